Source: an optimization exercise on an open RTL-to-GDS flow (aim: small area). Production flows keep margins and buffers that such runs may drop.
At most, simulation tests tie the RTL to the original design; equivalence was not proved.
Runs are listed by start time; runs that overlapped did not see each other's results, and the first one shown may already differ from the original design.
Some runs may be left out. An edit can pass the tests and still lose a function that they never use.
For runs 2 to 4, 23, 25 and 29, only the layout was checked, not whether the RTL still works.
The clock port is modelled as an ideal driver; clocking choices that lean on that would not hold on a real chip.
No activity file was given, so power comes from the tool's default toggle rates.

==> design/flow/design.v <==
module paritygen(ip,clk,rst_p,parity);
	input ip,rst_p,clk;  
	output reg parity;  
	reg [5:0]counter;
	always @(posedge clk)
	begin
		if (rst_p || counter == 33)  
		begin
			parity <= 1'b0;
			counter <= 0;
		end
		else begin  
		    parity <= ^{ip,parity};
			counter <= counter + 1;
		end
	end
endmodule
module UART_Tx(TransmittedSerialData,DoneTx,DataIn,CLK_Baudin,RstTx,NewData,Flag_in);  
	localparam IDLE = 2'b00, TRANSFER = 2'b01, PARITY = 2'b10; 
	localparam size = 32;  
	input [size-1:0]DataIn;  
	input CLK_Baudin,RstTx,NewData;  
  	input Flag_in; 
	output reg TransmittedSerialData;  
	output reg DoneTx;  
	reg [size-1:0]shift;  
  	reg [size-1:0]DataBuffer;  
	reg [$clog2(size)+1:0]counter;  
	reg [1:0]STATE;  
	reg Paritygen_rst;  
	reg ReTransmit;  
	wire Parity; 
	paritygen parity1(  .ip(shift[0]), 
						.clk(CLK_Baudin),
						.rst_p(Paritygen_rst), 
						.parity(Parity)); 
	always @(posedge CLK_Baudin or posedge RstTx)
	begin
		if (RstTx) 
		begin
			TransmittedSerialData <= 1'b1;
			counter <= 0;
          	DataBuffer <= {size{1'b0}};
			STATE <= IDLE ;
			DoneTx <= 1'b0;
			Paritygen_rst <= 1'b1;
          	ReTransmit <= 1'b0;
		end
		else  
		begin
			case(STATE)
			IDLE : begin  
              		if (ReTransmit) begin  
                			Paritygen_rst<=1'b1;
                			shift <= DataBuffer;
                			STATE <= TRANSFER;
					counter <= 0;  
         				DoneTx<=0;
              		end
              		else if (NewData)  
				begin
					Paritygen_rst<=1'b1;
                  			DataBuffer <= DataIn;
					shift <= DataIn;
					STATE <= TRANSFER;
                  			DoneTx<=0;
				end
				else begin  
					STATE <= IDLE;
					TransmittedSerialData <= 1'b1;
					counter <= 0;
					Paritygen_rst <= 1'b1;
					shift <= {size{1'b0}};
				end
			end
			TRANSFER : begin  
				if (counter == 0) begin
					TransmittedSerialData <= 1'b0;
					counter <= counter + 1;
					STATE <= TRANSFER;
					DoneTx <= 1'b0;
					Paritygen_rst <= 1'b0;
                  			ReTransmit <= 1'b0;
				end
				else if (counter != 0 & counter <= size) begin  
					TransmittedSerialData <= shift[0];
					shift <= shift >> 1;
					counter <= counter + 1;
					STATE <= TRANSFER;
				end
				else if (counter == size+1) begin  
					TransmittedSerialData <= Parity;
					STATE <= TRANSFER;
					counter <= counter + 1 ;
				end
              			else begin
                  			STATE <= PARITY;
                		end
			end
			PARITY : begin
				if (Flag_in == 1'b0) begin  
					TransmittedSerialData <= 1'b1;
					STATE <= IDLE ;
					DoneTx <= 1'b1;
					Paritygen_rst <= 1'b0;
					counter <= 0;
                  			ReTransmit <=1'b0;
                  			DataBuffer <= {size{1'b0}};
				end
				else begin  
					TransmittedSerialData <= 1'b1;  
					STATE <= IDLE ;
					DoneTx <= 1'b0;
					Paritygen_rst <= 1'b1;
					counter <= 0;
                  			ReTransmit <= 1'b1;
				end
			end
			default : begin  
				STATE <= IDLE;
				Paritygen_rst<=1'b1;
              			DoneTx <= 1'b0;
			end
			endcase
		end
	end
endmodule
module UART_Rx(DataOut, DoneRx, SerialInputData, CLK_Baudin, RstRx, Flag_Rx, DoneTx);  
	parameter IDLE = 2'b00, RECEIVE = 2'b01, STOP = 2'b10;  
	parameter size = 32;  
	input SerialInputData;  
	input CLK_Baudin, RstRx;  
	input DoneTx;  
	output reg [size-1:0] DataOut;  
	output reg DoneRx;  
	output reg Flag_Rx;  
	reg [1:0] STATE;  
	reg [$clog2(size)+1:0] counter;  
	reg Paritygen_rstR;  
	reg [size-1:0] shift_reg;  
	wire Parity_Rx;
  paritygen parity2 (.ip(SerialInputData),
						.clk(CLK_Baudin),
						.rst_p(Paritygen_rstR),
						.parity(Parity_Rx));  
	always @(posedge CLK_Baudin or posedge RstRx)
	begin
		if (RstRx)  
		begin
			DataOut <= {size{1'b0}};
			shift_reg <= {size{1'b0}};
			counter <= 0;
			STATE <= IDLE;
			DoneRx <= 1'b0;
			Flag_Rx <= 1'b0;
			Paritygen_rstR <= 1'b1;
		end
		else  
		begin
			case (STATE)
			IDLE : begin  
				shift_reg <= {size{1'b0}};
				DataOut <= shift_reg;  
				counter <= 1'b0;
				Flag_Rx <= 1'b0;
				Paritygen_rstR <= 1'b1;
                DoneRx <=1'b0;
				if(SerialInputData == 1'b0)  
                  begin
					STATE <= RECEIVE;
					Paritygen_rstR <= 1'b0;
					DoneRx <= 1'b0;  
					counter <= 1'b1;
                    Flag_Rx <= 1'b0;
				end
				else begin
					STATE <= IDLE;
					counter <= 1'b0;
				end
			end
			RECEIVE : begin  
              if(counter <= size) begin
                shift_reg <= {SerialInputData, shift_reg[size-1:1]};
				counter <= counter + 1;
				end
			  else if(counter == size+1) begin
                   if(Parity_Rx != SerialInputData) begin
						Flag_Rx <= 1'b1;  
						shift_reg <={size{1'b0}};  
                        DataOut <= shift_reg;
						STATE <= STOP;  
                        DoneRx <=0;
                        counter <= counter +1;
				    end
				   else begin
						Flag_Rx <= 1'b0;
						DataOut <= shift_reg;
						STATE <= STOP;
                        counter <= counter +1;
                    end
				end
			end
			STOP: begin
              if(counter == size +2) begin
                STATE <= IDLE;
				DoneRx <= !Flag_Rx;  
                Flag_Rx <= 1'b0;
			  end 
              else begin
                counter <= counter+1;
              end
			end
			default : begin
				STATE <= IDLE;
			end
			endcase
        end
    end
endmodule
module uart_txrx (
    input  wire        clk,        
    input  wire        rst,        
    input  wire [31:0] tx_data,    
    input  wire        tx_start,   
    input  wire        tx_retry,   
    output wire        txd,        
    output wire        tx_done,    
    input  wire        rxd,        
    output wire [31:0] rx_data,    
    output wire        rx_done,    
    output wire        rx_error    
);
    UART_Tx u_tx (
        .TransmittedSerialData(txd),
        .DoneTx(tx_done),
        .DataIn(tx_data),
        .CLK_Baudin(clk),
        .RstTx(rst),
        .NewData(tx_start),
        .Flag_in(tx_retry)
    );
    UART_Rx u_rx (
        .DataOut(rx_data),
        .DoneRx(rx_done),
        .SerialInputData(rxd),
        .CLK_Baudin(clk),
        .RstRx(rst),
        .Flag_Rx(rx_error),
        .DoneTx(tx_done)
    );
endmodule
==> design/flow/run.sh <==
#!/bin/bash
# synth_recipe.tcl (not shown) runs the flow's synth.tcl, then flattens the netlist and writes it again
# the make line also repeats each setting of config.mk as NAME=value (left out here)
make -C /OpenROAD-flow-scripts/flow DESIGN_CONFIG=/design/flow/config.mk WORK_HOME=/design/flow/orfs CLKGATE_MAP_FILE= SYNTH_SCRIPT=/design/flow/synth_recipe.tcl finish
==> design/flow/config.mk <==
export PLATFORM = sky130hd
export DESIGN_NAME = uart_txrx
export DESIGN_NICKNAME = uart_txrx
export VERILOG_FILES = /design/flow/design.v
export SDC_FILE = /design/flow/constraint.sdc
export NUM_CORES = 4
export LEC_CHECK = 0
export CAP_MARGIN = 20
export CORE_MARGIN = 2
export CORE_UTILIZATION = 40
export PLACE_DENSITY = 0.6
export SLEW_MARGIN = 20
==> design/flow/constraint.sdc <==
create_clock -name core_clock -period 5.0 [get_ports {clk}]
set_input_delay 1.0000 -clock core_clock [delete_from_list [all_inputs] [get_ports {clk}]]
set_output_delay 1.0000 -clock core_clock [all_outputs]
set_load 0.01 [all_outputs]
==> results of run 1 <==
## power by group through the flow
| stage | clock network [mW] | logic [mW] | registers, mW |
|---|---|---|---|
| CTS | 1.29 | 1.34 | 2.08 |
| finish | 1.25 | 1.36 | 2.08 |
| detailed placement | 0 | 1.32 | 2.09 |
| global placement | 0 | 1.27 | 2.08 |
| global route | 1.34 | 1.53 | 2.12 |
| floorplan | 0 | 1.07 | 2.01 |
## layout make-up
class                           instances  area [µm²]
Fill cell                            1591        9150
Sequential cell                       167        4270
Multi-Input combinational cell        431        2790
Timing Repair Buffer                   82         828
Clock buffer                           17         425
Tap cell                              229         287
Clock inverter                         15         145
Inverter                               14        56.3
## through the flow
step | instances | total power [mW] | cell area (µm²) | utilization, % | hold slack (ns)
detailed placement | 921 | 3.42 | 8190 | 45.6 | 0.467
floorplan | 655 | 3.08 | 7320 | - | 0.429
global route | 955 | 4.99 | 8810 | 49.0 | 0.503
CTS | 953 | 4.70 | 8760 | 48.8 | 0.482
global placement | 921 | 3.35 | 8190 | 45.6 | 0.445
finish | 955 | 4.69 | 8810 | 49.0 | 0.471
## per-layer routing
layer	up-vias	wire (µm)	track usage [%]
met4	0	158	5.05
met3	13	655	4.40
met1	2515	7060	21.9
met5	-	0	0
li1	2449	-	-
met2	107	7440	26.2
## critical path: stages
cell             delay [ns]
clkdlybuf4s50_1        0.46
buf_4                  0.34
and3_1                 0.56
buf_4                  0.41
nand2_1                0.09
a2bb2oi_1              0.16
## cell usage after synthesis, types with 2 or more instances
master,n,share of area [%]
a211oi_1,2,0.21
a21oi_1,37,2.5
a22o_1,64,7.7
a31o_2,3,0.36
a31oi_1,2,0.17
a32o_1,5,0.68
and3_1,3,0.26
buf_1,3,0.15
buf_2,7,0.48
buf_6,6,0.92
clkbuf_1,27,1.4
dfrtp_1,118,40
dfstp_2,3,1.1
dfxtp_1,14,3.8
edfxtp_1,32,13
ha_1,15,2.6
inv_1,13,0.67
mux2_2,33,5.1
mux2i_1,5,0.68
nand2_1,81,4.2
nand2b_1,2,0.17
nand3_1,18,1.2
nand3b_1,3,0.31
nand4_1,4,0.34
nor2_1,62,3.2
nor2b_1,2,0.17
nor3_1,9,0.62
nor4b_1,3,0.36
o211ai_1,3,0.31
o21ai_0,41,2.8
or4_1,2,0.21
xnor2_1,7,0.84
xor2_1,7,0.84
## how the worst min path moves through the flow
| stage | start | to | slack, ns | cells after the start |
|---|---|---|---|---|
| final | u_rx.parity2.counter[0]$_SDFF_PP0_ | u_rx.parity2.counter[0]$_SDFF_PP0_ | 0.47 | 1 |
| after global routing | u_rx.parity2.counter[0]$_SDFF_PP0_ | u_rx.parity2.counter[0]$_SDFF_PP0_ | 0.50 | 1 |
| after CTS | u_tx.parity1.counter[0]$_SDFF_PP0_ | u_tx.parity1.counter[0]$_SDFF_PP0_ | 0.48 | 1 |
| after detailed placement | u_tx.parity1.counter[0]$_SDFF_PP0_ | u_tx.parity1.counter[0]$_SDFF_PP0_ | 0.47 | 1 |
| after global placement | u_rx.parity2.counter[0]$_SDFF_PP0_ | u_rx.parity2.counter[0]$_SDFF_PP0_ | 0.44 | 1 |
| after floorplan | u_rx.parity2.counter[0]$_SDFF_PP0_ | u_rx.parity2.counter[0]$_SDFF_PP0_ | 0.43 | 1 |
## kinds of logic (layout without fill, tap and decap cells)
family,after synthesis,in the layout
xor gates and xnor gates,14,14
and+or+nand+nor,197,197
muxes,39,39
buffers and inverters,57,128
adders and majority gates,15,15
DFF,167,167
AOI/OAI and AO/OA,166,166
==> reports/qor.csv, run 1 <==
stage,metric,value,unit
status,status,finished clean,
clock_tree,clk_latency,0.43,ns
timing,hold_viol_final,0,
drt,drc,0,
power,switchingPower,1.57,mW
floorplan,dieHeight,139,µm
grt,overflow,0,
place,numPortBuffers,72,
synth,synth-xor-area-share,1.68,%
layout,drive_gt1_share,12.9,%
clock_tree,cts_hold_buf,0,
drt,num_vias,5084,
power,comb_power_share,28.9,%
drt,dr.pass1.iters,5,
clock_tree,cts_made_buffers,17,
setup_path,crit_required,5.35,ns
synth,synth_top_family_by_area,compound AO/OA/AOI/OAI gates,
synth,ys.flop_type,dfrtp_1,
power,netSwitchingFraction,33.5,%
setup_path,critPathArrivalTime,3.03,ns
synth,async_reset_ff_share,72.5,%
synth,synth-seq-cells,167,
clock_tree,htree_levels,4,
floorplan,core,18000,µm²
timing,tightest_slew,0.936,ns
setup_path,cp-start-kind,primary input,
layout,final_cell_mix,"dfrtp_1, nand2_1, clkdlybuf4s50_1, a22o_1, nor2_1",
synth,synth_cells,655,
grt,grt_max_degree,77,
layout,layout_commonest_cell,dfrtp_1,
synth,synthAdderAreaFrac,2.56,%
place,gp_congestion,0.784,
power,seqPwrFrac,44.3,%
power,peakVddDrop,0.296,mV
timing,setup_viol,0,
timing,fin_tns_setup,0,ns
floorplan,rows,49,
setup_path,reg2reg_from,u_tx.counter[0]$_DFFE_PP0P_,
timing,fin_crit,2.68,ns
timing,clock.fmax,0.373,GHz
setup_path,path_class,in -> reg,
clock_tree,cts_tree,done,
drt,routedWlPerCell,16.0,µm
floorplan,num_io_pins,73,
grt,antenna_found_initial,0,
place,dpl_worst_slack,1.88,ns
power,intPower,3.12,mW
synth,syn_area_per_cell,11.2,µm²
clock_tree,cts_setup_buffers,0,
timing,fin_skew,0.0132,ns
clock_tree,clockBufferDepth,2,
power,p_clk_share,26.8,%
min_path,hold_class,reg -> reg,
setup_path,rrSetupSlack,2.43,ns
drt,ant_nets,0,
synth,syn_nets,707,
timing,setup_slack,2.32,ns
layout,layout.nets,765,
setup_path,crit_start,tx_start,
grt,grt_pass1_wl,25.6,mm
synth,seq_area_frac_synth,58.4,%
flow_run,drv_cap,0,
synth,muxShareOfSynthArea,5.92,%
timing,period_share,53.7,%
synth,synth_compound_area_share,15.9,%
timing,final_max_slew_viol_count,0,
layout,synthToLayoutAreaGrowth,20.4,%
setup_path,cp_max_fo,34,
clock_tree,post_cts_resized,0,
setup_path,cp-endpoint,u_tx.counter[5]$_DFFE_PP0P_,
timing,max-slew-margin-rel,37.6,%
synth,synth_area,7320,µm²
power,power_density,532,nW/µm²
grt,grt_usage,16.4,%
power,p_leak,3.93,nW
clock_tree,cts.sinks,167,
grt,first_global_vias,5058,
synth,synth-simple-area-share,11.9,%
clock_tree,root_buffer,clkbuf_16,
synth,ys.warnings.count,3,
place,dpl.hpwl,9.68,mm
setup_path,worst_setup_path_end_kind,flop,
setup_path,rr_endpoint,u_tx.shift[8]$_DFFE_PP_,
drt,via_per_inst,5.32,
layout,diodes,0,
synth,synth_cell_types,52,
synth,synth-edff-count,32,
floorplan,dieArea,19400,µm²
floorplan,initial_core_util,40.7,%
timing,rsz0062_at_grt,no,
clock_tree,cts.clk_slew.worst_paths,0.07,ns
setup_path,rr_worst_depth,7,
drt,drt_wl_total,15.3,mm
floorplan,die_w,139,µm
drt,drtIter0Drc,397,
==> inputs of run 2 (changes only) <==
==> design/flow/design.v (replaced) <==
module paritygen(ip, clk, en, hold, parity);
	input ip, clk, en, hold;
	output reg parity;
	always @(posedge clk)
		parity <= en ? (parity ^ ip) : (hold & parity);
endmodule
module UART_Tx(TransmittedSerialData,DoneTx,DataIn,CLK_Baudin,RstTx,NewData,Flag_in);
	localparam size = 32;
	input [size-1:0] DataIn;
	input CLK_Baudin, RstTx, NewData;
	input Flag_in;
	output TransmittedSerialData;
	output DoneTx;
	localparam [5:0] ST_START = 6'd30, ST_PEND = 6'd2, ST_IDLE = 6'd3, ST_DONE = 6'd4;
	reg [5:0] counter;
	reg [36:0] ring;
	wire idle   = (counter == ST_IDLE) | (counter == ST_DONE);
	wire load   = idle & NewData;
	wire data_ph = counter[5];
	wire par_ph  = (counter[5:1] == 5'd0);
	wire Parity;
	paritygen parity1(.ip(ring[0]), .clk(CLK_Baudin), .en(data_ph), .hold(par_ph), .parity(Parity));
	always @(posedge CLK_Baudin or posedge RstTx) begin
		if (RstTx)
			counter <= ST_IDLE;
		else if (idle) begin
			if (NewData) counter <= ST_START;
		end
		else if (counter == 6'd1)
			counter <= Flag_in ? ST_PEND : ST_DONE;
		else if (counter == ST_PEND)
			counter <= ST_START;
		else
			counter <= counter + 6'd1;
	end
	integer i;
	always @(posedge CLK_Baudin) begin
		for (i = 0; i < 37; i = i + 1)
			ring[i] <= ring[(i + 1) % 37];
		if (load)
			ring[33:2] <= DataIn;
	end
	assign TransmittedSerialData = data_ph ? ring[0] :
	                               par_ph ? Parity :
	                               (counter != 6'd31);
	assign DoneTx = (counter == ST_DONE);
endmodule
module UART_Rx(DataOut, DoneRx, SerialInputData, CLK_Baudin, RstRx, Flag_Rx, DoneTx);
	parameter size = 32;
	input SerialInputData;
	input CLK_Baudin, RstRx;
	input DoneTx;  
	output [size-1:0] DataOut;
	output DoneRx;
	output Flag_Rx;
	localparam [5:0] ST_START = 6'd30, ST_CHECK = 6'd63, ST_END = 6'd0, ST_IDLE = 6'd1;
	reg [5:0] counter;
	reg [size+1:0] shift_reg;
	wire Parity_Rx;
	wire idle = (counter == ST_IDLE) | (counter == ST_END);
	wire check = (counter == ST_CHECK);
	paritygen parity2(.ip(SerialInputData), .clk(CLK_Baudin), .en(!idle & !check), .hold(check), .parity(Parity_Rx));
	always @(posedge CLK_Baudin or posedge RstRx) begin
		if (RstRx)
			counter <= ST_IDLE;
		else if (idle)
			counter <= SerialInputData ? ST_IDLE : ST_START;
		else
			counter <= counter + 6'd1;
	end
	always @(posedge CLK_Baudin)
		shift_reg <= {SerialInputData, shift_reg[size+1:1]};
	assign DataOut = shift_reg[size-1:0];
	assign Flag_Rx = check & Parity_Rx;
	assign DoneRx = (counter == ST_END) & !Parity_Rx;
endmodule
module uart_txrx (
    input  wire        clk,        
    input  wire        rst,        
    input  wire [31:0] tx_data,    
    input  wire        tx_start,   
    input  wire        tx_retry,   
    output wire        txd,        
    output wire        tx_done,    
    input  wire        rxd,        
    output wire [31:0] rx_data,    
    output wire        rx_done,    
    output wire        rx_error    
);
    UART_Tx u_tx (
        .TransmittedSerialData(txd),
        .DoneTx(tx_done),
        .DataIn(tx_data),
        .CLK_Baudin(clk),
        .RstTx(rst),
        .NewData(tx_start),
        .Flag_in(tx_retry)
    );
    UART_Rx u_rx (
        .DataOut(rx_data),
        .DoneRx(rx_done),
        .SerialInputData(rxd),
        .CLK_Baudin(clk),
        .RstRx(rst),
        .Flag_Rx(rx_error),
        .DoneTx(tx_done)
    );
endmodule
==> run 2 against run 1 <==
  * Critical endpoint is now txd
  * Clock power decreased by 62%
  * Sequential power decreased by about 50%
  * Cell count decreased by 60%
  * Non-clock buffer count decreased by 10
  * Clock-buffer cell count decreased by 6
  * Largest power group unchanged
  * Flip-flop and latch count decreased by 82
  * Worst setup slack got worse by 0.70 ns
  * Die area decreased by 57%
  * Maximum frequency decreased by 21%
  * Clock skew decreased by 0.0067 ns
  * Critical path depth decreased by 1
==> reports/qor.csv, run 2 <==
stage,metric,value,unit
status,status,finished clean,
timing,rsz0062_at_grt,no,
synth,netlist_top_cells_count,"dfxtp_1, buf_4, mux2_4",
floorplan,dieArea,8310,µm²
timing,hold_viol_final,0,
place,gp_congestion,0.797,
synth,muxShareOfSynthArea,16.1,%
drt,drtIter0Drc,12,
setup_path,rrSetupSlack,2.14,ns
floorplan,core,7290,µm²
timing,clock.fmax,0.296,GHz
setup_path,path_buf_inv,1,
timing,tightest_slew,1.05,ns
layout,final_cell_mix,"dfxtp_1, clkdlybuf4s50_1, mux2_4, nand2_1, clkbuf_8",
floorplan,rows,31,
synth,async_reset_ff_share,14.1,%
drt,routedWlPerCell,12.5,µm
timing,fin_skew,0.00657,ns
layout,diodes,0,
synth,synth_compound_area_share,4.86,%
synth,synth-simple-area-share,5.14,%
setup_path,crit_start,u_tx.counter[5]$_DFFE_PP0P_,
synth,syn_area_per_cell,13.0,µm²
grt,grt_usage,12.0,%
drt,num_vias,1671,
clock_tree,cts_setup_buffers,0,
setup_path,critPathSlowestCell,nor4_1,
min_path,hold_class,reg -> reg,
synth,yosys.area.top_type,dfxtp_1,
clock_tree,htree_levels,3,
timing,setup_viol,0,
setup_path,reg2reg_from,u_tx.counter[0]$_DFFE_PP1P_,
setup_path,crit_cells,5,
place,placedInstanceArea,3580,µm²
clock_tree,clockBufferDepth,2,
floorplan,num_io_pins,73,
place,dp_cells,366,
place,dpl_worst_slack,1.99,ns
grt,antenna_found_initial,0,
power,peakVddDrop,0.266,mV
timing,holdWs,0.330,ns
drt,dr.pass1.iters,4,
synth,synth_area,3040,µm²
synth,synth_most_common_cell,dfxtp_1,
grt,overflow,0,
setup_path,rr_endpoint,u_tx.ring[16]$_DFF_P_,
grt,grt_max_degree,34,
synth,synth-xor-area-share,2.02,%
layout,postLayoutCellArea,3780,µm²
synth,synth-edff-count,0,
place,numPortBuffers,72,
synth,synth_cell_types,33,
setup_path,cp-start-kind,flop,
timing,fin_tns_setup,0,ns
place,dpl.hpwl,3.28,mm
floorplan,initial_core_util,41.7,%
timing,max-slew-margin-rel,30.1,%
synth,seq_area_frac_synth,58.1,%
drt,drt_wl_total,4.76,mm
synth,netlist.area_leader.share,48.1,%
clock_tree,cts_hold_buf,0,
layout,layout.cells.non_filler,382,
synth,ys.warnings.count,3,
setup_path,crit_chain,nor4_1 > nand2_1 > o2bb2ai_1 > o21ai_0 > clkdlybuf4s50_1,
synth,synthAdderAreaFrac,2.88,%
layout,layout_commonest_cell,dfxtp_1,
timing,final_max_slew_viol_count,0,
synth,synth_top_family_by_area,multiplexers,
setup_path,slowest_delay,0.74,ns
clock_tree,cts_made_buffers,9,
setup_path,cp_max_fo,8,
setup_path,crit_required,4.00,ns
drt,drc,0,
clock_tree,cts.clk_slew.worst_paths,0.08,ns
setup_path,path_class,reg -> out,
timing,fin_crit,3.38,ns
clock_tree,clk_latency,0.34,ns
flow_run,drv_cap,0,
clock_tree,root_buffer,clkbuf_8,
grt,first_global_vias,1618,
setup_path,cp-endpoint,txd,
drt,ant_nets,0,
floorplan,die_w,91.2,µm
clock_tree,cts_tree,done,
layout,fill_cells,657,
synth,synth-seq-cells,85,
layout,drive_gt1_share,18.4,%
timing,setup_slack,1.62,ns
clock_tree,post_cts_resized,0,
power,p_leak,1.66,nW
synth,synth_cells,234,
power,power_density,531,nW/µm²
setup_path,worst_setup_path_end_kind,output port,
setup_path,critPathArrivalTime,2.38,ns
floorplan,dieHeight,91.2,µm
timing,period_share,67.6,%
synth,yosys-top-cells-area,"dfxtp_1, mux2_4, buf_4, dfrtp_1, ha_1",
layout,synthToLayoutAreaGrowth,24.3,%
setup_path,cp_top_family,simple AND/OR/NAND/NOR gates,
layout,layout.nets,322,
clock_tree,cts.sinks,85,
synth,ys.flop_type,dfxtp_1,
drt,via_per_inst,4.37,
synth,syn_nets,278,
grt,grt_pass1_wl,7.80,mm
setup_path,rr_worst_depth,5,
layout,largest_reg_flops,37,
[run 2: cell type report]
class | instances | area, µm² | area share [%]
inverters | 7 | 26.3 | 0.695
flip-flops and latches | 85 | 1770 | 46.7
clock buffers | 11 | 141 | 3.74
clock inverters | 5 | 60.1 | 1.59
well taps | 99 | 124 | 3.28
repair buffers | 72 | 721 | 19.1
multi-input cells | 103 | 942 | 24.9
[run 2: cells by family (layout without fill, tap and decap cells)]
logic type | after synthesis | in the layout
AO/OA/AOI/OAI | 23 | 23
XOR/XNOR | 7 | 7
adder cells (fa/ha/maj) | 7 | 7
buffers and inverters | 46 | 95
flip-flops | 85 | 85
multiplexers | 34 | 34
AND/OR/NAND/NOR | 32 | 32
[run 2: worst register-to-register path, stage by stage, from the launching register on]
cell and delay [ns]:
dfstp_2 0.61, ha_1 0.28, mux2i_1 0.10, or4_1 0.58
or2_2 0.72, mux2_4 0.46
[run 2: stage by stage]
stage	power, mW	utilization [%]
2_1_floorplan	1.43	-
3_3_place_gp	1.54	49.1
3_5_place_dp	1.55	49.1
4_1_cts	2.04	51.8
5_1_grt	2.15	51.8
6_report	2.01	51.8
[run 2: worst min-delay path by stage]
stage                                     startpoint                          to  slack, ns  cells past startpoint
final                          u_tx.ring[35]$_DFF_P_       u_tx.ring[34]$_DFF_P_       0.33                      0
after global routing            u_tx.ring[2]$_DFF_P_        u_tx.ring[1]$_DFF_P_       0.34                      0
after CTS                      u_tx.ring[35]$_DFF_P_       u_tx.ring[34]$_DFF_P_       0.33                      0
after detailed placement       u_tx.ring[35]$_DFF_P_       u_tx.ring[34]$_DFF_P_       0.31                      0
after global placement    u_rx.shift_reg[32]$_DFF_P_  u_rx.shift_reg[31]$_DFF_P_       0.31                      0
after floorplan           u_rx.shift_reg[32]$_DFF_P_  u_rx.shift_reg[31]$_DFF_P_       0.31                      0
[run 2: layer usage]
metal  wire length, µm  up-vias  global-route usage, %
met4                82        0                   6.44
met2              1950       51                   15.7
met5                 0        -                      0
met1              2460      770                   17.5
met3               264        8                   3.49
li1                  -      842                      -
[run 2: report_power, final]
part	switching, mW	total [mW]	internal, mW
Clock	0.227	0.473	0.246
Sequential	0.123	1.03	0.909
Combinational	0.173	0.503	0.330
==> inputs of run 3 (changes only) <==
==> design/flow/flow/run.sh (new file) <==
#!/bin/bash
# The standard ORFS layout (standard.sh, standard synthesis included),
# with smaller port buffers, a clock tree without dummy loads, and power
# (size) recovery after global routing. Each ORFS step logs to orfs/logs/;
# make's own output goes to flow_make.log.
set -euo pipefail
bash standard.sh \
  "BUFFER_PORTS_ARGS=-buffer_cell sky130_fd_sc_hd__buf_1" \
  "CTS_ARGS=-sink_clustering_enable -repair_clock_nets -dont_use_dummy_load -buf_list sky130_fd_sc_hd__clkbuf_16 -sink_clustering_size 100 -sink_clustering_max_diameter 500" \
  RECOVER_POWER=100 \
  finish > flow_make.log 2>&1
==> design/flow/standard.sh (new file) <==
#!/bin/bash
# synth_recipe.tcl (not shown) runs the flow's synth.tcl, then flattens the netlist and writes it again
# the make line also repeats each setting of config.mk as NAME=value (left out here)
make -C /OpenROAD-flow-scripts/flow DESIGN_CONFIG=/design/flow/config.mk WORK_HOME=/design/flow/orfs CLKGATE_MAP_FILE= SYNTH_SCRIPT=/design/flow/synth_recipe.tcl "${@:-finish}"
removed: design/flow/run.sh
==> run 3 against run 2 <==
  * Clock-buffer cell count fell by 2
  * Global-route usage fell by 0.64 points
  * Power fell by 4.3%
  * Largest power group unchanged
  * Synthesized area did not move
==> reports/qor.csv, run 3 <==
stage,metric,value,unit
clock_tree,cts_setup_buffers,0,
min_path,hold_class,reg -> reg,
synth,yosys.area.top_type,dfxtp_1,
layout,drive_gt1_share,5.43,%
drt,drc,0,
place,dpl.hpwl,3.16,mm
setup_path,slowest_delay,0.78,ns
layout,diodes,0,
drt,dr.pass1.iters,4,
layout,final_cell_mix,"dfxtp_1, buf_1, mux2_1, nand2_1",
drt,via_per_inst,4.36,
floorplan,die_w,91.2,µm
clock_tree,htree_levels,3,
synth,syn_area_per_cell,13.0,µm²
layout,layout_commonest_cell,dfxtp_1,
floorplan,num_io_pins,73,
clock_tree,clockBufferDepth,2,
power,p_leak,1.36,nW
synth,synth-xor-area-share,2.02,%
clock_tree,cts_tree,done,
timing,setup_viol,0,
timing,tightest_slew,1.38,ns
synth,yosys-top-cells-area,"dfxtp_1, mux2_4, buf_4, dfrtp_1, ha_1",
timing,setup_slack,1.97,ns
grt,overflow,0,
synth,synth-seq-cells,85,
status,status,finished clean,
synth,async_reset_ff_share,14.1,%
clock_tree,cts.sinks,85,
setup_path,worst_setup_path_end_kind,output port,
timing,hold_viol_final,0,
clock_tree,cts.clk_slew.worst_paths,0.05,ns
setup_path,cp_max_fo,8,
flow_run,drv_cap,0,
timing,rsz0062_at_grt,no,
place,gp_congestion,0.821,
synth,synth_area,3040,µm²
timing,final_max_slew_viol_count,0,
place,placedInstanceArea,3130,µm²
setup_path,crit_required,4.00,ns
timing,max-slew-margin-rel,8.14,%
place,dpl_worst_slack,2.19,ns
timing,fin_crit,3.03,ns
synth,synth_cell_types,33,
power,power_density,592,nW/µm²
floorplan,initial_core_util,41.7,%
layout,largest_reg_flops,37,
floorplan,core,7290,µm²
synth,ys.flop_type,dfxtp_1,
grt,grt_pass1_wl,7.31,mm
drt,ant_nets,0,
synth,ys.warnings.count,3,
drt,routedWlPerCell,11.9,µm
setup_path,crit_chain,nor4_1 > nand2_1 > o2bb2ai_1 > o21ai_0 > buf_1,
synth,netlist_top_cells_count,"dfxtp_1, buf_4, mux2_4",
grt,first_global_vias,1519,
drt,drt_wl_total,4.47,mm
timing,fin_skew,0.0194,ns
place,numPortBuffers,72,
timing,period_share,60.7,%
synth,muxShareOfSynthArea,16.1,%
setup_path,path_class,reg -> out,
clock_tree,root_buffer,clkbuf_16,
synth,netlist.area_leader.share,48.1,%
synth,synth_compound_area_share,4.86,%
clock_tree,cts_made_buffers,9,
grt,antenna_found_initial,0,
place,dp_cells,366,
timing,clock.fmax,0.330,GHz
synth,synth_most_common_cell,dfxtp_1,
layout,utilization,44.5,%
layout,synthToLayoutAreaGrowth,6.83,%
synth,synth_cells,234,
clock_tree,post_cts_resized,0,
setup_path,critPathSlowestCell,nor4_1,
synth,synth-edff-count,0,
power,peakVddDrop,0.256,mV
drt,drtIter0Drc,29,
layout,layout.nets,322,
clock_tree,clk_latency,0.33,ns
setup_path,cp-start-kind,flop,
clock_tree,cts_hold_buf,0,
layout,postLayoutCellArea,3250,µm²
timing,fin_tns_setup,0,ns
floorplan,dieHeight,91.2,µm
synth,synth-simple-area-share,5.14,%
grt,grt_usage,11.4,%
synth,synthAdderAreaFrac,2.88,%
setup_path,critPathArrivalTime,2.03,ns
layout,layout.cells.non_filler,375,
synth,seq_area_frac_synth,58.1,%
floorplan,rows,31,
drt,num_vias,1634,
synth,syn_nets,278,
synth,synth_top_family_by_area,multiplexers,
floorplan,dieArea,8310,µm²
grt,grt_max_degree,34,
[run 3: cell types whose count changed in the layout (fill, tap and decap cells not counted), sizes merged]
cell | before | now
buf | 0 | 71
bufinv | 1 | 0
clkbuf | 11 | 10
clkdlybuf4s50 | 72 | 0
clkinv | 3 | 0
clkinvlp | 1 | 0
[run 3: metal layers]
layer  global-route usage (%)  up-vias  share of wire, %
li1                         -      837                 -
met1                     15.8      733                49
met2                     15.1       59                41
met3                     5.23        5               7.6
met4                     4.55        0               1.4
met5                        0        -                 0
[run 3: logic make-up (layout without fill, tap and decap cells)]
kind of cell,Yosys count,count (layout)
buffers and inverters,46,88
muxes,34,34
AOI/OAI and AO/OA,23,23
DFF,85,85
xor gates and xnor gates,7,7
adders and majority gates,7,7
and+or+nand+nor,32,32
[run 3: cell type report]
| class | instances | area [µm²] |
|---|---|---|
| fill | 743 | 4040 |
| sequential | 85 | 1770 |
| multi-input combinational | 103 | 837 |
| timing repair buffer | 72 | 270 |
| clock buffer | 9 | 225 |
| tap | 99 | 124 |
| inverter | 7 | 26.3 |
[run 3: critical path, delay by kind of cell, from the launching register on]
| family | cells | cell delay (ns) |
|---|---|---|
| simple gates | 2 | 0.89 |
| flops | 1 | 0.45 |
| compound gates | 2 | 0.24 |
| buf+inv | 1 | 0.14 |
[run 3: stage by stage]
stage	power, mW	hold WS, ns
after floorplan	1.43	0.310
final	1.92	0.322
after global routing	2.06	0.333
after detailed placement	1.50	0.316
after CTS	2.05	0.320
after global placement	1.49	0.313
[run 3: worst paths after layout]
kind                                             startpoint                           to  slack (ns)  cells after the start
worst max-delay path            u_tx.counter[5]$_DFFE_PP0P_                          txd        1.97                      5
worst min-delay path                   u_tx.ring[1]$_DFF_P_         u_tx.ring[0]$_DFF_P_        0.32                      0
worst max register to register  u_tx.counter[1]$_DFFE_PP1P_         u_tx.ring[2]$_DFF_P_        1.97                      6
worst min register to register         u_tx.ring[1]$_DFF_P_         u_tx.ring[0]$_DFF_P_        0.32                      0
max in group asynchronous                               rst  u_tx.counter[0]$_DFFE_PP1P_        3.98                      2
min in group asynchronous                               rst    u_rx.counter[3]$_DFF_PP0_        0.66                      2
[run 3: report_power, final]
| group | switching, mW | total, mW | internal, mW |
|---|---|---|---|
| logic | 0.166 | 0.368 | 0.202 |
| clock network | 0.213 | 0.528 | 0.315 |
| registers | 0.118 | 1.03 | 0.908 |
==> inputs of run 4 (changes only) <==
--- a/design/flow/flow/run.sh
+++ b/design/flow/flow/run.sh
@@ -8,3 +8,3 @@
   "BUFFER_PORTS_ARGS=-buffer_cell sky130_fd_sc_hd__buf_1" \
-  "CTS_ARGS=-sink_clustering_enable -repair_clock_nets -dont_use_dummy_load -buf_list sky130_fd_sc_hd__clkbuf_16 -sink_clustering_size 100 -sink_clustering_max_diameter 500" \
+  "CTS_ARGS=-sink_clustering_enable -repair_clock_nets -dont_use_dummy_load -buf_list sky130_fd_sc_hd__clkbuf_8" \
   RECOVER_POWER=100 \
==> run 4 against run 3 <==
  * Still clean on timing, DRC and antenna
  * First-iteration DRC count fell by 21%
  * Routed wire length fell by 1.7%
  * Clock skew increased by 0.0061 ns
  * Critical path depth unchanged
  * Via count barely moved
  * Flip-flop and latch count stayed put
  * Global-route usage down 0.21 points
  * Design area fell by 3.0%
  * Critical path type unchanged
  * Critical endpoint unchanged
==> reports/qor.csv, run 4 <==
stage,metric,value,unit
drt,ant_nets,0,
layout,layout.cells.non_filler,375,
drt,drtIter0Drc,23,
timing,tightest_slew,1.40,ns
grt,top_usage_layer,met1,
drt,num_vias,1633,
synth,yosys-top-cells-area,"dfxtp_1, mux2_4, buf_4, dfrtp_1, ha_1",
floorplan,rows,31,
place,placedInstanceArea,3130,µm²
min_path,hold_class,reg -> reg,
clock_tree,cts.sinks,85,
floorplan,dieArea,8310,µm²
clock_tree,cts_made_buffers,9,
power,finalPower,1.75,mW
setup_path,path_class,reg -> out,
drt,drc,0,
layout,diodes,0,
synth,synth_cells,234,
layout,multi_input_area,841,µm²
layout,layout.nets,322,
layout,register_area,1770,µm²
timing,setup_viol,0,
synth,ys.flop_type,dfxtp_1,
setup_path,rrSetupSlack,1.96,ns
setup_path,rr_endpoint,u_tx.ring[2]$_DFF_P_,
clock_tree,root_buffer,clkbuf_8,
timing,fin_tns_setup,0,ns
floorplan,core,7290,µm²
drt,drt_wl_total,4.39,mm
synth,ys.warnings.count,3,
place,dpl_worst_slack,2.19,ns
synth,synth_most_common_cell,dfxtp_1,
clock_tree,post_cts_resized,0,
setup_path,cp_max_fo,8,
setup_path,crit_chain,nor4_1 > nand2_1 > o2bb2ai_1 > o21ai_0 > buf_1,
setup_path,cp-endpoint,txd,
clock_tree,cts.clk_slew.worst_paths,0.07,ns
synth,synth-seq-cells,85,
synth,syn_area_per_cell,13.0,µm²
grt,grt_max_degree,34,
setup_path,slowest_delay,0.77,ns
synth,synth_cell_types,33,
setup_path,cp-start-kind,flop,
grt,grt_util_met1,15.6,%
clock_tree,htree_levels,3,
synth,seq_area_frac_synth,58.1,%
min_path,worstHoldStart,u_tx.ring[36]$_DFF_P_,
clock_tree,clockBufferDepth,2,
drt,dr.pass1.iters,4,
setup_path,critPathSlowestCell,nor4_1,
setup_path,reg2reg_from,u_tx.counter[1]$_DFFE_PP1P_,
synth,synth_area,3040,µm²
setup_path,rr_worst_depth,6,
synth,async_reset_ff_share,14.1,%
power,power_density,555,nW/µm²
place,dpl.hpwl,3.16,mm
layout,layout_commonest_cell,dfxtp_1,
timing,rsz0062_at_grt,no,
layout,final_cell_mix,"dfxtp_1, buf_1, mux2_1, nand2_1",
place,gp_congestion,0.821,
layout,drive_gt1_share,5.80,%
layout,largest_reg_flops,37,
grt,grt_pass1_wl,7.23,mm
power,p_leak,1.32,nW
place,dp_cells,366,
timing,clock.fmax,0.329,GHz
flow_run,drv_cap,0,
synth,synth-edff-count,0,
timing,setup_slack,1.96,ns
timing,hold_viol_final,0,
timing,period_share,60.9,%
grt,grtUsageMet2,14.8,%
clock_tree,cts_tree,done,
synth,netlist.area_leader.share,48.1,%
floorplan,dieHeight,91.2,µm
floorplan,initial_core_util,41.7,%
grt,first_global_vias,1510,
layout,synthToLayoutAreaGrowth,3.62,%
grt,met3_usage,5.48,%
status,status,finished clean,
clock_tree,cts_hold_buf,0,
grt,antenna_found_initial,0,
clock_tree,clk_latency,0.34,ns
floorplan,num_io_pins,73,
layout,postLayoutCellArea,3150,µm²
setup_path,crit_start,u_tx.counter[5]$_DFFE_PP0P_,
grt,overflow,0,
place,numPortBuffers,72,
drt,routedWlPerCell,11.7,µm
setup_path,crit_required,4.00,ns
timing,fin_crit,3.04,ns
synth,syn_nets,278,
clock_tree,cts_setup_buffers,0,
timing,final_max_slew_viol_count,0,
power,peakVddDrop,0.215,mV
timing,fin_skew,0.0255,ns
grt,grt_usage,11.1,%
synth,yosys.area.top_type,dfxtp_1,
drt,via_per_inst,4.35,
setup_path,worst_setup_path_end_kind,output port,
synth,netlist_top_cells_count,"dfxtp_1, buf_4, mux2_4",
layout,fill_cells,759,
setup_path,critPathArrivalTime,2.04,ns
timing,max-slew-margin-rel,6.71,%
floorplan,die_w,91.2,µm
run 4: kinds of logic after synthesis:
group,Yosys count,share of synthesized area (%)
DFF,85,58.1
xor gates and xnor gates,7,2.02
adders and majority gates,7,2.88
and+or+nand+nor,32,5.14
buffers and inverters,46,10.9
muxes,34,16.1
AOI/OAI and AO/OA,23,4.86
run 4: per-stage QoR:
stage                     hold slack (ns)  utilization [%]
final                               0.316             43.2
after detailed placement            0.316             42.9
after global placement              0.313             42.9
after CTS                           0.315             44.6
after global routing                0.337             43.2
after floorplan                     0.310                -
run 4: worst max-delay path, delay by kind of cell (launching register included):
family,cells,cell delay [ns]
AND/OR/NAND/NOR,2,0.88
flip-flops,1,0.45
AO/OA/AOI/OAI,2,0.24
buffers and inverters,1,0.14
run 4: cell type report:
cell class / instances / share of cell area (%)
clock buffer: 9 / 3.93
sequential: 85 / 56.0
multi-input combinational: 103 / 26.7
timing repair buffer: 72 / 8.58
inverter: 7 / 0.834
tap: 99 / 3.93
run 4: where the power goes:
group,internal (mW),switching (mW)
logic,0.205,0.166
clock network,0.161,0.190
registers,0.906,0.118
total,1.27,0.475
run 4: worst min-delay path by stage:
stage	end	slack [ns]	depth (start not counted)
after floorplan	u_rx.shift_reg[31]$_DFF_P_	0.31	0
after global routing	u_tx.ring[34]$_DFF_P_	0.34	0
after global placement	u_rx.shift_reg[31]$_DFF_P_	0.31	0
final	u_tx.ring[35]$_DFF_P_	0.32	0
after detailed placement	u_tx.ring[35]$_DFF_P_	0.32	0
after CTS	u_tx.ring[35]$_DFF_P_	0.32	0
run 4: routing by layer:
| layer | vias up | routed length, µm |
|---|---|---|
| li1 | 839 | - |
| met1 | 732 | 2230 |
| met3 | 2 | 318 |
| met4 | 0 | 27 |
| met5 | - | 0 |
| met2 | 60 | 1820 |
==> inputs of run 5 (changes only) <==
==> design/flow/design.v (replaced) <==
module paritygen(ip, clk, clr, parity);
	input ip, clk, clr;
	output reg parity;
	always @(posedge clk)
		parity <= !clr & (parity ^ ip);
endmodule
module UART_Tx(TransmittedSerialData,DoneTx,DataIn,CLK_Baudin,RstTx,NewData,Flag_in);
	localparam size = 32;
	input [size-1:0] DataIn;
	input CLK_Baudin, RstTx, NewData;
	input Flag_in;
	output TransmittedSerialData;
	output reg DoneTx;
	localparam [5:0] ST_IDLE  = 6'd0;
	localparam [5:0] ST_FIRST = 6'd1;    
	localparam [5:0] ST_INJ   = 6'd18;   
	localparam [5:0] ST_LAST  = 6'd11;   
	localparam [5:0] ST_PEND  = 6'd22;   
	reg [5:0] counter;
	reg [36:0] ring;
	wire idle = (counter == ST_IDLE);
	wire pend = (counter == ST_PEND);
	wire last = (counter == ST_LAST);
	wire inj  = (counter == ST_INJ);
	wire load = idle & NewData;
	wire Parity;
	paritygen parity1(.ip(ring[1]), .clk(CLK_Baudin), .clr(idle | pend), .parity(Parity));
	always @(posedge CLK_Baudin or posedge RstTx) begin
		if (RstTx) begin
			counter <= ST_IDLE;
			DoneTx <= 1'b0;
		end else begin
			if (load | pend)
				counter <= ST_FIRST;
			else if (last & !Flag_in)
				counter <= ST_IDLE;
			else
				counter <= {counter[4:0], counter[5] ^ counter[4]};
			if (load)
				DoneTx <= 1'b0;
			else if (last)
				DoneTx <= !Flag_in;
		end
	end
	always @(posedge CLK_Baudin) begin
		ring[36]    <= load | ring[0];
		ring[35:34] <= ring[36:35];
		ring[33:2]  <= load ? DataIn : ring[34:3];
		ring[1]     <= load ? 1'b0 : inj ? Parity : ring[2];
		ring[0]     <= load ? 1'b1 : inj ? Parity : ring[1];
	end
	assign TransmittedSerialData = ring[0] | idle;
endmodule
module UART_Rx(DataOut, DoneRx, SerialInputData, CLK_Baudin, RstRx, Flag_Rx, DoneTx);
	parameter size = 32;
	input SerialInputData;
	input CLK_Baudin, RstRx;
	input DoneTx;  
	output [size-1:0] DataOut;
	output DoneRx;
	output Flag_Rx;
	localparam [5:0] ST_IDLE  = 6'd0;
	localparam [5:0] ST_FIRST = 6'd1;
	localparam [5:0] ST_CHECK = 6'd18;
	reg [5:0] counter;
	reg [size+1:0] shift_reg;
	reg good;
	wire idle  = (counter == ST_IDLE);
	wire check = (counter == ST_CHECK);
	always @(posedge CLK_Baudin or posedge RstRx) begin
		if (RstRx) begin
			counter <= ST_IDLE;
			good <= 1'b0;
		end else begin
			if (idle)
				counter <= SerialInputData ? ST_IDLE : ST_FIRST;
			else if (check)
				counter <= ST_IDLE;
			else
				counter <= {counter[4:0], counter[5] ^ counter[4]};
			if (idle)
				good <= !SerialInputData;
			else if (!check)
				good <= good ^ SerialInputData;
		end
	end
	always @(posedge CLK_Baudin)
		shift_reg <= {SerialInputData, shift_reg[size+1:1]};
	assign DataOut = shift_reg[size-1:0];
	assign Flag_Rx = check & !good;
	assign DoneRx = idle & good;
endmodule
module uart_txrx (
    input  wire        clk,        
    input  wire        rst,        
    input  wire [31:0] tx_data,    
    input  wire        tx_start,   
    input  wire        tx_retry,   
    output wire        txd,        
    output wire        tx_done,    
    input  wire        rxd,        
    output wire [31:0] rx_data,    
    output wire        rx_done,    
    output wire        rx_error    
);
    UART_Tx u_tx (
        .TransmittedSerialData(txd),
        .DoneTx(tx_done),
        .DataIn(tx_data),
        .CLK_Baudin(clk),
        .RstTx(rst),
        .NewData(tx_start),
        .Flag_in(tx_retry)
    );
    UART_Rx u_rx (
        .DataOut(rx_data),
        .DoneRx(rx_done),
        .SerialInputData(rxd),
        .CLK_Baudin(clk),
        .RstRx(rst),
        .Flag_Rx(rx_error),
        .DoneTx(tx_done)
    );
endmodule
==> run 5 against run 4 <==
  * The layout now fails its checks (max-capacitance violations, max-slew violations)
  * Combinational power shrank 42%
  * Clock-buffer cell count unchanged
  * Cell count shrank 6.7%
  * Worst setup slack better by 0.24 ns
  * Global-route usage decreased by 0.29 points
  * Maximum frequency increased by 8.4%
  * Sequential power shrank 13%
  * Synthesized cell count down 9.4%
  * Flip-flop and latch count is 1 higher
  * Sequential share of layout area rose by 3.4 points
  * Critical endpoint is now u_tx.counter[0]$_DFF_PP0_
  * Largest power group unchanged
==> reports/qor.csv, run 5 <==
stage,metric,value,unit
timing,period_share,56.1,%
drt,via_per_inst,4.28,
floorplan,die_w,88.0,µm
synth,synth-seq-cells,86,
drt,drc,0,
synth,synth_top_family_by_area,multiplexers,
synth,syn_nets,251,
setup_path,path_class,in -> reg,
power,p_leak,1.24,nW
clock_tree,cts_tree,done,
floorplan,dieArea,7750,µm²
drt,routedWlPerCell,11.3,µm
clock_tree,cts_hold_buf,0,
grt,grt_max_degree,37,
timing,fin_tns_setup,0,ns
timing,setup_slack,2.19,ns
timing,final_max_slew_viol_count,37,
floorplan,rows,30,
grt,grt_usage,10.8,%
synth,synth_area,2820,µm²
synth,synth-xor-area-share,0.310,%
grt,grt_pass1_wl,6.17,mm
synth,synth_compound_area_share,2.44,%
timing,setup_viol,0,
setup_path,cp-start-kind,primary input,
setup_path,crit_chain,buf_1 > nand4b_1 > clkbuf_1 > and2_0 > or2b_1,
clock_tree,root_buffer,clkbuf_8,
clock_tree,cts.clk_slew.worst_paths,0.07,ns
setup_path,crit_required,5.21,ns
synth,ys.warnings.count,3,
power,peakVddDrop,0.176,mV
layout,largest_reg_flops,37,
floorplan,dieHeight,88.0,µm
layout,fill_cells,685,
layout,utilization,44.2,%
clock_tree,cts_made_buffers,9,
setup_path,critPathArrivalTime,3.01,ns
layout,multi_input_area,696,µm²
timing,clock.fmax,0.356,GHz
place,numPortBuffers,72,
floorplan,core,6830,µm²
drt,drt_wl_total,3.97,mm
flow_run,drv_cap,1,
timing,rsz0062_at_grt,no,
grt,first_global_vias,1361,
floorplan,num_io_pins,73,
setup_path,cp_top_family,buffers and inverters,
timing,tightest_slew,1.80,ns
layout,synthToLayoutAreaGrowth,6.82,%
drt,drtIter0Drc,36,
clock_tree,cts_setup_buffers,0,
timing,max-slew-margin-rel,-20.0,%
min_path,hold_class,reg -> reg,
clock_tree,cts.sinks,86,
place,gp_congestion,0.772,
clock_tree,clk_latency,0.33,ns
synth,synth_most_common_cell,dfxtp_1,
place,dp_cells,341,
clock_tree,clockBufferDepth,2,
place,dpl_worst_slack,2.75,ns
layout,layout.nets,295,
drt,dr.pass1.iters,4,
status,so_faults,"max-capacitance violations, max-slew violations",
synth,netlist.area_leader.share,51.0,%
clock_tree,htree_levels,3,
setup_path,path_buf_inv,2,
power,power_density,486,nW/µm²
synth,ys.flop_type,dfxtp_1,
layout,register_area,1790,µm²
synth,synth_cell_types,36,
drt,num_vias,1497,
grt,overflow,0,
synth,synth-edff-count,0,
synth,syn_area_per_cell,13.3,µm²
grt,antenna_found_initial,0,
clock_tree,post_cts_resized,0,
layout,layout.cells.non_filler,350,
layout,final_cell_mix,"buf_1, dfxtp_1, mux2_2, dfrtp_1, clkbuf_8",
setup_path,worst_setup_path_end_kind,flop,
layout,drive_gt1_share,16.5,%
synth,netlist_top_cells_count,"dfxtp_1, buf_4, mux2_2",
synth,synth-simple-area-share,8.51,%
power,finalPower,1.46,mW
synth,yosys.area.top_type,dfxtp_1,
synth,muxShareOfSynthArea,13.4,%
synth,seq_area_frac_synth,63.4,%
drt,ant_nets,0,
setup_path,cp_max_fo,36,
synth,yosys-top-cells-area,"dfxtp_1, dfrtp_1, mux2_2, buf_4, buf_6",
timing,fin_crit,2.81,ns
setup_path,slowest_delay,1.30,ns
synth,synth_cells,212,
floorplan,initial_core_util,41.3,%
synth,async_reset_ff_share,16.3,%
layout,diodes,0,
status,status,"complete, but fails checks",
place,dpl.hpwl,2.72,mm
setup_path,critPathSlowestCell,clkbuf_1,
synth,synthAdderAreaFrac,0.886,%
timing,fin_skew,0.0171,ns
timing,hold_viol_final,0,
## run 5: cells by family (layout without fill, tap and decap cells)
group,Yosys count,count (layout)
AOI/OAI and AO/OA,11,11
adders and majority gates,2,2
DFF,86,86
buffers and inverters,43,85
xor gates and xnor gates,1,1
muxes,33,33
and+or+nand+nor,36,36
## run 5: final timing paths
check,startpoint,end,slack [ns],depth (start not counted)
max in group asynchronous,rst,u_tx.counter[5]$_DFF_PP0_,3.98,2
worst max-delay path,tx_start,u_tx.counter[0]$_DFF_PP0_,2.19,5
min in group asynchronous,rst,u_rx.good$_DFFE_PP0P_,0.66,2
worst min-delay path,u_rx.shift_reg[32]$_DFF_P_,u_rx.shift_reg[31]$_DFF_P_,0.33,0
worst min register to register,u_rx.shift_reg[32]$_DFF_P_,u_rx.shift_reg[31]$_DFF_P_,0.33,0
worst max register to register,u_tx.counter[4]$_DFF_PP0_,u_tx.counter[0]$_DFF_PP0_,2.27,6
## run 5: metal layers
| metal | vias up | wire length, µm | global-route usage [%] |
|---|---|---|---|
| met3 | 6 | 254 | 4.05 |
| met2 | 39 | 1790 | 15.4 |
| met4 | 0 | 83 | 8.26 |
| met1 | 703 | 1840 | 13.3 |
| met5 | - | 0 | 0 |
| li1 | 749 | - | - |
## run 5: through the flow
step | hold WS (ns) | cell area [µm²]
floorplan | 0.310 | 2820
global placement | 0.310 | 2920
global route | 0.343 | 3020
finish | 0.331 | 3020
CTS | 0.332 | 3050
detailed placement | 0.314 | 2920
## run 5: layout make-up
class	instances	area share [%]
Timing Repair Buffer	73	9.08
Multi-Input combinational cell	83	23.1
Sequential cell	86	59.4
Tap cell	96	3.98
Clock buffer	9	4.11
Inverter	3	0.373
## run 5: report_power, final
group | internal, mW | total [mW] | leakage, nW | switching, mW
logic | 0.127 | 0.217 | 0.414 | 0.0896
clock network | 0.161 | 0.357 | 0.0647 | 0.196
registers | 0.819 | 0.891 | 0.766 | 0.0715
total | 1.11 | 1.46 | 1.24 | 0.357
## run 5: worst reg2reg max path: cells and delay by family (launching register included)
family / cells / cell delay (ns)
adder cells (fa/ha/maj): 1 / 0.24
flip-flops: 1 / 0.36
buffers and inverters: 2 / 1.35
AND/OR/NAND/NOR: 3 / 0.68
==> inputs of run 6 (changes only) <==
--- a/design/flow/config.mk
+++ b/design/flow/config.mk
@@ -9,4 +9,4 @@
 export CORE_MARGIN = 2
-export CORE_UTILIZATION = 40
-export PLACE_DENSITY = 0.6
+export CORE_UTILIZATION = 75
+export PLACE_DENSITY = 0.85
 export SLEW_MARGIN = 20
==> run 6 against run 5 <==
  * Still fails the layout checks on max-capacitance violations, max-slew violations
  * Clock skew down 0.0015 ns
  * Utilization rose by 37 points
  * Register-to-register slack is essentially flat
  * Maximum frequency shrank 1.9%
  * Hold slack worse by 0.015 ns
  * Power up 0.54%
  * Synthesized area unchanged
  * Critical endpoint is now rx_done
  * Largest power group unchanged
==> reports/qor.csv, run 6 <==
stage,metric,value,unit
timing,max-slew-margin-rel,-23.6,%
synth,seq_area_frac_synth,63.4,%
drt,drt_wl_total,4.20,mm
synth,syn_area_per_cell,13.3,µm²
clock_tree,cts_hold_buf,0,
synth,syn_nets,251,
grt,grt_usage,22.2,%
clock_tree,clk_latency,0.34,ns
clock_tree,cts.clk_slew.worst_paths,0.07,ns
drt,ant_nets,0,
power,peakVddDrop,0.285,mV
synth,synth_area,2820,µm²
synth,ys.flop_type,dfxtp_1,
synth,yosys.area.top_type,dfxtp_1,
layout,synthToLayoutAreaGrowth,4.87,%
synth,synth_most_common_cell,dfxtp_1,
status,status,"complete, but fails checks",
clock_tree,cts_setup_buffers,0,
layout,fill_cells,225,
grt,antenna_found_initial,0,
floorplan,num_io_pins,73,
status,so_faults,"max-capacitance violations, max-slew violations",
drt,dr.pass1.iters,4,
timing,fin_crit,2.86,ns
timing,setup_viol,0,
setup_path,critPathArrivalTime,1.86,ns
place,numPortBuffers,72,
grt,first_global_vias,1508,
drt,num_vias,1491,
drt,routedWlPerCell,13.9,µm
min_path,worstHoldStart,u_tx.ring[35]$_DFF_P_,
power,p_leak,1.25,nW
clock_tree,cts_tree,done,
floorplan,dieArea,4270,µm²
min_path,hold_depth,0,
grt,overflow,0,
drt,via_per_inst,4.94,
place,dpl.hpwl,2.97,mm
setup_path,rr_worst_depth,6,
setup_path,worst_setup_path_end_kind,output port,
synth,synth_cells,212,
floorplan,die_w,65.4,µm
setup_path,rr_endpoint,u_tx.counter[0]$_DFF_PP0_,
timing,tightest_slew,1.85,ns
setup_path,rrSetupSlack,2.26,ns
min_path,min_to,u_tx.ring[34]$_DFF_P_,
flow_run,drv_cap,1,
timing,rsz0062_at_grt,no,
floorplan,dieHeight,65.4,µm
setup_path,path_class,reg -> out,
clock_tree,cts.sinks,86,
layout,layout.cells.non_filler,302,
setup_path,cp-start-kind,flop,
synth,yosys-top-cells-area,"dfxtp_1, dfrtp_1, mux2_2, buf_4, buf_6",
synth,synth_cell_types,36,
grt,grt_pass1_wl,6.80,mm
timing,fin_tns_setup,0,ns
timing,fin_skew,0.0156,ns
clock_tree,root_buffer,clkbuf_8,
timing,hold_viol_final,0,
timing,clock.fmax,0.350,GHz
min_path,hold_class,reg -> reg,
setup_path,cp_max_fo,6,
layout,drive_gt1_share,17.3,%
synth,netlist.area_leader.share,51.0,%
synth,synth-seq-cells,86,
synth,netlist_top_cells_count,"dfxtp_1, buf_4, mux2_2",
setup_path,crit_required,4.00,ns
layout,largest_reg_flops,37,
synth,async_reset_ff_share,16.3,%
timing,final_max_slew_viol_count,38,
power,power_density,497,nW/µm²
floorplan,rows,22,
clock_tree,htree_levels,3,
layout,final_cell_mix,"buf_1, dfxtp_1, mux2_2, dfrtp_1, clkbuf_8",
layout,layout.nets,295,
setup_path,reg2reg_from,u_tx.counter[4]$_DFF_PP0_,
clock_tree,post_cts_resized,0,
timing,period_share,57.2,%
place,dp_cells,293,
layout,diodes,0,
floorplan,initial_core_util,77.7,%
synth,synth-edff-count,0,
grt,grt_max_degree,38,
synth,ys.warnings.count,3,
drt,drtIter0Drc,62,
drt,drc,0,
clock_tree,clockBufferDepth,2,
clock_tree,cts_made_buffers,9,
floorplan,core,3630,µm²
place,gp_congestion,0.764,
-- run 6: cell counts after synthesis --
Identical to the previous run, type by type.
-- run 6: report_power, final --
| part | internal, mW | total, mW | switching, mW |
|---|---|---|---|
| Combinational | 0.128 | 0.223 | 0.0942 |
| Sequential | 0.819 | 0.896 | 0.0765 |
| Clock | 0.161 | 0.354 | 0.193 |
-- run 6: through the flow --
step | worst slack, ns | utilization (%) | hold slack, ns | area (µm²) | power, mW
CTS | 2.35 | 82.2 | 0.318 | 2990 | 1.49
detailed placement | 2.72 | 78.8 | 0.316 | 2860 | 1.14
finish | 2.14 | 81.5 | 0.316 | 2960 | 1.47
floorplan | 2.94 | - | 0.310 | 2820 | 1.09
global placement | 2.76 | 78.8 | 0.311 | 2860 | 1.13
global route | 1.99 | 81.5 | 0.320 | 2960 | 1.56
-- run 6: layout make-up --
| cell class | instances | area, µm² | area share [%] |
|---|---|---|---|
| Inverter | 3 | 11.3 | 0.380 |
| Sequential cell | 86 | 1790 | 60.5 |
| Timing Repair Buffer | 73 | 274 | 9.25 |
| Clock buffer | 9 | 124 | 4.18 |
| Tap cell | 48 | 60.1 | 2.03 |
| Multi-Input combinational cell | 83 | 701 | 23.7 |
-- run 6: metal layers --
layer | up-vias | share of wire [%] | track usage, %
met1 | 690 | 42 | 25.6
met5 | - | 0 | 0
met2 | 46 | 49 | 35.3
met4 | 0 | 1.8 | 10.2
met3 | 6 | 7.3 | 10.1
li1 | 749 | - | -
-- run 6: worst max path at each step --
stage                         startpoint      end  slack (ns)  cells past startpoint
6_report       u_rx.counter[5]$_DFF_PP0_  rx_done        2.14                      3
5_1_grt        u_rx.counter[5]$_DFF_PP0_  rx_done        1.99                      3
4_1_cts        u_rx.counter[5]$_DFF_PP0_  rx_done        2.35                      3
3_5_place_dp   u_rx.counter[0]$_DFF_PP0_  rx_done        2.72                      3
3_3_place_gp   u_rx.counter[0]$_DFF_PP0_  rx_done        2.76                      3
2_1_floorplan  u_rx.counter[0]$_DFF_PP0_  rx_done        2.94                      2
-- run 6: cells by family after synthesis --
family / synth area share (%)
flops: 63.4
buf+inv: 11.0
simple gates: 8.51
mux: 13.4
compound gates: 2.44
fa+ha+maj: 0.886
xor+xnor: 0.310
-- run 6: worst max-delay path, stage by stage (launching register included) --
cell and delay, ns:
dfrtp_1 0.41, nor4_1 0.70, and3_1 0.27, buf_1 0.15
==> inputs of run 7 (changes only) <==
==> design/flow/flow/run.sh (replaced) <==
#!/bin/bash
# The standard ORFS layout (standard.sh, standard synthesis included),
# with smaller port buffers, cells sized down after placement, and a clock
# tree without dummy loads. Each ORFS step logs to orfs/logs/; make's own
# output goes to flow_make.log.
set -euo pipefail
bash standard.sh \
  "BUFFER_PORTS_ARGS=-buffer_cell sky130_fd_sc_hd__buf_1" \
  "POST_RESIZE_TCL=$PWD/flow/post_resize.tcl" \
  "CTS_ARGS=-sink_clustering_enable -repair_clock_nets -dont_use_dummy_load -buf_list sky130_fd_sc_hd__clkbuf_8" \
  finish > flow_make.log 2>&1
==> design/flow/flow/post_resize.tcl (new file) <==
# After the standard placement resize: size cells down where timing allows
# (power recovery), then repair any slew or capacitance the downsizing broke.
log_cmd repair_timing -recover_power 100 -verbose
log_cmd repair_design -verbose
--- a/design/flow/config.mk
+++ b/design/flow/config.mk
@@ -9,4 +9,4 @@
 export CORE_MARGIN = 2
-export CORE_UTILIZATION = 75
-export PLACE_DENSITY = 0.85
+export CORE_UTILIZATION = 70
+export PLACE_DENSITY = 0.8
 export SLEW_MARGIN = 20
==> run 7 against run 6 <==
  * Now clean on timing, DRC and antenna
  * Worst setup slack worse by 0.035 ns
  * Clock power up 2%
  * Synthesized cell count unchanged
  * Sequential share of layout area down 0.077 points
  * Sequential power about the same
  * Register-to-register slack better by 0.42 ns
  * Highest routed layer unchanged
==> reports/qor.csv, run 7 <==
stage,metric,value,unit
place,numPortBuffers,72,
drt,ant_nets,0,
clock_tree,cts.clk_slew.worst_paths,0.07,ns
synth,netlist_top_cells_count,"dfxtp_1, buf_4, mux2_2",
synth,synth-edff-count,0,
synth,synth_area,2820,µm²
drt,routedWlPerCell,12.9,µm
layout,multi_input_area,701,µm²
drt,dr.pass1.iters,4,
synth,ys.warnings.count,3,
setup_path,cp_max_fo,6,
setup_path,critPathArrivalTime,1.90,ns
synth,synth-seq-cells,86,
layout,largest_reg_flops,37,
timing,fin_skew,0.0192,ns
floorplan,num_io_pins,73,
synth,ys.flop_type,dfxtp_1,
setup_path,cp-start-kind,flop,
grt,grt_usage,18.6,%
timing,fin_tns_setup,0,ns
synth,synth_cells,212,
floorplan,dieArea,4560,µm²
setup_path,worst_setup_path_end_kind,output port,
timing,hold_viol_final,0,
power,peakVddDrop,0.309,mV
clock_tree,cts.sinks,86,
setup_path,rrSetupSlack,2.68,ns
drt,drtIter0Drc,48,
synth,yosys.area.top_type,dfxtp_1,
synth,synth_most_common_cell,dfxtp_1,
status,status,finished clean,
clock_tree,cts_hold_buf,0,
grt,antenna_found_initial,0,
clock_tree,cts_made_buffers,9,
timing,setup_viol,0,
grt,grt_pass1_wl,6.00,mm
synth,syn_nets,251,
grt,first_global_vias,1354,
drt,via_per_inst,4.89,
setup_path,rr_endpoint,u_tx.counter[0]$_DFF_PP0_,
timing,fin_crit,2.90,ns
clock_tree,cts_tree,done,
setup_path,crit_required,4.00,ns
synth,syn_area_per_cell,13.3,µm²
drt,drc,0,
floorplan,rows,23,
layout,final_cell_mix,"buf_1, dfxtp_1, mux2_2, dfrtp_1, clkbuf_8",
place,dpl.hpwl,2.80,mm
floorplan,core,3940,µm²
timing,final_max_slew_viol_count,0,
timing,tightest_slew,0.823,ns
clock_tree,htree_levels,3,
layout,register_area,1790,µm²
layout,fill_cells,277,
setup_path,rr_worst_depth,6,
drt,num_vias,1486,
timing,period_share,57.9,%
floorplan,dieHeight,67.5,µm
place,gp_congestion,0.743,
floorplan,initial_core_util,71.6,%
layout,synthToLayoutAreaGrowth,5.01,%
timing,rsz0062_at_grt,no,
synth,seq_area_frac_synth,63.4,%
drt,drt_wl_total,3.92,mm
min_path,hold_class,reg -> reg,
clock_tree,clk_latency,0.34,ns
grt,grt_max_degree,27,
power,p_leak,1.25,nW
synth,synth_cell_types,36,
place,dpl_worst_slack,1.83,ns
synth,netlist.area_leader.share,51.0,%
layout,drive_gt1_share,18.5,%
setup_path,path_class,reg -> out,
flow_run,drv_cap,0,
clock_tree,root_buffer,clkbuf_8,
synth,yosys-top-cells-area,"dfxtp_1, dfrtp_1, mux2_2, buf_4, buf_6",
timing,setup_slack,2.10,ns
layout,diodes,0,
setup_path,crit_start,u_rx.counter[0]$_DFF_PP0_,
setup_path,reg2reg_from,u_tx.counter[4]$_DFF_PP0_,
grt,overflow,0,
floorplan,die_w,67.5,µm
timing,clock.fmax,0.345,GHz
layout,layout.nets,295,
synth,async_reset_ff_share,16.3,%
power,power_density,498,nW/µm²
clock_tree,post_cts_resized,0,
clock_tree,clockBufferDepth,2,
timing,max-slew-margin-rel,44.6,%
setup_path,cp-endpoint,rx_done,
clock_tree,cts_setup_buffers,0,
==> run 7: area by class of cell <==
type	instances	share of cell area [%]
sequential	86	60.4
multi-input combinational	83	23.6
timing repair buffer	73	9.28
clock buffer	9	4.18
tap	50	2.11
inverter	3	0.380
==> run 7: worst min path at each step <==
stage | from | to | slack, ns | depth (start not counted)
3_3_place_gp | u_tx.ring[35]$_DFF_P_ | u_tx.ring[34]$_DFF_P_ | 0.31 | 0
6_report | u_tx.ring[36]$_DFF_P_ | u_tx.ring[35]$_DFF_P_ | 0.33 | 0
3_5_place_dp | u_rx.shift_reg[33]$_DFF_P_ | u_rx.shift_reg[32]$_DFF_P_ | 0.31 | 0
5_1_grt | u_rx.shift_reg[11]$_DFF_P_ | u_rx.shift_reg[10]$_DFF_P_ | 0.34 | 0
2_1_floorplan | u_rx.shift_reg[32]$_DFF_P_ | u_rx.shift_reg[31]$_DFF_P_ | 0.31 | 0
4_1_cts | u_tx.ring[36]$_DFF_P_ | u_tx.ring[35]$_DFF_P_ | 0.32 | 0
==> run 7: layer usage <==
| layer | wire length [µm] | GRT usage [%] | vias to the layer above |
|---|---|---|---|
| met5 | 0 | 0 | - |
| met1 | 1850 | 23.7 | 677 |
| met3 | 298 | 8.33 | 9 |
| li1 | - | - | 753 |
| met4 | 75 | 9.95 | 0 |
| met2 | 1700 | 26.5 | 47 |
==> run 7: critical path, cell delays in order, from the launching register on <==
cell	delay, ns
dfrtp_1	0.40
nor4_1	0.73
and3_1	0.27
buf_1	0.15
==> run 7: kinds of logic (layout without fill, tap and decap cells) <==
| family | Yosys count | in the layout | synth area share, % |
|---|---|---|---|
| flops | 86 | 86 | 63.4 |
| mux | 33 | 33 | 13.4 |
| simple gates | 36 | 36 | 8.51 |
| fa+ha+maj | 2 | 2 | 0.886 |
| buf+inv | 43 | 85 | 11.0 |
| compound gates | 11 | 11 | 2.44 |
| xor+xnor | 1 | 1 | 0.310 |
==> run 7: power breakdown <==
part	internal (mW)	switching [mW]
Clock	0.161	0.199
Sequential	0.819	0.0755
Combinational	0.130	0.0925
Total	1.11	0.367
==> run 7: per-stage QoR <==
step / total power [mW] / hold slack [ns] / area, µm² / util [%] / cells
2_1_floorplan: 1.09 / 0.310 / 2820 / - / 212
3_3_place_gp: 1.13 / 0.310 / 2860 / 72.6 / 295
3_5_place_dp: 1.13 / 0.314 / 2840 / 72.0 / 295
4_1_cts: 1.49 / 0.323 / 2960 / 75.2 / 304
5_1_grt: 1.56 / 0.338 / 2970 / 75.2 / 304
6_report: 1.48 / 0.327 / 2970 / 75.2 / 304
==> inputs of run 8 (changes only) <==
--- a/design/flow/config.mk
+++ b/design/flow/config.mk
@@ -9,4 +9,4 @@
 export CORE_MARGIN = 2
-export CORE_UTILIZATION = 70
-export PLACE_DENSITY = 0.8
+export CORE_UTILIZATION = 40
+export PLACE_DENSITY = 0.6
 export SLEW_MARGIN = 20
==> run 8 against run 7 <==
  * Still clean on timing, DRC and antenna
  * Cell count grew 15%
  * Clock power is essentially flat
  * First-iteration DRC count shrank 2.1%
  * Critical endpoint unchanged
  * Largest cell class unchanged
  * Highest routed layer unchanged
==> reports/qor.csv, run 8 <==
stage,metric,value,unit
floorplan,num_io_pins,73,
clock_tree,cts.sinks,86,
min_path,hold_class,reg -> reg,
drt,num_vias,1490,
floorplan,rows,30,
flow_run,drv_cap,0,
synth,async_reset_ff_share,16.3,%
synth,netlist_top_cells_count,"dfxtp_1, buf_4, mux2_2",
synth,netlist.area_leader.share,51.0,%
timing,max-slew-margin-rel,44.4,%
setup_path,cp-start-kind,flop,
layout,largest_reg_flops,37,
synth,yosys.area.top_type,dfxtp_1,
power,power_density,486,nW/µm²
clock_tree,cts.clk_slew.worst_paths,0.07,ns
clock_tree,htree_levels,3,
place,dpl.hpwl,2.70,mm
timing,rsz0062_at_grt,no,
drt,via_per_inst,4.26,
synth,seq_area_frac_synth,63.4,%
setup_path,reg2reg_from,u_tx.counter[0]$_DFF_PP0_,
layout,final_cell_mix,"buf_1, dfxtp_1, mux2_2, dfrtp_1, clkbuf_8",
setup_path,cp_max_fo,6,
setup_path,crit_chain,nor4_1 > and3_1 > buf_1,
clock_tree,root_buffer,clkbuf_8,
clock_tree,cts_setup_buffers,0,
power,p_leak,1.25,nW
synth,synth_most_common_cell,dfxtp_1,
synth,synth-seq-cells,86,
timing,clock.fmax,0.355,GHz
layout,diodes,0,
synth,syn_area_per_cell,13.3,µm²
timing,fin_tns_setup,0,ns
status,status,finished clean,
setup_path,path_class,reg -> out,
drt,routedWlPerCell,11.3,µm
clock_tree,post_cts_resized,0,
floorplan,initial_core_util,41.3,%
floorplan,dieArea,7750,µm²
layout,layout.nets,295,
floorplan,die_w,88.0,µm
timing,fin_skew,0.0173,ns
grt,first_global_vias,1350,
synth,ys.flop_type,dfxtp_1,
place,numPortBuffers,72,
clock_tree,cts_made_buffers,9,
drt,ant_nets,0,
grt,grt_usage,10.8,%
drt,dr.pass1.iters,4,
clock_tree,clockBufferDepth,2,
clock_tree,cts_hold_buf,0,
drt,drt_wl_total,3.96,mm
place,gp_congestion,0.772,
synth,synth-edff-count,0,
synth,syn_nets,251,
setup_path,rr_worst_depth,5,
synth,synth_cells,212,
synth,ys.warnings.count,3,
synth,yosys-top-cells-area,"dfxtp_1, dfrtp_1, mux2_2, buf_4, buf_6",
clock_tree,clk_latency,0.33,ns
setup_path,critPathArrivalTime,1.82,ns
setup_path,crit_start,u_rx.counter[5]$_DFF_PP0_,
grt,grt_max_degree,37,
setup_path,critPathSlowestCell,nor4_1,
setup_path,slowest_delay,0.68,ns
power,peakVddDrop,0.177,mV
floorplan,core,6830,µm²
timing,setup_viol,0,
grt,overflow,0,
synth,synth_area,2820,µm²
setup_path,rr_endpoint,u_tx.counter[5]$_DFF_PP0_,
timing,hold_viol_final,0,
grt,antenna_found_initial,0,
timing,fin_crit,2.82,ns
layout,drive_gt1_share,17.7,%
setup_path,worst_setup_path_end_kind,output port,
timing,period_share,56.3,%
timing,tightest_slew,0.834,ns
setup_path,cp-endpoint,rx_done,
layout,synthToLayoutAreaGrowth,6.87,%
layout,layout.cells.non_filler,350,
clock_tree,cts_tree,done,
drt,drc,0,
timing,final_max_slew_viol_count,0,
drt,drtIter0Drc,47,
setup_path,rrSetupSlack,2.94,ns
place,dp_cells,341,
setup_path,crit_required,4.00,ns
grt,grt_pass1_wl,6.11,mm
synth,synth_cell_types,36,
floorplan,dieHeight,88.0,µm
-- run 8: cell count changes in the layout (fill, tap and decap cells not counted) --
cell    delta
nor3_1     +1
mux2_1     +1
mux2_2     -1
nor3_2     -1
-- run 8: layer usage --
layer | track usage [%] | vias to the layer above | share of wire (%)
li1 | - | 752 | -
met1 | 13.1 | 696 | 46
met2 | 15.5 | 38 | 46
met3 | 4.34 | 4 | 6.8
met4 | 7.85 | 0 | 1.3
met5 | 0 | - | 0
-- run 8: worst max-delay path, delay by kind of cell (launching register included) --
family / cells / cell delay [ns]
flip-flops: 1 / 0.41
AND/OR/NAND/NOR: 2 / 0.94
buffers and inverters: 1 / 0.15
-- run 8: through the flow --
| stage | hold WS (ns) | cell area, µm² | worst slack (ns) | util [%] | power, mW |
|---|---|---|---|---|---|
| 2_1_floorplan | 0.310 | 2820 | 2.94 | - | 1.09 |
| 3_3_place_gp | 0.310 | 2920 | 2.75 | 42.8 | 1.13 |
| 3_5_place_dp | 0.314 | 2890 | 2.52 | 42.4 | 1.12 |
| 4_1_cts | 0.315 | 3020 | 2.15 | 44.2 | 1.49 |
| 5_1_grt | 0.328 | 3020 | 2.00 | 44.2 | 1.56 |
| 6_report | 0.317 | 3020 | 2.18 | 44.2 | 1.47 |
-- run 8: how the worst min path moves through the flow --
| stage | start | to | cells after the start |
|---|---|---|---|
| global placement | u_tx.ring[35]$_DFF_P_ | u_tx.ring[34]$_DFF_P_ | 0 |
| global route | u_tx.ring[36]$_DFF_P_ | u_tx.ring[35]$_DFF_P_ | 0 |
| floorplan | u_rx.shift_reg[32]$_DFF_P_ | u_rx.shift_reg[31]$_DFF_P_ | 0 |
| detailed placement | u_rx.shift_reg[32]$_DFF_P_ | u_rx.shift_reg[31]$_DFF_P_ | 0 |
| finish | u_tx.ring[36]$_DFF_P_ | u_tx.ring[35]$_DFF_P_ | 0 |
| CTS | u_tx.ring[36]$_DFF_P_ | u_tx.ring[35]$_DFF_P_ | 0 |
-- run 8: logic make-up (layout without fill, tap and decap cells) --
kind of cell | after synthesis | count (layout) | share of synthesized area (%)
buffers and inverters | 43 | 85 | 11.0
XOR/XNOR | 1 | 1 | 0.310
flip-flops | 86 | 86 | 63.4
adder cells (fa/ha/maj) | 2 | 2 | 0.886
AO/OA/AOI/OAI | 11 | 11 | 2.44
multiplexers | 33 | 33 | 13.4
AND/OR/NAND/NOR | 36 | 36 | 8.51
-- run 8: area by class of cell --
type / count / area [µm²]
repair buffers: 73 / 275
multi-input cells: 83 / 696
inverters: 3 / 11.3
flip-flops and latches: 86 / 1790
clock buffers: 9 / 124
well taps: 96 / 120
fillers: 685 / 3810
-- run 8: report_power, final --
part / internal [mW] / total, mW / switching [mW]
Clock: 0.161 / 0.358 / 0.197
Sequential: 0.819 / 0.890 / 0.0707
Combinational: 0.128 / 0.218 / 0.0896
Total: 1.11 / 1.47 / 0.358
==> inputs of run 9 (changes only) <==
--- a/design/flow/design.v
+++ b/design/flow/design.v
@@ -15,11 +15,8 @@
 	localparam [5:0] ST_FIRST = 6'd1;    
-	localparam [5:0] ST_INJ   = 6'd18;   
-	localparam [5:0] ST_LAST  = 6'd11;   
-	localparam [5:0] ST_PEND  = 6'd22;   
 	reg [5:0] counter;
 	reg [36:0] ring;
-	wire idle = (counter == ST_IDLE);
-	wire pend = (counter == ST_PEND);
-	wire last = (counter == ST_LAST);
-	wire inj  = (counter == ST_INJ);
+	wire idle = (counter[3:0] == 4'b0000);
+	wire pend = (counter[3:0] == 4'b1000);
+	wire last = ({counter[5], counter[2:0]} == 4'b0100);
+	wire inj  = ({counter[5:3], counter[0]} == 4'b1001);
 	wire load = idle & NewData;
@@ -37,3 +34,3 @@
 			else
-				counter <= {counter[4:0], counter[5] ^ counter[4]};
+				counter <= {counter[4:0], counter[5] ^ counter[0]};
 			if (load)
@@ -63,3 +60,2 @@
 	localparam [5:0] ST_FIRST = 6'd1;
-	localparam [5:0] ST_CHECK = 6'd18;
 	reg [5:0] counter;
@@ -67,4 +63,4 @@
 	reg good;
-	wire idle  = (counter == ST_IDLE);
-	wire check = (counter == ST_CHECK);
+	wire idle  = (counter[2:0] == 3'b000);
+	wire check = ({counter[5:3], counter[0]} == 4'b1001);
 	always @(posedge CLK_Baudin or posedge RstRx) begin
@@ -79,3 +75,3 @@
 			else
-				counter <= {counter[4:0], counter[5] ^ counter[4]};
+				counter <= {counter[4:0], counter[5] ^ counter[0]};
 			if (idle)
--- a/design/flow/config.mk
+++ b/design/flow/config.mk
@@ -7,2 +7,3 @@
 export LEC_CHECK = 0
+export ABC_AREA = 1
 export CAP_MARGIN = 20
==> run 9 against run 8 <==
  * Clock-buffer cell count is the same
  * First-iteration DRC count shrank 2.1%
  * Highest routed layer unchanged
  * Largest cell class unchanged
  * Still clean on timing, DRC and antenna
  * Synthesized cell count grew 37%
  * Via count grew 14%
  * Hold slack gained 0.011 ns
==> reports/qor.csv, run 9 <==
stage,metric,value,unit
status,status,finished clean,
synth,synth_cells,290,
grt,antenna_found_initial,0,
synth,yosys.area.top_type,dfxtp_1,
place,placedInstanceArea,2810,µm²
place,dpl.hpwl,2.91,mm
clock_tree,cts_made_buffers,9,
drt,dr.pass1.iters,4,
timing,setup_viol,0,
power,p_clk_share,21.5,%
power,power_density,567,nW/µm²
synth,ys.flop_type,dfxtp_1,
layout,largest_reg_flops,37,
floorplan,num_io_pins,73,
power,seqPwrFrac,59.7,%
flow_run,drv_cap,0,
timing,period_share,51.5,%
power,comb_power_share,18.8,%
floorplan,core,6720,µm²
synth,seq_area_frac_synth,65.0,%
timing,tightest_slew,0.722,ns
power,peakVddDrop,0.226,mV
clock_tree,clk_latency,0.34,ns
layout,postLayoutCellArea,2940,µm²
setup_path,cp-start-kind,flop,
synth,synth-seq-cells,86,
drt,drc,0,
min_path,hold_class,reg -> reg,
clock_tree,cts_hold_buf,0,
floorplan,dieArea,7570,µm²
power,netSwitchingFraction,27.9,%
drt,num_vias,1701,
floorplan,initial_core_util,41.0,%
timing,rsz0062_at_grt,no,
clock_tree,post_cts_resized,0,
place,numPortBuffers,72,
clock_tree,clockBufferDepth,2,
grt,overflow,0,
drt,routedWlPerCell,10.4,µm
timing,clock.fmax,0.388,GHz
grt,grt_util_met1,13.3,%
timing,fin_crit,2.58,ns
synth,synth_most_common_cell,nand2_1,
floorplan,rows,30,
layout,final_cell_mix,"nand2_1, buf_1, dfxtp_1, nor2_1, inv_1",
grt,grt_usage,11.6,%
synth,syn_nets,327,
drt,via_per_inst,4.14,
grt,grt_pass1_wl,6.64,mm
clock_tree,htree_levels,3,
synth,synth-edff-count,0,
synth,netlist_top_cells_count,"nand2_1, dfxtp_1, buf_4",
grt,first_global_vias,1533,
layout,diodes,0,
synth,yosys-top-cells-area,"dfxtp_1, nand2_1, dfrtp_1, buf_4, nor2_1",
power,intPower,1.20,mW
clock_tree,cts.sinks,86,
grt,met3_usage,6.92,%
grt,top_usage_layer,met2,
layout,drive_gt1_share,3.63,%
synth,synth_cell_types,19,
synth,ys.warnings.count,3,
setup_path,worst_setup_path_end_kind,output port,
drt,ant_nets,0,
timing,max-slew-margin-rel,51.8,%
synth,netlist.area_leader.share,52.3,%
grt,grtUsageMet2,18.1,%
setup_path,crit_required,4.00,ns
timing,hold_viol_final,0,
clock_tree,cts_setup_buffers,0,
clock_tree,cts_tree,done,
setup_path,path_class,reg -> out,
timing,fin_tns_setup,0,ns
power,switchingPower,0.464,mW
timing,final_max_slew_viol_count,0,
clock_tree,root_buffer,clkbuf_8,
clock_tree,cts.clk_slew.worst_paths,0.06,ns
synth,synth_area,2760,µm²
timing,fin_skew,0.0255,ns
floorplan,die_w,87.0,µm
drt,drt_wl_total,4.29,mm
setup_path,cp_max_fo,5,
synth,syn_area_per_cell,9.51,µm²
grt,grt_max_degree,37,
floorplan,dieHeight,87.0,µm
power,p_leak,1.39,nW
place,gp_congestion,0.771,
drt,drtIter0Drc,46,
setup_path,critPathArrivalTime,1.58,ns
layout,layout.nets,370,
layout,layout_commonest_cell,nand2_1,
layout,synthToLayoutAreaGrowth,6.62,%
synth,async_reset_ff_share,16.3,%
-- run 9: changes by cell type after synthesis, moves of 4 or more --
cell and delta:
nand2_1 +113, mux2_2 -30, nor2_1 +13, inv_1 +12
and2_1 -4, nand2b_1 -4
-- run 9: worst max-delay path: stages, from the launching register on --
cell and delay (ns):
dfrtp_1 0.41, nor2_1 0.30, nand2_1 0.17, o21ai_0 0.18, buf_1 0.19
-- run 9: power by group through the flow --
stage,clock network [mW],registers [mW],logic (mW)
after floorplan,0,0.993,0.279
after CTS,0.382,0.996,0.320
after detailed placement,0,1.01,0.318
after global routing,0.407,1.02,0.373
after global placement,0,1.01,0.315
final,0.357,0.995,0.313
-- run 9: layout make-up --
type / instances / area [µm²]
multi-input cells: 148 / 592
repair buffers: 72 / 270
fillers: 658 / 3780
flip-flops and latches: 86 / 1790
inverters: 16 / 62.6
well taps: 80 / 100
clock buffers: 9 / 124
-- run 9: worst paths after layout --
| kind | slack, ns | start | endpoint | depth (start not counted) |
|---|---|---|---|---|
| worst min register to register | 0.33 | u_tx.ring[35]$_DFF_P_ | u_tx.ring[34]$_DFF_P_ | 0 |
| worst max-delay path | 2.42 | u_tx.counter[0]$_DFF_PP0_ | txd | 4 |
| worst min-delay path | 0.33 | u_tx.ring[35]$_DFF_P_ | u_tx.ring[34]$_DFF_P_ | 0 |
| worst max register to register | 2.87 | u_tx.counter[0]$_DFF_PP0_ | u_tx.ring[4]$_DFF_P_ | 5 |
| min in group asynchronous | 0.66 | rst | u_rx.good$_DFFE_PP0P_ | 2 |
| max in group asynchronous | 3.94 | rst | u_rx.counter[0]$_DFF_PP0_ | 2 |
-- run 9: layer usage --
metal,up-vias,wire length [µm]
li1,914,-
met1,733,1980
met2,49,1910
met3,5,357
met4,0,46
met5,-,0
-- run 9: kinds of logic (layout without fill, tap and decap cells) --
family / count (synthesis) / count (layout) / synth area share (%)
compound gates: 7 / 7 / 1.32
xor+xnor: 2 / 2 / 0.635
buf+inv: 56 / 97 / 13.0
flops: 86 / 86 / 65.0
simple gates: 139 / 139 / 20.1
-- run 9: stage by stage --
step	cells	utilization (%)	hold slack (ns)	power [mW]	setup slack [ns]
global route	411	43.8	0.336	1.80	2.26
detailed placement	402	41.8	0.317	1.32	1.93
global placement	402	42.1	0.311	1.33	2.85
floorplan	290	-	0.310	1.27	3.05
CTS	411	43.7	0.333	1.70	2.26
finish	411	43.8	0.328	1.67	2.42
==> inputs of run 10 (changes only) <==
--- a/design/flow/config.mk
+++ b/design/flow/config.mk
@@ -7,3 +7,2 @@
 export LEC_CHECK = 0
-export ABC_AREA = 1
 export CAP_MARGIN = 20
==> run 10 against run 9 <==
  * Hold slack got worse by 0.00098 ns
  * Synthesized area grew 3.0%
  * Clock-buffer cell count unchanged
  * Maximum frequency shrank 2.0%
  * Global-route usage is 0.69 points lower
  * Clock skew decreased by 0.014 ns
  * Sequential power is 4% higher
  * Via count down 16%
  * Design area is essentially flat
  * Largest power group unchanged
==> reports/qor.csv, run 10 <==
stage,metric,value,unit
clock_tree,htree_levels,3,
timing,clock.fmax,0.381,GHz
drt,ant_nets,0,
place,gp_congestion,0.746,
floorplan,rows,30,
timing,max-slew-margin-rel,47.6,%
setup_path,rrSetupSlack,2.85,ns
timing,fin_tns_setup,0,ns
synth,netlist_top_cells_count,"dfxtp_1, buf_4, mux2_4",
drt,drc,0,
synth,synth_area,2840,µm²
synth,seq_area_frac_synth,63.1,%
place,dpl_worst_slack,2.18,ns
setup_path,cp-start-kind,flop,
min_path,hold_depth,0,
min_path,hold_class,reg -> reg,
synth,synth-edff-count,0,
layout,largest_reg_flops,37,
floorplan,num_io_pins,73,
timing,tightest_slew,0.784,ns
synth,netlist.area_leader.share,50.7,%
synth,synth_most_common_cell,dfxtp_1,
timing,period_share,52.6,%
timing,setup_slack,2.37,ns
clock_tree,cts_made_buffers,9,
layout,drive_gt1_share,6.56,%
layout,diodes,0,
grt,first_global_vias,1310,
timing,setup_viol,0,
synth,synth-seq-cells,86,
synth,muxShareOfSynthArea,16.6,%
synth,synthAdderAreaFrac,0,%
floorplan,initial_core_util,41.6,%
synth,ys.warnings.count,3,
synth,yosys.area.top_type,dfxtp_1,
synth,synth_top_family_by_area,multiplexers,
grt,grt_pass1_wl,6.15,mm
setup_path,cp_max_fo,8,
drt,drtIter0Drc,29,
clock_tree,cts_tree,done,
layout,utilization,43.1,%
status,status,finished clean,
clock_tree,cts_hold_buf,0,
floorplan,core,6830,µm²
timing,fin_skew,0.0118,ns
setup_path,path_class,reg -> out,
drt,num_vias,1434,
layout,layout.nets,283,
drt,dr.pass1.iters,4,
synth,synth_cell_types,30,
synth,syn_area_per_cell,14.1,µm²
clock_tree,cts.clk_slew.worst_paths,0.07,ns
drt,via_per_inst,4.22,
synth,ys.flop_type,dfxtp_1,
power,peakVddDrop,0.262,mV
clock_tree,root_buffer,clkbuf_8,
place,dpl.hpwl,2.77,mm
flow_run,drv_cap,0,
clock_tree,clk_latency,0.34,ns
clock_tree,post_cts_resized,0,
synth,synth_cells,201,
synth,synth-xor-area-share,0.616,%
synth,async_reset_ff_share,16.3,%
clock_tree,clockBufferDepth,2,
grt,grt_usage,10.9,%
drt,drt_wl_total,4.03,mm
power,finalPower,1.66,mW
synth,synth_compound_area_share,3.21,%
clock_tree,cts.sinks,86,
synth,yosys-top-cells-area,"dfxtp_1, mux2_4, dfrtp_1, buf_4, mux2_2",
synth,synth-simple-area-share,5.94,%
power,power_density,566,nW/µm²
timing,rsz0062_at_grt,no,
layout,final_cell_mix,"buf_1, dfxtp_1, mux2_1, dfrtp_1, clkbuf_8",
setup_path,crit_start,u_tx.counter[0]$_DFF_PP0_,
floorplan,dieHeight,88.3,µm
power,p_leak,1.16,nW
grt,overflow,0,
grt,grt_max_degree,36,
floorplan,dieArea,7790,µm²
layout,synthToLayoutAreaGrowth,3.52,%
timing,fin_crit,2.63,ns
synth,syn_nets,238,
clock_tree,cts_setup_buffers,0,
setup_path,cp-endpoint,txd,
timing,hold_viol_final,0,
timing,final_max_slew_viol_count,0,
setup_path,critPathArrivalTime,1.63,ns
floorplan,die_w,88.3,µm
setup_path,worst_setup_path_end_kind,output port,
drt,routedWlPerCell,11.8,µm
place,numPortBuffers,72,
setup_path,rr_endpoint,u_tx.ring[32]$_DFF_P_,
setup_path,crit_required,4.00,ns
setup_path,rr_worst_depth,3,
grt,antenna_found_initial,0,
setup_path,reg2reg_from,u_tx.counter[0]$_DFF_PP0_,
## run 10: critical path, stage by stage, from the launching register on
cell and delay (ns):
dfrtp_1 0.45, nor4_1 0.49, or2_2 0.20, buf_1 0.15
## run 10: logic make-up after synthesis
family,count (synthesis)
buffers and inverters,40
multiplexers,33
AND/OR/NAND/NOR,27
flip-flops,86
AO/OA/AOI/OAI,13
XOR/XNOR,2
## run 10: where the power goes
group	leakage (nW)	switching (mW)	internal, mW
Combinational	0.329	0.117	0.158
Sequential	0.770	0.113	0.917
Clock	0.0647	0.199	0.161
## run 10: routing by layer
layer | global-route usage (%) | part of all wire, % | vias to the layer above
li1 | - | - | 719
met1 | 12.8 | 44 | 671
met2 | 15.5 | 47 | 39
met3 | 7.09 | 7.9 | 5
met4 | 4.96 | 1.3 | 0
met5 | 0 | 0 | -
## run 10: final cells by class
type / count / area [µm²]
flip-flops and latches: 86 / 1790
repair buffers: 72 / 270
inverters: 2 / 7.51
clock buffers: 9 / 124
multi-input cells: 75 / 628
well taps: 96 / 120
fillers: 668 / 3890
## run 10: worst min path at each step
stage          slack [ns]                         end                  startpoint
2_1_floorplan        0.31  u_rx.shift_reg[31]$_DFF_P_  u_rx.shift_reg[32]$_DFF_P_
3_3_place_gp         0.31       u_tx.ring[35]$_DFF_P_       u_tx.ring[36]$_DFF_P_
3_5_place_dp         0.31       u_tx.ring[35]$_DFF_P_       u_tx.ring[36]$_DFF_P_
4_1_cts              0.33  u_rx.shift_reg[32]$_DFF_P_  u_rx.shift_reg[33]$_DFF_P_
5_1_grt              0.34  u_rx.shift_reg[32]$_DFF_P_  u_rx.shift_reg[33]$_DFF_P_
6_report             0.33  u_rx.shift_reg[32]$_DFF_P_  u_rx.shift_reg[33]$_DFF_P_
## run 10: through the flow
stage	area, µm²	std cells	hold WS [ns]
after floorplan	2840	201	0.310
after global placement	2940	331	0.312
after detailed placement	2820	331	0.314
after CTS	2940	340	0.331
after global routing	2940	340	0.337
final	2940	340	0.327
==> inputs of run 11 (changes only) <==
--- a/design/flow/design.v
+++ b/design/flow/design.v
@@ -1,6 +1,13 @@
-module paritygen(ip, clk, clr, parity);
-	input ip, clk, clr;
+module paritygen(ip, clk, rst, clr, hold, set, setval, parity);
+	input ip, clk, rst, clr, hold, set, setval;
 	output reg parity;
-	always @(posedge clk)
-		parity <= !clr & (parity ^ ip);
+	always @(posedge clk or posedge rst)
+		if (rst)
+			parity <= 1'b0;
+		else if (clr)
+			parity <= 1'b0;
+		else if (set)
+			parity <= setval;
+		else if (!hold)
+			parity <= parity ^ ip;
 endmodule
@@ -12,3 +19,3 @@
 	output TransmittedSerialData;
-	output reg DoneTx;
+	output DoneTx;
 	localparam [5:0] ST_IDLE  = 6'd0;
@@ -23,19 +30,13 @@
 	wire Parity;
-	paritygen parity1(.ip(ring[1]), .clk(CLK_Baudin), .clr(idle | pend), .parity(Parity));
+	paritygen parity1(.ip(ring[1]), .clk(CLK_Baudin), .rst(RstTx), .clr(load | pend),
+	                  .hold(idle), .set(last), .setval(!Flag_in), .parity(Parity));
 	always @(posedge CLK_Baudin or posedge RstTx) begin
-		if (RstTx) begin
+		if (RstTx)
 			counter <= ST_IDLE;
-			DoneTx <= 1'b0;
-		end else begin
-			if (load | pend)
-				counter <= ST_FIRST;
-			else if (last & !Flag_in)
-				counter <= ST_IDLE;
-			else
-				counter <= {counter[4:0], counter[5] ^ counter[0]};
-			if (load)
-				DoneTx <= 1'b0;
-			else if (last)
-				DoneTx <= !Flag_in;
-		end
+		else if (load | pend)
+			counter <= ST_FIRST;
+		else if (last & !Flag_in)
+			counter <= ST_IDLE;
+		else
+			counter <= {counter[4:0], counter[5] ^ counter[0]};
 	end
@@ -49,2 +50,3 @@
 	assign TransmittedSerialData = ring[0] | idle;
+	assign DoneTx = idle & Parity;
 endmodule
==> run 11 against run 10 <==
  * Design area increased by 0.55%
  * Largest cell class unchanged
  * Synthesized area is 0.22% lower
  * Synthesized cell count decreased by 1.5%
  * Maximum frequency rose by 2.7%
  * Clock-buffer cell count did not move
  * Hold slack worse by 0.0057 ns
  * First-iteration DRC count decreased by 48%
  * Clock skew increased by 0.012 ns
  * Sequential share of layout area down 1.0 points
==> reports/qor.csv, run 11 <==
stage,metric,value,unit
layout,layout_commonest_cell,buf_1,
setup_path,critPathArrivalTime,1.56,ns
clock_tree,root_buffer,clkbuf_8,
setup_path,reg2reg_from,u_tx.counter[0]$_DFF_PP0_,
synth,netlist.area_leader.share,50.1,%
setup_path,rr_worst_depth,4,
synth,synth_most_common_cell,dfxtp_1,
clock_tree,cts_hold_buf,0,
drt,routedWlPerCell,11.4,µm
floorplan,dieHeight,88.2,µm
timing,setup_viol,0,
synth,synthAdderAreaFrac,0,%
grt,antenna_found_initial,0,
grt,first_global_vias,1339,
setup_path,crit_required,4.00,ns
drt,ant_nets,0,
setup_path,crit_chain,nor3_1 > and2_0 > buf_1,
clock_tree,cts_setup_buffers,0,
min_path,hold_class,reg -> reg,
clock_tree,post_cts_resized,0,
synth,synth_cells,198,
clock_tree,cts.clk_slew.worst_paths,0.08,ns
timing,max-slew-margin-rel,48.9,%
synth,yosys-top-cells-area,"dfxtp_1, mux2_4, dfrtp_1, buf_4, mux2_2",
clock_tree,htree_levels,3,
layout,drive_gt1_share,16.5,%
setup_path,cp-start-kind,flop,
floorplan,rows,30,
synth,synth-edff-count,0,
floorplan,core,6830,µm²
layout,synthToLayoutAreaGrowth,4.32,%
status,status,finished clean,
place,dpl.hpwl,2.67,mm
floorplan,die_w,88.2,µm
min_path,worstHoldStart,u_tx.ring[35]$_DFF_P_,
synth,synth-seq-cells,85,
synth,synth_area,2840,µm²
layout,layout.nets,281,
layout,final_cell_mix,"buf_1, dfxtp_1, mux2_2, dfrtp_1, clkbuf_8",
layout,utilization,43.3,%
min_path,min_to,u_tx.ring[34]$_DFF_P_,
synth,ys.warnings.count,3,
floorplan,num_io_pins,73,
timing,tightest_slew,0.765,ns
grt,grt_pass1_wl,5.96,mm
clock_tree,cts_made_buffers,9,
grt,grt_max_degree,21,
setup_path,path_buf_inv,1,
grt,overflow,0,
timing,fin_skew,0.0235,ns
setup_path,rr_endpoint,u_tx.ring[15]$_DFF_P_,
synth,netlist_top_cells_count,"dfxtp_1, buf_4, mux2_4",
setup_path,cp_max_fo,4,
drt,drt_wl_total,3.84,mm
grt,grt_usage,10.6,%
synth,synth_compound_area_share,2.52,%
floorplan,initial_core_util,41.5,%
drt,drtIter0Drc,15,
synth,syn_area_per_cell,14.3,µm²
synth,async_reset_ff_share,16.5,%
timing,clock.fmax,0.391,GHz
synth,synth_cell_types,30,
setup_path,critPathSlowestCell,nor3_1,
timing,fin_crit,2.56,ns
flow_run,drv_cap,0,
drt,via_per_inst,4.20,
synth,syn_nets,235,
layout,diodes,0,
clock_tree,clockBufferDepth,2,
drt,drc,0,
clock_tree,clk_latency,0.34,ns
clock_tree,cts.sinks,85,
synth,seq_area_frac_synth,62.5,%
drt,dr.pass1.iters,4,
clock_tree,cts_tree,done,
synth,synth-xor-area-share,0.927,%
timing,hold_viol_final,0,
layout,largest_reg_flops,37,
setup_path,slowest_delay,0.45,ns
setup_path,rrSetupSlack,2.90,ns
place,numPortBuffers,72,
layout,fill_cells,681,
drt,num_vias,1421,
floorplan,dieArea,7780,µm²
synth,synth_top_family_by_area,multiplexers,
synth,synth-simple-area-share,6.44,%
synth,yosys.area.top_type,dfxtp_1,
synth,ys.flop_type,dfxtp_1,
synth,muxShareOfSynthArea,17.0,%
timing,holdWs,0.322,ns
timing,final_max_slew_viol_count,0,
power,peakVddDrop,0.218,mV
setup_path,cp_top_family,simple AND/OR/NAND/NOR gates,
power,power_density,515,nW/µm²
min_path,hold_depth,0,
setup_path,worst_setup_path_end_kind,output port,
place,gp_congestion,0.748,
setup_path,path_class,reg -> out,
power,p_leak,1.21,nW
timing,fin_tns_setup,0,ns
timing,rsz0062_at_grt,no,
timing,period_share,51.2,%
==> run 11: changes by cell type in the layout (fill, tap and decap cells not counted), moves of 2 or more <==
cell,delta
mux2_2,+22
mux2_1,-21
o31ai_1,-4
and2_1,+3
nor2b_1,-3
nand4bb_1,+2
==> run 11: worst max-delay path by stage <==
stage,cells past startpoint,slack [ns],end,start
after floorplan,3,3.06,tx_done,u_tx.counter[0]$_DFF_PP0_
after global placement,3,2.71,u_tx.ring[6]$_DFF_P_,tx_start
after detailed placement,4,2.48,u_tx.ring[6]$_DFF_P_,tx_start
after CTS,3,2.42,tx_done,u_tx.counter[0]$_DFF_PP0_
after global routing,3,2.31,rx_done,u_rx.counter[2]$_DFF_PP0_
final,3,2.44,rx_done,u_rx.counter[2]$_DFF_PP0_
==> run 11: cells by family after synthesis <==
group,after synthesis
compound gates,10
xor+xnor,3
buf+inv,40
flops,85
mux,34
simple gates,26
==> run 11: stage by stage <==
stage               setup WS (ns)  std cells  total power [mW]  instance area, µm²
global placement             2.71        328              1.23                2930
detailed placement           2.48        329              1.18                2830
finish                       2.44        338              1.52                2960
global route                 2.31        338              1.63                2960
floorplan                    3.06        198              1.19                2840
CTS                          2.42        338              1.55                2960
==> run 11: cell type report <==
cell class	instances	area, µm²	share of cell area (%)
Clock buffer	9	124	4.19
Inverter	2	7.51	0.254
Multi-Input combinational cell	73	649	22.0
Sequential cell	85	1770	59.9
Tap cell	96	120	4.06
Timing Repair Buffer	73	285	9.64
==> run 11: where the power goes <==
part / internal [mW] / switching, mW
sequential: 0.829 / 0.0930
combinational: 0.148 / 0.0977
clock: 0.161 / 0.194
==> run 11: layer usage <==
layer | GRT usage, % | wire length (µm) | part of all wire (%) | vias up
li1 | - | - | - | 706
met1 | 12.4 | 1760 | 46 | 666
met2 | 15.0 | 1740 | 45 | 43
met3 | 6.50 | 269 | 7.0 | 6
met4 | 5.37 | 73 | 1.9 | 0
met5 | 0 | 0 | 0 | -
==> inputs of run 12 (changes only) <==
==> design/flow/flow/run.sh (replaced) <==
#!/bin/bash
# The standard ORFS layout (standard.sh, standard synthesis included),
# with smaller port buffers, cells sized down after placement, and a small
# hand-built two-level clock tree (flow/pre_cts.tcl). Each ORFS step logs to
# orfs/logs/; make's own output goes to flow_make.log.
set -euo pipefail
bash standard.sh \
  "BUFFER_PORTS_ARGS=-buffer_cell sky130_fd_sc_hd__buf_1" \
  "POST_RESIZE_TCL=$PWD/flow/post_resize.tcl" \
  "PRE_CTS_TCL=$PWD/flow/pre_cts.tcl" \
  "CTS_ARGS=-clk_nets clk -sink_clustering_enable -dont_use_dummy_load -buf_list sky130_fd_sc_hd__clkbuf_8" \
  finish > flow_make.log 2>&1
==> design/flow/flow/mtree.tcl (new file) <==
# Manual clock tree for a small design: the register clock pins are split
# into K groups of (nearly) equal size by recursive bisection along the
# longer side; each group gets a LEAF buffer at its centre, and one ROOT
# buffer on the clock port drives the K leaf buffers.
proc mct_split {pts K} {
  if {$K <= 1} { return [list $pts] }
  set xs {}; set ys {}
  foreach p $pts { lappend xs [lindex $p 0]; lappend ys [lindex $p 1] }
  set xs [lsort -integer $xs]; set ys [lsort -integer $ys]
  set w [expr {[lindex $xs end] - [lindex $xs 0]}]
  set h [expr {[lindex $ys end] - [lindex $ys 0]}]
  set ax [expr {$w >= $h ? 0 : 1}]
  set sorted [lsort -integer -index $ax $pts]
  set k1 [expr {$K / 2}]
  set n1 [expr {int(round(double([llength $pts]) * $k1 / $K))}]
  return [concat [mct_split [lrange $sorted 0 [expr {$n1 - 1}]] $k1] \
                 [mct_split [lrange $sorted $n1 end] [expr {$K - $k1}]]]
}
proc manual_clock_tree {K leaf root} {
  set block [ord::get_db_block]
  set db [ord::get_db]
  set clknet [$block findNet clk]
  set pts {}
  set i 0
  foreach it [$clknet getITerms] {
    set bb [[$it getInst] getBBox]
    lappend pts [list [expr {([$bb xMin]+[$bb xMax])/2}] [expr {([$bb yMin]+[$bb yMax])/2}] $it]
  }
  set groups [mct_split $pts $K]
  set lm [$db findMaster $leaf]
  set rm [$db findMaster $root]
  set rootnet [odb::dbNet_create $block clknet_root]
  $rootnet setSigType CLOCK
  set k 0
  set sx 0; set sy 0
  foreach g $groups {
    set net [odb::dbNet_create $block clknet_leaf_$k]
    $net setSigType CLOCK
    set gx 0; set gy 0
    foreach p $g {
      set it [lindex $p 2]
      $it disconnect
      $it connect $net
      set gx [expr {$gx + [lindex $p 0]}]; set gy [expr {$gy + [lindex $p 1]}]
    }
    set gx [expr {$gx / [llength $g]}]; set gy [expr {$gy / [llength $g]}]
    set inst [odb::dbInst_create $block $lm clkbuf_leaf_$k]
    [$inst findITerm A] connect $rootnet
    [$inst findITerm X] connect $net
    $inst setLocation $gx $gy
    $inst setPlacementStatus PLACED
    set sx [expr {$sx + $gx}]; set sy [expr {$sy + $gy}]
    puts "clock leaf $k: [llength $g] registers"
    incr k
  }
  set rinst [odb::dbInst_create $block $rm clkbuf_root]
  [$rinst findITerm A] connect $clknet
  [$rinst findITerm X] connect $rootnet
  $rinst setLocation [expr {$sx / $K}] [expr {$sy / $K}]
  $rinst setPlacementStatus PLACED
}

# Undo manual_clock_tree: every register clock pin back on the clock port.
proc remove_manual_clock_tree {} {
  set block [ord::get_db_block]
  set clknet [$block findNet clk]
  foreach net [$block getNets] {
    if {![string match clknet_leaf_* [$net getName]]} continue
    foreach it [$net getITerms] {
      if {[string match clkbuf_leaf_* [[$it getInst] getName]]} continue
      $it disconnect
      $it connect $clknet
    }
  }
  foreach inst [$block getInsts] {
    if {[string match clkbuf_leaf_* [$inst getName]] || [$inst getName] eq "clkbuf_root"} {
      odb::dbInst_destroy $inst
    }
  }
  foreach net [$block getNets] {
    if {[string match clknet_leaf_* [$net getName]] || [$net getName] eq "clknet_root"} {
      odb::dbNet_destroy $net
    }
  }
}

proc worst_clock_pin_slew {} {
  estimate_parasitics -placement
  set worst 0
  foreach p [get_pins -hierarchical */CLK] {
    set s [get_property $p slew_max]
    if {$s > $worst} { set worst $s }
  }
  return $worst
}

proc build_clock_tree {candidates limit} {
  set_propagated_clock [all_clocks]
  foreach c $candidates {
    lassign $c K leaf root
    manual_clock_tree $K sky130_fd_sc_hd__$leaf sky130_fd_sc_hd__$root
    set s [worst_clock_pin_slew]
    puts "clock tree $K x $leaf from $root: estimated worst clock-pin slew $s"
    if {$s <= $limit} { return 1 }
    remove_manual_clock_tree
  }
  return 0
}
==> design/flow/flow/pre_cts.tcl (new file) <==
source [file join [file dirname [info script]] mtree.tcl]
build_clock_tree {
  {9 clkbuf_4 clkbuf_2}
  {5 clkbuf_8 clkbuf_2}
  {10 clkbuf_4 clkbuf_2}
  {6 clkbuf_8 clkbuf_2}
  {11 clkbuf_4 clkbuf_2}
  {7 clkbuf_8 clkbuf_2}
} 0.105
==> run 12 against run 11 <==
  * Routed wire length is 0.68% higher
  * Design area is 1.5% lower
  * Power is 4.2% lower
  * Via count is 1.5% higher
  * First-iteration DRC count stayed put
  * Register-to-register slack hardly changed
  * Hold slack better by 0.0067 ns
  * Cell count is 0.59% higher
  * Critical path type unchanged
  * Worst setup slack worse by 0.19 ns
  * Critical path depth stayed put
  * Flip-flop and latch count stayed put
  * Clock power is 18% lower
==> reports/qor.csv, run 12 <==
stage,metric,value,unit
layout,utilization,42.7,%
timing,clock.fmax,0.363,GHz
place,numPortBuffers,72,
drt,num_vias,1443,
clock_tree,cts.clk_slew.worst_paths,0.09,ns
synth,netlist_top_cells_count,"dfxtp_1, buf_4, mux2_4",
grt,overflow,0,
setup_path,critPathSlowestCell,nor3_1,
setup_path,slowest_delay,0.45,ns
synth,seq_area_frac_synth,62.5,%
setup_path,rr_endpoint,u_tx.ring[6]$_DFF_P_,
synth,synth_area,2840,µm²
drt,dr.pass1.iters,4,
power,peakVddDrop,0.224,mV
timing,max-slew-margin-rel,48.8,%
setup_path,path_class,reg -> out,
synth,ys.warnings.count,3,
setup_path,crit_chain,nor3_1 > and2_0 > buf_1,
layout,layout.nets,283,
synth,synth-edff-count,0,
layout,drive_gt1_share,17.2,%
drt,drt_wl_total,3.87,mm
grt,grt_usage,9.26,%
grt,antenna_found_initial,0,
layout,final_cell_mix,"buf_1, dfxtp_1, mux2_2, dfrtp_1, clkbuf_4",
setup_path,crit_required,4.00,ns
setup_path,reg2reg_from,u_tx.counter[0]$_DFF_PP0_,
grt,first_global_vias,1314,
drt,routedWlPerCell,11.4,µm
synth,synth_cell_types,30,
floorplan,num_io_pins,73,
min_path,hold_class,reg -> reg,
setup_path,cp_max_fo,4,
layout,largest_reg_flops,37,
timing,period_share,55.1,%
timing,fin_crit,2.75,ns
place,dpl_worst_slack,2.48,ns
floorplan,dieHeight,88.2,µm
timing,rsz0062_at_grt,no,
power,p_leak,1.20,nW
synth,synth-seq-cells,85,
floorplan,dieArea,7780,µm²
floorplan,die_w,88.2,µm
place,dpl.hpwl,2.67,mm
flow_run,drv_cap,0,
floorplan,initial_core_util,41.5,%
drt,drtIter0Drc,15,
timing,fin_tns_setup,0,ns
layout,synthToLayoutAreaGrowth,2.78,%
drt,drc,0,
grt,grt_pass1_wl,5.98,mm
power,finalPower,1.46,mW
synth,netlist.area_leader.share,50.1,%
setup_path,rrSetupSlack,2.90,ns
timing,final_max_slew_viol_count,0,
synth,yosys-top-cells-area,"dfxtp_1, mux2_4, dfrtp_1, buf_4, mux2_2",
timing,setup_slack,2.25,ns
grt,grt_max_degree,21,
layout,layout_commonest_cell,buf_1,
min_path,min_to,u_tx.ring[34]$_DFF_P_,
setup_path,critPathArrivalTime,1.75,ns
min_path,worstHoldStart,u_tx.ring[35]$_DFF_P_,
layout,diodes,0,
min_path,hold_depth,0,
status,status,finished clean,
floorplan,rows,30,
synth,async_reset_ff_share,16.5,%
synth,syn_area_per_cell,14.3,µm²
timing,hold_viol_final,0,
setup_path,rr_worst_depth,4,
setup_path,worst_setup_path_end_kind,output port,
clock_tree,cts_setup_buffers,0,
synth,yosys.area.top_type,dfxtp_1,
timing,setup_viol,0,
timing,fin_skew,0.0105,ns
synth,syn_nets,235,
place,gp_congestion,0.748,
timing,tightest_slew,0.766,ns
setup_path,crit_start,u_rx.counter[2]$_DFF_PP0_,
power,power_density,501,nW/µm²
drt,via_per_inst,4.24,
clock_tree,cts_hold_buf,0,
drt,ant_nets,0,
synth,synth_most_common_cell,dfxtp_1,
synth,synth_cells,198,
clock_tree,post_cts_resized,0,
clock_tree,clk_latency,0.54,ns
floorplan,core,6830,µm²
setup_path,cp-start-kind,flop,
synth,ys.flop_type,dfxtp_1,
run 12: report_power, final:
group | total (mW) | internal [mW] | switching, mW
logic | 0.246 | 0.148 | 0.0977
registers | 0.921 | 0.828 | 0.0926
clock network | 0.292 | 0.0960 | 0.196
run 12: stage by stage:
stage	hold slack, ns	instance area [µm²]	std cells
final	0.328	2910	340
after global routing	0.337	2910	340
after CTS	0.335	2910	340
after detailed placement	0.315	2830	329
after global placement	0.312	2930	328
after floorplan	0.310	2840	198
run 12: worst max path at each step:
stage	endpoint	slack, ns	cells past startpoint
floorplan	tx_done	3.06	3
global placement	u_tx.ring[6]$_DFF_P_	2.71	3
detailed placement	u_tx.ring[6]$_DFF_P_	2.48	4
CTS	tx_done	2.17	3
global route	rx_done	2.09	3
finish	rx_done	2.25	3
run 12: area by class of cell:
cell class,count,area (µm²)
buffer,11,80.1
sequential,85,1770
multi-input combinational,73,649
tap,96,120
timing repair buffer,73,285
fill,694,3920
inverter,2,7.51
run 12: cells by family after synthesis:
| family | count (synthesis) | share of synthesized area [%] |
|---|---|---|
| AOI/OAI and AO/OA | 10 | 2.52 |
| xor gates and xnor gates | 3 | 0.927 |
| DFF | 85 | 62.5 |
| and+or+nand+nor | 26 | 6.44 |
| muxes | 34 | 17.0 |
| buffers and inverters | 40 | 10.6 |
run 12: critical path: cells and delay by family (launching register included):
| kind | cells | cell delay, ns |
|---|---|---|
| buffers and inverters | 1 | 0.16 |
| flip-flops | 1 | 0.41 |
| AND/OR/NAND/NOR | 2 | 0.65 |
run 12: routing by layer:
metal  wire (µm)  up-vias  GRT usage (%)
met2        1700       44           13.5
li1            -      717              -
met1        1770      671           13.4
met5           0        -              0
met4         117        0           3.17
met3         282       11           2.26
==> inputs of run 13 (changes only) <==
--- a/design/flow/config.mk
+++ b/design/flow/config.mk
@@ -9,4 +9,4 @@
 export CORE_MARGIN = 2
-export CORE_UTILIZATION = 40
-export PLACE_DENSITY = 0.6
+export CORE_UTILIZATION = 70
+export PLACE_DENSITY = 0.8
 export SLEW_MARGIN = 20
==> run 13 against run 12 <==
  * Largest power group unchanged
  * Sequential power is essentially flat
  * Synthesized cell count is the same
  * Maximum frequency rose by 1.8%
  * Design area down 1.7%
  * Via count fell by 1.2%
  * Clock power is 6.8% lower
  * Still clean on timing, DRC and antenna
  * Critical path depth is the same
  * Utilization grew 30 points
  * Routed wire length shrank 5.7%
  * Combinational power barely moved
  * Register-to-register slack improved by 0.08 ns
==> reports/qor.csv, run 13 <==
stage,metric,value,unit
status,status,finished clean,
grt,grt_max_degree,15,
setup_path,rr_worst_depth,5,
timing,fin_crit,2.70,ns
layout,layout.nets,283,
timing,setup_viol,0,
setup_path,critPathArrivalTime,1.70,ns
layout,layout.cells.non_filler,294,
layout,largest_reg_flops,37,
place,dpl.hpwl,2.62,mm
synth,synth_cell_types,30,
floorplan,rows,23,
floorplan,num_io_pins,73,
synth,async_reset_ff_share,16.5,%
layout,final_cell_mix,"buf_1, dfxtp_1, mux2_2, dfrtp_1, mux2_1",
synth,synth_most_common_cell,dfxtp_1,
synth,ys.flop_type,dfxtp_1,
clock_tree,cts_setup_buffers,0,
drt,routedWlPerCell,12.4,µm
clock_tree,cts.clk_slew.worst_paths,0.09,ns
drt,drc,0,
setup_path,slowest_delay,0.50,ns
setup_path,critPathSlowestCell,dfrtp_1,
drt,drt_wl_total,3.65,mm
synth,yosys.area.top_type,dfxtp_1,
grt,first_global_vias,1212,
min_path,hold_depth,0,
drt,via_per_inst,4.85,
place,dp_cells,284,
timing,clock.fmax,0.370,GHz
power,p_leak,1.20,nW
timing,max-slew-margin-rel,64.6,%
synth,ys.warnings.count,3,
setup_path,worst_setup_path_end_kind,output port,
floorplan,core,3940,µm²
timing,hold_viol_final,0,
floorplan,die_w,67.6,µm
drt,drtIter0Drc,21,
min_path,hold_class,reg -> reg,
drt,ant_nets,0,
grt,grt_usage,15.3,%
layout,postLayoutCellArea,2860,µm²
setup_path,crit_chain,nor4_1 > and2_0 > buf_1,
synth,syn_nets,235,
place,placedInstanceArea,2790,µm²
power,peakVddDrop,0.287,mV
flow_run,drv_cap,0,
synth,syn_area_per_cell,14.3,µm²
timing,final_max_slew_viol_count,0,
clock_tree,clk_latency,0.51,ns
grt,antenna_found_initial,0,
clock_tree,post_cts_resized,0,
setup_path,crit_required,4.00,ns
setup_path,path_class,reg -> out,
drt,num_vias,1426,
timing,fin_skew,0.0112,ns
floorplan,dieHeight,67.6,µm
drt,dr.pass1.iters,4,
clock_tree,cts_hold_buf,0,
timing,rsz0062_at_grt,no,
layout,diodes,0,
grt,grt_pass1_wl,5.46,mm
synth,synth-seq-cells,85,
timing,holdWs,0.336,ns
floorplan,dieArea,4580,µm²
synth,netlist_top_cells_count,"dfxtp_1, buf_4, mux2_4",
power,power_density,502,nW/µm²
layout,synthToLayoutAreaGrowth,1.02,%
timing,period_share,54.1,%
timing,fin_tns_setup,0,ns
synth,netlist.area_leader.share,50.1,%
layout,fill_cells,275,
timing,tightest_slew,0.530,ns
timing,setup_slack,2.30,ns
setup_path,cp-start-kind,flop,
synth,synth-edff-count,0,
synth,synth_area,2840,µm²
place,dpl_worst_slack,2.55,ns
synth,synth_cells,198,
layout,utilization,72.6,%
place,gp_congestion,0.807,
synth,yosys-top-cells-area,"dfxtp_1, mux2_4, dfrtp_1, buf_4, mux2_2",
place,numPortBuffers,72,
layout,drive_gt1_share,15.6,%
grt,overflow,0,
floorplan,initial_core_util,71.9,%
layout,layout_commonest_cell,buf_1,
synth,seq_area_frac_synth,62.5,%
setup_path,cp_max_fo,8,
power,finalPower,1.44,mW
## run 13: changes by cell type in the layout (fill, tap and decap cells not counted), sizes merged
cell	change
buf	+1
clkbuf	-1
## run 13: final timing paths
kind / start / end / slack [ns]
max: u_tx.counter[0]$_DFF_PP0_ / tx_done / 2.30
min: u_rx.shift_reg[33]$_DFF_P_ / u_rx.shift_reg[32]$_DFF_P_ / 0.34
max reg2reg: u_tx.counter[0]$_DFF_PP0_ / u_tx.ring[16]$_DFF_P_ / 2.98
min reg2reg: u_rx.shift_reg[33]$_DFF_P_ / u_rx.shift_reg[32]$_DFF_P_ / 0.34
max in group asynchronous: rst / u_tx.counter[0]$_DFF_PP0_ / 4.18
min in group asynchronous: rst / u_tx.counter[3]$_DFF_PP0_ / 0.47
## run 13: per-layer routing
| metal | global-route usage [%] | wire length [µm] | vias to the layer above | part of all wire, % |
|---|---|---|---|---|
| met1 | 20.4 | 1540 | 655 | 42 |
| met2 | 24.8 | 1710 | 43 | 47 |
| met4 | 3.83 | 85 | 0 | 2.3 |
| met3 | 4.00 | 310 | 9 | 8.5 |
| met5 | 0 | 0 | - | 0 |
| li1 | - | - | 719 | - |
## run 13: final cells by class
type	count	area (µm²)	area share, %
flip-flops and latches	85	1770	61.9
multi-input cells	73	649	22.7
repair buffers	74	300	10.5
plain buffers	10	72.6	2.53
well taps	50	62.6	2.18
inverters	2	7.51	0.262
## run 13: cells by family (layout without fill, tap and decap cells)
kind of cell    Yosys count  count (layout)  synth area share, %
flops                    85              85                 62.5
simple gates             26              26                 6.44
compound gates           10              10                 2.52
buf+inv                  40              86                 10.6
mux                      34              34                 17.0
xor+xnor                  3               3                0.927
## run 13: critical path: cells and delay by family (launching register included)
| family | cells | cell delay [ns] |
|---|---|---|
| and+or+nand+nor | 2 | 0.56 |
| DFF | 1 | 0.50 |
| buffers and inverters | 1 | 0.15 |
## run 13: power by group
part,internal [mW],switching [mW]
sequential,0.828,0.0948
clock,0.0871,0.185
combinational,0.148,0.0960
==> inputs of run 14 (changes only) <==
--- a/design/flow/design.v
+++ b/design/flow/design.v
@@ -1,13 +1,6 @@
-module paritygen(ip, clk, rst, clr, hold, set, setval, parity);
-	input ip, clk, rst, clr, hold, set, setval;
+module paritygen(ip, clk, clr, parity);
+	input ip, clk, clr;
 	output reg parity;
-	always @(posedge clk or posedge rst)
-		if (rst)
-			parity <= 1'b0;
-		else if (clr)
-			parity <= 1'b0;
-		else if (set)
-			parity <= setval;
-		else if (!hold)
-			parity <= parity ^ ip;
+	always @(posedge clk)
+		parity <= !clr & (parity ^ ip);
 endmodule
@@ -19,3 +12,3 @@
 	output TransmittedSerialData;
-	output DoneTx;
+	output reg DoneTx;
 	localparam [5:0] ST_IDLE  = 6'd0;
@@ -30,13 +23,19 @@
 	wire Parity;
-	paritygen parity1(.ip(ring[1]), .clk(CLK_Baudin), .rst(RstTx), .clr(load | pend),
-	                  .hold(idle), .set(last), .setval(!Flag_in), .parity(Parity));
+	paritygen parity1(.ip(ring[1]), .clk(CLK_Baudin), .clr(idle | pend), .parity(Parity));
 	always @(posedge CLK_Baudin or posedge RstTx) begin
-		if (RstTx)
+		if (RstTx) begin
 			counter <= ST_IDLE;
-		else if (load | pend)
-			counter <= ST_FIRST;
-		else if (last & !Flag_in)
-			counter <= ST_IDLE;
-		else
-			counter <= {counter[4:0], counter[5] ^ counter[0]};
+			DoneTx <= 1'b0;
+		end else begin
+			if (load | pend)
+				counter <= ST_FIRST;
+			else if (last & !Flag_in)
+				counter <= ST_IDLE;
+			else
+				counter <= {counter[4:0], counter[5] ^ counter[0]};
+			if (load)
+				DoneTx <= 1'b0;
+			else if (last)
+				DoneTx <= !Flag_in;
+		end
 	end
@@ -50,3 +49,2 @@
 	assign TransmittedSerialData = ring[0] | idle;
-	assign DoneTx = idle & Parity;
 endmodule
--- a/design/flow/config.mk
+++ b/design/flow/config.mk
@@ -9,4 +9,4 @@
 export CORE_MARGIN = 2
-export CORE_UTILIZATION = 70
-export PLACE_DENSITY = 0.8
+export CORE_UTILIZATION = 40
+export PLACE_DENSITY = 0.6
 export SLEW_MARGIN = 20
==> run 14 against run 13 <==
  * Design area grew 1.4%
  * Critical path depth is the same
  * Largest cell class unchanged
  * First-iteration DRC count rose by 48%
  * Combinational power is 12% higher
  * Sequential power increased by 12%
  * Highest routed layer unchanged
==> reports/qor.csv, run 14 <==
stage,metric,value,unit
floorplan,rows,30,
place,gp_congestion,0.746,
layout,drive_gt1_share,5.79,%
synth,yosys.area.top_type,dfxtp_1,
layout,postLayoutCellArea,2910,µm²
timing,final_max_slew_viol_count,0,
setup_path,worst_setup_path_end_kind,output port,
layout,multi_input_area,628,µm²
synth,async_reset_ff_share,16.3,%
timing,holdWs,0.326,ns
floorplan,die_w,88.3,µm
timing,setup_viol,0,
setup_path,cp_top_family,simple AND/OR/NAND/NOR gates,
synth,synth_top_family_by_area,multiplexers,
timing,fin_skew,0.0119,ns
synth,synth_most_common_cell,dfxtp_1,
synth,synth_cell_types,30,
layout,largest_reg_flops,37,
clock_tree,post_cts_resized,0,
place,numPortBuffers,72,
grt,antenna_found_initial,0,
place,dpl.hpwl,2.77,mm
layout,layout.nets,281,
setup_path,critPathArrivalTime,1.78,ns
power,finalPower,1.61,mW
synth,ys.flop_type,dfxtp_1,
setup_path,cp-start-kind,flop,
grt,grt_usage,9.40,%
drt,drc,0,
synth,synth-edff-count,0,
grt,first_global_vias,1303,
power,power_density,554,nW/µm²
setup_path,rrSetupSlack,2.84,ns
synth,synth_compound_area_share,3.21,%
timing,period_share,55.6,%
clock_tree,cts.clk_slew.worst_paths,0.09,ns
min_path,worstHoldStart,u_tx.ring[36]$_DFF_P_,
timing,max-slew-margin-rel,47.9,%
synth,synth-simple-area-share,5.94,%
synth,synth_area,2840,µm²
timing,clock.fmax,0.360,GHz
setup_path,slowest_delay,0.49,ns
synth,seq_area_frac_synth,63.1,%
setup_path,crit_required,4.00,ns
timing,tightest_slew,0.779,ns
flow_run,drv_cap,0,
synth,synthAdderAreaFrac,0,%
grt,overflow,0,
setup_path,crit_chain,nor4_1 > or2_2 > buf_1,
timing,fin_tns_setup,0,ns
drt,drt_wl_total,4.03,mm
layout,final_cell_mix,"buf_1, dfxtp_1, mux2_1, dfrtp_1, clkbuf_8",
synth,synth-xor-area-share,0.616,%
floorplan,dieHeight,88.3,µm
timing,rsz0062_at_grt,no,
drt,num_vias,1424,
synth,syn_area_per_cell,14.1,µm²
drt,ant_nets,0,
floorplan,initial_core_util,41.6,%
min_path,hold_class,reg -> reg,
status,status,finished clean,
setup_path,reg2reg_from,u_tx.counter[0]$_DFF_PP0_,
clock_tree,clk_latency,0.48,ns
setup_path,rr_endpoint,u_tx.ring[32]$_DFF_P_,
grt,grt_pass1_wl,6.09,mm
power,p_leak,1.15,nW
synth,synth-seq-cells,86,
floorplan,core,6830,µm²
synth,ys.warnings.count,3,
setup_path,cp_max_fo,8,
floorplan,num_io_pins,73,
synth,netlist.area_leader.share,50.7,%
clock_tree,cts_setup_buffers,0,
setup_path,path_buf_inv,1,
drt,drtIter0Drc,31,
setup_path,path_class,reg -> out,
layout,register_area,1790,µm²
synth,yosys-top-cells-area,"dfxtp_1, mux2_4, dfrtp_1, buf_4, mux2_2",
grt,grt_max_degree,36,
timing,fin_crit,2.78,ns
floorplan,dieArea,7790,µm²
min_path,min_to,u_tx.ring[35]$_DFF_P_,
layout,diodes,0,
drt,dr.pass1.iters,4,
clock_tree,cts_hold_buf,0,
layout,fill_cells,666,
setup_path,critPathSlowestCell,nor4_1,
power,peakVddDrop,0.303,mV
drt,routedWlPerCell,11.9,µm
synth,synth_cells,201,
synth,muxShareOfSynthArea,16.6,%
drt,via_per_inst,4.21,
timing,hold_viol_final,0,
synth,syn_nets,238,
place,placedInstanceArea,2820,µm²
layout,synthToLayoutAreaGrowth,2.25,%
setup_path,rr_worst_depth,3,
synth,netlist_top_cells_count,"dfxtp_1, buf_4, mux2_4",
min_path,hold_depth,0,
-- run 14: cell type report --
| type | instances | share of cell area, % |
|---|---|---|
| Sequential cell | 86 | 61.7 |
| Multi-Input combinational cell | 75 | 21.6 |
| Timing Repair Buffer | 72 | 9.30 |
| Tap cell | 96 | 4.13 |
| Buffer | 7 | 3.01 |
| Inverter | 2 | 0.258 |
-- run 14: stage by stage --
step / util (%) / cells / setup slack [ns]
2_1_floorplan: - / 201 / 3.01
3_3_place_gp: 43.0 / 331 / 2.84
3_5_place_dp: 41.2 / 331 / 2.18
4_1_cts: 42.5 / 338 / 2.21
5_1_grt: 42.5 / 338 / 2.03
6_report: 42.5 / 338 / 2.22
-- run 14: worst register-to-register path, stage by stage, from the launching register on --
cell,delay (ns)
dfrtp_1,0.46
nor4_1,0.49
nand2_2,0.57
mux2_1,0.52
-- run 14: how the worst max path moves through the flow --
stage | startpoint | endpoint | slack (ns) | cells past startpoint
2_1_floorplan | u_tx.counter[0]$_DFF_PP0_ | txd | 3.01 | 3
3_3_place_gp | tx_start | u_tx.ring[6]$_DFF_P_ | 2.84 | 3
3_5_place_dp | tx_start | u_tx.ring[32]$_DFF_P_ | 2.18 | 3
4_1_cts | u_tx.counter[0]$_DFF_PP0_ | txd | 2.21 | 3
5_1_grt | u_tx.counter[1]$_DFF_PP0_ | txd | 2.03 | 3
6_report | u_tx.counter[0]$_DFF_PP0_ | txd | 2.22 | 3
-- run 14: metal layers --
layer	wire [µm]	share of wire (%)	track usage, %	vias up
met3	337	8.4	2.52	6
met2	1870	46	15.5	38
met4	83	2.1	1.65	0
li1	-	-	-	716
met5	0	0	0	-
met1	1740	43	12.6	664
-- run 14: cells by family (layout without fill, tap and decap cells) --
kind of cell / count (synthesis) / in the layout
AO/OA/AOI/OAI: 13 / 13
multiplexers: 33 / 33
buffers and inverters: 40 / 81
AND/OR/NAND/NOR: 27 / 27
XOR/XNOR: 2 / 2
flip-flops: 86 / 86
-- run 14: power breakdown --
part | leakage, nW | total [mW] | switching, mW | internal [mW]
Clock | 0.0473 | 0.307 | 0.195 | 0.111
Sequential | 0.770 | 1.03 | 0.113 | 0.916
Combinational | 0.329 | 0.274 | 0.116 | 0.158
Total | 1.15 | 1.61 | 0.425 | 1.19
==> inputs of run 15 (changes only) <==
--- a/design/flow/config.mk
+++ b/design/flow/config.mk
@@ -7,3 +7,3 @@
 export LEC_CHECK = 0
-export CAP_MARGIN = 20
+export CAP_MARGIN = 5
 export CORE_MARGIN = 2
@@ -11,2 +11,2 @@
 export PLACE_DENSITY = 0.6
-export SLEW_MARGIN = 20
+export SLEW_MARGIN = 5
==> run 15 against run 14 <==
  * First-iteration DRC count stayed put
  * Utilization stayed put
  * Via count stayed put
  * Sequential power hardly changed
  * Critical endpoint unchanged
  * Synthesized area stayed put
  * Power stayed put
  * Hold slack stayed put
  * Cell count stayed put
  * Combinational power hardly changed
  * Design area stayed put
  * Die area stayed put
  * Routed wire length stayed put
  * Highest routed layer unchanged
  * Still clean
==> reports/qor.csv, run 15 <==
stage,metric,value,unit
power,power_density,554,nW/µm²
clock_tree,clk_latency,0.48,ns
grt,overflow,0,
synth,syn_nets,238,
drt,via_per_inst,4.21,
clock_tree,post_cts_resized,0,
timing,clock.fmax,0.360,GHz
setup_path,cp-start-kind,flop,
synth,ys.warnings.count,3,
place,numPortBuffers,72,
floorplan,dieHeight,88.3,µm
grt,grt_usage,9.40,%
place,dpl_worst_slack,2.18,ns
setup_path,slowest_delay,0.49,ns
timing,fin_skew,0.0119,ns
synth,synth_cell_types,30,
setup_path,crit_required,4.00,ns
synth,netlist.area_leader.share,50.7,%
power,seqPwrFrac,63.9,%
layout,largest_reg_flops,37,
flow_run,drv_cap,0,
setup_path,critPathSlowestCell,nor4_1,
drt,drt_wl_total,4.03,mm
setup_path,path_class,reg -> out,
floorplan,dieArea,7790,µm²
drt,routedWlPerCell,11.9,µm
grt,first_global_vias,1303,
synth,synth-edff-count,0,
layout,drive_gt1_share,5.79,%
synth,ys.flop_type,dfxtp_1,
synth,yosys.area.top_type,dfxtp_1,
layout,layout.nets,281,
timing,hold_viol_final,0,
min_path,worstHoldStart,u_tx.ring[36]$_DFF_P_,
setup_path,reg2reg_from,u_tx.counter[0]$_DFF_PP0_,
layout,final_cell_mix,"buf_1, dfxtp_1, mux2_1, dfrtp_1, clkbuf_8",
synth,synth_area,2840,µm²
clock_tree,cts_setup_buffers,0,
drt,drtIter0Drc,31,
synth,synth-seq-cells,86,
power,netSwitchingFraction,26.4,%
timing,setup_slack,2.22,ns
timing,tightest_slew,0.779,ns
min_path,hold_class,reg -> reg,
timing,max-slew-margin-rel,47.9,%
setup_path,crit_start,u_tx.counter[0]$_DFF_PP0_,
setup_path,worst_setup_path_end_kind,output port,
power,comb_power_share,17.0,%
setup_path,critPathArrivalTime,1.78,ns
timing,final_max_slew_viol_count,0,
place,dpl.hpwl,2.77,mm
power,p_leak,1.15,nW
floorplan,rows,30,
drt,ant_nets,0,
timing,rsz0062_at_grt,no,
synth,netlist_top_cells_count,"dfxtp_1, buf_4, mux2_4",
timing,fin_tns_setup,0,ns
setup_path,cp_max_fo,8,
timing,period_share,55.6,%
power,peakVddDrop,0.303,mV
layout,diodes,0,
timing,setup_viol,0,
floorplan,die_w,88.3,µm
drt,num_vias,1424,
grt,antenna_found_initial,0,
synth,async_reset_ff_share,16.3,%
status,status,finished clean,
place,gp_congestion,0.746,
floorplan,num_io_pins,73,
layout,synthToLayoutAreaGrowth,2.25,%
grt,grt_pass1_wl,6.09,mm
synth,synth_most_common_cell,dfxtp_1,
synth,synth_cells,201,
setup_path,cp_top_family,simple AND/OR/NAND/NOR gates,
synth,seq_area_frac_synth,63.1,%
setup_path,crit_chain,nor4_1 > or2_2 > buf_1,
power,switchingPower,0.425,mW
clock_tree,cts_hold_buf,0,
setup_path,path_buf_inv,1,
drt,dr.pass1.iters,4,
power,p_clk_share,19.0,%
power,intPower,1.19,mW
floorplan,initial_core_util,41.6,%
timing,fin_crit,2.78,ns
floorplan,core,6830,µm²
grt,grt_max_degree,36,
synth,syn_area_per_cell,14.1,µm²
clock_tree,cts.clk_slew.worst_paths,0.09,ns
synth,yosys-top-cells-area,"dfxtp_1, mux2_4, dfrtp_1, buf_4, mux2_2",
drt,drc,0,
-- run 15: cell counts in the layout (fill, tap and decap cells not counted) --
Identical to the previous run, type by type.
-- run 15: path summary, 6_finish.rpt --
check | endpoint | slack (ns) | cells past startpoint
worst max-delay path | txd | 2.22 | 3
worst min-delay path | u_tx.ring[35]$_DFF_P_ | 0.33 | 0
worst max register to register | u_tx.ring[32]$_DFF_P_ | 2.84 | 3
worst min register to register | u_tx.ring[35]$_DFF_P_ | 0.33 | 0
max in group asynchronous | u_tx.counter[2]$_DFF_PP0_ | 4.12 | 2
min in group asynchronous | u_rx.counter[0]$_DFF_PP0_ | 0.52 | 2
-- run 15: cell type report --
| cell class | count | area, µm² |
|---|---|---|
| repair buffers | 72 | 270 |
| plain buffers | 7 | 87.6 |
| multi-input cells | 75 | 628 |
| inverters | 2 | 7.51 |
| flip-flops and latches | 86 | 1790 |
| well taps | 96 | 120 |
| fillers | 666 | 3930 |
-- run 15: power groups by stage --
stage / clock network (mW) / registers (mW) / logic (mW)
finish: 0.307 / 1.03 / 0.274
global placement: 0 / 1.06 / 0.363
detailed placement: 0 / 1.04 / 0.277
floorplan: 0 / 1.02 / 0.352
global route: 0.353 / 1.06 / 0.313
CTS: 0.325 / 1.03 / 0.282
-- run 15: kinds of logic (layout without fill, tap and decap cells) --
family	count (synthesis)	in the layout	share of synthesized area, %
AOI/OAI and AO/OA	13	13	3.21
xor gates and xnor gates	2	2	0.617
DFF	86	86	63.1
and+or+nand+nor	27	27	5.94
buffers and inverters	40	81	10.6
muxes	33	33	16.6
-- run 15: routing by layer --
| metal | global-route usage [%] | part of all wire, % | vias up |
|---|---|---|---|
| li1 | - | - | 716 |
| met1 | 12.6 | 43 | 664 |
| met2 | 15.5 | 46 | 38 |
| met3 | 2.52 | 8.4 | 6 |
| met4 | 1.65 | 2.1 | 0 |
| met5 | 0 | 0 | - |
-- run 15: stage by stage --
stage	cells	total power [mW]	cell area (µm²)	hold slack, ns	util, %
floorplan	201	1.37	2840	0.310	-
global placement	331	1.42	2940	0.312	43.0
detailed placement	331	1.32	2820	0.314	41.2
CTS	338	1.64	2900	0.332	42.5
global route	338	1.73	2910	0.343	42.5
finish	338	1.61	2910	0.326	42.5
==> inputs of run 16 (changes only) <==
--- a/design/flow/flow/run.sh
+++ b/design/flow/flow/run.sh
@@ -2,3 +2,4 @@
 # The standard ORFS layout (standard.sh, standard synthesis included),
-# with smaller port buffers, cells sized down after placement, and a small
+# with the capture muxes swapped for a22o cells (flow/pre_floorplan.tcl),
+# smaller port buffers, cells sized down after placement, and a small
 # hand-built two-level clock tree (flow/pre_cts.tcl). Each ORFS step logs to
@@ -9,2 +10,3 @@
   "POST_RESIZE_TCL=$PWD/flow/post_resize.tcl" \
+  "PRE_FLOORPLAN_TCL=$PWD/flow/pre_floorplan.tcl" \
   "PRE_CTS_TCL=$PWD/flow/pre_cts.tcl" \
==> design/flow/flow/pre_floorplan.tcl (new file) <==
# Before floorplanning: Yosys/ABC maps the transmitter's word capture (load a
# bit of tx_data or take the next ring stage) to one mux2 per bit, all on one
# select net. An a22o (8.76 um2) with the select and its inverse, the inverse
# made once by a shared inverter, does the same in less area than a mux2
# (11.26 um2), so swap every mux2 whose select drives two or more of them.
# Buffers left without a load are removed by the floorplan step.
set block [ord::get_db_block]
set db [ord::get_db]
set a22o [$db findMaster sky130_fd_sc_hd__a22o_1]
set inv [$db findMaster sky130_fd_sc_hd__inv_1]
# the net a select comes from before any buffers ABC put on it
proc unbuffered {net} {
  while 1 {
    set drv ""
    foreach it [$net getITerms] { if {[$it isOutputSignal]} { set drv [$it getInst] } }
    if {$drv eq "" || ![string match sky130_fd_sc_hd__buf_* [[$drv getMaster] getName]]} {
      return $net
    }
    set net [[$drv findITerm A] getNet]
  }
}
set bysel [dict create]
foreach inst [$block getInsts] {
  if {![string match sky130_fd_sc_hd__mux2_* [[$inst getMaster] getName]]} continue
  set snet [unbuffered [[$inst findITerm S] getNet]]
  dict lappend bysel [$snet getId] $inst
}
set n 0
set swapped 0
dict for {sid insts} $bysel {
  if {[llength $insts] < 2} continue
  set snet [odb::dbNet_getNet $block $sid]
  set nnet [odb::dbNet_create $block mux_sel_n_$n]
  set iv [odb::dbInst_create $block $inv mux_sel_inv_$n]
  [$iv findITerm A] connect $snet
  [$iv findITerm Y] connect $nnet
  foreach inst $insts {
    set a0 [[$inst findITerm A0] getNet]
    set a1 [[$inst findITerm A1] getNet]
    set x [[$inst findITerm X] getNet]
    set name [$inst getName]
    odb::dbInst_destroy $inst
    set g [odb::dbInst_create $block $a22o $name]
    [$g findITerm A1] connect $snet
    [$g findITerm A2] connect $a1
    [$g findITerm B1] connect $nnet
    [$g findITerm B2] connect $a0
    [$g findITerm X] connect $x
    incr swapped
  }
  incr n
}
puts "pre_floorplan: $swapped mux2 cells on $n select nets swapped for a22o"
--- a/design/flow/config.mk
+++ b/design/flow/config.mk
@@ -7,3 +7,3 @@
 export LEC_CHECK = 0
-export CAP_MARGIN = 5
+export CAP_MARGIN = 20
 export CORE_MARGIN = 2
@@ -11,2 +11,2 @@
 export PLACE_DENSITY = 0.6
-export SLEW_MARGIN = 5
+export SLEW_MARGIN = 20
==> run 16 against run 15 <==
  * Power up 2.0%
  * Largest cell class unchanged
  * Still clean
  * Register-to-register slack worse by 0.55 ns
  * Design area down 3.4%
  * Cell count down 5.3%
  * Utilization up 1.4 points
  * Worst setup slack worse by 0.029 ns
  * Sequential power about the same
  * Global-route usage up 1.5 points
  * Flip-flop and latch count unchanged
  * Sequential share of layout area up 2.2 points
  * Clock power about the same
==> reports/qor.csv, run 16 <==
stage,metric,value,unit
layout,synthToLayoutAreaGrowth,6.21,%
drt,num_vias,1497,
synth,synth_area,2640,µm²
setup_path,slowest_delay,0.52,ns
grt,antenna_found_initial,0,
drt,via_per_inst,4.68,
setup_path,worst_setup_path_end_kind,output port,
drt,ant_nets,0,
setup_path,critPathSlowestCell,nor4_1,
grt,first_global_vias,1402,
grt,grt_usage,10.9,%
status,status,finished clean,
timing,holdWs,0.329,ns
place,dp_cells,313,
place,dpl.hpwl,2.72,mm
timing,rsz0062_at_grt,no,
timing,fin_tns_setup,0,ns
timing,max-slew-margin-rel,34.6,%
setup_path,path_class,reg -> out,
setup_path,reg2reg_from,u_tx.counter[1]$_DFF_PP0_,
drt,dr.pass1.iters,4,
setup_path,cp-start-kind,flop,
floorplan,die_w,85.3,µm
clock_tree,clk_latency,0.48,ns
power,p_leak,1.11,nW
place,gp_congestion,0.811,
setup_path,crit_chain,nor4_1 > or2_2 > buf_1,
power,peakVddDrop,0.302,mV
layout,largest_reg_flops,37,
synth,syn_nets,237,
clock_tree,cts_hold_buf,0,
layout,diodes,0,
layout,utilization,43.9,%
grt,grt_max_degree,37,
layout,drive_gt1_share,3.70,%
flow_run,drv_cap,0,
clock_tree,post_cts_resized,0,
layout,layout.nets,282,
drt,routedWlPerCell,12.9,µm
min_path,hold_depth,0,
setup_path,cp_max_fo,7,
timing,clock.fmax,0.356,GHz
timing,tightest_slew,0.979,ns
floorplan,num_io_pins,73,
floorplan,core,6390,µm²
clock_tree,cts_setup_buffers,0,
timing,period_share,56.2,%
layout,final_cell_mix,"buf_1, dfxtp_1, a22o_1, dfrtp_1, clkbuf_8",
timing,fin_crit,2.81,ns
drt,drt_wl_total,4.12,mm
setup_path,rrSetupSlack,2.29,ns
layout,layout.cells.non_filler,320,
clock_tree,cts.clk_slew.worst_paths,0.09,ns
setup_path,rr_endpoint,u_tx.ring[11]$_DFF_P_,
timing,setup_viol,0,
min_path,worstHoldStart,u_rx.shift_reg[32]$_DFF_P_,
setup_path,critPathArrivalTime,1.81,ns
synth,synth_cells,200,
grt,overflow,0,
timing,fin_skew,0.00594,ns
synth,ys.warnings.count,3,
min_path,hold_class,reg -> reg,
place,numPortBuffers,72,
min_path,min_to,u_rx.shift_reg[31]$_DFF_P_,
floorplan,dieArea,7270,µm²
setup_path,crit_required,4.00,ns
floorplan,rows,29,
floorplan,dieHeight,85.3,µm
drt,drtIter0Drc,75,
grt,grt_pass1_wl,6.73,mm
drt,drc,0,
setup_path,rr_worst_depth,4,
timing,hold_viol_final,0,
power,power_density,585,nW/µm²
floorplan,initial_core_util,41.4,%
synth,syn_area_per_cell,13.2,µm²
timing,final_max_slew_viol_count,0,
==> run 16: final cells by class <==
cell class | count | area, µm²
inverters | 3 | 11.3
multi-input cells | 75 | 548
flip-flops and latches | 86 | 1790
well taps | 77 | 96.3
fillers | 617 | 3580
repair buffers | 72 | 270
plain buffers | 7 | 87.6
==> run 16: per-layer routing <==
layer  track usage, %  share of wire, %
met4             1.59               1.5
met3             3.79                11
met2             16.5                40
met5                0                 0
met1             15.4                48
==> run 16: power breakdown <==
group | internal, mW | leakage (nW) | switching, mW | total, mW
logic | 0.190 | 0.297 | 0.117 | 0.307
registers | 0.913 | 0.769 | 0.117 | 1.03
clock network | 0.111 | 0.0473 | 0.193 | 0.304
total | 1.21 | 1.11 | 0.428 | 1.64
==> run 16: through the flow <==
step	instance area (µm²)	power, mW	setup slack, ns
2_1_floorplan	2640	1.31	3.01
3_3_place_gp	2740	1.36	2.45
3_5_place_dp	2720	1.35	1.78
4_1_cts	2800	1.66	1.92
5_1_grt	2810	1.75	1.94
6_report	2810	1.64	2.19
==> run 16: critical path: cells and delay by family, from the launching register on <==
family / cells / cell delay (ns)
buffers and inverters: 1 / 0.15
DFF: 1 / 0.46
and+or+nand+nor: 2 / 0.72
==> run 16: worst max path at each step <==
stage                            end                       from  slack, ns
3_3_place_gp   u_tx.ring[11]$_DFF_P_                   tx_start       2.45
5_1_grt        u_tx.ring[17]$_DFF_P_  u_tx.counter[1]$_DFF_PP0_       1.94
3_5_place_dp   u_tx.ring[11]$_DFF_P_                   tx_start       1.78
2_1_floorplan                    txd  u_tx.counter[0]$_DFF_PP0_       3.01
4_1_cts        u_tx.ring[11]$_DFF_P_  u_tx.counter[1]$_DFF_PP0_       1.92
6_report                         txd  u_tx.counter[1]$_DFF_PP0_       2.19
==> inputs of run 17 (changes only) <==
--- a/design/flow/flow/run.sh
+++ b/design/flow/flow/run.sh
@@ -2,3 +2,4 @@
 # The standard ORFS layout (standard.sh, standard synthesis included),
-# with the capture muxes swapped for a22o cells (flow/pre_floorplan.tcl),
+# with the capture muxes swapped for a22o cells and the rest of the logic
+# remapped for area by OpenROAD's restructure (flow/pre_floorplan.tcl),
 # smaller port buffers, cells sized down after placement, and a small
@@ -7,3 +8,6 @@
 set -euo pipefail
+python3 flow/filt_lib.py "$FLOW_HOME/platforms/sky130hd/lib/sky130_fd_sc_hd__tt_025C_1v80.lib" \
+  "$PWD/rmp.lib" > filt_lib.log 2>&1
 bash standard.sh \
+  "RMP_LIB=$PWD/rmp.lib" \
   "BUFFER_PORTS_ARGS=-buffer_cell sky130_fd_sc_hd__buf_1" \
==> design/flow/flow/filt_lib.py (new file) <==
# Copy a liberty file without the cells ORFS marks don't-use for sky130hd
# (probe cells, lpflow cells), for ABC to map to.
import re, sys
src, dst = sys.argv[1], sys.argv[2]
drop = re.compile(r'sky130_fd_sc_hd__(probe|lpflow_)')
out = []
skip_depth = None
depth = 0
with open(src) as f:
    for line in f:
        if skip_depth is None:
            m = re.match(r'\s*cell\s*\(\s*"?([^")]+)"?\s*\)', line)
            if m and drop.match(m.group(1)):
                skip_depth = depth
        opens = line.count('{'); closes = line.count('}')
        if skip_depth is None:
            out.append(line)
        depth += opens - closes
        if skip_depth is not None and depth <= skip_depth:
            skip_depth = None
with open(dst, 'w') as g:
    g.writelines(out)
--- a/design/flow/flow/pre_floorplan.tcl
+++ b/design/flow/flow/pre_floorplan.tcl
@@ -53 +53,12 @@
 puts "pre_floorplan: $swapped mux2 cells on $n select nets swapped for a22o"
+
+# Then let OpenROAD's restructure remap the combinational logic with ABC for
+# area, against a copy of the library without the don't-use cells (run.sh
+# writes it).
+set rmp_dir $::env(OBJECTS_DIR)/rmp
+file mkdir $rmp_dir
+set_dont_use $::env(DONT_USE_CELLS)
+restructure -target area -liberty_file $::env(RMP_LIB) \
+  -tielo_port sky130_fd_sc_hd__conb_1/LO -tiehi_port sky130_fd_sc_hd__conb_1/HI \
+  -work_dir $rmp_dir -abc_logfile $rmp_dir/abc.log
+report_design_area
==> run 17 against run 16 <==
  * The run now fails in floorplan (2_1_floorplan)
  * Synthesized cell count grew 0.50%
==> reports/qor.csv, run 17 <==
stage,metric,value,unit
status,status,stopped before the end,
status,stop_stage,floorplan (2_1_floorplan),
status,error_line,[ERROR EST-0104] inconsistent parasitics state,
floorplan,dieHeight,82.5,µm
synth,synth_cells,201,
floorplan,initial_core_util,41.6,%
synth,ys.warnings.count,3,
floorplan,die_w,82.5,µm
floorplan,rows,28,
==> inputs of run 18 (changes only) <==
--- a/design/flow/flow/run.sh
+++ b/design/flow/flow/run.sh
@@ -3,3 +3,4 @@
 # with the capture muxes swapped for a22o cells and the rest of the logic
-# remapped for area by OpenROAD's restructure (flow/pre_floorplan.tcl),
+# remapped for area by OpenROAD's restructure (flow/pre_floorplan.tcl,
+# flow/post_floorplan.tcl),
 # smaller port buffers, cells sized down after placement, and a small
@@ -15,2 +16,3 @@
   "PRE_FLOORPLAN_TCL=$PWD/flow/pre_floorplan.tcl" \
+  "POST_FLOORPLAN_TCL=$PWD/flow/post_floorplan.tcl" \
   "PRE_CTS_TCL=$PWD/flow/pre_cts.tcl" \
==> design/flow/flow/post_floorplan.tcl (new file) <==
# After floorplanning: let OpenROAD's restructure remap the combinational
# logic with ABC for area, against a copy of the library without the don't-use cells (run.sh
# writes it).
set rmp_dir $::env(OBJECTS_DIR)/rmp
file mkdir $rmp_dir
set_dont_use $::env(DONT_USE_CELLS)
restructure -target area -liberty_file $::env(RMP_LIB) \
  -tielo_port sky130_fd_sc_hd__conb_1/LO -tiehi_port sky130_fd_sc_hd__conb_1/HI \
  -work_dir $rmp_dir -abc_logfile $rmp_dir/abc.log
report_design_area
--- a/design/flow/flow/pre_floorplan.tcl
+++ b/design/flow/flow/pre_floorplan.tcl
@@ -54,11 +54 @@
 
-# Then let OpenROAD's restructure remap the combinational logic with ABC for
-# area, against a copy of the library without the don't-use cells (run.sh
-# writes it).
-set rmp_dir $::env(OBJECTS_DIR)/rmp
-file mkdir $rmp_dir
-set_dont_use $::env(DONT_USE_CELLS)
-restructure -target area -liberty_file $::env(RMP_LIB) \
-  -tielo_port sky130_fd_sc_hd__conb_1/LO -tiehi_port sky130_fd_sc_hd__conb_1/HI \
-  -work_dir $rmp_dir -abc_logfile $rmp_dir/abc.log
-report_design_area
==> run 18 against run 17 <==
  * Synthesized cell count down 0.50%
  * Now clean on timing, DRC and antenna
==> reports/qor.csv, run 18 <==
stage,metric,value,unit
power,peakVddDrop,0.237,mV
layout,synthToLayoutAreaGrowth,5.87,%
power,intPower,1.02,mW
floorplan,dieHeight,85.3,µm
timing,hold_viol_final,0,
timing,fin_crit,2.94,ns
grt,grt_pass1_wl,6.62,mm
setup_path,crit_start,u_rx.counter[0]$_DFF_PP0_,
layout,diodes,0,
floorplan,dieArea,7270,µm²
power,power_density,493,nW/µm²
power,comb_power_share,15.6,%
power,seqPwrFrac,62.7,%
layout,postLayoutCellArea,2800,µm²
timing,tightest_slew,0.887,ns
synth,synth_cells,200,
timing,fin_tns_setup,0,ns
layout,fill_cells,622,
drt,drt_wl_total,4.09,mm
clock_tree,cts_setup_buffers,0,
drt,routedWlPerCell,12.6,µm
layout,register_area,1790,µm²
timing,setup_viol,0,
place,gp_congestion,0.879,
floorplan,die_w,85.3,µm
grt,antenna_found_initial,0,
layout,final_cell_mix,"buf_1, dfxtp_1, a22o_1, dfrtp_1, clkinv_1",
drt,drc,0,
drt,ant_nets,0,
grt,grt_max_degree,37,
synth,syn_area_per_cell,13.2,µm²
clock_tree,cts_hold_buf,0,
clock_tree,clk_latency,0.47,ns
setup_path,critPathArrivalTime,1.94,ns
setup_path,cp_max_fo,5,
setup_path,rr_worst_depth,7,
power,switchingPower,0.360,mW
drt,dr.pass1.iters,4,
clock_tree,post_cts_resized,0,
setup_path,crit_required,4.00,ns
min_path,hold_class,reg -> reg,
synth,ys.warnings.count,3,
grt,grt_usage,10.7,%
min_path,hold_depth,0,
clock_tree,cts.clk_slew.worst_paths,0.09,ns
place,numPortBuffers,72,
layout,layout.nets,286,
setup_path,cp-endpoint,rx_error,
power,netSwitchingFraction,26.1,%
drt,num_vias,1550,
layout,largest_reg_flops,37,
synth,synth_area,2640,µm²
timing,rsz0062_at_grt,no,
setup_path,worst_setup_path_end_kind,output port,
layout,drive_gt1_share,3.24,%
place,dpl.hpwl,2.81,mm
timing,final_max_slew_viol_count,0,
timing,fin_skew,0.00629,ns
drt,drtIter0Drc,48,
timing,max-slew-margin-rel,40.5,%
synth,syn_nets,237,
layout,multi_input_area,502,µm²
floorplan,core,6390,µm²
setup_path,rrSetupSlack,2.55,ns
power,finalPower,1.38,mW
floorplan,rows,29,
floorplan,initial_core_util,41.4,%
timing,period_share,58.7,%
layout,utilization,43.8,%
floorplan,num_io_pins,73,
place,placedInstanceArea,2710,µm²
power,p_clk_share,21.7,%
drt,via_per_inst,4.78,
power,p_leak,1.09,nW
status,status,finished clean,
timing,clock.fmax,0.341,GHz
flow_run,drv_cap,0,
grt,first_global_vias,1413,
setup_path,reg2reg_from,u_tx.counter[0]$_DFF_PP0_,
setup_path,cp-start-kind,flop,
grt,overflow,0,
setup_path,rr_endpoint,u_tx.ring[0]$_SDFF_PP1_,
setup_path,path_class,reg -> out,
[run 18: critical path, cell delays in order (launching register included)]
cell	delay, ns
dfrtp_1	0.38
clkinv_1	0.11
nor4_1	0.62
nor2b_1	0.21
buf_1	0.15
[run 18: how the worst min path moves through the flow]
stage,slack [ns],endpoint,startpoint
detailed placement,0.31,u_tx.ring[35]$_DFF_P_,u_tx.ring[36]$_DFF_P_
global route,0.34,u_rx.shift_reg[32]$_DFF_P_,u_rx.shift_reg[33]$_DFF_P_
finish,0.33,u_rx.shift_reg[31]$_DFF_P_,u_rx.shift_reg[32]$_DFF_P_
CTS,0.34,u_rx.shift_reg[31]$_DFF_P_,u_rx.shift_reg[32]$_DFF_P_
global placement,0.31,u_tx.ring[35]$_DFF_P_,u_tx.ring[36]$_DFF_P_
floorplan,0.31,u_rx.shift_reg[31]$_DFF_P_,u_rx.shift_reg[32]$_DFF_P_
[run 18: layout make-up]
class | instances | share of cell area (%)
multi-input combinational | 70 | 17.9
inverter | 11 | 1.48
tap | 77 | 3.45
timing repair buffer | 73 | 9.93
buffer | 7 | 3.13
sequential | 86 | 64.1
[run 18: routing by layer]
layer	track usage, %	vias to the layer above	part of all wire (%)
met5	0	-	0
met4	1.73	0	1.8
met3	2.33	8	8.3
met2	16.1	57	42
met1	16.2	735	48
li1	-	750	-
[run 18: metrics by stage]
step	hold slack, ns	instances	setup WS, ns
2_1_floorplan	0.310	200	3.01
3_3_place_gp	0.313	317	2.08
3_5_place_dp	0.314	317	2.05
4_1_cts	0.336	324	1.96
5_1_grt	0.340	324	1.73
6_report	0.333	324	2.06
[run 18: power groups by stage]
stage	logic [mW]	clock network, mW	registers (mW)
detailed placement	0.215	0	0.879
global route	0.246	0.342	0.878
CTS	0.218	0.319	0.865
floorplan	0.293	0	1.01
global placement	0.211	0	0.876
finish	0.215	0.300	0.864
==> inputs of run 19 (changes only) <==
--- a/design/flow/design.v
+++ b/design/flow/design.v
@@ -1,6 +1,13 @@
-module paritygen(ip, clk, clr, parity);
-	input ip, clk, clr;
+module paritygen(ip, clk, rst, clr, hold, set, setval, parity);
+	input ip, clk, rst, clr, hold, set, setval;
 	output reg parity;
-	always @(posedge clk)
-		parity <= !clr & (parity ^ ip);
+	always @(posedge clk or posedge rst)
+		if (rst)
+			parity <= 1'b0;
+		else if (clr)
+			parity <= 1'b0;
+		else if (set)
+			parity <= setval;
+		else if (!hold)
+			parity <= parity ^ ip;
 endmodule
@@ -12,3 +19,3 @@
 	output TransmittedSerialData;
-	output reg DoneTx;
+	output DoneTx;
 	localparam [5:0] ST_IDLE  = 6'd0;
@@ -23,19 +30,13 @@
 	wire Parity;
-	paritygen parity1(.ip(ring[1]), .clk(CLK_Baudin), .clr(idle | pend), .parity(Parity));
+	paritygen parity1(.ip(ring[1]), .clk(CLK_Baudin), .rst(RstTx), .clr(load | pend),
+	                  .hold(idle), .set(last), .setval(!Flag_in), .parity(Parity));
 	always @(posedge CLK_Baudin or posedge RstTx) begin
-		if (RstTx) begin
+		if (RstTx)
 			counter <= ST_IDLE;
-			DoneTx <= 1'b0;
-		end else begin
-			if (load | pend)
-				counter <= ST_FIRST;
-			else if (last & !Flag_in)
-				counter <= ST_IDLE;
-			else
-				counter <= {counter[4:0], counter[5] ^ counter[0]};
-			if (load)
-				DoneTx <= 1'b0;
-			else if (last)
-				DoneTx <= !Flag_in;
-		end
+		else if (load | pend)
+			counter <= ST_FIRST;
+		else if (last & !Flag_in)
+			counter <= ST_IDLE;
+		else
+			counter <= {counter[4:0], counter[5] ^ counter[0]};
 	end
@@ -49,2 +50,3 @@
 	assign TransmittedSerialData = ring[0] | idle;
+	assign DoneTx = idle & Parity;
 endmodule
==> run 19 against run 18 <==
  * Flip-flop and latch count decreased by 1
  * Utilization is essentially flat
  * Routed wire length increased by 0.24%
  * Via count fell by 3.7%
  * Maximum frequency is 3.6% higher
  * First-iteration DRC count fell by 8.3%
  * Power increased by 15%
  * Critical path type unchanged
  * Largest cell class unchanged
==> reports/qor.csv, run 19 <==
stage,metric,value,unit
status,status,finished clean,
timing,max-slew-margin-rel,40.8,%
grt,grt_util_met1,16.3,%
clock_tree,cts_setup_buffers,0,
grt,grt_max_degree,35,
clock_tree,clk_latency,0.47,ns
setup_path,crit_required,4.00,ns
clock_tree,cts.clk_slew.worst_paths,0.09,ns
drt,routedWlPerCell,12.5,µm
floorplan,rows,29,
power,switchingPower,0.412,mW
grt,met3_usage,3.89,%
layout,final_cell_mix,"buf_1, dfxtp_1, a22o_1, dfrtp_1, clkinv_1",
power,seqPwrFrac,62.2,%
timing,rsz0062_at_grt,no,
drt,drtIter0Drc,44,
timing,period_share,56.7,%
timing,fin_crit,2.83,ns
grt,grtUsageMet2,16.5,%
place,dp_cells,320,
synth,syn_area_per_cell,13.4,µm²
power,peakVddDrop,0.315,mV
layout,layout.nets,289,
clock_tree,cts_hold_buf,0,
setup_path,rr_worst_depth,5,
layout,drive_gt1_share,3.20,%
place,dpl_worst_slack,2.15,ns
min_path,worstHoldStart,u_tx.ring[36]$_DFF_P_,
floorplan,core,6350,µm²
timing,clock.fmax,0.353,GHz
layout,largest_reg_flops,37,
floorplan,die_w,85.2,µm
setup_path,rrSetupSlack,2.65,ns
timing,fin_skew,0.0102,ns
power,intPower,1.17,mW
setup_path,path_class,reg -> out,
synth,synth_area,2640,µm²
setup_path,rr_endpoint,u_tx.ring[7]$_DFF_P_,
grt,antenna_found_initial,0,
flow_run,drv_cap,0,
timing,setup_slack,2.17,ns
power,p_leak,1.09,nW
synth,synth_cells,197,
floorplan,num_io_pins,73,
power,comb_power_share,18.8,%
drt,drt_wl_total,4.10,mm
timing,final_max_slew_viol_count,0,
timing,tightest_slew,0.883,ns
power,p_clk_share,19.0,%
floorplan,dieHeight,85.2,µm
drt,via_per_inst,4.56,
min_path,hold_depth,0,
drt,dr.pass1.iters,4,
place,numPortBuffers,72,
floorplan,initial_core_util,41.5,%
timing,fin_tns_setup,0,ns
place,dpl.hpwl,2.74,mm
synth,ys.warnings.count,3,
setup_path,cp-start-kind,flop,
min_path,min_to,u_tx.ring[35]$_DFF_P_,
setup_path,critPathArrivalTime,1.83,ns
layout,layout_commonest_cell,buf_1,
drt,ant_nets,0,
synth,syn_nets,234,
grt,top_usage_layer,met2,
timing,hold_viol_final,0,
grt,grt_usage,11.2,%
drt,drc,0,
grt,overflow,0,
layout,synthToLayoutAreaGrowth,5.56,%
layout,utilization,43.8,%
setup_path,cp_max_fo,5,
setup_path,reg2reg_from,u_tx.counter[0]$_DFF_PP0_,
floorplan,dieArea,7250,µm²
timing,setup_viol,0,
power,power_density,569,nW/µm²
layout,diodes,0,
drt,num_vias,1492,
clock_tree,post_cts_resized,0,
layout,layout.cells.non_filler,327,
grt,first_global_vias,1433,
place,gp_congestion,0.712,
grt,grt_pass1_wl,6.89,mm
power,netSwitchingFraction,26.1,%
min_path,hold_class,reg -> reg,
setup_path,worst_setup_path_end_kind,output port,
==> run 19: through the flow <==
stage	area (µm²)	total power [mW]	hold slack, ns
final	2780	1.58	0.333
after global routing	2780	1.70	0.340
after CTS	2780	1.60	0.335
after detailed placement	2690	1.30	0.315
after global placement	2690	1.29	0.312
after floorplan	2640	1.17	0.310
==> run 19: power by group through the flow <==
stage / Sequential [mW] / Combinational, mW / Clock [mW]
final: 0.985 / 0.297 / 0.300
after global routing: 1.01 / 0.341 / 0.349
after CTS: 0.987 / 0.302 / 0.315
after detailed placement: 0.997 / 0.301 / 0
after global placement: 0.999 / 0.294 / 0
after floorplan: 0.916 / 0.256 / 0
==> run 19: area by class of cell <==
class	instances	area (µm²)
Buffer	7	87.6
Fill cell	643	3570
Inverter	13	48.8
Multi-Input combinational cell	72	499
Sequential cell	85	1770
Tap cell	77	96.3
Timing Repair Buffer	73	278
==> run 19: worst max-delay path, cell delays in order, from the launching register on <==
cell and delay [ns]:
dfrtp_1 0.37, clkinv_1 0.08, nor4_1 0.55, nor2b_1 0.21, buf_1 0.16
==> run 19: how the worst max path moves through the flow <==
stage,from,end,slack (ns),depth (start not counted)
2_1_floorplan,tx_start,u_tx.ring[10]$_DFF_P_,2.93,3
3_3_place_gp,tx_start,u_tx.ring[7]$_DFF_P_,2.14,5
3_5_place_dp,tx_start,u_tx.ring[8]$_DFF_P_,2.15,5
4_1_cts,u_rx.counter[5]$_DFF_PP0_,rx_error,2.07,4
5_1_grt,u_rx.counter[0]$_DFF_PP0_,rx_error,1.73,4
6_report,u_rx.counter[5]$_DFF_PP0_,rx_error,2.17,4
==> run 19: per-layer routing <==
| metal | up-vias | wire length, µm |
|---|---|---|
| met1 | 678 | 1940 |
| met4 | 0 | 46 |
| met3 | 5 | 415 |
| li1 | 762 | - |
| met5 | - | 0 |
| met2 | 47 | 1700 |
==> inputs of run 20 (changes only) <==
--- a/design/flow/design.v
+++ b/design/flow/design.v
@@ -1,13 +1,6 @@
-module paritygen(ip, clk, rst, clr, hold, set, setval, parity);
-	input ip, clk, rst, clr, hold, set, setval;
+module paritygen(ip, clk, clr, parity);
+	input ip, clk, clr;
 	output reg parity;
-	always @(posedge clk or posedge rst)
-		if (rst)
-			parity <= 1'b0;
-		else if (clr)
-			parity <= 1'b0;
-		else if (set)
-			parity <= setval;
-		else if (!hold)
-			parity <= parity ^ ip;
+	always @(posedge clk)
+		parity <= !clr & (parity ^ ip);
 endmodule
@@ -19,3 +12,3 @@
 	output TransmittedSerialData;
-	output DoneTx;
+	output reg DoneTx;
 	localparam [5:0] ST_IDLE  = 6'd0;
@@ -30,13 +23,19 @@
 	wire Parity;
-	paritygen parity1(.ip(ring[1]), .clk(CLK_Baudin), .rst(RstTx), .clr(load | pend),
-	                  .hold(idle), .set(last), .setval(!Flag_in), .parity(Parity));
+	paritygen parity1(.ip(ring[1]), .clk(CLK_Baudin), .clr(idle | pend), .parity(Parity));
 	always @(posedge CLK_Baudin or posedge RstTx) begin
-		if (RstTx)
+		if (RstTx) begin
 			counter <= ST_IDLE;
-		else if (load | pend)
-			counter <= ST_FIRST;
-		else if (last & !Flag_in)
-			counter <= ST_IDLE;
-		else
-			counter <= {counter[4:0], counter[5] ^ counter[0]};
+			DoneTx <= 1'b0;
+		end else begin
+			if (load | pend)
+				counter <= ST_FIRST;
+			else if (last & !Flag_in)
+				counter <= ST_IDLE;
+			else
+				counter <= {counter[4:0], counter[5] ^ counter[0]};
+			if (load)
+				DoneTx <= 1'b0;
+			else if (last)
+				DoneTx <= !Flag_in;
+		end
 	end
@@ -50,3 +49,2 @@
 	assign TransmittedSerialData = ring[0] | idle;
-	assign DoneTx = idle & Parity;
 endmodule
--- a/design/flow/flow/pre_cts.tcl
+++ b/design/flow/flow/pre_cts.tcl
@@ -8,2 +8,2 @@
   {7 clkbuf_8 clkbuf_2}
-} 0.105
+} 0.115
==> run 20 against run 19 <==
  * Via count grew 2.3%
  * Utilization is 0.23 points lower
  * First-iteration DRC count up 50%
  * Flip-flop and latch count up 1
  * Clock skew fell by 0.0021 ns
  * Power fell by 14%
  * Critical path depth unchanged
  * Register-to-register slack worse by 0.09 ns
  * Cell count shrank 1.2%
  * Critical endpoint unchanged
  * Largest power group unchanged
  * Combinational power decreased by 28%
  * Sequential power shrank 12%
  * Design area is essentially flat
==> reports/qor.csv, run 20 <==
stage,metric,value,unit
status,status,finished clean,
setup_path,crit_chain,clkinv_1 > nor4_1 > nor2b_1 > buf_1,
layout,drive_gt1_share,2.85,%
timing,fin_tns_setup,0,ns
layout,final_cell_mix,"buf_1, dfxtp_1, a22o_1, dfrtp_1, clkinv_1",
power,intPower,1.00,mW
timing,hold_viol_final,0,
drt,dr.pass1.iters,4,
layout,synthToLayoutAreaGrowth,5.35,%
timing,period_share,58.7,%
synth,syn_area_per_cell,13.2,µm²
grt,first_global_vias,1404,
drt,drt_wl_total,4.13,mm
timing,final_max_slew_viol_count,0,
power,switchingPower,0.360,mW
power,comb_power_share,15.8,%
floorplan,dieHeight,85.3,µm
timing,clock.fmax,0.341,GHz
grt,overflow,0,
synth,synth_area,2640,µm²
drt,via_per_inst,4.73,
grt,grt_max_degree,37,
timing,max-slew-margin-rel,41.4,%
grt,antenna_found_initial,0,
place,numPortBuffers,72,
drt,num_vias,1527,
layout,diodes,0,
floorplan,initial_core_util,41.4,%
timing,tightest_slew,0.873,ns
power,seqPwrFrac,63.5,%
flow_run,drv_cap,0,
setup_path,cp-start-kind,flop,
setup_path,rrSetupSlack,2.56,ns
floorplan,num_io_pins,73,
grt,grt_usage,10.7,%
floorplan,core,6390,µm²
setup_path,critPathArrivalTime,1.93,ns
layout,largest_reg_flops,37,
power,peakVddDrop,0.247,mV
place,gp_congestion,0.879,
min_path,hold_class,reg -> reg,
setup_path,worst_setup_path_end_kind,output port,
place,dpl_worst_slack,2.05,ns
synth,ys.warnings.count,3,
setup_path,cp_max_fo,5,
timing,setup_viol,0,
layout,layout.nets,285,
power,power_density,489,nW/µm²
timing,setup_slack,2.07,ns
setup_path,slowest_delay,0.62,ns
drt,routedWlPerCell,12.8,µm
setup_path,crit_required,4.00,ns
setup_path,path_class,reg -> out,
power,netSwitchingFraction,26.4,%
grt,grt_pass1_wl,6.58,mm
synth,synth_cells,200,
place,dpl.hpwl,2.81,mm
power,finalPower,1.36,mW
layout,utilization,43.6,%
clock_tree,post_cts_resized,0,
power,p_leak,1.08,nW
clock_tree,cts_setup_buffers,0,
drt,drtIter0Drc,66,
floorplan,die_w,85.3,µm
timing,rsz0062_at_grt,no,
synth,syn_nets,237,
timing,fin_skew,0.00805,ns
timing,fin_crit,2.93,ns
floorplan,dieArea,7270,µm²
clock_tree,clk_latency,0.46,ns
floorplan,rows,29,
clock_tree,cts.clk_slew.worst_paths,0.09,ns
drt,ant_nets,0,
power,p_clk_share,20.8,%
setup_path,critPathSlowestCell,nor4_1,
drt,drc,0,
clock_tree,cts_hold_buf,0,
## run 20: layout make-up
type                    instances  area [µm²]
repair buffers                 73         278
multi-input cells              70         502
fillers                       628        3600
plain buffers                   6        73.8
flip-flops and latches         86        1790
well taps                      77        96.3
inverters                      11        41.3
## run 20: final timing paths
| path | cells past startpoint | start | endpoint |
|---|---|---|---|
| min in group asynchronous | 2 | rst | u_rx.counter[5]$_DFF_PP0_ |
| max in group asynchronous | 2 | rst | u_rx.counter[0]$_DFF_PP0_ |
| setup reg to reg | 7 | u_tx.counter[0]$_DFF_PP0_ | u_tx.ring[0]$_SDFF_PP1_ |
| setup / recovery | 4 | u_rx.counter[0]$_DFF_PP0_ | rx_error |
| hold reg to reg | 0 | u_rx.shift_reg[32]$_DFF_P_ | u_rx.shift_reg[31]$_DFF_P_ |
| hold / removal | 0 | u_rx.shift_reg[32]$_DFF_P_ | u_rx.shift_reg[31]$_DFF_P_ |
## run 20: worst max-delay path: cells and delay by family (launching register included)
| family | cells | cell delay [ns] |
|---|---|---|
| buffers and inverters | 2 | 0.26 |
| DFF | 1 | 0.38 |
| and+or+nand+nor | 2 | 0.83 |
## run 20: through the flow
| stage | hold slack, ns | instance area [µm²] | std cells |
|---|---|---|---|
| after floorplan | 0.310 | 2640 | 200 |
| after global placement | 0.313 | 2710 | 317 |
| after detailed placement | 0.314 | 2710 | 317 |
| after CTS | 0.338 | 2780 | 323 |
| after global routing | 0.342 | 2780 | 323 |
| final | 0.335 | 2780 | 323 |
## run 20: metal layers
layer / up-vias / track usage, % / share of wire, %
li1: 749 / - / -
met1: 716 / 16.0 / 48
met2: 55 / 16.1 / 42
met3: 7 / 1.75 / 7.8
met4: 0 / 2.74 / 2.2
met5: - / 0 / 0
## run 20: power groups by stage
stage / Clock [mW] / Combinational (mW) / Sequential (mW)
4_1_cts: 0.300 / 0.218 / 0.865
3_5_place_dp: 0 / 0.215 / 0.879
5_1_grt: 0.317 / 0.246 / 0.878
2_1_floorplan: 0 / 0.293 / 1.01
3_3_place_gp: 0 / 0.211 / 0.876
6_report: 0.283 / 0.215 / 0.864
==> inputs of run 21 (changes only) <==
--- a/design/flow/design.v
+++ b/design/flow/design.v
@@ -1,6 +1,13 @@
-module paritygen(ip, clk, clr, parity);
-	input ip, clk, clr;
+module paritygen(ip, clk, rst, clr, hold, set, setval, parity);
+	input ip, clk, rst, clr, hold, set, setval;
 	output reg parity;
-	always @(posedge clk)
-		parity <= !clr & (parity ^ ip);
+	always @(posedge clk or posedge rst)
+		if (rst)
+			parity <= 1'b0;
+		else if (clr)
+			parity <= 1'b0;
+		else if (set)
+			parity <= setval;
+		else if (!hold)
+			parity <= parity ^ ip;
 endmodule
@@ -12,3 +19,3 @@
 	output TransmittedSerialData;
-	output reg DoneTx;
+	output DoneTx;
 	localparam [5:0] ST_IDLE  = 6'd0;
@@ -23,19 +30,13 @@
 	wire Parity;
-	paritygen parity1(.ip(ring[1]), .clk(CLK_Baudin), .clr(idle | pend), .parity(Parity));
+	paritygen parity1(.ip(ring[1]), .clk(CLK_Baudin), .rst(RstTx), .clr(load | pend),
+	                  .hold(idle), .set(last), .setval(!Flag_in), .parity(Parity));
 	always @(posedge CLK_Baudin or posedge RstTx) begin
-		if (RstTx) begin
+		if (RstTx)
 			counter <= ST_IDLE;
-			DoneTx <= 1'b0;
-		end else begin
-			if (load | pend)
-				counter <= ST_FIRST;
-			else if (last & !Flag_in)
-				counter <= ST_IDLE;
-			else
-				counter <= {counter[4:0], counter[5] ^ counter[0]};
-			if (load)
-				DoneTx <= 1'b0;
-			else if (last)
-				DoneTx <= !Flag_in;
-		end
+		else if (load | pend)
+			counter <= ST_FIRST;
+		else if (last & !Flag_in)
+			counter <= ST_IDLE;
+		else
+			counter <= {counter[4:0], counter[5] ^ counter[0]};
 	end
@@ -49,2 +50,3 @@
 	assign TransmittedSerialData = ring[0] | idle;
+	assign DoneTx = idle & Parity;
 endmodule
==> run 21 against run 20 <==
  * Still clean on timing, DRC and antenna
  * Flip-flop and latch count is 1 lower
  * Maximum frequency up 2.4%
  * Power is 14% higher
  * Critical endpoint unchanged
==> reports/qor.csv, run 21 <==
stage,metric,value,unit
timing,max-slew-margin-rel,41.4,%
timing,tightest_slew,0.874,ns
place,dp_cells,320,
layout,drive_gt1_share,4.35,%
power,peakVddDrop,0.249,mV
setup_path,rrSetupSlack,2.63,ns
clock_tree,clk_latency,0.49,ns
drt,drc,0,
layout,layout.cells.non_filler,330,
setup_path,slowest_delay,0.50,ns
power,power_density,563,nW/µm²
synth,syn_area_per_cell,13.4,µm²
grt,antenna_found_initial,0,
layout,layout.nets,292,
timing,setup_viol,0,
place,gp_congestion,0.712,
grt,grt_max_degree,35,
clock_tree,cts.clk_slew.worst_paths,0.10,ns
timing,fin_tns_setup,0,ns
timing,hold_viol_final,0,
floorplan,die_w,85.2,µm
drt,dr.pass1.iters,4,
synth,synth_cells,197,
drt,num_vias,1508,
floorplan,dieArea,7250,µm²
setup_path,worst_setup_path_end_kind,output port,
timing,period_share,57.3,%
clock_tree,post_cts_resized,0,
setup_path,rr_endpoint,u_tx.ring[15]$_DFF_P_,
floorplan,dieHeight,85.2,µm
setup_path,crit_chain,clkinv_1 > nor4_1 > nor2b_1 > buf_1,
timing,rsz0062_at_grt,no,
timing,fin_skew,0.0161,ns
layout,synthToLayoutAreaGrowth,4.99,%
clock_tree,cts_hold_buf,0,
layout,layout_commonest_cell,buf_1,
setup_path,path_class,reg -> out,
place,numPortBuffers,72,
drt,drtIter0Drc,67,
timing,final_max_slew_viol_count,0,
layout,largest_reg_flops,37,
drt,drt_wl_total,4.15,mm
min_path,worstHoldStart,u_rx.shift_reg[32]$_DFF_P_,
place,dpl.hpwl,2.74,mm
min_path,hold_class,reg -> reg,
setup_path,cp_max_fo,5,
min_path,hold_depth,0,
setup_path,critPathSlowestCell,nor4_1,
status,status,finished clean,
floorplan,initial_core_util,41.5,%
place,placedInstanceArea,2690,µm²
drt,routedWlPerCell,12.6,µm
drt,ant_nets,0,
layout,final_cell_mix,"buf_1, dfxtp_1, a22o_1, dfrtp_1, clkinv_1",
setup_path,crit_required,4.00,ns
grt,overflow,0,
floorplan,rows,29,
power,finalPower,1.56,mW
timing,fin_crit,2.86,ns
synth,synth_area,2640,µm²
setup_path,cp-start-kind,flop,
setup_path,critPathArrivalTime,1.86,ns
grt,grt_usage,11.2,%
synth,syn_nets,234,
setup_path,reg2reg_from,u_tx.counter[0]$_DFF_PP0_,
grt,first_global_vias,1464,
power,p_leak,1.09,nW
clock_tree,cts_setup_buffers,0,
drt,via_per_inst,4.57,
floorplan,core,6350,µm²
min_path,min_to,u_rx.shift_reg[31]$_DFF_P_,
timing,holdWs,0.338,ns
layout,diodes,0,
grt,grt_pass1_wl,6.89,mm
synth,ys.warnings.count,3,
layout,postLayoutCellArea,2770,µm²
floorplan,num_io_pins,73,
setup_path,rr_worst_depth,5,
timing,clock.fmax,0.349,GHz
flow_run,drv_cap,0,
## run 21: cell type report
type,instances,area [µm²]
inverter,13,48.8
multi-input combinational,72,499
timing repair buffer,73,278
tap,77,96.3
fill,641,3580
sequential,85,1770
buffer,10,72.6
## run 21: report_power, final
part / switching [mW] / internal [mW] / leakage, nW
Combinational: 0.131 / 0.166 / 0.285
Clock: 0.189 / 0.0873 / 0.0456
Sequential: 0.0928 / 0.892 / 0.759
Total: 0.412 / 1.15 / 1.09
## run 21: worst max path at each step
| stage | start | slack (ns) | end | cells after the start |
|---|---|---|---|---|
| after global routing | u_rx.counter[0]$_DFF_PP0_ | 1.70 | rx_error | 4 |
| after floorplan | tx_start | 2.93 | u_tx.ring[10]$_DFF_P_ | 3 |
| after global placement | tx_start | 2.14 | u_tx.ring[7]$_DFF_P_ | 5 |
| after CTS | u_rx.counter[0]$_DFF_PP0_ | 2.02 | rx_error | 4 |
| after detailed placement | tx_start | 2.15 | u_tx.ring[8]$_DFF_P_ | 5 |
| final | u_rx.counter[0]$_DFF_PP0_ | 2.14 | rx_error | 4 |
## run 21: routing by layer
layer	wire [µm]	up-vias	share of wire (%)	GRT usage [%]
met5	0	-	0	0
met4	80	0	1.9	2.31
met3	423	7	10	4.09
met2	1730	49	42	16.8
met1	1920	688	46	15.7
li1	-	764	-	-
## run 21: worst max-delay path: cells and delay by family, from the launching register on
family                 cells  cell delay, ns
buffers and inverters      2            0.27
and+or+nand+nor            2            0.71
DFF                        1            0.39
## run 21: stage by stage
step                setup slack (ns)  utilization (%)
floorplan                       2.93                -
global placement                2.14             42.4
detailed placement              2.15             42.4
CTS                             2.02             43.6
global route                    1.70             43.6
finish                          2.14             43.6
==> inputs of run 22 (changes only) <==
--- a/design/flow/flow/pre_cts.tcl
+++ b/design/flow/flow/pre_cts.tcl
@@ -2,2 +2,4 @@
 build_clock_tree {
+  {4 clkbuf_8 clkbuf_2}
+  {8 clkbuf_4 clkbuf_2}
   {9 clkbuf_4 clkbuf_2}
--- a/design/flow/config.mk
+++ b/design/flow/config.mk
@@ -9,4 +9,4 @@
 export CORE_MARGIN = 2
-export CORE_UTILIZATION = 40
-export PLACE_DENSITY = 0.6
+export CORE_UTILIZATION = 70
+export PLACE_DENSITY = 0.8
 export SLEW_MARGIN = 20
==> run 22 against run 21 <==
  * Still clean on timing, DRC and antenna
  * Clock power is 7% lower
  * Clock skew is 0.0049 ns lower
  * Hold slack worse by 0.0024 ns
  * Combinational power is 2% higher
  * Register-to-register slack worse by 0.26 ns
  * Design area is 1.7% lower
  * Critical endpoint unchanged
  * Highest routed layer unchanged
==> reports/qor.csv, run 22 <==
stage,metric,value,unit
setup_path,rrSetupSlack,2.37,ns
timing,setup_slack,2.11,ns
power,netSwitchingFraction,26.5,%
timing,fin_crit,2.89,ns
drt,num_vias,1540,
timing,clock.fmax,0.346,GHz
power,seqPwrFrac,63.8,%
min_path,hold_class,reg -> reg,
setup_path,cp-start-kind,flop,
setup_path,rr_worst_depth,5,
place,numPortBuffers,72,
layout,postLayoutCellArea,2720,µm²
drt,via_per_inst,5.13,
drt,drtIter0Drc,88,
place,dp_cells,291,
setup_path,cp-endpoint,rx_error,
place,dpl_worst_slack,0.989,ns
drt,drc,0,
power,switchingPower,0.410,mW
grt,first_global_vias,1440,
timing,rsz0062_at_grt,no,
synth,synth_area,2640,µm²
clock_tree,clk_latency,0.43,ns
flow_run,drv_cap,0,
floorplan,dieArea,4270,µm²
timing,period_share,57.7,%
clock_tree,post_cts_resized,0,
timing,final_max_slew_viol_count,0,
layout,synthToLayoutAreaGrowth,3.23,%
floorplan,rows,22,
setup_path,rr_endpoint,u_tx.ring[3]$_DFF_P_,
drt,routedWlPerCell,13.2,µm
drt,dr.pass1.iters,4,
setup_path,path_class,reg -> out,
place,placedInstanceArea,2650,µm²
grt,overflow,0,
timing,max-slew-margin-rel,42.6,%
timing,holdWs,0.336,ns
power,p_leak,1.08,nW
timing,setup_viol,0,
setup_path,worst_setup_path_end_kind,output port,
place,dpl.hpwl,2.73,mm
synth,synth_cells,197,
min_path,worstHoldStart,u_rx.shift_reg[32]$_DFF_P_,
layout,final_cell_mix,"buf_1, dfxtp_1, a22o_1, dfrtp_1, clkinv_1",
floorplan,core,3630,µm²
floorplan,initial_core_util,72.5,%
grt,grt_pass1_wl,6.31,mm
timing,fin_tns_setup,0,ns
place,gp_congestion,0.896,
timing,hold_viol_final,0,
timing,fin_skew,0.0113,ns
clock_tree,cts_hold_buf,0,
clock_tree,cts.clk_slew.worst_paths,0.11,ns
power,intPower,1.14,mW
power,p_clk_share,16.6,%
grt,antenna_found_initial,0,
layout,diodes,0,
setup_path,crit_start,u_rx.counter[5]$_DFF_PP0_,
layout,layout.nets,291,
power,finalPower,1.55,mW
floorplan,num_io_pins,73,
power,power_density,569,nW/µm²
power,comb_power_share,19.6,%
setup_path,crit_required,4.00,ns
synth,ys.warnings.count,3,
setup_path,critPathArrivalTime,1.89,ns
grt,grt_max_degree,35,
layout,largest_reg_flops,37,
grt,grt_usage,18.3,%
drt,drt_wl_total,3.96,mm
status,status,finished clean,
setup_path,reg2reg_from,u_tx.counter[0]$_DFF_PP0_,
synth,syn_area_per_cell,13.4,µm²
clock_tree,cts_setup_buffers,0,
layout,layout_commonest_cell,buf_1,
power,peakVddDrop,0.315,mV
layout,drive_gt1_share,3.97,%
timing,tightest_slew,0.856,ns
setup_path,cp_max_fo,5,
floorplan,dieHeight,65.4,µm
synth,syn_nets,234,
layout,utilization,74.9,%
floorplan,die_w,65.4,µm
layout,layout.cells.non_filler,300,
drt,ant_nets,0,
[run 22: changes by cell type in the layout (fill, tap and decap cells not counted)]
cell	previous run	this run
buf_4	1	0
clkbuf_2	1	2
clkbuf_4	9	8
[run 22: worst min-delay path by stage]
stage / to / slack (ns) / cells after the start
2_1_floorplan: u_rx.shift_reg[31]$_DFF_P_ / 0.31 / 0
3_3_place_gp: u_tx.ring[35]$_DFF_P_ / 0.31 / 0
3_5_place_dp: u_tx.ring[35]$_DFF_P_ / 0.32 / 0
4_1_cts: u_rx.shift_reg[31]$_DFF_P_ / 0.34 / 0
5_1_grt: u_tx.ring[34]$_DFF_P_ / 0.35 / 0
6_report: u_rx.shift_reg[31]$_DFF_P_ / 0.34 / 0
[run 22: power by group through the flow]
stage	Clock (mW)	Sequential, mW	Combinational (mW)
2_1_floorplan	0	0.916	0.256
3_3_place_gp	0	0.997	0.288
3_5_place_dp	0	0.996	0.303
4_1_cts	0.267	0.986	0.307
5_1_grt	0.296	1.01	0.339
6_report	0.257	0.987	0.303
[run 22: critical path: stages (launching register included)]
cell and delay [ns]:
dfrtp_1 0.38, clkinv_1 0.09, nor4_1 0.62, nor2b_1 0.21
buf_1 0.16
[run 22: cell type report]
| cell class | instances | area, µm² |
|---|---|---|
| buffer | 9 | 65.1 |
| fill | 258 | 913 |
| inverter | 13 | 48.8 |
| multi-input combinational | 72 | 499 |
| sequential | 85 | 1770 |
| tap | 48 | 60.1 |
| timing repair buffer | 73 | 275 |
[run 22: layer usage]
| metal | vias to the layer above | share of wire (%) | GRT usage (%) |
|---|---|---|---|
| met5 | - | 0 | 0 |
| met4 | 0 | 1.5 | 3.91 |
| met3 | 7 | 5.8 | 2.74 |
| met2 | 40 | 47 | 31.3 |
| met1 | 726 | 45 | 25.0 |
| li1 | 767 | - | - |
==> inputs of run 23 (changes only) <==
--- a/design/flow/design.v
+++ b/design/flow/design.v
@@ -21,9 +21,9 @@
 	localparam [5:0] ST_IDLE  = 6'd0;
-	localparam [5:0] ST_FIRST = 6'd1;    
+	localparam [5:0] ST_FIRST = 6'd3;    
 	reg [5:0] counter;
 	reg [36:0] ring;
-	wire idle = (counter[3:0] == 4'b0000);
-	wire pend = (counter[3:0] == 4'b1000);
-	wire last = ({counter[5], counter[2:0]} == 4'b0100);
-	wire inj  = ({counter[5:3], counter[0]} == 4'b1001);
+	wire idle = ({counter[3], counter[2], counter[1], counter[0]} == 4'b0000);
+	wire pend = ({counter[3], counter[2], counter[1], counter[0]} == 4'b0001);
+	wire last = ({counter[3], counter[2], counter[1], counter[0]} == 4'b1000);
+	wire inj  = ({counter[5], counter[4], counter[1], counter[0]} == 4'b0010);
 	wire load = idle & NewData;
@@ -61,3 +61,3 @@
 	localparam [5:0] ST_IDLE  = 6'd0;
-	localparam [5:0] ST_FIRST = 6'd1;
+	localparam [5:0] ST_FIRST = 6'd8;
 	reg [5:0] counter;
@@ -65,4 +65,4 @@
 	reg good;
-	wire idle  = (counter[2:0] == 3'b000);
-	wire check = ({counter[5:3], counter[0]} == 4'b1001);
+	wire idle  = ({counter[5], counter[4], counter[3], counter[0]} == 4'b0000);
+	wire check = ({counter[4], counter[3], counter[2], counter[1]} == 4'b0010);
 	always @(posedge CLK_Baudin or posedge RstRx) begin
==> run 23 against run 22 <==
  * Still clean on timing, DRC and antenna
  * Register-to-register slack worse by 0.03 ns
  * Combinational power barely moved
  * Maximum frequency decreased by 3.0%
  * Power rose by 0.87%
  * Worst setup slack got worse by 0.089 ns
  * Sequential share of layout area is 0.48 points higher
  * Critical path type unchanged
==> reports/qor.csv, run 23 <==
stage,metric,value,unit
min_path,hold_class,reg -> reg,
power,p_leak,1.07,nW
place,placedInstanceArea,2630,µm²
floorplan,die_w,65.0,µm
clock_tree,clk_latency,0.46,ns
setup_path,cp-endpoint,rx_done,
power,finalPower,1.56,mW
layout,fill_cells,250,
timing,hold_viol_final,0,
layout,final_cell_mix,"buf_1, dfxtp_1, a22o_1, dfrtp_1, clkinv_1",
timing,clock.fmax,0.336,GHz
setup_path,crit_required,4.00,ns
synth,syn_nets,232,
setup_path,reg2reg_from,u_tx.counter[0]$_DFF_PP0_,
setup_path,cp_max_fo,5,
timing,setup_viol,0,
clock_tree,post_cts_resized,0,
timing,final_max_slew_viol_count,0,
floorplan,dieArea,4220,µm²
floorplan,num_io_pins,73,
drt,ant_nets,0,
timing,fin_crit,2.97,ns
grt,grt_usage,19.5,%
floorplan,dieHeight,65.0,µm
floorplan,core,3610,µm²
timing,tightest_slew,0.673,ns
timing,period_share,59.5,%
drt,drtIter0Drc,97,
layout,layout.nets,284,
grt,antenna_found_initial,0,
synth,syn_area_per_cell,13.3,µm²
power,power_density,578,nW/µm²
layout,postLayoutCellArea,2700,µm²
setup_path,rr_endpoint,u_tx.ring[13]$_DFF_P_,
drt,drc,0,
timing,fin_skew,0.00640,ns
place,dpl_worst_slack,1.17,ns
floorplan,initial_core_util,72.1,%
power,peakVddDrop,0.291,mV
layout,diodes,0,
layout,layout.cells.non_filler,293,
drt,drt_wl_total,4.01,mm
flow_run,drv_cap,0,
setup_path,path_class,reg -> out,
setup_path,rr_worst_depth,6,
setup_path,crit_start,u_rx.counter[4]$_DFF_PP0_,
timing,fin_tns_setup,0,ns
layout,layout_commonest_cell,buf_1,
drt,via_per_inst,5.04,
place,dp_cells,284,
synth,synth_area,2600,µm²
clock_tree,cts_setup_buffers,0,
min_path,hold_depth,0,
grt,grt_max_degree,35,
timing,rsz0062_at_grt,no,
clock_tree,cts_hold_buf,0,
status,status,finished clean,
timing,max-slew-margin-rel,54.7,%
setup_path,critPathArrivalTime,1.97,ns
drt,dr.pass1.iters,4,
clock_tree,cts.clk_slew.worst_paths,0.10,ns
floorplan,rows,22,
setup_path,cp-start-kind,flop,
layout,largest_reg_flops,37,
place,numPortBuffers,72,
timing,setup_slack,2.03,ns
layout,synthToLayoutAreaGrowth,3.80,%
synth,synth_cells,195,
setup_path,rrSetupSlack,2.34,ns
grt,grt_pass1_wl,6.50,mm
synth,ys.warnings.count,3,
grt,first_global_vias,1420,
setup_path,worst_setup_path_end_kind,output port,
layout,drive_gt1_share,4.08,%
place,gp_congestion,0.782,
drt,routedWlPerCell,13.7,µm
place,dpl.hpwl,2.77,mm
drt,num_vias,1477,
grt,overflow,0,
-- run 23: cell types whose count changed in the layout (fill, tap and decap cells not counted), moves of 2 or more --
| cell | previous run | this run |
|---|---|---|
| clkinv_1 | 13 | 9 |
| nor2_1 | 10 | 7 |
| a21oi_1 | 3 | 1 |
| a31oi_1 | 2 | 0 |
| and2_0 | 2 | 0 |
-- run 23: layer usage --
metal	global-route usage [%]	wire length, µm
met1	25.8	1740
met2	33.8	1950
met5	0	0
met3	3.13	248
met4	4.26	65
-- run 23: power by group --
part | switching [mW] | internal (mW)
registers | 0.0966 | 0.900
logic | 0.131 | 0.175
clock network | 0.179 | 0.0788
total | 0.407 | 1.15
-- run 23: worst min-delay path by stage --
stage,from,to,slack (ns)
after floorplan,u_rx.shift_reg[32]$_DFF_P_,u_rx.shift_reg[31]$_DFF_P_,0.31
after global placement,u_tx.ring[35]$_DFF_P_,u_tx.ring[34]$_DFF_P_,0.31
after detailed placement,u_tx.ring[36]$_DFF_P_,u_tx.ring[35]$_DFF_P_,0.31
after CTS,u_tx.ring[36]$_DFF_P_,u_tx.ring[35]$_DFF_P_,0.34
after global routing,u_tx.ring[36]$_DFF_P_,u_tx.ring[35]$_DFF_P_,0.35
final,u_tx.ring[36]$_DFF_P_,u_tx.ring[35]$_DFF_P_,0.34
-- run 23: cell type report --
type	count	area, µm²	share of cell area [%]
flip-flops and latches	85	1770	65.6
multi-input cells	68	490	18.2
repair buffers	74	279	10.3
plain buffers	9	65.1	2.41
well taps	48	60.1	2.22
inverters	9	33.8	1.25
-- run 23: stage by stage --
| step | hold WS [ns] | util, % |
|---|---|---|
| floorplan | 0.310 | - |
| global placement | 0.311 | 73.2 |
| detailed placement | 0.314 | 73.0 |
| CTS | 0.340 | 74.8 |
| global route | 0.346 | 74.9 |
| finish | 0.337 | 74.9 |
-- run 23: worst max-delay path, stage by stage, from the launching register on --
cell	delay, ns
dfrtp_1	0.40
nor4_1	0.62
clkinv_1	0.20
nor2b_1	0.14
buf_1	0.16
==> inputs of run 24 (changes only) <==
--- a/design/flow/design.v
+++ b/design/flow/design.v
@@ -61,3 +61,3 @@
 	localparam [5:0] ST_IDLE  = 6'd0;
-	localparam [5:0] ST_FIRST = 6'd8;
+	localparam [5:0] ST_FIRST = 6'd9;
 	reg [5:0] counter;
@@ -65,4 +65,4 @@
 	reg good;
-	wire idle  = ({counter[5], counter[4], counter[3], counter[0]} == 4'b0000);
-	wire check = ({counter[4], counter[3], counter[2], counter[1]} == 4'b0010);
+	wire idle  = ({counter[5], counter[2], counter[1], counter[0]} == 4'b0000);
+	wire check = ({counter[3], counter[2], counter[1], counter[0]} == 4'b0100);
 	always @(posedge CLK_Baudin or posedge RstRx) begin
@@ -77,3 +77,3 @@
 			else
-				counter <= {counter[4:0], counter[5] ^ counter[0]};
+				counter <= {counter[4:0], counter[5] ^ counter[4]};
 			if (idle)
==> run 24 against run 23 <==
  * Still clean on timing, DRC and antenna
  * Maximum frequency up 0.33%
  * Sequential power down 0.7%
  * Largest cell class unchanged
  * Worst setup slack better by 0.0097 ns
  * Critical endpoint unchanged
  * Highest routed layer unchanged
==> reports/qor.csv, run 24 <==
stage,metric,value,unit
grt,grt_pass1_wl,6.33,mm
power,peakVddDrop,0.320,mV
timing,hold_viol_final,0,
place,dpl.hpwl,2.74,mm
layout,synthToLayoutAreaGrowth,3.66,%
synth,synth_cells,196,
setup_path,crit_required,4.00,ns
drt,drc,0,
power,seqPwrFrac,63.3,%
timing,max-slew-margin-rel,43.1,%
grt,first_global_vias,1397,
clock_tree,post_cts_resized,0,
synth,synth_area,2600,µm²
setup_path,rrSetupSlack,2.70,ns
drt,ant_nets,0,
power,p_leak,1.07,nW
floorplan,dieArea,4220,µm²
power,intPower,1.16,mW
clock_tree,clk_latency,0.46,ns
place,numPortBuffers,72,
place,dp_cells,282,
timing,final_max_slew_viol_count,0,
power,finalPower,1.56,mW
synth,syn_nets,233,
clock_tree,cts_setup_buffers,0,
synth,syn_area_per_cell,13.3,µm²
flow_run,drv_cap,0,
grt,grt_max_degree,35,
setup_path,critPathArrivalTime,1.97,ns
status,status,finished clean,
timing,period_share,59.3,%
timing,clock.fmax,0.337,GHz
synth,ys.warnings.count,3,
setup_path,path_class,reg -> out,
grt,overflow,0,
floorplan,rows,22,
layout,layout_commonest_cell,buf_1,
grt,antenna_found_initial,0,
clock_tree,cts_hold_buf,0,
layout,final_cell_mix,"buf_1, dfxtp_1, a22o_1, dfrtp_1, clkinv_1",
power,switchingPower,0.408,mW
drt,drt_wl_total,3.94,mm
drt,drtIter0Drc,91,
timing,fin_skew,0.0107,ns
layout,diodes,0,
place,gp_congestion,0.758,
timing,tightest_slew,0.848,ns
timing,setup_viol,0,
floorplan,dieHeight,64.9,µm
power,power_density,581,nW/µm²
place,dpl_worst_slack,2.17,ns
floorplan,initial_core_util,72.1,%
floorplan,core,3610,µm²
drt,num_vias,1460,
power,comb_power_share,20.3,%
grt,grt_usage,18.7,%
floorplan,die_w,64.9,µm
drt,via_per_inst,5.02,
drt,dr.pass1.iters,4,
drt,routedWlPerCell,13.5,µm
layout,largest_reg_flops,37,
timing,fin_crit,2.97,ns
power,netSwitchingFraction,26.1,%
floorplan,num_io_pins,73,
timing,fin_tns_setup,0,ns
timing,setup_slack,2.03,ns
min_path,hold_class,reg -> reg,
power,p_clk_share,16.5,%
clock_tree,cts.clk_slew.worst_paths,0.10,ns
timing,rsz0062_at_grt,no,
setup_path,cp_max_fo,4,
setup_path,worst_setup_path_end_kind,output port,
layout,drive_gt1_share,4.12,%
layout,layout.nets,282,
layout,layout.cells.non_filler,291,
setup_path,cp-start-kind,flop,
run 24: final cells by class:
| type | instances | area, µm² |
|---|---|---|
| Buffer | 9 | 65.1 |
| Multi-Input combinational cell | 67 | 487 |
| Fill cell | 254 | 911 |
| Inverter | 9 | 33.8 |
| Tap cell | 48 | 60.1 |
| Timing Repair Buffer | 73 | 278 |
| Sequential cell | 85 | 1770 |
run 24: critical path, stage by stage, from the launching register on:
cell      delay (ns)
dfrtp_1         0.41
nor4_1          0.55
clkinv_1        0.24
nor2b_1         0.15
buf_1           0.16
run 24: worst paths after layout:
| path | startpoint | end | depth (start not counted) |
|---|---|---|---|
| min reg2reg | u_tx.ring[36]$_DFF_P_ | u_tx.ring[35]$_DFF_P_ | 0 |
| min | u_tx.ring[36]$_DFF_P_ | u_tx.ring[35]$_DFF_P_ | 0 |
| min in group asynchronous | rst | u_rx.counter[3]$_DFF_PP0_ | 2 |
| max reg2reg | u_tx.counter[0]$_DFF_PP0_ | u_tx.ring[36]$_DFF_P_ | 5 |
| max in group asynchronous | rst | u_tx.parity1.parity$_DFFE_PP0P_ | 2 |
| max | u_rx.counter[0]$_DFF_PP0_ | rx_done | 4 |
run 24: metal layers:
layer,global-route usage [%],part of all wire (%),vias to the layer above
met1,25.6,46,675
met5,0,0,-
met2,31.6,47,41
met3,3.30,6.0,7
met4,3.46,1.3,0
li1,-,-,737
run 24: power by group through the flow:
stage          Combinational [mW]  Clock [mW]  Sequential (mW)
2_1_floorplan               0.290           0            0.982
5_1_grt                     0.361       0.298             1.01
3_3_place_gp                0.302           0             1.00
6_report                    0.317       0.258            0.990
3_5_place_dp                0.318           0             1.00
4_1_cts                     0.322       0.268            0.991
run 24: through the flow:
step	utilization (%)	hold WS, ns	cell area, µm²
5_1_grt	74.7	0.333	2700
3_5_place_dp	72.9	0.312	2630
2_1_floorplan	-	0.310	2600
6_report	74.7	0.337	2700
4_1_cts	74.7	0.338	2700
3_3_place_gp	72.9	0.311	2630
==> inputs of run 25 (changes only) <==
--- a/design/flow/design.v
+++ b/design/flow/design.v
@@ -22,3 +22,4 @@
 	localparam [5:0] ST_FIRST = 6'd3;    
-	reg [5:0] counter;
+	reg count0, count1, count2, count3, count4, count5;
+	wire [5:0] counter = {count5, count4, count3, count2, count1, count0};
 	reg [36:0] ring;
@@ -32,12 +33,27 @@
 	                  .hold(idle), .set(last), .setval(!Flag_in), .parity(Parity));
-	always @(posedge CLK_Baudin or posedge RstTx) begin
-		if (RstTx)
-			counter <= ST_IDLE;
-		else if (load | pend)
-			counter <= ST_FIRST;
-		else if (last & !Flag_in)
-			counter <= ST_IDLE;
+	reg [5:0] counter_next;
+	always @* begin
+		if (load | pend)
+			counter_next = ST_FIRST;
+		else if (idle | (last & !Flag_in))
+			counter_next = ST_IDLE;
 		else
-			counter <= {counter[4:0], counter[5] ^ counter[0]};
+			counter_next = {counter[4:0], counter[5] ^ counter[0]};
 	end
+	always @(posedge CLK_Baudin or posedge RstTx)
+		if (RstTx) count0 <= 1'b0;
+		else count0 <= counter_next[0];
+	always @(posedge CLK_Baudin or posedge RstTx)
+		if (RstTx) count1 <= 1'b0;
+		else count1 <= counter_next[1];
+	always @(posedge CLK_Baudin or posedge RstTx)
+		if (RstTx) count2 <= 1'b0;
+		else count2 <= counter_next[2];
+	always @(posedge CLK_Baudin or posedge RstTx)
+		if (RstTx) count3 <= 1'b0;
+		else count3 <= counter_next[3];
+	always @(posedge CLK_Baudin)
+		count4 <= counter_next[4];
+	always @(posedge CLK_Baudin)
+		count5 <= counter_next[5];
 	always @(posedge CLK_Baudin) begin
@@ -62,3 +78,4 @@
 	localparam [5:0] ST_FIRST = 6'd9;
-	reg [5:0] counter;
+	reg count0, count1, count2, count3, count4, count5;
+	wire [5:0] counter = {count5, count4, count3, count2, count1, count0};
 	reg [size+1:0] shift_reg;
@@ -69,11 +86,4 @@
 		if (RstRx) begin
-			counter <= ST_IDLE;
 			good <= 1'b0;
 		end else begin
-			if (idle)
-				counter <= SerialInputData ? ST_IDLE : ST_FIRST;
-			else if (check)
-				counter <= ST_IDLE;
-			else
-				counter <= {counter[4:0], counter[5] ^ counter[4]};
 			if (idle)
@@ -84,2 +94,27 @@
 	end
+	reg [5:0] counter_next;
+	always @* begin
+		if (idle)
+			counter_next = SerialInputData ? ST_IDLE : ST_FIRST;
+		else if (check)
+			counter_next = ST_IDLE;
+		else
+			counter_next = {counter[4:0], counter[5] ^ counter[4]};
+	end
+	always @(posedge CLK_Baudin or posedge RstRx)
+		if (RstRx) count0 <= 1'b0;
+		else count0 <= counter_next[0];
+	always @(posedge CLK_Baudin or posedge RstRx)
+		if (RstRx) count1 <= 1'b0;
+		else count1 <= counter_next[1];
+	always @(posedge CLK_Baudin or posedge RstRx)
+		if (RstRx) count2 <= 1'b0;
+		else count2 <= counter_next[2];
+	always @(posedge CLK_Baudin)
+		count3 <= counter_next[3];
+	always @(posedge CLK_Baudin)
+		count4 <= counter_next[4];
+	always @(posedge CLK_Baudin or posedge RstRx)
+		if (RstRx) count5 <= 1'b0;
+		else count5 <= counter_next[5];
 	always @(posedge CLK_Baudin)
==> run 25 against run 24 <==
  * Worst setup slack worse by 0.018 ns
  * Critical path depth unchanged
  * Still clean
  * Flip-flop and latch count unchanged
  * Critical path type unchanged
  * Clock power about the same
  * Largest cell class unchanged
  * Combinational power up 11%
  * Via count up 3.4%
  * Die area up 0.73%
==> reports/qor.csv, run 25 <==
stage,metric,value,unit
layout,largest_reg_flops,37,
setup_path,reg2reg_from,u_tx.count1$_DFF_PP0_,
drt,num_vias,1510,
floorplan,core,3630,µm²
timing,final_max_slew_viol_count,0,
setup_path,rr_worst_depth,8,
place,gp_congestion,0.798,
timing,fin_tns_setup,0,ns
layout,diodes,0,
floorplan,dieArea,4250,µm²
timing,period_share,59.7,%
layout,drive_gt1_share,4.44,%
synth,syn_area_per_cell,13.1,µm²
floorplan,dieHeight,65.2,µm
timing,fin_crit,2.98,ns
setup_path,path_class,reg -> out,
place,dpl.hpwl,2.82,mm
setup_path,crit_required,4.00,ns
synth,syn_nets,237,
layout,layout.nets,287,
grt,first_global_vias,1452,
setup_path,critPathSlowestCell,nor4_1,
floorplan,rows,22,
grt,grt_pass1_wl,6.42,mm
timing,holdWs,0.338,ns
grt,grt_max_degree,36,
drt,routedWlPerCell,13.4,µm
min_path,hold_class,reg -> reg,
drt,dr.pass1.iters,4,
timing,setup_viol,0,
layout,synthToLayoutAreaGrowth,2.96,%
floorplan,die_w,65.2,µm
layout,layout_commonest_cell,dfxtp_1,
floorplan,initial_core_util,72.1,%
layout,final_cell_mix,"dfxtp_1, buf_1, a22o_1, clkinv_1, dfrtp_1",
setup_path,crit_chain,nor4_1 > clkinv_1 > nor2b_1 > buf_1,
power,peakVddDrop,0.351,mV
synth,synth_cells,200,
min_path,worstHoldStart,u_tx.ring[35]$_DFF_P_,
setup_path,path_buf_inv,2,
setup_path,worst_setup_path_end_kind,output port,
setup_path,rr_endpoint,u_tx.ring[4]$_DFF_P_,
min_path,hold_depth,0,
drt,via_per_inst,5.10,
layout,fill_cells,264,
clock_tree,cts_hold_buf,0,
clock_tree,cts.clk_slew.worst_paths,0.10,ns
floorplan,num_io_pins,73,
grt,grt_usage,18.7,%
grt,overflow,0,
place,dp_cells,287,
setup_path,cp_top_family,simple AND/OR/NAND/NOR gates,
min_path,min_to,u_tx.ring[34]$_DFF_P_,
drt,ant_nets,0,
flow_run,drv_cap,0,
timing,hold_viol_final,0,
place,numPortBuffers,72,
timing,max-slew-margin-rel,46.1,%
setup_path,critPathArrivalTime,1.98,ns
timing,rsz0062_at_grt,no,
synth,synth_area,2620,µm²
setup_path,cp-start-kind,flop,
timing,tightest_slew,0.804,ns
grt,antenna_found_initial,0,
power,p_leak,1.07,nW
clock_tree,clk_latency,0.44,ns
setup_path,slowest_delay,0.60,ns
power,power_density,595,nW/µm²
setup_path,rrSetupSlack,2.16,ns
drt,drt_wl_total,3.97,mm
timing,clock.fmax,0.335,GHz
layout,layout.cells.non_filler,296,
drt,drc,0,
status,status,finished clean,
timing,fin_skew,0.0169,ns
clock_tree,post_cts_resized,0,
setup_path,cp_max_fo,4,
drt,drtIter0Drc,75,
clock_tree,cts_setup_buffers,0,
synth,ys.warnings.count,3,
[run 25: final cells by class]
cell class | instances | area, µm² | share of cell area, %
flip-flops and latches | 85 | 1750 | 64.9
multi-input cells | 71 | 505 | 18.7
plain buffers | 9 | 65.1 | 2.41
repair buffers | 73 | 278 | 10.3
inverters | 10 | 37.5 | 1.39
well taps | 48 | 60.1 | 2.23
[run 25: worst reg2reg max path, stage by stage (launching register included)]
cell	delay, ns
dfrtp_1	0.41
nor2_1	0.23
clkinv_1	0.16
nor2_1	0.17
nand2_1	0.12
nor2_2	0.09
buf_4	0.32
clkinv_1	0.74
a22o_1	0.49
[run 25: through the flow]
stage / total power, mW / util (%) / area (µm²) / setup slack, ns
CTS: 1.62 / 74.2 / 2700 / 1.97
finish: 1.60 / 74.2 / 2700 / 2.02
global route: 1.71 / 74.2 / 2700 / 1.77
detailed placement: 1.36 / 72.5 / 2630 / 2.04
floorplan: 1.30 / - / 2620 / 2.43
global placement: 1.35 / 72.5 / 2630 / 2.06
[run 25: layer usage]
layer	wire length [µm]	GRT usage, %
met3	253	2.74
met2	1910	32.1
met5	0	0
met4	43	4.17
met1	1770	25.3
[run 25: how the worst max path moves through the flow]
stage | cells after the start | slack [ns] | startpoint | endpoint
floorplan | 4 | 2.43 | tx_start | u_tx.ring[10]$_DFF_P_
global placement | 6 | 2.06 | tx_start | u_tx.ring[4]$_DFF_P_
detailed placement | 6 | 2.04 | tx_start | u_tx.ring[4]$_DFF_P_
CTS | 4 | 1.97 | u_rx.count5$_DFF_PP0_ | rx_done
global route | 4 | 1.77 | u_rx.count0$_DFF_PP0_ | rx_done
finish | 4 | 2.02 | u_rx.count0$_DFF_PP0_ | rx_done
[run 25: report_power, final]
group / switching [mW] / leakage (nW) / total [mW] / internal [mW]
clock: 0.176 / 0.0410 / 0.255 / 0.0789
combinational: 0.159 / 0.281 / 0.352 / 0.193
sequential: 0.0975 / 0.752 / 0.998 / 0.900
total: 0.433 / 1.07 / 1.60 / 1.17
==> inputs of run 26 (changes only) <==
==> design/flow/design.v: back to that of run 24 <==
--- a/design/flow/flow/pre_cts.tcl
+++ b/design/flow/flow/pre_cts.tcl
@@ -2,3 +2,6 @@
 build_clock_tree {
+  {7 clkbuf_4 clkbuf_1}
+  {7 clkbuf_4 clkbuf_2}
   {4 clkbuf_8 clkbuf_2}
+  {8 clkbuf_4 clkbuf_1}
   {8 clkbuf_4 clkbuf_2}
--- a/design/flow/config.mk
+++ b/design/flow/config.mk
@@ -9,4 +9,4 @@
 export CORE_MARGIN = 2
-export CORE_UTILIZATION = 70
-export PLACE_DENSITY = 0.8
+export CORE_UTILIZATION = 85
+export PLACE_DENSITY = 0.92
 export SLEW_MARGIN = 20
==> run 26 against run 25 <==
  * Global-route usage up 9.9 points
  * Hold slack worse by 0.053 ns
  * Routed wire length grew 24%
  * Utilization is 15 points higher
  * Worst setup slack got worse by 0.31 ns
  * Combinational power fell by 4%
  * Power about the same
  * Design area shrank 1.0%
  * Critical path depth unchanged
  * Synthesized cell count shrank 2.0%
  * Register-to-register slack better by 0.24 ns
==> reports/qor.csv, run 26 <==
stage,metric,value,unit
drt,num_vias,1592,
grt,overflow,0,
drt,drt_wl_total,4.94,mm
timing,max-slew-margin-rel,41.6,%
floorplan,dieArea,3520,µm²
setup_path,worst_setup_path_end_kind,output port,
setup_path,slowest_delay,0.62,ns
setup_path,critPathSlowestCell,nor4_1,
layout,drive_gt1_share,3.72,%
power,finalPower,1.61,mW
setup_path,cp-start-kind,flop,
power,peakVddDrop,0.369,mV
timing,rsz0062_at_grt,no,
grt,first_global_vias,1589,
timing,clock.fmax,0.303,GHz
setup_path,path_class,reg -> out,
power,p_leak,1.07,nW
clock_tree,cts_setup_buffers,0,
setup_path,rr_worst_depth,4,
timing,fin_skew,0.0146,ns
setup_path,cp_max_fo,4,
clock_tree,cts.clk_slew.worst_paths,0.12,ns
layout,layout.cells.non_filler,275,
status,status,finished clean,
setup_path,reg2reg_from,u_tx.counter[0]$_DFF_PP0_,
drt,drc,0,
power,comb_power_share,21.0,%
timing,setup_slack,1.70,ns
synth,syn_area_per_cell,13.3,µm²
floorplan,initial_core_util,87.3,%
setup_path,rr_endpoint,u_tx.ring[23]$_DFF_P_,
setup_path,critPathArrivalTime,2.30,ns
layout,postLayoutCellArea,2670,µm²
clock_tree,post_cts_resized,0,
place,dpl.hpwl,3.48,mm
power,intPower,1.15,mW
grt,antenna_found_initial,0,
layout,largest_reg_flops,37,
timing,hold_viol_final,0,
power,seqPwrFrac,63.0,%
drt,dr.pass1.iters,4,
place,dpl_worst_slack,1.39,ns
floorplan,num_io_pins,73,
layout,final_cell_mix,"buf_1, dfxtp_1, a22o_1, dfrtp_1, clkinv_1",
flow_run,drv_cap,0,
drt,ant_nets,0,
min_path,hold_class,in -> async,
timing,fin_crit,3.30,ns
grt,grt_pass1_wl,7.49,mm
layout,layout_commonest_cell,buf_1,
layout,synthToLayoutAreaGrowth,2.69,%
synth,syn_nets,233,
place,placedInstanceArea,2600,µm²
layout,layout.nets,281,
power,power_density,601,nW/µm²
setup_path,crit_chain,nor4_1 > clkinv_1 > nor2b_1 > buf_1,
floorplan,die_w,59.3,µm
timing,setup_viol,0,
synth,ys.warnings.count,3,
place,numPortBuffers,72,
power,netSwitchingFraction,28.1,%
place,gp_congestion,0.734,
grt,grt_usage,28.6,%
power,p_clk_share,16.0,%
timing,period_share,65.9,%
drt,routedWlPerCell,18.0,µm
grt,grt_max_degree,35,
synth,synth_area,2600,µm²
clock_tree,clk_latency,0.62,ns
clock_tree,cts_hold_buf,0,
floorplan,rows,20,
layout,diodes,0,
timing,final_max_slew_viol_count,0,
timing,tightest_slew,0.871,ns
floorplan,dieHeight,59.3,µm
place,dp_cells,266,
timing,fin_tns_setup,0,ns
synth,synth_cells,196,
setup_path,rrSetupSlack,2.40,ns
setup_path,crit_required,4.00,ns
power,switchingPower,0.451,mW
floorplan,core,2980,µm²
drt,drtIter0Drc,78,
drt,via_per_inst,5.79,
-- run 26: cell types whose count changed in the layout (fill, tap and decap cells not counted), sizes merged, moves of 2 or more --
cell    before  now
nand2b       2    0
nor2b        5    3
dfxtp       75   71
nor2         8    6
dfrtp       10   14
-- run 26: layout make-up --
cell class / instances / area (µm²)
buffer: 9 / 63.8
fill: 125 / 308
inverter: 9 / 33.8
multi-input combinational: 67 / 489
sequential: 85 / 1770
tap: 33 / 41.3
timing repair buffer: 72 / 270
-- run 26: per-stage QoR --
step / hold slack (ns) / utilization [%]
final: 0.285 / 89.7
after CTS: 0.245 / 89.6
after global routing: 0.258 / 89.7
after detailed placement: 0.316 / 87.4
after global placement: 0.315 / 87.4
after floorplan: 0.310 / -
-- run 26: worst max-delay path, delay by kind of cell (launching register included) --
family                 cells  cell delay (ns)
buffers and inverters      2             0.45
flip-flops                 1             0.43
AND/OR/NAND/NOR            2             0.80
-- run 26: worst max path at each step --
stage / to / from
2_1_floorplan: rx_error / u_rx.counter[0]$_DFF_PP0_
3_3_place_gp: u_tx.ring[6]$_DFF_P_ / tx_start
3_5_place_dp: u_tx.ring[23]$_DFF_P_ / tx_start
4_1_cts: rx_done / u_rx.counter[0]$_DFF_PP0_
5_1_grt: rx_done / u_rx.counter[0]$_DFF_PP0_
6_report: rx_done / u_rx.counter[0]$_DFF_PP0_
-- run 26: per-layer routing --
layer / part of all wire, % / GRT usage (%)
met5: 0 / 0
met4: 2.7 / 9.74
met3: 4.5 / 3.28
met2: 55 / 54.2
met1: 37 / 32.9
-- run 26: power groups by stage --
stage                     clock [mW]  sequential (mW)  combinational [mW]
after floorplan                    0            0.982               0.290
after global placement             0            0.997               0.297
after detailed placement           0             1.02               0.332
after CTS                      0.257             1.01               0.340
after global routing           0.281             1.03               0.370
final                          0.256             1.01               0.338
==> inputs of run 27 (changes only) <==
--- a/design/flow/design.v
+++ b/design/flow/design.v
@@ -42,2 +42,4 @@
 	end
+	localparam [36:0] INV = 37'h2_AAAA_AAA8;
+	wire [36:0] ring_v = ring ^ INV;    
 	always @(posedge CLK_Baudin) begin
@@ -45,4 +47,4 @@
 		ring[35:34] <= ring[36:35];
-		ring[33:2]  <= load ? DataIn : ring[34:3];
-		ring[1]     <= load ? 1'b0 : inj ? Parity : ring[2];
+		ring[33:2]  <= (load ? DataIn : ring_v[34:3]) ^ INV[33:2];
+		ring[1]     <= load ? 1'b0 : inj ? Parity : ring_v[2];
 		ring[0]     <= load ? 1'b1 : inj ? Parity : ring[1];
--- a/design/flow/flow/pre_cts.tcl
+++ b/design/flow/flow/pre_cts.tcl
@@ -2,6 +2,3 @@
 build_clock_tree {
-  {7 clkbuf_4 clkbuf_1}
-  {7 clkbuf_4 clkbuf_2}
   {4 clkbuf_8 clkbuf_2}
-  {8 clkbuf_4 clkbuf_1}
   {8 clkbuf_4 clkbuf_2}
--- a/design/flow/config.mk
+++ b/design/flow/config.mk
@@ -9,4 +9,4 @@
 export CORE_MARGIN = 2
-export CORE_UTILIZATION = 85
-export PLACE_DENSITY = 0.92
+export CORE_UTILIZATION = 70
+export PLACE_DENSITY = 0.8
 export SLEW_MARGIN = 20
==> run 27 against run 26 <==
  * Clock skew rose by 0.0021 ns
  * Power is 5.6% lower
  * Clock power decreased by 2%
  * Hold slack improved by 0.054 ns
  * Synthesized cell count increased by 11%
  * Via count fell by 5.8%
  * Routed wire length decreased by 24%
  * Design area fell by 0.56%
  * Cell count grew 12%
  * Flip-flop and latch count did not move
  * Sequential power about the same
  * Sequential share of layout area grew 0.38 points
  * Largest cell class unchanged
  * Highest routed layer unchanged
==> reports/qor.csv, run 27 <==
stage,metric,value,unit
status,status,finished clean,
setup_path,crit_cells,4,
synth,netlist_top_cells_count,"dfxtp_1, buf_4, mux2i_1, o21ai_1, nand3_1",
synth,synth-edff-count,0,
clock_tree,cts.clk_slew.worst_paths,0.10,ns
setup_path,cp_top_family,simple AND/OR/NAND/NOR gates,
synth,async_reset_ff_share,16.5,%
floorplan,num_io_pins,73,
clock_tree,clk_latency,0.45,ns
place,numPortBuffers,72,
floorplan,dieHeight,65.8,µm
synth,seq_area_frac_synth,66.3,%
floorplan,core,3660,µm²
place,gp_congestion,0.822,
drt,ant_nets,0,
drt,drt_wl_total,3.77,mm
floorplan,die_w,65.8,µm
clock_tree,cts_hold_buf,0,
synth,netlist.area_leader.share,53.2,%
drt,drtIter0Drc,58,
setup_path,path_class,reg -> out,
timing,final_max_slew_viol_count,0,
timing,max-slew-margin-rel,60.5,%
grt,overflow,0,
timing,hold_viol_final,0,
layout,synthToLayoutAreaGrowth,-0.609,%
synth,ys.flop_type,dfxtp_1,
place,dpl.hpwl,2.70,mm
grt,grt_max_degree,51,
drt,num_vias,1499,
synth,synth-seq-cells,85,
synth,synth_most_common_cell,dfxtp_1,
synth,synth_cells,218,
synth,yosys.area.top_type,dfxtp_1,
grt,grt_usage,17.7,%
setup_path,cp_max_fo,4,
timing,fin_skew,0.0167,ns
layout,diodes,0,
setup_path,slowest_delay,0.56,ns
timing,period_share,59.2,%
timing,clock.fmax,0.338,GHz
layout,layout_commonest_cell,buf_1,
timing,fin_crit,2.96,ns
drt,dr.pass1.iters,4,
power,p_leak,1.05,nW
synth,yosys-top-cells-area,"dfxtp_1, dfrtp_1, buf_4, mux2i_1, o21ai_1",
flow_run,drv_cap,0,
synth,syn_area_per_cell,12.3,µm²
place,dpl_worst_slack,2.44,ns
drt,drc,0,
setup_path,rr_worst_depth,5,
min_path,hold_depth,0,
timing,fin_tns_setup,0,ns
layout,drive_gt1_share,3.86,%
setup_path,path_buf_inv,2,
power,finalPower,1.51,mW
synth,ys.warnings.count,3,
layout,layout.nets,298,
setup_path,critPathArrivalTime,1.96,ns
grt,antenna_found_initial,0,
layout,layout.cells.non_filler,307,
floorplan,rows,22,
timing,setup_viol,0,
drt,routedWlPerCell,12.3,µm
setup_path,crit_chain,nor4_1 > clkinv_1 > nor2b_1 > buf_1,
timing,tightest_slew,0.588,ns
floorplan,dieArea,4330,µm²
timing,setup_slack,2.04,ns
layout,largest_reg_flops,37,
setup_path,worst_setup_path_end_kind,output port,
grt,first_global_vias,1382,
power,power_density,571,nW/µm²
setup_path,crit_required,4.00,ns
layout,final_cell_mix,"buf_1, dfxtp_1, nor2_1, a21oi_1, o22ai_1",
setup_path,critPathSlowestCell,nor4_1,
drt,via_per_inst,4.88,
layout,utilization,72.5,%
place,dp_cells,298,
grt,grt_pass1_wl,6.03,mm
synth,synth_area,2670,µm²
timing,rsz0062_at_grt,no,
setup_path,cp-start-kind,flop,
clock_tree,cts_setup_buffers,0,
power,peakVddDrop,0.301,mV
synth,syn_nets,255,
synth,synth_cell_types,26,
floorplan,initial_core_util,73.0,%
min_path,hold_class,reg -> reg,
layout,fill_cells,277,
clock_tree,post_cts_resized,0,
## run 27: through the flow
step                      cell area [µm²]  hold slack [ns]
after floorplan                      2670            0.310
after global placement               2590            0.313
after detailed placement             2590            0.316
after CTS                            2660            0.342
after global routing                 2660            0.345
final                                2660            0.339
## run 27: path summary, 6_finish.rpt
check	end	slack, ns	from
worst max-delay path	rx_done	2.04	u_rx.counter[0]$_DFF_PP0_
worst min-delay path	u_tx.ring[35]$_DFF_P_	0.34	u_tx.ring[36]$_DFF_P_
worst max register to register	u_tx.ring[36]$_DFF_P_	2.93	u_tx.counter[0]$_DFF_PP0_
worst min register to register	u_tx.ring[35]$_DFF_P_	0.34	u_tx.ring[36]$_DFF_P_
max in group asynchronous	u_rx.counter[4]$_DFF_PP0_	4.28	rst
min in group asynchronous	u_tx.counter[0]$_DFF_PP0_	0.46	rst
## run 27: logic make-up after synthesis
group                     Yosys count  synth area share, %
muxes                              18                 6.74
AOI/OAI and AO/OA                  20                 4.26
buffers and inverters              46                 11.7
and+or+nand+nor                    46                 9.98
xor gates and xnor gates            3                0.984
DFF                                85                 66.3
## run 27: per-layer routing
layer  part of all wire (%)  GRT usage [%]  up-vias
li1                       -              -      775
met1                     45           24.1      673
met2                     46           29.2       49
met3                    8.2           3.92        2
met4                   0.50           3.65        0
met5                      0              0        -
## run 27: final cells by class
cell class / instances / area (µm²) / area share, %
timing repair buffer: 73 / 278 / 10.5
sequential: 85 / 1770 / 66.7
inverter: 9 / 33.8 / 1.27
tap: 48 / 60.1 / 2.26
buffer: 9 / 65.1 / 2.45
multi-input combinational: 83 / 447 / 16.8
## run 27: report_power, final
| group | switching [mW] | leakage (nW) | total (mW) | internal [mW] |
|---|---|---|---|---|
| clock network | 0.172 | 0.0410 | 0.251 | 0.0789 |
| registers | 0.0923 | 0.765 | 0.993 | 0.900 |
| logic | 0.138 | 0.247 | 0.271 | 0.134 |
==> inputs of run 28 (changes only) <==
--- a/design/flow/flow/pre_cts.tcl
+++ b/design/flow/flow/pre_cts.tcl
@@ -2,3 +2,6 @@
 build_clock_tree {
+  {7 clkbuf_4 clkbuf_1}
+  {7 clkbuf_4 clkbuf_2}
   {4 clkbuf_8 clkbuf_2}
+  {8 clkbuf_4 clkbuf_1}
   {8 clkbuf_4 clkbuf_2}
--- a/design/flow/config.mk
+++ b/design/flow/config.mk
@@ -9,4 +9,4 @@
 export CORE_MARGIN = 2
-export CORE_UTILIZATION = 70
-export PLACE_DENSITY = 0.8
+export CORE_UTILIZATION = 85
+export PLACE_DENSITY = 0.92
 export SLEW_MARGIN = 20
==> run 28 against run 27 <==
  * Still clean on timing, DRC and antenna
  * Clock skew is 0.0022 ns lower
  * Flip-flop and latch count unchanged
  * Routed wire length grew 14%
  * Hold slack got worse by 0.075 ns
  * Critical path depth is the same
  * Synthesized cell count stayed put
  * First-iteration DRC count rose by 57%
  * Maximum frequency down 9.0%
  * Design area decreased by 0.24%
  * Synthesized area stayed put
  * Largest cell class unchanged
  * Largest power group unchanged
==> reports/qor.csv, run 28 <==
stage,metric,value,unit
power,p_clk_share,16.9,%
setup_path,worst_setup_path_end_kind,output port,
layout,drive_gt1_share,3.47,%
grt,antenna_found_initial,0,
drt,routedWlPerCell,14.2,µm
synth,netlist_top_cells_count,"dfxtp_1, buf_4, mux2i_1, o21ai_1, nand3_1",
synth,syn_area_per_cell,12.3,µm²
floorplan,rows,20,
clock_tree,clk_latency,0.65,ns
power,switchingPower,0.427,mW
timing,final_max_slew_viol_count,0,
power,power_density,580,nW/µm²
setup_path,reg2reg_from,u_tx.counter[0]$_DFF_PP0_,
drt,num_vias,1570,
timing,holdWs,0.264,ns
timing,hold_viol_final,0,
timing,tightest_slew,0.679,ns
layout,final_cell_mix,"buf_1, dfxtp_1, nor2_1, a21oi_1, o22ai_1",
drt,ant_nets,0,
synth,synth_top_family_by_area,buffers and inverters,
setup_path,path_class,reg -> out,
synth,syn_nets,255,
setup_path,cp-start-kind,flop,
drt,drtIter0Drc,91,
power,p_leak,1.05,nW
timing,fin_tns_setup,0,ns
setup_path,crit_required,4.00,ns
layout,layout.nets,298,
place,numPortBuffers,72,
clock_tree,post_cts_resized,0,
grt,first_global_vias,1562,
setup_path,rrSetupSlack,2.92,ns
synth,synth-simple-area-share,9.98,%
layout,layout_commonest_cell,buf_1,
synth,yosys.area.top_type,dfxtp_1,
layout,largest_reg_flops,37,
timing,setup_slack,1.75,ns
synth,synth-edff-count,0,
place,gp_congestion,0.780,
setup_path,rr_endpoint,u_tx.ring[36]$_DFF_P_,
min_path,hold_class,in -> async,
timing,clock.fmax,0.307,GHz
power,intPower,1.11,mW
timing,rsz0062_at_grt,no,
synth,seq_area_frac_synth,66.3,%
timing,setup_viol,0,
synth,yosys-top-cells-area,"dfxtp_1, dfrtp_1, buf_4, mux2i_1, o21ai_1",
synth,synth_most_common_cell,dfxtp_1,
timing,fin_skew,0.0144,ns
synth,muxShareOfSynthArea,6.74,%
synth,synth_cell_types,26,
layout,diodes,0,
clock_tree,cts_setup_buffers,0,
setup_path,cp_max_fo,4,
drt,drc,0,
clock_tree,cts_hold_buf,0,
power,comb_power_share,17.9,%
floorplan,core,3030,µm²
power,seqPwrFrac,65.2,%
drt,drt_wl_total,4.30,mm
drt,dr.pass1.iters,4,
grt,grt_max_degree,51,
status,status,finished clean,
floorplan,num_io_pins,73,
synth,synth_area,2670,µm²
power,peakVddDrop,0.389,mV
floorplan,dieHeight,60.1,µm
timing,period_share,65.1,%
synth,ys.flop_type,dfxtp_1,
timing,fin_crit,3.25,ns
power,netSwitchingFraction,27.8,%
layout,synthToLayoutAreaGrowth,-0.843,%
floorplan,dieArea,3610,µm²
floorplan,die_w,60.1,µm
synth,synth-seq-cells,85,
synth,synth_cells,218,
grt,overflow,0,
synth,netlist.area_leader.share,53.2,%
setup_path,critPathArrivalTime,2.25,ns
grt,grt_pass1_wl,6.89,mm
synth,synth_compound_area_share,4.26,%
synth,ys.warnings.count,3,
synth,async_reset_ff_share,16.5,%
synth,synthAdderAreaFrac,0,%
grt,grt_usage,24.9,%
floorplan,initial_core_util,88.2,%
clock_tree,cts.clk_slew.worst_paths,0.12,ns
place,dpl.hpwl,3.04,mm
flow_run,drv_cap,0,
setup_path,rr_worst_depth,5,
synth,synth-xor-area-share,0.984,%
drt,via_per_inst,5.18,
timing,max-slew-margin-rel,54.3,%
place,dpl_worst_slack,2.41,ns
[run 28: cell counts after synthesis]
Identical to the previous run, type by type.
[run 28: layout make-up]
cell class | instances | area, µm²
Timing Repair Buffer | 73 | 278
Tap cell | 44 | 55.1
Inverter | 9 | 33.8
Fill cell | 161 | 379
Sequential cell | 85 | 1770
Buffer | 9 | 63.8
Multi-Input combinational cell | 83 | 447
[run 28: how the worst max path moves through the flow]
stage	depth (start not counted)	slack [ns]	to	from
after floorplan	2	2.85	rx_error	u_rx.counter[0]$_DFF_PP0_
after global placement	5	2.49	u_tx.ring[36]$_DFF_P_	tx_start
after detailed placement	4	2.41	rx_done	u_rx.counter[0]$_DFF_PP0_
after CTS	4	1.64	rx_done	u_rx.counter[0]$_DFF_PP0_
after global routing	4	1.42	rx_done	u_rx.counter[0]$_DFF_PP0_
final	4	1.75	rx_done	u_rx.counter[5]$_DFF_PP0_
[run 28: stage by stage]
step | cells | util [%] | area, µm² | power (mW)
after global routing | 303 | 87.5 | 2650 | 1.63
final | 303 | 87.5 | 2650 | 1.54
after global placement | 294 | 85.4 | 2580 | 1.26
after floorplan | 218 | - | 2670 | 1.24
after detailed placement | 294 | 85.4 | 2580 | 1.29
after CTS | 303 | 87.5 | 2650 | 1.54
[run 28: cells by family (layout without fill, tap and decap cells)]
| kind of cell | after synthesis | count (layout) |
|---|---|---|
| AO/OA/AOI/OAI | 20 | 41 |
| XOR/XNOR | 3 | 2 |
| buffers and inverters | 46 | 91 |
| flip-flops | 85 | 85 |
| multiplexers | 18 | 0 |
| AND/OR/NAND/NOR | 46 | 40 |
[run 28: critical path, cell delays in order (launching register included)]
cell	delay, ns
dfrtp_1	0.42
nor4_1	0.62
clkinv_1	0.26
nor2b_1	0.16
buf_1	0.16
[run 28: power by group through the flow]
stage | registers [mW] | logic, mW | clock network (mW)
3_5_place_dp | 1.01 | 0.278 | 0
6_report | 1.00 | 0.276 | 0.259
3_3_place_gp | 1.00 | 0.258 | 0
2_1_floorplan | 0.986 | 0.250 | 0
4_1_cts | 1.00 | 0.280 | 0.261
5_1_grt | 1.02 | 0.314 | 0.297
[run 28: per-layer routing]
layer  global-route usage, %  part of all wire (%)  vias up
li1                        -                     -      770
met3                    4.11                   6.3        6
met2                    45.2                    53       54
met1                    30.7                    40      740
met5                       0                     0        -
met4                    6.03                   1.3        0
==> inputs of run 29 (changes only) <==
--- a/design/flow/design.v
+++ b/design/flow/design.v
@@ -22,3 +22,4 @@
 	localparam [5:0] ST_FIRST = 6'd3;    
-	reg [5:0] counter;
+	reg count0, count1, count2, count3, count4, count5;
+	wire [5:0] counter = {count5, count4, count3, count2, count1, count0};
 	reg [36:0] ring;
@@ -32,12 +33,27 @@
 	                  .hold(idle), .set(last), .setval(!Flag_in), .parity(Parity));
-	always @(posedge CLK_Baudin or posedge RstTx) begin
-		if (RstTx)
-			counter <= ST_IDLE;
-		else if (load | pend)
-			counter <= ST_FIRST;
-		else if (last & !Flag_in)
-			counter <= ST_IDLE;
+	reg [5:0] counter_next;
+	always @* begin
+		if (load | pend)
+			counter_next = ST_FIRST;
+		else if (idle | (last & !Flag_in))
+			counter_next = ST_IDLE;
 		else
-			counter <= {counter[4:0], counter[5] ^ counter[0]};
+			counter_next = {counter[4:0], counter[5] ^ counter[0]};
 	end
+	always @(posedge CLK_Baudin or posedge RstTx)
+		if (RstTx) count0 <= 1'b0;
+		else count0 <= counter_next[0];
+	always @(posedge CLK_Baudin or posedge RstTx)
+		if (RstTx) count1 <= 1'b0;
+		else count1 <= counter_next[1];
+	always @(posedge CLK_Baudin or posedge RstTx)
+		if (RstTx) count2 <= 1'b0;
+		else count2 <= counter_next[2];
+	always @(posedge CLK_Baudin or posedge RstTx)
+		if (RstTx) count3 <= 1'b0;
+		else count3 <= counter_next[3];
+	always @(posedge CLK_Baudin)
+		count4 <= counter_next[4];
+	always @(posedge CLK_Baudin)
+		count5 <= counter_next[5];
 	localparam [36:0] INV = 37'h2_AAAA_AAA8;
@@ -64,3 +80,4 @@
 	localparam [5:0] ST_FIRST = 6'd9;
-	reg [5:0] counter;
+	reg count0, count1, count2, count3, count4, count5;
+	wire [5:0] counter = {count5, count4, count3, count2, count1, count0};
 	reg [size+1:0] shift_reg;
@@ -71,11 +88,4 @@
 		if (RstRx) begin
-			counter <= ST_IDLE;
 			good <= 1'b0;
 		end else begin
-			if (idle)
-				counter <= SerialInputData ? ST_IDLE : ST_FIRST;
-			else if (check)
-				counter <= ST_IDLE;
-			else
-				counter <= {counter[4:0], counter[5] ^ counter[4]};
 			if (idle)
@@ -86,2 +96,27 @@
 	end
+	reg [5:0] counter_next;
+	always @* begin
+		if (idle)
+			counter_next = SerialInputData ? ST_IDLE : ST_FIRST;
+		else if (check)
+			counter_next = ST_IDLE;
+		else
+			counter_next = {counter[4:0], counter[5] ^ counter[4]};
+	end
+	always @(posedge CLK_Baudin or posedge RstRx)
+		if (RstRx) count0 <= 1'b0;
+		else count0 <= counter_next[0];
+	always @(posedge CLK_Baudin or posedge RstRx)
+		if (RstRx) count1 <= 1'b0;
+		else count1 <= counter_next[1];
+	always @(posedge CLK_Baudin or posedge RstRx)
+		if (RstRx) count2 <= 1'b0;
+		else count2 <= counter_next[2];
+	always @(posedge CLK_Baudin)
+		count3 <= counter_next[3];
+	always @(posedge CLK_Baudin)
+		count4 <= counter_next[4];
+	always @(posedge CLK_Baudin or posedge RstRx)
+		if (RstRx) count5 <= 1'b0;
+		else count5 <= counter_next[5];
 	always @(posedge CLK_Baudin)
--- a/design/flow/flow/pre_cts.tcl
+++ b/design/flow/flow/pre_cts.tcl
@@ -2,6 +2,3 @@
 build_clock_tree {
-  {7 clkbuf_4 clkbuf_1}
-  {7 clkbuf_4 clkbuf_2}
   {4 clkbuf_8 clkbuf_2}
-  {8 clkbuf_4 clkbuf_1}
   {8 clkbuf_4 clkbuf_2}
--- a/design/flow/config.mk
+++ b/design/flow/config.mk
@@ -9,4 +9,4 @@
 export CORE_MARGIN = 2
-export CORE_UTILIZATION = 85
-export PLACE_DENSITY = 0.92
+export CORE_UTILIZATION = 70
+export PLACE_DENSITY = 0.8
 export SLEW_MARGIN = 20
==> run 29 against run 28 <==
  * Still clean on timing, DRC and antenna
  * Sequential share of layout area is 0.94 points lower
  * Utilization is 16 points lower
  * Critical path depth is 6 higher
  * Clock power is 2% lower
  * Global-route usage is 7.2 points lower
  * Sequential power hardly changed
  * Maximum frequency is 5.8% lower
  * Hold slack better by 0.076 ns
  * Register-to-register slack worse by 1.4 ns
  * Critical endpoint is now u_tx.ring[16]$_DFF_P_
  * Largest cell class unchanged
  * Largest power group unchanged
==> reports/qor.csv, run 29 <==
stage,metric,value,unit
synth,synth_most_common_cell,dfxtp_1,
grt,grt_max_degree,32,
drt,via_per_inst,4.98,
timing,max-slew-margin-rel,40.3,%
synth,ys.flop_type,dfxtp_1,
layout,utilization,71.5,%
synth,netlist_top_cells_count,"dfxtp_1, buf_4, mux2i_1",
flow_run,drv_cap,0,
min_path,hold_class,reg -> reg,
power,power_density,584,nW/µm²
place,numPortBuffers,72,
power,intPower,1.12,mW
grt,grt_usage,17.7,%
layout,final_cell_mix,"dfxtp_1, buf_1, nor2_1, a21oi_1, o22ai_1",
timing,hold_viol_final,0,
synth,yosys.area.top_type,dfxtp_1,
timing,rsz0062_at_grt,no,
place,gp_congestion,0.823,
timing,fin_tns_setup,0,ns
floorplan,core,3720,µm²
grt,antenna_found_initial,0,
drt,drtIter0Drc,40,
drt,drc,0,
timing,setup_viol,0,
layout,drive_gt1_share,3.77,%
synth,syn_area_per_cell,12.4,µm²
clock_tree,cts_hold_buf,0,
floorplan,die_w,66.6,µm
synth,seq_area_frac_synth,63.8,%
place,dpl.hpwl,2.81,mm
clock_tree,cts.clk_slew.worst_paths,0.10,ns
synth,synth_cells,222,
power,seqPwrFrac,64.0,%
clock_tree,post_cts_resized,0,
setup_path,cp_max_fo,31,
drt,ant_nets,0,
timing,final_max_slew_viol_count,0,
layout,largest_reg_flops,37,
grt,overflow,0,
setup_path,crit_required,5.32,ns
power,p_leak,1.05,nW
timing,fin_crit,3.45,ns
layout,layout.nets,304,
grt,first_global_vias,1459,
synth,netlist.area_leader.share,54.7,%
layout,synthToLayoutAreaGrowth,-3.28,%
power,netSwitchingFraction,27.6,%
drt,drt_wl_total,3.98,mm
drt,dr.pass1.iters,4,
synth,synth_area,2750,µm²
drt,num_vias,1558,
synth,synth_cell_types,36,
status,status,finished clean,
setup_path,cp-start-kind,flop,
drt,routedWlPerCell,12.7,µm
synth,synth-seq-cells,85,
timing,period_share,69.1,%
min_path,hold_depth,0,
layout,diodes,0,
grt,grt_pass1_wl,6.27,mm
synth,async_reset_ff_share,11.8,%
power,p_clk_share,16.3,%
floorplan,dieHeight,66.6,µm
floorplan,num_io_pins,73,
floorplan,dieArea,4440,µm²
power,switchingPower,0.429,mW
power,comb_power_share,19.6,%
layout,layout_commonest_cell,dfxtp_1,
synth,syn_nets,259,
floorplan,rows,22,
setup_path,path_class,reg -> reg,
timing,tightest_slew,0.895,ns
synth,ys.warnings.count,3,
setup_path,worst_setup_path_end_kind,flop,
setup_path,rr_worst_depth,10,
synth,yosys-top-cells-area,"dfxtp_1, dfrtp_1, buf_4, mux2i_1, nor3_1",
clock_tree,cts_setup_buffers,0,
timing,fin_skew,0.0121,ns
synth,synth-edff-count,0,
timing,clock.fmax,0.290,GHz
floorplan,initial_core_util,73.9,%
setup_path,critPathArrivalTime,3.78,ns
timing,holdWs,0.340,ns
clock_tree,clk_latency,0.45,ns
power,peakVddDrop,0.302,mV
-- run 29: cell types whose count changed in the layout (fill, tap and decap cells not counted), moves of 2 or more --
cell / delta
nor2_1: +2
dfxtp_1: +4
nor2b_1: +2
clkbuf_2: +2
dfrtp_1: -4
nand2b_1: +2
-- run 29: area by class of cell --
| class | instances | area (µm²) |
|---|---|---|
| multi-input cells | 87 | 463 |
| fillers | 299 | 1060 |
| flip-flops and latches | 85 | 1750 |
| well taps | 48 | 60.1 |
| plain buffers | 9 | 65.1 |
| inverters | 10 | 37.5 |
| repair buffers | 74 | 279 |
-- run 29: cells by family (layout without fill, tap and decap cells) --
group,Yosys count,after routing,share of synthesized area [%]
AO/OA/AOI/OAI,28,45,6.97
XOR/XNOR,3,1,0.957
buffers and inverters,47,93,12.8
flip-flops,85,85,63.8
multiplexers,18,0,6.56
AND/OR/NAND/NOR,41,41,8.93
-- run 29: critical path: stages (launching register included) --
cell	delay (ns)
dfrtp_1	0.42
nor2_1	0.22
clkinv_1	0.15
nor2_1	0.17
nand2_1	0.12
nor2_1	0.09
clkbuf_1	0.68
clkinv_1	0.66
clkbuf_2	0.52
nor2_1	0.23
a21oi_1	0.06
-- run 29: layer usage --
layer	track usage, %	share of wire, %	vias up
li1	-	-	793
met1	23.3	44	716
met2	30.8	48	43
met3	2.70	6.2	6
met4	4.08	1.3	0
met5	0	0	-
-- run 29: final timing paths --
| check | startpoint | slack, ns | endpoint |
|---|---|---|---|
| hold / removal | u_rx.shift_reg[32]$_DFF_P_ | 0.34 | u_rx.shift_reg[31]$_DFF_P_ |
| setup reg to reg | u_tx.count1$_DFF_PP0_ | 1.55 | u_tx.ring[16]$_DFF_P_ |
| max in group asynchronous | rst | 4.38 | u_rx.count5$_DFF_PP0_ |
| min in group asynchronous | rst | 0.42 | u_tx.count3$_DFF_PP0_ |
| setup / recovery | u_tx.count1$_DFF_PP0_ | 1.55 | u_tx.ring[16]$_DFF_P_ |
| hold reg to reg | u_rx.shift_reg[32]$_DFF_P_ | 0.34 | u_rx.shift_reg[31]$_DFF_P_ |
-- run 29: power groups by stage --
stage / registers [mW] / logic [mW] / clock network, mW
floorplan: 0.996 / 0.330 / 0
global placement: 1.00 / 0.293 / 0
detailed placement: 1.01 / 0.303 / 0
CTS: 0.992 / 0.306 / 0.264
global route: 1.02 / 0.349 / 0.291
finish: 0.993 / 0.304 / 0.253
-- run 29: through the flow --
| stage | std cells | cell area (µm²) | setup slack, ns | power [mW] |
|---|---|---|---|---|
| finish | 313 | 2660 | 1.55 | 1.55 |
| global route | 313 | 2660 | 1.15 | 1.66 |
| CTS | 313 | 2660 | 1.40 | 1.56 |
| detailed placement | 304 | 2590 | 1.31 | 1.31 |
| global placement | 303 | 2590 | 2.03 | 1.29 |
| floorplan | 222 | 2750 | 2.70 | 1.33 |
==> inputs of run 30 (changes only) <==
--- a/design/flow/design.v
+++ b/design/flow/design.v
@@ -22,4 +22,3 @@
 	localparam [5:0] ST_FIRST = 6'd3;    
-	reg count0, count1, count2, count3, count4, count5;
-	wire [5:0] counter = {count5, count4, count3, count2, count1, count0};
+	reg [5:0] counter;
 	reg [36:0] ring;
@@ -33,27 +32,12 @@
 	                  .hold(idle), .set(last), .setval(!Flag_in), .parity(Parity));
-	reg [5:0] counter_next;
-	always @* begin
-		if (load | pend)
-			counter_next = ST_FIRST;
-		else if (idle | (last & !Flag_in))
-			counter_next = ST_IDLE;
+	always @(posedge CLK_Baudin or posedge RstTx) begin
+		if (RstTx)
+			counter <= ST_IDLE;
+		else if (load | pend)
+			counter <= ST_FIRST;
+		else if (last & !Flag_in)
+			counter <= ST_IDLE;
 		else
-			counter_next = {counter[4:0], counter[5] ^ counter[0]};
+			counter <= {counter[4:0], counter[5] ^ counter[0]};
 	end
-	always @(posedge CLK_Baudin or posedge RstTx)
-		if (RstTx) count0 <= 1'b0;
-		else count0 <= counter_next[0];
-	always @(posedge CLK_Baudin or posedge RstTx)
-		if (RstTx) count1 <= 1'b0;
-		else count1 <= counter_next[1];
-	always @(posedge CLK_Baudin or posedge RstTx)
-		if (RstTx) count2 <= 1'b0;
-		else count2 <= counter_next[2];
-	always @(posedge CLK_Baudin or posedge RstTx)
-		if (RstTx) count3 <= 1'b0;
-		else count3 <= counter_next[3];
-	always @(posedge CLK_Baudin)
-		count4 <= counter_next[4];
-	always @(posedge CLK_Baudin)
-		count5 <= counter_next[5];
 	localparam [36:0] INV = 37'h2_AAAA_AAA8;
==> run 30 against run 29 <==
  * Critical endpoint is now rx_done
  * Critical path type is now reg -> out
  * Clock power hardly changed
  * Still clean
  * Hold slack worse by 0.012 ns
  * Largest power group unchanged
  * Sequential share of layout area is 0.56 points higher
  * Maximum frequency is 18% higher
  * Worst setup slack better by 0.54 ns
  * Sequential power hardly changed
==> reports/qor.csv, run 30 <==
stage,metric,value,unit
place,numPortBuffers,72,
timing,final_max_slew_viol_count,0,
grt,grt_util_met1,21.5,%
power,finalPower,1.52,mW
clock_tree,clk_latency,0.46,ns
timing,fin_crit,2.91,ns
timing,holdWs,0.328,ns
layout,synthToLayoutAreaGrowth,-0.470,%
drt,drt_wl_total,3.67,mm
power,peakVddDrop,0.346,mV
synth,synth_cell_types,26,
grt,met3_usage,3.94,%
setup_path,cp-start-kind,flop,
clock_tree,post_cts_resized,0,
floorplan,dieHeight,65.7,µm
layout,largest_reg_flops,37,
floorplan,die_w,65.7,µm
power,power_density,572,nW/µm²
synth,synth_most_common_cell,dfxtp_1,
clock_tree,cts_hold_buf,0,
drt,via_per_inst,4.99,
synth,synth_cells,218,
min_path,hold_class,reg -> reg,
layout,drive_gt1_share,3.88,%
grt,grtUsageMet2,29.3,%
drt,routedWlPerCell,12.0,µm
drt,drc,0,
timing,fin_tns_setup,0,ns
power,p_leak,1.04,nW
synth,seq_area_frac_synth,66.2,%
layout,layout_commonest_cell,dfxtp_1,
layout,final_cell_mix,"dfxtp_1, buf_1, nor2_1, o22ai_1, a21oi_1",
setup_path,crit_chain,nor4_1 > clkinv_1 > nor2b_1 > buf_1,
drt,num_vias,1527,
flow_run,drv_cap,0,
setup_path,cp_max_fo,4,
synth,yosys-top-cells-area,"dfxtp_1, dfrtp_1, buf_4, mux2i_1, o21ai_1",
synth,synth-edff-count,0,
timing,period_share,58.3,%
floorplan,rows,22,
place,dpl.hpwl,2.60,mm
layout,layout.nets,297,
synth,async_reset_ff_share,14.1,%
layout,register_area,1760,µm²
timing,hold_viol_final,0,
synth,ys.flop_type,dfxtp_1,
grt,overflow,0,
synth,synth-seq-cells,85,
timing,fin_skew,0.0154,ns
drt,drtIter0Drc,99,
floorplan,core,3660,µm²
floorplan,dieArea,4310,µm²
layout,multi_input_area,458,µm²
status,status,finished clean,
setup_path,path_class,reg -> out,
timing,rsz0062_at_grt,no,
timing,max-slew-margin-rel,61.5,%
grt,grt_usage,16.9,%
timing,setup_viol,0,
synth,synth_area,2660,µm²
drt,dr.pass1.iters,4,
synth,ys.warnings.count,3,
layout,diodes,0,
grt,first_global_vias,1415,
grt,grt_max_degree,51,
place,gp_congestion,0.799,
setup_path,crit_required,4.00,ns
clock_tree,cts.clk_slew.worst_paths,0.11,ns
grt,top_usage_layer,met2,
clock_tree,cts_setup_buffers,0,
synth,syn_nets,255,
setup_path,slowest_delay,0.53,ns
setup_path,critPathSlowestCell,nor4_1,
synth,yosys.area.top_type,dfxtp_1,
synth,syn_area_per_cell,12.2,µm²
synth,netlist_top_cells_count,"dfxtp_1, buf_4, mux2i_1, o21ai_1, nand3_1",
setup_path,worst_setup_path_end_kind,output port,
layout,fill_cells,293,
drt,ant_nets,0,
setup_path,critPathArrivalTime,1.91,ns
grt,antenna_found_initial,0,
timing,tightest_slew,0.573,ns
floorplan,initial_core_util,72.7,%
synth,netlist.area_leader.share,54.9,%
grt,grt_pass1_wl,5.82,mm
floorplan,num_io_pins,73,
timing,clock.fmax,0.343,GHz
==> run 30: cells by family after synthesis <==
logic type             after synthesis  synth area share, %
flip-flops                          85                 66.2
AND/OR/NAND/NOR                     46                 10.0
buffers and inverters               46                 11.8
AO/OA/AOI/OAI                       20                 4.28
multiplexers                        18                 6.77
XOR/XNOR                             3                0.987
==> run 30: area by class of cell <==
type | count | area share [%]
Inverter | 7 | 0.992
Tap cell | 48 | 2.27
Buffer | 9 | 2.46
Sequential cell | 85 | 66.5
Multi-Input combinational cell | 84 | 17.3
Timing Repair Buffer | 73 | 10.5
==> run 30: stage by stage <==
stage	std cells	worst slack [ns]	utilization (%)	cell area, µm²
finish	306	2.09	72.4	2650
floorplan	218	2.85	-	2660
CTS	306	2.05	72.4	2650
global placement	297	2.46	70.6	2580
global route	306	1.86	72.4	2650
detailed placement	297	2.45	70.6	2580
==> run 30: worst paths after layout <==
check	cells past startpoint	startpoint	to	slack (ns)
setup / recovery	4	u_rx.count0$_DFF_PP0_	rx_done	2.09
max in group asynchronous	2	rst	u_rx.count5$_DFF_PP0_	4.33
hold / removal	0	u_tx.ring[35]$_DFF_P_	u_tx.ring[34]$_DFF_P_	0.33
hold reg to reg	0	u_tx.ring[35]$_DFF_P_	u_tx.ring[34]$_DFF_P_	0.33
setup reg to reg	5	u_tx.counter[0]$_DFF_PP0_	u_tx.ring[36]$_DFF_P_	2.97
min in group asynchronous	2	rst	u_rx.good$_DFFE_PP0P_	0.44
==> run 30: worst max-delay path, delay by kind of cell (launching register included) <==
kind / cells / cell delay (ns)
and+or+nand+nor: 2 / 0.68
buffers and inverters: 2 / 0.38
DFF: 1 / 0.41
==> run 30: power breakdown <==
group          internal (mW)  total (mW)  switching (mW)
clock network         0.0788       0.256           0.177
logic                  0.137       0.268           0.131
registers              0.901       0.993          0.0921
total                   1.12        1.52           0.400
==> run 30: layer usage <==
| metal | up-vias | wire length [µm] | part of all wire [%] |
|---|---|---|---|
| met5 | - | 0 | 0 |
| met4 | 0 | 42 | 1.1 |
| met3 | 9 | 352 | 9.6 |
| met2 | 60 | 1720 | 47 |
| met1 | 688 | 1550 | 42 |
| li1 | 770 | - | - |
==> inputs of run 31 (changes only) <==
--- a/design/flow/config.mk
+++ b/design/flow/config.mk
@@ -7,3 +7,3 @@
 export LEC_CHECK = 0
-export CAP_MARGIN = 20
+export CAP_MARGIN = 0
 export CORE_MARGIN = 2
@@ -11,2 +11,2 @@
 export PLACE_DENSITY = 0.8
-export SLEW_MARGIN = 20
+export SLEW_MARGIN = 0
==> run 31 against run 30 <==
  * Power stayed put
  * Flip-flop and latch count unchanged
  * Die area unchanged
  * Cell count unchanged
  * Clock skew did not move
  * Clock power about the same
  * Synthesized cell count unchanged
  * Worst setup slack unchanged
  * Register-to-register slack hardly changed
  * Synthesized area unchanged
  * First-iteration DRC count unchanged
  * Critical path type unchanged
  * Critical endpoint unchanged
  * Largest cell class unchanged
==> reports/qor.csv, run 31 <==
stage,metric,value,unit
drt,drt_wl_total,3.67,mm
timing,fin_tns_setup,0,ns
min_path,hold_class,reg -> reg,
timing,setup_viol,0,
power,netSwitchingFraction,26.4,%
layout,postLayoutCellArea,2650,µm²
synth,synth_most_common_cell,dfxtp_1,
clock_tree,cts.clk_slew.worst_paths,0.11,ns
setup_path,rrSetupSlack,2.97,ns
timing,clock.fmax,0.343,GHz
power,power_density,572,nW/µm²
layout,layout.nets,297,
floorplan,dieArea,4310,µm²
grt,first_global_vias,1415,
place,placedInstanceArea,2580,µm²
synth,async_reset_ff_share,14.1,%
layout,fill_cells,293,
setup_path,path_class,reg -> out,
timing,tightest_slew,0.573,ns
drt,num_vias,1527,
floorplan,dieHeight,65.7,µm
power,peakVddDrop,0.346,mV
setup_path,cp_max_fo,4,
timing,period_share,58.3,%
layout,drive_gt1_share,3.88,%
layout,diodes,0,
grt,grt_util_met1,21.5,%
floorplan,num_io_pins,73,
place,dpl_worst_slack,2.45,ns
layout,layout.cells.non_filler,306,
layout,largest_reg_flops,37,
grt,met3_usage,3.94,%
place,gp_congestion,0.799,
layout,multi_input_area,458,µm²
place,numPortBuffers,72,
layout,register_area,1760,µm²
drt,via_per_inst,4.99,
layout,final_cell_mix,"dfxtp_1, buf_1, nor2_1, o22ai_1, a21oi_1",
status,status,finished clean,
timing,setup_slack,2.09,ns
grt,grt_usage,16.9,%
setup_path,worst_setup_path_end_kind,output port,
setup_path,rr_endpoint,u_tx.ring[36]$_DFF_P_,
synth,ys.warnings.count,3,
timing,rsz0062_at_grt,no,
grt,grtUsageMet2,29.3,%
timing,max-slew-margin-rel,61.5,%
floorplan,die_w,65.7,µm
setup_path,cp-start-kind,flop,
timing,fin_skew,0.0154,ns
layout,layout_commonest_cell,dfxtp_1,
power,seqPwrFrac,65.5,%
synth,syn_area_per_cell,12.2,µm²
power,p_clk_share,16.9,%
drt,routedWlPerCell,12.0,µm
clock_tree,clk_latency,0.46,ns
grt,grt_max_degree,51,
flow_run,drv_cap,0,
timing,fin_crit,2.91,ns
synth,netlist.area_leader.share,54.9,%
place,dpl.hpwl,2.60,mm
setup_path,cp-endpoint,rx_done,
setup_path,crit_start,u_rx.count0$_DFF_PP0_,
synth,synth-edff-count,0,
grt,top_usage_layer,met2,
grt,overflow,0,
clock_tree,cts_hold_buf,0,
synth,yosys-top-cells-area,"dfxtp_1, dfrtp_1, buf_4, mux2i_1, o21ai_1",
drt,dr.pass1.iters,4,
synth,synth_area,2660,µm²
floorplan,initial_core_util,72.7,%
synth,ys.flop_type,dfxtp_1,
drt,ant_nets,0,
floorplan,core,3660,µm²
clock_tree,post_cts_resized,0,
timing,hold_viol_final,0,
place,dp_cells,297,
setup_path,critPathArrivalTime,1.91,ns
setup_path,reg2reg_from,u_tx.counter[0]$_DFF_PP0_,
synth,synth-seq-cells,85,
power,intPower,1.12,mW
grt,antenna_found_initial,0,
power,finalPower,1.52,mW
synth,synth_cells,218,
layout,synthToLayoutAreaGrowth,-0.470,%
power,p_leak,1.04,nW
synth,netlist_top_cells_count,"dfxtp_1, buf_4, mux2i_1, o21ai_1, nand3_1",
setup_path,rr_worst_depth,5,
power,switchingPower,0.400,mW
synth,syn_nets,255,
setup_path,crit_required,4.00,ns
drt,drtIter0Drc,99,
power,comb_power_share,17.6,%
synth,synth_cell_types,26,
clock_tree,cts_setup_buffers,0,
grt,grt_pass1_wl,5.82,mm
drt,drc,0,
synth,yosys.area.top_type,dfxtp_1,
timing,final_max_slew_viol_count,0,
floorplan,rows,22,
synth,seq_area_frac_synth,66.2,%
==> run 31: how the worst min path moves through the flow <==
stage	from	to	cells past startpoint
global route	u_tx.ring[36]$_DFF_P_	u_tx.ring[35]$_DFF_P_	0
global placement	u_tx.ring[35]$_DFF_P_	u_tx.ring[34]$_DFF_P_	0
CTS	u_tx.ring[35]$_DFF_P_	u_tx.ring[34]$_DFF_P_	0
detailed placement	u_tx.ring[35]$_DFF_P_	u_tx.ring[34]$_DFF_P_	0
floorplan	u_rx.shift_reg[32]$_DFF_P_	u_rx.shift_reg[31]$_DFF_P_	0
finish	u_tx.ring[35]$_DFF_P_	u_tx.ring[34]$_DFF_P_	0
==> run 31: cell type report <==
cell class,count,area share [%]
Buffer,9,2.46
Sequential cell,85,66.5
Timing Repair Buffer,73,10.5
Tap cell,48,2.27
Inverter,7,0.992
Multi-Input combinational cell,84,17.3
==> run 31: stage by stage <==
| stage | hold slack [ns] | utilization, % |
|---|---|---|
| 2_1_floorplan | 0.310 | - |
| 4_1_cts | 0.339 | 72.4 |
| 3_3_place_gp | 0.311 | 70.6 |
| 5_1_grt | 0.351 | 72.4 |
| 6_report | 0.328 | 72.4 |
| 3_5_place_dp | 0.315 | 70.6 |
==> run 31: kinds of logic (layout without fill, tap and decap cells) <==
| kind of cell | Yosys count | in the layout | share of synthesized area (%) |
|---|---|---|---|
| buf+inv | 46 | 89 | 11.8 |
| compound gates | 20 | 40 | 4.28 |
| mux | 18 | 0 | 6.77 |
| flops | 85 | 85 | 66.2 |
| simple gates | 46 | 42 | 10.0 |
| xor+xnor | 3 | 2 | 0.987 |
==> run 31: worst max-delay path, stage by stage (launching register included) <==
cell and delay (ns):
dfrtp_1 0.41, nor4_1 0.53, clkinv_1 0.22, nor2b_1 0.15
buf_1 0.16
==> run 31: routing by layer <==
| metal | part of all wire [%] | up-vias |
|---|---|---|
| li1 | - | 770 |
| met1 | 42 | 688 |
| met2 | 47 | 60 |
| met3 | 9.6 | 9 |
| met4 | 1.1 | 0 |
| met5 | 0 | - |
==> run 31: power by group through the flow <==
stage | combinational [mW] | sequential (mW) | clock, mW
after floorplan | 0.249 | 0.986 | 0
after detailed placement | 0.271 | 1.01 | 0
after global placement | 0.261 | 1.00 | 0
after CTS | 0.272 | 0.996 | 0.267
final | 0.268 | 0.993 | 0.256
after global routing | 0.308 | 1.02 | 0.295
==> inputs of run 32 (changes only) <==
--- a/design/flow/design.v
+++ b/design/flow/design.v
@@ -66,3 +66,3 @@
 	wire [5:0] counter = {count5, count4, count3, count2, count1, count0};
-	reg [size+1:0] shift_reg;
+	reg [size-1:0] shift_reg;
 	reg good;
@@ -105,5 +105,6 @@
 		else count5 <= counter_next[5];
+	wire rotate = (!counter[0] & !counter[4] & !counter[5]);
 	always @(posedge CLK_Baudin)
-		shift_reg <= {SerialInputData, shift_reg[size+1:1]};
-	assign DataOut = shift_reg[size-1:0];
+		shift_reg <= {rotate ? shift_reg[0] : SerialInputData, shift_reg[size-1:1]};
+	assign DataOut = {shift_reg[size-3:0], shift_reg[size-1:size-2]};
 	assign Flag_Rx = check & !good;
--- a/design/flow/config.mk
+++ b/design/flow/config.mk
@@ -7,3 +7,3 @@
 export LEC_CHECK = 0
-export CAP_MARGIN = 0
+export CAP_MARGIN = 20
 export CORE_MARGIN = 2
@@ -11,2 +11,2 @@
 export PLACE_DENSITY = 0.8
-export SLEW_MARGIN = 0
+export SLEW_MARGIN = 20
==> run 32 against run 31 <==
  * Register-to-register slack hardly changed
  * Design area is 0.94% lower
  * Maximum frequency is 1.2% higher
  * Power is 3.2% higher
  * Utilization is 6.9 points higher
==> reports/qor.csv, run 32 <==
stage,metric,value,unit
layout,synthToLayoutAreaGrowth,9.45,%
drt,routedWlPerCell,11.9,µm
timing,fin_skew,0.0115,ns
synth,synth_area,2400,µm²
flow_run,drv_cap,0,
drt,ant_nets,0,
drt,via_per_inst,4.89,
place,dpl.hpwl,2.59,mm
min_path,hold_class,reg -> reg,
synth,seq_area_frac_synth,71.8,%
timing,fin_crit,2.88,ns
synth,syn_nets,223,
timing,period_share,57.6,%
setup_path,critPathArrivalTime,1.88,ns
grt,grt_pass1_wl,6.13,mm
layout,layout.nets,297,
place,gp_congestion,0.831,
place,numPortBuffers,72,
synth,synth-xor-area-share,1.10,%
floorplan,num_io_pins,73,
synth,netlist.area_leader.share,59.3,%
synth,synth_cell_types,28,
synth,ys.warnings.count,3,
clock_tree,cts.clk_slew.worst_paths,0.09,ns
drt,drc,0,
timing,rsz0062_at_grt,no,
grt,first_global_vias,1458,
layout,final_cell_mix,"buf_1, dfxtp_1, nor2_1, o22ai_1, a21oi_1",
floorplan,initial_core_util,72.4,%
synth,synth_top_family_by_area,simple AND/OR/NAND/NOR gates,
min_path,min_to,u_tx.ring[34]$_DFF_P_,
grt,overflow,0,
layout,drive_gt1_share,3.88,%
layout,largest_reg_flops,37,
synth,syn_area_per_cell,12.9,µm²
timing,fin_tns_setup,0,ns
synth,synth-simple-area-share,11.3,%
drt,num_vias,1486,
setup_path,crit_required,4.00,ns
floorplan,dieArea,3910,µm²
synth,synth_cells,186,
synth,synth-edff-count,0,
timing,max-slew-margin-rel,62.9,%
clock_tree,post_cts_resized,0,
layout,diodes,0,
clock_tree,cts_hold_buf,0,
place,dp_cells,295,
timing,clock.fmax,0.347,GHz
min_path,hold_depth,0,
drt,drtIter0Drc,58,
setup_path,reg2reg_from,u_tx.counter[0]$_DFF_PP0_,
layout,fill_cells,218,
timing,hold_viol_final,0,
drt,dr.pass1.iters,4,
drt,drt_wl_total,3.62,mm
power,power_density,597,nW/µm²
synth,yosys-top-cells-area,"dfxtp_1, dfrtp_1, mux2i_1, o21ai_1, nand3_1",
drt,route.met3.wl,296,µm
power,p_leak,1.03,nW
drt,wl_met1,1.69,mm
floorplan,rows,21,
setup_path,rr_endpoint,u_tx.ring[36]$_DFF_P_,
setup_path,rrSetupSlack,2.96,ns
synth,muxShareOfSynthArea,7.99,%
setup_path,path_class,reg -> out,
grt,grt_max_degree,51,
synth,synth_compound_area_share,4.75,%
floorplan,core,3310,µm²
power,peakVddDrop,0.351,mV
synth,synth-seq-cells,83,
floorplan,dieHeight,62.5,µm
layout,layout_commonest_cell,buf_1,
setup_path,cp-start-kind,flop,
synth,yosys.area.top_type,dfxtp_1,
power,finalPower,1.57,mW
clock_tree,cts_setup_buffers,0,
synth,async_reset_ff_share,14.5,%
synth,synth_most_common_cell,dfxtp_1,
drt,maxUsedRoutingLayer,met4,
setup_path,cp_max_fo,4,
floorplan,die_w,62.5,µm
grt,antenna_found_initial,0,
setup_path,rr_worst_depth,5,
timing,holdWs,0.334,ns
synth,ys.flop_type,dfxtp_1,
synth,netlist_top_cells_count,"dfxtp_1, mux2i_1, o21ai_1",
min_path,worstHoldStart,u_tx.ring[35]$_DFF_P_,
clock_tree,clk_latency,0.44,ns
grt,grt_usage,18.8,%
layout,layout.cells.non_filler,304,
synth,synthAdderAreaFrac,0,%
timing,tightest_slew,0.551,ns
timing,final_max_slew_viol_count,0,
timing,setup_viol,0,
setup_path,worst_setup_path_end_kind,output port,
drt,route.met2.wl,1.61,mm
status,status,finished clean,
==> run 32: stage by stage <==
step | util, % | setup slack, ns | cell area, µm²
final | 79.3 | 2.12 | 2620
after global routing | 79.3 | 1.82 | 2620
after CTS | 79.3 | 2.06 | 2620
after detailed placement | 77.3 | 2.45 | 2560
after global placement | 77.3 | 2.47 | 2560
after floorplan | - | 2.84 | 2400
==> run 32: final cells by class <==
cell class	count	area [µm²]	area share (%)
Sequential cell	83	1720	65.6
Tap cell	46	57.6	2.19
Inverter	7	26.3	1.00
Timing Repair Buffer	73	278	10.6
Multi-Input combinational cell	86	475	18.1
Buffer	9	65.1	2.48
==> run 32: cells by family after synthesis <==
| kind of cell | after synthesis |
|---|---|
| xor+xnor | 3 |
| buf+inv | 14 |
| mux | 19 |
| simple gates | 47 |
| compound gates | 20 |
| flops | 83 |
==> run 32: worst max-delay path by stage <==
stage,from,slack [ns],cells past startpoint,to
floorplan,u_rx.count0$_DFF_PP0_,2.84,2,rx_error
global placement,tx_start,2.47,5,u_tx.ring[36]$_DFF_P_
detailed placement,tx_start,2.45,5,u_tx.ring[36]$_DFF_P_
CTS,u_rx.count0$_DFF_PP0_,2.06,4,rx_done
global route,u_rx.count5$_DFF_PP0_,1.82,4,rx_done
finish,u_rx.count0$_DFF_PP0_,2.12,4,rx_done
==> run 32: routing by layer <==
layer  global-route usage [%]  vias to the layer above
met5                        0                        -
met4                     3.06                        0
met3                     4.14                        4
met2                     30.8                       52
met1                     26.6                      658
li1                         -                      772
==> run 32: where the power goes <==
group	leakage (nW)	switching [mW]	internal, mW
Clock	0.0410	0.167	0.0789
Sequential	0.740	0.105	0.910
Combinational	0.251	0.154	0.151
Total	1.03	0.426	1.14
==> run 32: critical path, cell delays in order, from the launching register on <==
cell	delay [ns]
dfrtp_1	0.42
nor4_1	0.53
clkinv_1	0.21
nor2b_1	0.14
buf_1	0.15

[separate check: timing with driven ports]
Ports are ideal in the flow. The routed layouts listed here were re-timed in OpenROAD.
Step 1: set_driving_cell puts a clkbuf_16 on clk and a buf_2 on each other input, an assumption about the parent block.
Step 2, shift: input delay + t, output delay - t, t = (earliest + latest rising clock arrival at the registers) / 2. This alone moves slack from input paths to output paths.
a / b / c = no drivers / after step 1 / after step 2; a / b = the first two.
run | t (ns) | slack for setup (ns) | worst slew at a driven data input, ns
run 1 | 0.464 | 2.317 / 2.334 / 1.870 | 0.06
run 2 | 0.362 | 1.620 / 1.589 / 1.952 | 0.06
run 3 | 0.352 | 1.966 / 1.934 / 1.973 | 0.05
run 4 | 0.356 | 1.957 / 1.929 / 1.959 | 0.05
run 5 | 0.354 | 2.193 / 2.184 / 1.848 | 0.05
run 6 | 0.360 | 2.139 / 2.110 / 1.871 | 0.05
run 7 | 0.357 | 2.104 / 2.077 / 2.314 | 0.05
run 8 | 0.354 | 2.183 / 2.154 / 2.508 | 0.05
run 9 | 0.356 | 2.424 / 2.398 / 2.515 | 0.04
run 10 | 0.364 | 2.372 / 2.343 / 2.679 | 0.04
run 11 | 0.360 | 2.441 / 2.413 / 2.505 | 0.04
run 12 | 0.556 | 2.247 / 2.222 / 2.501 | 0.04
run 13 | 0.527 | 2.296 / 2.271 / 2.583 | 0.04
run 14 | 0.500 | 2.221 / 2.195 / 2.672 | 0.04
run 15 | 0.500 | 2.221 / 2.195 / 2.672 | 0.04
run 16 | 0.501 | 2.192 / 2.165 / 2.192 | 0.05
run 18 | 0.489 | 2.065 / 2.038 / 2.077 | 0.04
run 19 | 0.488 | 2.167 / 2.140 / 2.124 | 0.05
run 20 | 0.486 | 2.065 / 2.039 / 2.096 | 0.04
run 21 | 0.513 | 2.135 / 2.109 / 2.124 | 0.05
run 22 | 0.452 | 2.114 / 2.087 / 1.837 | 0.05
run 23 | 0.477 | 2.025 / 2.000 / 1.899 | 0.04
run 24 | 0.474 | 2.035 / 2.012 / 2.152 | 0.04
run 25 | 0.460 | 2.017 / 1.992 / 2.053 | 0.05
run 26 | 0.641 | 1.704 / 1.680 / 1.868 | 0.06
run 27 | 0.463 | 2.038 / 2.013 / 2.432 | 0.04
run 28 | 0.661 | 1.746 / 1.722 / 2.383 | 0.04
run 29 | 0.469 | 1.546 / 1.546 / 1.421 | 0.04
run 30 | 0.470 | 2.085 / 2.063 / 2.455 | 0.04
run 31 | 0.470 | 2.085 / 2.063 / 2.455 | 0.04
run 32 | 0.454 | 2.119 / 2.095 / 2.452 | 0.03
For run 1, which loses most, drivers alone change the setup slack by +0.017 ns; drivers and shift together by -0.447 ns.
